Source: an optimization exercise on an open RTL-to-GDS flow (aim: small area). Production flows keep margins and buffers that such runs may drop.
Where RTL was checked, it was by simulation tests only, not by an equivalence proof against the original.
Runs are listed by start time; runs that overlapped did not see each other's results, and the first one shown may already differ from the original design.
Not every run is shown, and edits may drop behaviour that the tests do not exercise.
The RTL of runs 2, 3 and 5 was laid out without a check of its function.
No activity file was given, so power comes from the tool's default toggle rates.

===== run.sh =====
#!/bin/bash
# synth_recipe.tcl (not shown) runs the flow's synth.tcl, then flattens the netlist and writes it again
# the make line also repeats each setting of config.mk as NAME=value (left out here)
make -C /OpenROAD-flow-scripts/flow DESIGN_CONFIG=/design/flow/config.mk WORK_HOME=/design/flow/orfs CLKGATE_MAP_FILE= SYNTH_SCRIPT=/design/flow/synth_recipe.tcl finish

===== config.mk =====
export PLATFORM = sky130hd
export DESIGN_NAME = uart_top
export DESIGN_NICKNAME = uart_top
export VERILOG_FILES = /design/flow/design.v
export SDC_FILE = /design/flow/constraint.sdc
export NUM_CORES = 4
export LEC_CHECK = 0
export CAP_MARGIN = 20
export CORE_MARGIN = 2
export CORE_UTILIZATION = 40
export SLEW_MARGIN = 20

===== constraint.sdc =====
create_clock -name core_clock -period 5.0 [get_ports {i_clk}]
set_input_delay 1.0000 -clock core_clock [delete_from_list [all_inputs] [get_ports {i_clk}]]
set_output_delay 1.0000 -clock core_clock [all_outputs]
set_load 0.01 [all_outputs]

===== design.v =====
module baud_gen #(
  parameter BAUD_WIDTH   = 24  
)(
  input  logic i_clk,
  input  logic i_rst_n,
  input  logic [BAUD_WIDTH - 1 : 0] i_brd_value,
  output logic o_baud
); 
  logic [BAUD_WIDTH - 1 : 0] p_brd_count, n_brd_count;
  logic tick;
  assign tick        = (p_brd_count == i_brd_value);
  assign n_brd_count = tick ? '0 : (p_brd_count + 1);
  always_ff @(posedge i_clk, negedge i_rst_n) begin: proc_devider_update
    if(~i_rst_n) p_brd_count  <= '0;
    else p_brd_count  <= n_brd_count;
  end
  assign o_baud = tick;
endmodule
module duo_port_RAM_single_clk #(
  parameter DATA_WIDTH = 8,
  parameter ADDR_WIDTH = 3
)(
  input  logic i_clk,
  input  logic [DATA_WIDTH - 1:0] i_data_a, i_data_b,
  input  logic [ADDR_WIDTH - 1:0] i_addr_a, i_addr_b,
  input  logic i_wr_a, i_wr_b,
  output logic [DATA_WIDTH - 1:0] o_data_a, o_data_b
);
  reg [DATA_WIDTH - 1:0] ram [2**ADDR_WIDTH - 1:0];
  always_ff @(posedge i_clk) begin
    if(i_wr_a) begin
      ram[i_addr_a] <= i_data_a;
      o_data_a      <= i_data_a;
    end else begin
      o_data_a      <= ram[i_addr_a];
    end
  end
  always_ff @(posedge i_clk) begin
    if(i_wr_b) begin
      ram[i_addr_b] <= i_data_b;
      o_data_b      <= i_data_b;
    end else begin
      o_data_b      <= ram[i_addr_b];
    end 
  end
endmodule
module syn_fifo #(
  parameter DEPTH = 16,
  parameter WIDTH = 8
)(
  input  logic i_clk,
  input  logic i_rst_n,
  input  logic i_wr_en,
  input  logic i_rd_en,
  input  logic [WIDTH - 1:0] i_data_in,
  output logic [WIDTH - 1:0] o_data_out,
  output logic o_full,
  output logic o_empty
);
  localparam ADDR_WIDTH = $clog2(DEPTH);
  logic [ADDR_WIDTH:0] p_rd_ptr, n_rd_ptr;
  logic [ADDR_WIDTH:0] p_wr_ptr, n_wr_ptr;
  logic update_wr_ptr, update_rd_ptr;
  assign update_wr_ptr = ~o_full  & i_wr_en;
  assign update_rd_ptr = ~o_empty & i_rd_en;
  always_ff @(posedge i_clk, negedge i_rst_n) begin: proc_update_ptr
    if(~i_rst_n) begin
      p_rd_ptr <= '0;
      p_wr_ptr <= '0;
    end
    else begin
      p_rd_ptr <= n_rd_ptr;
      p_wr_ptr <= n_wr_ptr;
    end
  end
  assign o_full  = (p_rd_ptr[ADDR_WIDTH] == ~p_wr_ptr[ADDR_WIDTH]) & (p_rd_ptr[ADDR_WIDTH - 1:0] == p_wr_ptr[ADDR_WIDTH - 1:0]);
  assign o_empty = (p_rd_ptr == p_wr_ptr);
  assign n_rd_ptr = update_rd_ptr ? (p_rd_ptr + 1'b1) : p_rd_ptr;
  assign n_wr_ptr = update_wr_ptr ? (p_wr_ptr + 1'b1) : p_wr_ptr;
  duo_port_RAM_single_clk #(.DATA_WIDTH(WIDTH), .ADDR_WIDTH(ADDR_WIDTH)) RAM (
    .i_clk(i_clk),
    .i_addr_a(p_wr_ptr[ADDR_WIDTH - 1:0]),
    .i_data_a(i_data_in),
    .i_addr_b(p_rd_ptr[ADDR_WIDTH - 1:0]),
    .i_data_b(i_data_in),
    .i_wr_a(update_wr_ptr),
    .i_wr_b(1'b0),
    .o_data_a(),
    .o_data_b(o_data_out)
  );
endmodule
module negedge_detect (
    input  logic i_clk,
    input  logic i_rst_n,
    input  logic i_rx_serial,
    input  logic i_rx_en,
    output logic o_rx_in,
    output logic o_start_signal
);
    logic rx_buffer_1, rx_buffer_2, rx_in;
    always_ff @(posedge i_clk, negedge i_rst_n) begin: proc_CDC_rx_buffer
        if(~i_rst_n) begin
            rx_buffer_1 <= 1'b1;
            rx_buffer_2 <= 1'b1;
            rx_in       <= 1'b1;
        end 
        else begin
            if(i_rx_en) begin
                rx_buffer_1 <= i_rx_serial;
                rx_buffer_2 <= rx_buffer_1;
                rx_in       <= rx_buffer_2;
            end 
            else begin
                rx_buffer_1 <= 1'b1;
                rx_buffer_2 <= 1'b1;
                rx_in       <= 1'b1;
            end
        end
    end
    assign o_start_signal = ~rx_buffer_2 & rx_in;
    assign o_rx_in        = rx_in;
endmodule
module parity_check (
    input  logic i_clk,
    input  logic i_baud,
    input  logic i_rst_n,
    input  logic i_rx_in,
    input  logic i_count_full,
    input  logic [2:0] i_parity_sel,
    input  logic [2:0] i_p_state,
    output logic o_parity_flag     
);
    localparam [2:0] IDLE        = 3'b000,
                     START       = 3'b001,
                     RECEIVER    = 3'b010,
                     PARITY      = 3'b011,
                     STOP_I      = 3'b100,
                     STOP_II     = 3'b101;
    logic p_xor_data, n_xor_data;
    always_comb begin: proc_parity_xor_data
        case(i_p_state)
            RECEIVER : n_xor_data = (i_count_full & i_baud)? (i_rx_in ^ p_xor_data) : p_xor_data;
            START    : n_xor_data = 1'b0;
            default  : n_xor_data = p_xor_data;
        endcase
    end    
    always_ff @(posedge i_clk, negedge i_rst_n) begin: proc_parity_check
        if(~i_rst_n) p_xor_data <= 1'b0;
        else p_xor_data <= n_xor_data;
    end
    logic parity_calc, parity_equal, parity_reg;
    always_comb begin: proc_sel_parity_calc_mode
        if(i_parity_sel[1]) parity_calc = i_parity_sel[0];  
        else parity_calc = p_xor_data ^ i_parity_sel[0];  
    end
    assign parity_equal  = i_parity_sel[2] & (parity_calc ^ i_rx_in);  
    always_comb begin: proc_setup_flag
        if(i_p_state == PARITY) parity_reg = parity_equal;
        else if(i_p_state == IDLE) parity_reg = 1'b0;
        else parity_reg = o_parity_flag;
    end
    always_ff @(posedge i_clk, negedge i_rst_n) begin: proc_parity_flag
        if(~i_rst_n) o_parity_flag <= 1'b0;
        else o_parity_flag <= parity_reg;
    end
endmodule
module data_collect (
    input  logic i_clk,
    input  logic i_rst_n,
    input  logic i_rx_serial,
    input  logic        i_count_full,
    input  logic [2:0]  i_p_state,
    input  logic [2:0]  i_index_data,
    output logic [7:0]  o_rx_data
);
    logic [7:0] temp_reg;
    localparam [2:0] IDLE        = 3'b000,
                     START       = 3'b001,
                     RECEIVER    = 3'b010,
                     PARITY      = 3'b011,
                     STOP_I      = 3'b100,
                     STOP_II     = 3'b101;
    logic [7:0] in_data, wr_en;
    always_ff @(posedge i_clk, negedge i_rst_n) begin: proc_rx_data
        if(~i_rst_n) temp_reg <= 8'b0;
        else temp_reg <= in_data;
    end
    always_comb begin: proc_decode_en
        case(i_index_data)
            3'b000 : wr_en = 8'b0000_0001;  
            3'b001 : wr_en = 8'b0000_0010;  
            3'b010 : wr_en = 8'b0000_0100;  
            3'b011 : wr_en = 8'b0000_1000;  
            3'b100 : wr_en = 8'b0001_0000;  
            3'b101 : wr_en = 8'b0010_0000;  
            3'b110 : wr_en = 8'b0100_0000;  
            3'b111 : wr_en = 8'b1000_0000;  
            default: wr_en = 8'b0000_0000;
        endcase
    end
    logic rec_state, start_state;
    assign rec_state   = (i_p_state == RECEIVER);  
    assign start_state = (i_p_state == START);
    always_comb begin: proc_mux_in_data
        integer i;
        for(i = 0; i < 8; i++) begin      
            if(start_state) in_data[i] = 1'b0;
            else if(rec_state) in_data[i] = (wr_en[i] & i_count_full) ? i_rx_serial : temp_reg[i];
            else in_data[i] = temp_reg[i];  
        end
    end
    assign o_rx_data = temp_reg;
endmodule
module overrun_check(
    input  logic i_clk,
    input  logic i_rst_n,
    input  logic i_rx_done,
    input  logic i_rx_fifo_full,
    output logic o_overrun_flag     
);
    localparam NORMAL  = 1'b0; 
    localparam OVERRUN = 1'b1;
    logic p_state, n_state;
    always_ff @(posedge i_clk, negedge i_rst_n) begin: proc_overrun_check
        if(~i_rst_n) p_state <= NORMAL;  
        else p_state <= n_state;  
    end
    always_comb begin
        case(p_state)
            NORMAL : n_state = (i_rx_fifo_full & i_rx_done) ? OVERRUN : NORMAL;  
            OVERRUN: n_state = i_rx_fifo_full ? OVERRUN : NORMAL;  
            default: n_state = NORMAL;  
        endcase
    end
    assign o_overrun_flag = p_state;
endmodule
module uart_rx #(parameter OV_SAMP = 16)(
    input  logic        i_clk,
    input  logic        i_baud,          
    input  logic        i_rst_n,
    input  logic        i_rx,            
    input  logic        i_fifo_full,     
    input  logic        i_rx_en,         
    input  logic [2:0]  i_parity_sel,    
    input  logic        i_stop_sel,      
    input  logic [1:0]  i_width_sel,     
    output logic        o_rx_fifo_wr_en, 
    output logic [7:0]  o_data,          
    output logic        o_error_frame,   
    output logic        o_error_parity,  
    output logic        o_error_overrun  
);
    localparam  MID_SAMP   = OV_SAMP/2;
    localparam [2:0] IDLE        = 3'b000,
                     START       = 3'b001,
                     RECEIVER    = 3'b010,
                     PARITY      = 3'b011,
                     STOP_I      = 3'b100,
                     STOP_II     = 3'b101;
    logic [2:0] bit_width;
    always_comb begin: proc_decode_bit_width
        case(i_width_sel)
            2'b00: bit_width    = 3'd4;  
            2'b01: bit_width    = 3'd5;  
            2'b10: bit_width    = 3'd6;  
            2'b11: bit_width    = 3'd7;  
            default: bit_width  = 3'd7;  
        endcase
    end
    logic rx_in, start_signal;
    negedge_detect rx_cdc_buffer(
        .i_clk(i_clk),
        .i_rst_n(i_rst_n),
        .i_rx_serial(i_rx),
        .i_rx_en(i_rx_en),
        .o_rx_in(rx_in),
        .o_start_signal(start_signal)
    );
    logic [2:0] p_state, n_state;
    logic [3:0] p_counter, n_counter; 
    logic [2:0] p_index, n_index;
    always_ff @(posedge i_clk, negedge i_rst_n) begin: proc_update_state
        if(~i_rst_n) begin
            p_state   <= IDLE;
            p_counter <= 4'b0;
            p_index   <= 4'b0;
        end
        else begin
            p_state   <= n_state;
            p_counter <= n_counter;
            p_index   <= n_index; 
        end 
    end
    logic  count_16, count_8;
    assign count_16 = (p_counter == OV_SAMP  - 1);   
    assign count_8  = (p_counter == MID_SAMP - 1);   
    logic receive_done;
    assign receive_done = (p_index == bit_width);  
    logic rx_done, parity_flag;
    assign o_rx_fifo_wr_en = rx_done;  
    assign o_error_parity  = parity_flag;
    assign o_error_frame   = ~rx_in;
    always_comb begin
        case(p_state)
            IDLE: begin 
                n_state   = (start_signal) ? START : IDLE;    
                n_counter = 4'b0;
                n_index   = 3'b0;
                rx_done   = 1'b0;
            end
            START: begin
                if(i_baud) begin  
                    if(count_8) n_state = rx_in ? IDLE : RECEIVER;  
                    else n_state = p_state;                         
                    n_counter = count_8 ? 4'b0 : p_counter + 4'b1;  
                end
                else begin
                    n_state   = p_state;
                    n_counter = p_counter;
                end
                n_index   = p_index;   
                rx_done   = 1'b0;
            end
            RECEIVER: begin
                if(i_baud) begin
                    if(count_16) begin
                        n_state   = receive_done ? (i_parity_sel[2] ? PARITY : STOP_I) : RECEIVER;
                        n_counter = 4'b0;
                        n_index   = receive_done ? 3'b0 : p_index + 3'b1;  
                    end
                    else begin
                        n_state   = p_state;
                        n_counter = p_counter + 4'b1;   
                        n_index   = p_index;
                    end
                end
                else begin
                    n_state   = p_state;
                    n_counter = p_counter;
                    n_index   = p_index;
                end
                rx_done = 1'b0;
            end
            PARITY: begin
                if(i_baud) begin 
                    if(count_16) begin
                        n_state   = STOP_I;  
                        n_counter = 4'b0;  
                    end
                    else begin
                        n_state   = p_state;
                        n_counter = p_counter + 4'b1;
                    end
                end
                else begin
                    n_state   = p_state;
                    n_counter = p_counter;
                end
                n_index   = p_index;
                rx_done = 1'b0;
            end
            STOP_I: begin
                if(i_baud) begin
                    if(count_16) begin
                        n_state   = i_stop_sel & rx_in ? STOP_II : IDLE;  
                        n_counter = 4'b0;
                        n_index   = 3'b0;
                        rx_done   = ~i_stop_sel | ~rx_in;  
                    end
                    else begin
                        n_state   = STOP_I;
                        n_counter = p_counter + 4'b1;
                        n_index   = p_index;
                        rx_done   = 1'b0;
                    end
                end
                else begin
                    n_state   = STOP_I;
                    n_counter = p_counter;
                    n_index   = p_index;
                    rx_done   = 1'b0;
                end
            end
            STOP_II: begin
                if(i_baud) begin
                    if(count_16) begin
                        n_state   = IDLE;
                        n_counter = 4'b0;
                        n_index   = 3'b0;
                        rx_done   = 1'b1;  
                    end
                    else begin
                        n_state   = STOP_II;
                        n_counter = p_counter + 4'b1;
                        n_index   = p_index;
                        rx_done   = 1'b0;
                    end
                end
                else begin
                    n_state   = STOP_II;
                    n_counter = p_counter;
                    n_index   = p_index;
                    rx_done   = 1'b0;
                end
            end
            default: begin
                n_state   = IDLE;
                n_counter = p_counter;
                n_index   = p_index;
                rx_done   = 1'b0;
            end
            endcase
    end
    parity_check parity_check(
        .i_clk(i_clk),
        .i_baud(i_baud),
        .i_rst_n(i_rst_n),
        .i_rx_in(rx_in),
        .i_count_full(count_16),
        .i_parity_sel(i_parity_sel),
        .i_p_state(p_state),
        .o_parity_flag(parity_flag)
    );
    data_collect data_collect(
        .i_clk(i_clk),
        .i_rst_n(i_rst_n),
        .i_rx_serial(rx_in),
        .i_count_full(count_16),
        .i_p_state(p_state),
        .i_index_data(p_index),
        .o_rx_data(o_data)
    );
    overrun_check overrun_check(
        .i_clk(i_clk),
        .i_rst_n(i_rst_n),
        .i_rx_done(rx_done),
        .i_rx_fifo_full(i_fifo_full),
        .o_overrun_flag(o_error_overrun)
    );
endmodule
module uart_tx #(parameter OV_SAMP = 16)(
    input  logic       i_clk,
    input  logic       i_baud,          
    input  logic       i_rst_n,
    input  logic       i_tx_en,         
    input  logic       i_fifo_tx_emty,  
    input  logic [7:0] i_data,          
    input  logic [2:0] i_parity_sel,    
    input  logic       i_stop_sel,      
    input  logic [1:0] i_width_sel,     
    output logic       o_tx_done,       
    output logic       o_tx             
);
    localparam MID_SAMPLE = OV_SAMP / 2;  
    localparam [2:0] IDLE        = 3'b000,
                     START       = 3'b001,
                     TRANSMITTER = 3'b010,
                     PARITY      = 3'b011,
                     STOP_I      = 3'b100,
                     STOP_II     = 3'b101;
    logic [2:0] bit_width;
    always_comb begin: proc_decode_bit_width
        case(i_width_sel)
            2'b00  : bit_width  = 3'd4;  
            2'b01  : bit_width  = 3'd5;  
            2'b10  : bit_width  = 3'd6;  
            2'b11  : bit_width  = 3'd7;  
            default: bit_width  = 3'd7;  
        endcase
    end
    logic [2:0] p_state, n_state;
    logic [3:0] p_counter, n_counter;
    logic [2:0] p_index, n_index;
    always_ff @(posedge i_clk or negedge i_rst_n) begin: proc_state_counter
        if(!i_rst_n) begin
            p_state   <= IDLE;
            p_counter <= 4'd0;
            p_index   <= 3'd0;
        end else begin
            p_state   <= n_state;
            p_counter <= n_counter;
            p_index   <= n_index;
        end
    end
    logic count_full, transmit_done;
    assign count_full    = (p_counter == OV_SAMP - 1);
    assign transmit_done = (p_index == bit_width);
    always_comb begin
        case(p_state)
            IDLE: begin
                n_state   = (i_tx_en & ~i_fifo_tx_emty) ? START : IDLE;
                n_counter = 4'b0;
                n_index   = 3'b0;
                o_tx_done = 1'b0;
            end
            START: begin
                if(i_baud) begin
                    n_state   = count_full ? TRANSMITTER : START;
                    n_counter = count_full ? 4'b0 : p_counter + 4'b1;
                end
                else begin
                    n_state   = p_state;
                    n_counter = p_counter;
                end
                n_index   = 3'b0;
                o_tx_done = 1'b0; 
            end
            TRANSMITTER: begin
                if(i_baud) begin
                    if(count_full) begin
                        n_state   = transmit_done ? (i_parity_sel[2] ? PARITY : STOP_I) : TRANSMITTER;
                        n_counter = 4'b0;
                        n_index   = transmit_done ? 3'b0 : p_index + 3'b1;
                    end
                    else begin
                        n_state   = p_state;
                        n_counter = p_counter + 4'b1;
                        n_index   = p_index;
                    end
                end 
                else begin
                    n_state   = p_state;
                    n_counter = p_counter;
                    n_index   = p_index;
                end
                o_tx_done = 1'b0;
            end
            PARITY: begin
                if(i_baud) begin
                    if(count_full) begin
                        n_state = STOP_I;
                        n_counter = 4'd0;
                    end
                    else begin
                        n_state   = p_state;
                        n_counter = p_counter + 1'b1;
                    end
                end
                else begin
                    n_state   = p_state;
                    n_counter = p_counter;
                end
                n_index   = p_index;
                o_tx_done = 1'b0;
            end
            STOP_I: begin
                if(i_baud) begin
                    if(count_full) begin
                        n_state = i_stop_sel ? STOP_II : IDLE;  
                        n_counter = 4'd0;
                        o_tx_done = ~i_stop_sel;  
                    end
                    else begin
                        n_state   = p_state;
                        n_counter = p_counter + 1'b1;
                        o_tx_done = 1'b0;
                    end
                end
                else begin
                    n_state   = p_state;
                    n_counter = p_counter;
                    o_tx_done = 1'b0;
                end
                n_index   = 3'd0;
            end
            STOP_II: begin
                if(i_baud) begin
                    if(count_full) begin
                        n_state   = IDLE;  
                        n_counter = 4'd0;
                        o_tx_done = 1'b1;
                    end
                    else begin
                        n_state   = p_state;
                        n_counter = p_counter + 1'b1;
                        o_tx_done = 1'b0;
                    end
                end
                else begin
                    n_state   = p_state;
                    n_counter = p_counter;
                    o_tx_done = 1'b0;
                end
                n_index   = 3'd0;
            end
            default: begin
                n_state   = IDLE;
                n_counter = p_counter;
                n_index   = p_index;
                o_tx_done = 1'b0;
            end
        endcase
    end
    logic [7:0] data_reg, data_in;
    assign data_in = ((p_state == START)) ? i_data : data_reg;
    always_ff @(posedge i_clk, negedge i_rst_n) begin: proc_latch_data
        if(~i_rst_n) data_reg <= 8'b0;
        else         data_reg <= data_in;
    end
    logic p_xor_data, n_xor_data;
    always_comb begin: proc_parity_xor_data
        case(p_state)
            TRANSMITTER: n_xor_data = (count_full & i_baud) ? (data_reg[p_index] ^ p_xor_data) : p_xor_data;
            START      : n_xor_data = 1'b0;
            default    : n_xor_data = p_xor_data;
        endcase
    end    
    always_ff @(posedge i_clk, negedge i_rst_n) begin: proc_parity_check
        if(~i_rst_n) p_xor_data <= 1'b0;
        else p_xor_data <= n_xor_data;
    end
    always_comb begin: proc_tx_out
        case(p_state)
            IDLE       : o_tx = 1'b1;  
            START      : o_tx = 1'b0;  
            TRANSMITTER: o_tx = data_reg[p_index];  
            PARITY     :  
            begin
                if(i_parity_sel[1]) o_tx = i_parity_sel[0];               
                else                o_tx = p_xor_data ^ i_parity_sel[0];  
            end
            STOP_I     : o_tx = 1'b1;  
            STOP_II    : o_tx = 1'b1;  
            default    : o_tx = 1'b1;  
        endcase
    end
endmodule
module uart_top(
    input  logic i_clk,  
    input  logic i_rst_n,  
    input  logic        i_rx_en,
    input  logic        i_tx_en,
    input  logic [ 1:0] i_width_sel,
    input  logic [ 2:0] i_parity_sel, 
    input  logic        i_stop_sel,   
    input  logic [23:0] i_baud_rate_value, 
    output logic o_tx_fifo_full,  
    output logic o_rx_data_avail,  
    output logic o_e_overrun_flag, 
    output logic o_e_parity_flag,  
    output logic o_e_frame_flag,   
    input  logic i_load_uart,   
    input  logic i_store_uart,  
    input  logic i_rx_serial,  
    output logic o_tx_serial,  
    input  logic [7:0] i_trans_data,
    output logic [7:0] o_receive_data
);
    logic baud_tick;
    baud_gen #(.BAUD_WIDTH(24)) baud_gen (
        .i_clk(i_clk),
        .i_rst_n(i_rst_n),
        .i_brd_value(i_baud_rate_value),
        .o_baud(baud_tick)
    );
    logic rx_fifo_full;
    logic rx_SIPO_done;
    logic rx_fifo_emty;
    logic fifo_e_frame, fifo_e_parity;
    assign o_rx_data_avail = ~rx_fifo_emty;
    logic [7:0] rx_data_in;
    logic [9:0] rx_fifo_data_in, rx_fifo_data_out;
    assign rx_fifo_data_in = {fifo_e_frame, fifo_e_parity, rx_data_in};
    assign o_e_frame_flag  = rx_fifo_data_out[9];
    assign o_e_parity_flag = rx_fifo_data_out[8];
    assign o_receive_data  = rx_fifo_data_out[7:0];
    syn_fifo #(.DEPTH(16), .WIDTH(10)) rx_fifo (
        .i_clk(i_clk),
        .i_rst_n(i_rst_n),
        .i_wr_en(rx_SIPO_done),
        .i_rd_en(i_load_uart),
        .i_data_in(rx_fifo_data_in),
        .o_data_out(rx_fifo_data_out),
        .o_full(rx_fifo_full),
        .o_empty(rx_fifo_emty)
    );
    uart_rx #(.OV_SAMP(16)) uart_rx (
        .i_clk(i_clk),
        .i_baud(baud_tick),
        .i_rst_n(i_rst_n),
        .i_rx(i_rx_serial),
        .i_fifo_full(rx_fifo_full),
        .i_rx_en(i_rx_en),
        .i_parity_sel(i_parity_sel),
        .i_stop_sel(i_stop_sel),
        .i_width_sel(i_width_sel),
        .o_rx_fifo_wr_en(rx_SIPO_done),
        .o_data(rx_data_in),
        .o_error_frame(fifo_e_frame),
        .o_error_parity(fifo_e_parity),
        .o_error_overrun(o_e_overrun_flag)
    );
    logic tx_fifo_empty;
    logic tx_done;
    logic [7:0] fifo_2_tx_data;
    syn_fifo #(.DEPTH(16), .WIDTH(8)) tx_fifo (
        .i_clk(i_clk),
        .i_rst_n(i_rst_n),
        .i_wr_en(i_store_uart),
        .i_rd_en(tx_done),
        .i_data_in(i_trans_data),
        .o_data_out(fifo_2_tx_data),
        .o_full(o_tx_fifo_full),
        .o_empty(tx_fifo_empty)
    );
    uart_tx #(.OV_SAMP(16)) uart_tx (
        .i_clk(i_clk),
        .i_baud(baud_tick),         
        .i_rst_n(i_rst_n),
        .i_tx_en(i_tx_en),        
        .i_fifo_tx_emty(tx_fifo_empty), 
        .i_data(fifo_2_tx_data),         
        .i_parity_sel(i_parity_sel),   
        .i_stop_sel(i_stop_sel),    
        .i_width_sel(i_width_sel),    
        .o_tx_done(tx_done),      
        .o_tx(o_tx_serial)           
    );  
endmodule

==> results_dict.tcl, run 1 <==
set metrics [dict create \
    status "no timing/DRC/antenna violations" \
    h-tree-depth 2 \
    max_freq_mhz 254.5 \
    synth_flop_cell "edfxtp_1" \
    timing.hold.ws_ns 0.4618 \
    via_per_inst 5.335 \
    power.density_mw_per_mm2 420.6 \
    rsz0062_at_grt "no" \
    dp_hpwl_um 22270 \
    path_clk_slew_ns 0.06 \
    die_x_um 206.2 \
    dr.pass1.iters 5 \
    track_usage_pct 16.68 \
    mappedNetlistArea_mm2 0.01636 \
    syn2layout_area_growth_pct 15.43 \
    arrival_ns 2.93 \
    ys_ff_latch 393 \
    start_kind "flip-flop" \
    fin_crit_sh_pct 78.60 \
    overflow 0 \
    utilization_pct 46.46 \
    initial_core_util_pct 40.25 \
    register_area_mm2 0.01119 \
    postCtsHoldBufs 0 \
    critPathCaptureType "output pin" \
    clock_sinks 393 \
    dpl-instance-area_mm2 0.01749 \
    clock_path_buffers 3 \
    wl_um 34340 \
    reg.largest.list "rx_fifo.RAM.ram (160), tx_fifo.RAM.ram (128), baud_gen.p_brd_count (24)" \
    num_antenna_cells 0 \
    hold_path.class "flip-flop to flip-flop" \
    final_antenna_net_count 0 \
    grt_pass1_wl_um 52950 \
    fin_cells 1609 \
    holdPathStages 1 \
    antenna_found_initial 0 \
    drive_above_1_share_pct 18.76 \
    finalCriticalPeriod_ns 3.930 \
    grt_max_degree 56 \
    syn_nets 1043 \
    post-cts-setup-buffers 0 \
    cp_max_fo 6 \
    grt_pass1_vias 8730 \
    syn_area_per_cell_um2 16.73 \
    post_drt_wl_per_cell_um 21.34 \
    dieArea_mm2 0.04253 \
    dr.first_iter.drc_count 648 \
    r2r_slack_ns 1.92 \
    clk_latency_ns 0.54 \
    die_h_um 206.2 \
    place.gp.congestion 0.8135 \
    fin_tns_setup_ns 0 \
    yosysUniqueCellTypes 66 \
    path_class "flip-flop to output pin" \
    setup_slack_ns 1.070 \
    hold_path_startpoint "tx_fifo.RAM.o_data_b[1]" \
    dp_slack_ns 0.8912 \
    largest_reg_flops 160 \
    nFillCells 3464 \
    drc 0 \
    placementRows 74 \
    reg2reg_from "baud_gen.p_brd_count[23]" \
    finalHoldViolations 0 \
    io_buffers 58 \
    setup_viol 0 \
    ios 59 \
    final_common_cell "edfxtp_1" \
    reg2reg_to "rx_fifo.RAM.ram[0][9]" \
    cts-root-buf "clkbuf_16" \
    cts_resized 0 \
    mostFrequentLayoutCells "288 x edfxtp_1, 92 x mux4_2, 81 x dfrtp_1, 73 x nor2_1, 60 x xnor2_1" \
    fin_area_mm2 0.01888 \
    tightest_slew_ns 0.9405 \
    p_leak_nw 6.865 \
    synth_enable_flop_cells 288 \
    dp_cells 1531 \
    vias 8584 \
    skew_ns 0.01234 \
    power_mw 7.942 \
    ir_drop_v 0.0002877 \
    core-area_mm2 0.04065 \
    maxCapViolations 0 \
    cts_buffers 42 \
    synthCells 978 \
    rr_worst_depth 5 \
    yosys_warnings 11 \
    slew_viol_final 0 \
    maxSlewHeadroom_pct 37.07 \
    largest_register "rx_fifo.RAM.ram" \
    worstPathRequired_ns 4.00 \
    final_nets 1108 \
    multiInputGateArea_mm2 0.004870 \
    seq_area_frac_synth_pct 68.39 \
    synth-async-reset-ratio_pct 22.14 \
    min_delay_worst_endpoint "uart_tx.data_reg[1]" \
    cts_tree "built" \
]
==> cells in the mapped netlist (14+ instances only) <==
cell type    n  area, µm²
xor2_1      19      166.4
a21oi_1     14      70.07
nand4_1     20      125.1
and3_1      20      125.1
xnor2_1     60      525.5
nand3_1     23      115.1
nor2_1      73      274.0
dfxtp_1     18      360.4
mux4_2      92       2072
ha_1        20      250.2
nand2_1     42      157.7
dfrtp_1     84       2102
inv_1       22      82.58
clkbuf_1    26      97.59
buf_2       19      95.09
o21ai_0     14      70.07
edfxtp_1   288       8648
==> power by group <==
part	internal, mW	switching, mW	leakage, nW
sequential	3.69	0.185	4.21
clock	1.84	1.24	0.679
combinational	0.467	0.521	1.98
==> layer usage <==
metal | track usage [%] | up-vias | wire, µm
met2 | 27.27 | 234 | 16890
met4 | 4.260 | 0 | 632
met3 | 2.617 | 53 | 1681
met5 | 0 | - | 0
li1 | - | 3907 | -
met1 | 23.45 | 4390 | 15140
==> how the worst max path moves through the flow <==
stage | from | depth (start not counted) | endpoint
2_1_floorplan | i_baud_rate_value[23] | 7 | rx_fifo.RAM.ram[3][0]
5_1_grt | uart_tx.p_index[0] | 5 | o_tx_serial
3_3_place_gp | i_baud_rate_value[23] | 6 | rx_fifo.RAM.ram[0][6]
3_5_place_dp | i_baud_rate_value[23] | 6 | rx_fifo.RAM.ram[0][9]
4_1_cts | uart_tx.p_index[0] | 5 | o_tx_serial
6_report | uart_tx.p_index[0] | 5 | o_tx_serial
==> area by class of cell <==
| cell class | instances | area share, % |
|---|---|---|
| inverter | 22 | 0.4373 |
| clock inverter | 21 | 1.000 |
| multi-input combinational | 512 | 25.79 |
| clock buffer | 57 | 6.361 |
| tap | 532 | 3.525 |
| timing repair buffer | 72 | 3.618 |
| sequential | 393 | 59.27 |
==> cell families after synthesis <==
kind of cell / count (synthesis) / synth area share (%)
compound gates: 70 / 2.914
xor+xnor: 79 / 4.229
fa+ha+maj: 20 / 1.530
buf+inv: 73 / 1.843
flops: 393 / 68.39
mux: 112 / 13.98
simple gates: 231 / 7.112
==> worst max-delay path: stages (launching register included) <==
cell	delay (ns)
dfrtp_1	0.49
mux4_2	0.55
mux2i_1	0.19
nor3_1	0.09
or4_1	0.56
clkdlybuf4s50_1	0.51
==> inputs of run 2 (changes only) <==
==> design.v (replaced) <==
module baud_gen #(
  parameter BAUD_WIDTH = 24
)(
  input  logic i_clk,
  input  logic i_rst_n,
  input  logic [BAUD_WIDTH - 1 : 0] i_brd_value,
  output logic o_baud
);
  logic [BAUD_WIDTH - 1 : 0] p_count;
  assign o_baud = (p_count == '0);
  always_ff @(posedge i_clk) begin: proc_divider_update
    if (~i_rst_n | o_baud) p_count <= i_brd_value;
    else                   p_count <= p_count - 1'b1;
  end
endmodule
module fifo_rows #(
  parameter DEPTH = 16,
  parameter WIDTH = 8
)(
  input  logic i_clk,
  input  logic [DEPTH - 1:0] i_hold,
  input  logic [DEPTH - 1:0] i_shift,
  input  logic [DEPTH - 1:0] i_load,
  input  logic [WIDTH - 1:0] i_data,
  output logic [WIDTH - 1:0] o_head
);
  logic [WIDTH - 1:0] mem [DEPTH];
  always_ff @(posedge i_clk) begin: proc_rows
    for (int i = 0; i < DEPTH; i++) begin
      if (i == DEPTH - 1)
        mem[i] <= ~(({WIDTH{i_hold[i]}} & mem[i]) |
                    ({WIDTH{i_load[i]}} & i_data));
      else
        mem[i] <= ~(({WIDTH{i_hold[i]}}  & mem[i]) |
                    ({WIDTH{i_shift[i]}} & mem[i + 1]) |
                    ({WIDTH{i_load[i]}}  & i_data));
    end
  end
  assign o_head = mem[0];
endmodule
module syn_fifo #(
  parameter DEPTH = 16,
  parameter WIDTH = 8
)(
  input  logic i_clk,
  input  logic i_rst_n,
  input  logic i_phase,           
  input  logic i_wr_en,
  input  logic i_rd_en,
  input  logic [WIDTH - 1:0] i_data_in,
  output logic [WIDTH - 1:0] o_data_out,
  output logic o_full,
  output logic o_empty
);
  localparam CW = $clog2(DEPTH) + 1;
  logic [CW - 1:0] p_count;
  assign o_full  = p_count[CW - 1];
  assign o_empty = (p_count == '0);
  logic do_wr, do_rd;
  assign do_wr = i_wr_en & ~o_full;
  assign do_rd = i_rd_en & ~o_empty;
  always_ff @(posedge i_clk, negedge i_rst_n) begin: proc_count
    if (~i_rst_n)            p_count <= '0;
    else if (do_wr & ~do_rd) p_count <= p_count + 1'b1;
    else if (do_rd & ~do_wr) p_count <= p_count - 1'b1;
  end
  logic [DEPTH:0] used;
  always_comb begin
    for (int i = 0; i <= DEPTH; i++) used[i] = (p_count > i);
  end
  logic [WIDTH - 1:0] din_x;
  assign din_x = i_data_in ^ {WIDTH{i_phase}};
  logic [DEPTH - 1:0] sel_hold, sel_shift, sel_in;
  always_comb begin
    for (int i = 0; i < DEPTH; i++) begin
      sel_hold[i]  = ~i_rd_en & used[i];
      sel_shift[i] =  i_rd_en & used[i + 1];
      sel_in[i]    = ~(sel_hold[i] | sel_shift[i]);
    end
  end
  logic [WIDTH - 1:0] head_x;
  fifo_rows #(.DEPTH(DEPTH), .WIDTH(WIDTH)) rows (
    .i_clk(i_clk),
    .i_hold(sel_hold),
    .i_shift(sel_shift),
    .i_load(sel_in),
    .i_data(din_x),
    .o_head(head_x)
  );
  assign o_data_out = head_x ^ {WIDTH{i_phase}};
endmodule
module uart_rx #(parameter OV_SAMP = 16)(
    input  logic        i_clk,
    input  logic        i_baud,          
    input  logic        i_rst_n,
    input  logic        i_rx,            
    input  logic        i_fifo_full,     
    input  logic        i_rx_en,
    input  logic [2:0]  i_parity_sel,
    input  logic        i_stop_sel,
    input  logic [1:0]  i_width_sel,
    output logic        o_rx_fifo_wr_en,  
    output logic [7:0]  o_data,
    output logic        o_error_frame,
    output logic        o_error_parity,
    output logic        o_error_overrun
);
    localparam [2:0] IDLE        = 3'b000,
                     START       = 3'b001,
                     RECEIVER    = 3'b010,
                     PARITY      = 3'b011,
                     STOP_I      = 3'b100,
                     STOP_II     = 3'b101;
    logic rx_buffer_1, rx_buffer_2, rx_in;
    logic sync_en;
    assign sync_en = i_rx_en & i_rst_n;
    always_ff @(posedge i_clk) begin: proc_sync
        rx_buffer_1 <= ~sync_en | i_rx;
        rx_buffer_2 <= ~sync_en | rx_buffer_1;
        rx_in       <= ~sync_en | rx_buffer_2;
    end
    logic start_signal;
    assign start_signal = ~rx_buffer_2 & rx_in;
    logic [2:0] p_state, n_state;
    logic [3:0] p_counter;
    logic [2:0] p_index;
    logic       p_parity;
    logic [7:0] p_data;
    logic       p_overrun;
    always_ff @(posedge i_clk, negedge i_rst_n) begin: proc_state
        if (~i_rst_n) p_state <= IDLE;
        else          p_state <= n_state;
    end
    logic bit_end, last_bit;
    assign bit_end  = i_baud & (p_counter == OV_SAMP - 1);
    assign last_bit = (p_index == {1'b1, i_width_sel});
    logic rx_done;
    always_comb begin
        n_state = p_state;
        rx_done = 1'b0;
        case (p_state)
            IDLE:     if (start_signal) n_state = START;
            START:    if (bit_end) n_state = rx_in ? IDLE : RECEIVER;
            RECEIVER: if (bit_end & last_bit) n_state = i_parity_sel[2] ? PARITY : STOP_I;
            PARITY:   if (bit_end) n_state = STOP_I;
            STOP_I:   if (bit_end) begin
                          n_state = (i_stop_sel & rx_in) ? STOP_II : IDLE;
                          rx_done = ~i_stop_sel | ~rx_in;
                      end
            STOP_II:  if (bit_end) begin
                          n_state = IDLE;
                          rx_done = 1'b1;
                      end
            default:  n_state = IDLE;
        endcase
    end
    always_ff @(posedge i_clk) begin: proc_datapath
        if (p_state == IDLE) p_counter <= 4'd8;
        else if (i_baud)     p_counter <= p_counter + 1'b1;
        if (p_state != RECEIVER) p_index <= '0;
        else if (bit_end)        p_index <= p_index + 1'b1;
        if (p_state == RECEIVER & bit_end) p_data[p_index] <= rx_in;
        if (p_state == START) p_parity <= 1'b0;
        else if (bit_end & ((p_state == RECEIVER & ~i_parity_sel[1]) | p_state == PARITY))
            p_parity <= p_parity ^ rx_in;
    end
    always_ff @(posedge i_clk, negedge i_rst_n) begin: proc_overrun
        if (~i_rst_n) p_overrun <= 1'b0;
        else          p_overrun <= i_fifo_full & (p_overrun | rx_done);
    end
    assign o_data = {p_data[7] & (&i_width_sel),
                     p_data[6] & i_width_sel[1],
                     p_data[5] & (|i_width_sel),
                     p_data[4:0]};
    assign o_error_parity  = i_parity_sel[2] & (p_parity ^ i_parity_sel[0]);
    assign o_error_frame   = ~rx_in;
    assign o_rx_fifo_wr_en = rx_done;
    assign o_error_overrun = p_overrun;
endmodule
module uart_tx #(parameter OV_SAMP = 16)(
    input  logic       i_clk,
    input  logic       i_baud,          
    input  logic       i_rst_n,
    input  logic       i_tx_en,         
    input  logic       i_fifo_tx_emty,  
    input  logic [7:0] i_data,          
    input  logic [2:0] i_parity_sel,
    input  logic       i_stop_sel,
    input  logic [1:0] i_width_sel,
    output logic       o_tx_done,       
    output logic       o_tx             
);
    localparam [2:0] IDLE        = 3'b000,
                     START       = 3'b001,
                     TRANSMITTER = 3'b010,
                     PARITY      = 3'b011,
                     STOP_I      = 3'b100,
                     STOP_II     = 3'b101;
    logic [2:0] p_state, n_state;
    logic [3:0] p_counter;
    logic [2:0] p_index;
    logic       p_xor_data;
    always_ff @(posedge i_clk or negedge i_rst_n) begin: proc_state
        if (!i_rst_n) p_state <= IDLE;
        else          p_state <= n_state;
    end
    logic bit_end, last_bit, data_bit;
    assign bit_end  = i_baud & (p_counter == OV_SAMP - 1);
    assign last_bit = (p_index == {1'b1, i_width_sel});
    assign data_bit = i_data[p_index];
    always_comb begin
        n_state   = p_state;
        o_tx_done = 1'b0;
        case (p_state)
            IDLE:        if (i_tx_en & ~i_fifo_tx_emty) n_state = START;
            START:       if (bit_end) n_state = TRANSMITTER;
            TRANSMITTER: if (bit_end & last_bit) n_state = i_parity_sel[2] ? PARITY : STOP_I;
            PARITY:      if (bit_end) n_state = STOP_I;
            STOP_I:      if (bit_end) begin
                             n_state   = i_stop_sel ? STOP_II : IDLE;
                             o_tx_done = ~i_stop_sel;
                         end
            STOP_II:     if (bit_end) begin
                             n_state   = IDLE;
                             o_tx_done = 1'b1;
                         end
            default:     n_state = IDLE;
        endcase
    end
    always_ff @(posedge i_clk) begin: proc_counters
        if (p_state == IDLE)  p_counter <= '0;
        else if (i_baud)      p_counter <= p_counter + 1'b1;
        if (p_state != TRANSMITTER) p_index <= '0;
        else if (bit_end)           p_index <= p_index + 1'b1;
        if (p_state == START)                      p_xor_data <= 1'b0;
        else if (p_state == TRANSMITTER & bit_end) p_xor_data <= p_xor_data ^ data_bit;
    end
    always_comb begin: proc_tx_out
        case (p_state)
            START      : o_tx = 1'b0;
            TRANSMITTER: o_tx = data_bit;
            PARITY     : o_tx = i_parity_sel[1] ? i_parity_sel[0] : (p_xor_data ^ i_parity_sel[0]);
            default    : o_tx = 1'b1;
        endcase
    end
endmodule
module uart_top(
    input  logic i_clk,
    input  logic i_rst_n,  
    input  logic        i_rx_en,
    input  logic        i_tx_en,
    input  logic [ 1:0] i_width_sel,
    input  logic [ 2:0] i_parity_sel,
    input  logic        i_stop_sel,
    input  logic [23:0] i_baud_rate_value,
    output logic o_tx_fifo_full,
    output logic o_rx_data_avail,
    output logic o_e_overrun_flag,
    output logic o_e_parity_flag,
    output logic o_e_frame_flag,
    input  logic i_load_uart,
    input  logic i_store_uart,
    input  logic i_rx_serial,
    output logic o_tx_serial,
    input  logic [7:0] i_trans_data,
    output logic [7:0] o_receive_data
);
    logic baud_tick;
    baud_gen #(.BAUD_WIDTH(24)) baud_gen (
        .i_clk(i_clk),
        .i_rst_n(i_rst_n),
        .i_brd_value(i_baud_rate_value),
        .o_baud(baud_tick)
    );
    logic phase;
    always_ff @(posedge i_clk, negedge i_rst_n) begin: proc_phase
        if (~i_rst_n) phase <= 1'b0;
        else          phase <= ~phase;
    end
    logic rx_fifo_full, rx_fifo_empty, rx_done;
    logic fifo_e_frame, fifo_e_parity;
    logic [7:0] rx_data_in;
    logic [9:0] rx_fifo_data_out;
    assign o_rx_data_avail = ~rx_fifo_empty;
    assign o_e_frame_flag  = rx_fifo_data_out[9];
    assign o_e_parity_flag = rx_fifo_data_out[8];
    assign o_receive_data  = rx_fifo_data_out[7:0];
    syn_fifo #(.DEPTH(16), .WIDTH(10)) rx_fifo (
        .i_clk(i_clk),
        .i_rst_n(i_rst_n),
        .i_phase(phase),
        .i_wr_en(rx_done),
        .i_rd_en(i_load_uart),
        .i_data_in({fifo_e_frame, fifo_e_parity, rx_data_in}),
        .o_data_out(rx_fifo_data_out),
        .o_full(rx_fifo_full),
        .o_empty(rx_fifo_empty)
    );
    uart_rx #(.OV_SAMP(16)) uart_rx (
        .i_clk(i_clk),
        .i_baud(baud_tick),
        .i_rst_n(i_rst_n),
        .i_rx(i_rx_serial),
        .i_fifo_full(rx_fifo_full),
        .i_rx_en(i_rx_en),
        .i_parity_sel(i_parity_sel),
        .i_stop_sel(i_stop_sel),
        .i_width_sel(i_width_sel),
        .o_rx_fifo_wr_en(rx_done),
        .o_data(rx_data_in),
        .o_error_frame(fifo_e_frame),
        .o_error_parity(fifo_e_parity),
        .o_error_overrun(o_e_overrun_flag)
    );
    logic tx_fifo_empty, tx_done;
    logic [7:0] fifo_2_tx_data;
    syn_fifo #(.DEPTH(16), .WIDTH(8)) tx_fifo (
        .i_clk(i_clk),
        .i_rst_n(i_rst_n),
        .i_phase(phase),
        .i_wr_en(i_store_uart),
        .i_rd_en(tx_done),
        .i_data_in(i_trans_data),
        .o_data_out(fifo_2_tx_data),
        .o_full(o_tx_fifo_full),
        .o_empty(tx_fifo_empty)
    );
    uart_tx #(.OV_SAMP(16)) uart_tx (
        .i_clk(i_clk),
        .i_baud(baud_tick),
        .i_rst_n(i_rst_n),
        .i_tx_en(i_tx_en),
        .i_fifo_tx_emty(tx_fifo_empty),
        .i_data(fifo_2_tx_data),
        .i_parity_sel(i_parity_sel),
        .i_stop_sel(i_stop_sel),
        .i_width_sel(i_width_sel),
        .o_tx_done(tx_done),
        .o_tx(o_tx_serial)
    );
endmodule
--- a/config.mk
+++ b/config.mk
@@ -9,3 +9,4 @@
 export CORE_MARGIN = 2
 export CORE_UTILIZATION = 40
 export SLEW_MARGIN = 20
+export SYNTH_HIERARCHICAL = 1
==> results_dict.tcl, run 2 <==
set metrics [dict create \
    status "no timing/DRC/antenna violations" \
    setup_viol 0 \
    crit_start "phase" \
    final_antenna_net_count 0 \
    cts_resized 0 \
    postCtsHoldBufs 0 \
    finalHoldViolations 0 \
    io_buffers 58 \
    max_freq_mhz 255.8 \
    fin_area_mm2 0.01635 \
    reg.largest.list "rx_fifo.rows.mem (160), tx_fifo.rows.mem (128), baud_gen.p_count (24)" \
    synthCells 1360 \
    drc 0 \
    cts_tree "built" \
    fin_tns_setup_ns 0 \
    utilization_pct 44.44 \
    path_cells "xor2_1 > nor2b_1 > a2111oi_4 > nor3_1 > or4_1 > clkdlybuf4s50_1" \
    final_common_cell "dfxtp_1" \
    ios 59 \
    mappedNetlistArea_mm2 0.01501 \
    place.gp.congestion 0.7766 \
    slew_viol_final 0 \
    setup_slack_ns 1.091 \
    yosysTopAreaCell "dfxtp_1" \
    dp_cells 1747 \
    post-cts-setup-buffers 0 \
    antenna_found_initial 0 \
    hold_path_startpoint "uart_rx.rx_buffer_1" \
    post_drt_wl_per_cell_um 19.41 \
    cp_max_fo 17 \
    ys_ff_latch 357 \
    start_kind "flip-flop" \
    final_nets 1386 \
    rsz0062_at_grt "no" \
    synth_area_leaders "dfxtp_1 44%, a222oi_1 18%, buf_6 5.4%, xor2_1 3.4%, dfrtp_1 3.0%" \
    worstPathRequired_ns 4.00 \
    grt_pass1_vias 10862 \
    drive_above_1_share_pct 8.996 \
    wl_um 35190 \
    die_x_um 197.7 \
    tightest_slew_ns 1.080 \
    dpl-instance-area_mm2 0.01512 \
    vias 11406 \
    fin_cells 1813 \
    cts_buffers 36 \
    synth_top_area_share_pct 44.13 \
    clock_sinks 357 \
    cts-root-buf "clkbuf_16" \
    reg2reg_from "baud_gen.p_count[11]" \
    clk_latency_ns 0.53 \
    skew_ns 0.02132 \
    maxSlewHeadroom_pct 27.38 \
    p_leak_nw 5.891 \
    via_per_inst 6.291 \
    critPathCaptureType "output pin" \
    synth_flop_cell "dfxtp_1" \
    synth.most_common_cell "dfxtp_1" \
    dp_hpwl_um 23410 \
    synth_common_cells "331 x dfxtp_1, 270 x a222oi_1, 72 x buf_6, 68 x nor2_1" \
    mostFrequentLayoutCells "331 x dfxtp_1, 270 x a222oi_1, 68 x nor2_1, 61 x nand2_1, 61 x a21oi_1" \
    finalCriticalPeriod_ns 3.909 \
    path_class "flip-flop to output pin" \
    die_h_um 197.7 \
    largest_register "rx_fifo.rows.mem" \
    overflow 0 \
    clock_path_buffers 3 \
    track_usage_pct 17.53 \
    initial_core_util_pct 40.82 \
    largest_reg_flops 160 \
    grt_max_degree 32 \
    placementRows 70 \
    power_mw 9.962 \
    power.density_mw_per_mm2 609.5 \
    syn2layout_area_growth_pct 8.867 \
    syn_area_per_cell_um2 11.04 \
    grt_pass1_wl_um 56460 \
    core-area_mm2 0.03679 \
    ir_drop_v 0.0003603 \
    synth_enable_flop_cells 8 \
    h-tree-depth 2 \
    seq_area_frac_synth_pct 48.73 \
    path_clk_slew_ns 0.06 \
    num_antenna_cells 0 \
    yosys_warnings 16 \
    dr.first_iter.drc_count 1706 \
    yosysUniqueCellTypes 76 \
    arrival_ns 2.91 \
    dr.pass1.iters 13 \
    hold_path.class "flip-flop to flip-flop" \
    max_stage_delay_ns 0.59 \
    critPathSlowestCell "dfrtp_2" \
    r2r_slack_ns 1.36 \
    dieArea_mm2 0.03910 \
    timing.hold.ws_ns 0.4155 \
    maxCapViolations 0 \
    nFillCells 3497 \
    fin_crit_sh_pct 78.18 \
    syn_nets 1429 \
    dp_slack_ns 1.158 \
    synth-async-reset-ratio_pct 5.042 \
]
==> run 2: cell count changes in the layout (fill, tap and decap cells not counted), sizes merged, moves of 35 or more <==
cell / delta
dfxtp: +313
a222oi: +270
dfrtp: -66
xnor2: -38
edfxtp: -280
o21ai: +35
mux4: -92
xor2: +39
a21oi: +47
==> run 2: path summary, 6_finish.rpt <==
check,to,depth (start not counted)
setup / recovery,o_tx_serial,6
max in group asynchronous,phase,2
min in group asynchronous,rx_fifo.p_count[1],2
hold reg to reg,uart_rx.rx_buffer_2,1
setup reg to reg,tx_fifo.rows.mem[9][5],10
hold / removal,uart_rx.rx_buffer_2,1
==> run 2: critical path, delay by kind of cell (launching register included) <==
kind,cells,cell delay (ns)
buf+inv,1,0.49
flops,1,0.59
xor+xnor,1,0.23
compound gates,1,0.37
simple gates,3,0.70
==> run 2: cell type report <==
class,instances,area (µm²),share of cell area (%)
well taps,468,585.6,3.582
inverters,19,71.32,0.4363
repair buffers,82,760.7,4.654
clock buffers,56,1079,6.598
clock inverters,10,135.1,0.8267
flip-flops and latches,357,7318,44.77
multi-input cells,821,6396,39.13
==> run 2: cell families after synthesis <==
logic type	synth area share [%]
buffers and inverters	8.850
muxes	1.108
adders and majority gates	2.000
AOI/OAI and AO/OA	25.84
DFF	48.73
and+or+nand+nor	8.800
xor gates and xnor gates	4.667
==> run 2: where the power goes <==
| part | total, mW | switching, mW | internal, mW |
|---|---|---|---|
| clock network | 2.75 | 1.10 | 1.65 |
| logic | 2.08 | 0.897 | 1.18 |
| registers | 5.14 | 0.979 | 4.16 |
==> run 2: per-layer routing <==
metal	up-vias	GRT usage, %	share of wire (%)
met3	42	2.368	4.8
met2	315	30.29	49
li1	5388	-	-
met5	-	0	0
met4	0	4.483	1.5
met1	5661	23.07	45
==> inputs of run 3 (changes only) <==
--- a/config.mk
+++ b/config.mk
@@ -7,6 +7,7 @@
 export LEC_CHECK = 0
 export CAP_MARGIN = 20
 export CORE_MARGIN = 2
-export CORE_UTILIZATION = 40
+export CORE_UTILIZATION = 60
+export CTS_BUF_LIST = sky130_fd_sc_hd__clkbuf_4 sky130_fd_sc_hd__clkbuf_8
 export SLEW_MARGIN = 20
 export SYNTH_HIERARCHICAL = 1
==> results_dict.tcl, run 3 <==
set metrics [dict create \
    rsz0062_at_grt "no" \
    fin_crit_sh_pct 79.21 \
    yosysUniqueCellTypes 76 \
    antenna_found_initial 0 \
    yosys_warnings 16 \
    worstPathRequired_ns 4.00 \
    seq_area_frac_synth_pct 48.73 \
    h-tree-depth 2 \
    cts-root-buf "clkbuf_8" \
    wl_um 33870 \
    ys_ff_latch 357 \
    drc 0 \
    overflow 0 \
    path_cells "xor2_1 > nor2b_1 > a2111oi_4 > nor3_1 > or4_1 > clkdlybuf4s50_1" \
    arrival_ns 2.96 \
    path_clk_slew_ns 0.06 \
    dr.first_iter.drc_count 1985 \
    synthCells 1360 \
    mappedNetlistArea_mm2 0.01501 \
    postCtsHoldBufs 0 \
    critPathCaptureType "output pin" \
    synth_enable_flop_cells 8 \
    crit_buf_inv 1 \
    place.gp.congestion 0.8172 \
    largest_reg_flops 160 \
    clk_latency_ns 0.58 \
    timing.hold.ws_ns 0.4171 \
    core-area_mm2 0.02446 \
    final_nets 1412 \
    maxSlewHeadroom_pct 33.67 \
    cpLargestDelayFamily "simple AND/OR/NAND/NOR gates" \
    tightest_slew_ns 0.9865 \
    synth_common_cells "331 x dfxtp_1, 270 x a222oi_1, 72 x buf_6, 68 x nor2_1" \
    reg.largest.list "rx_fifo.rows.mem (160), tx_fifo.rows.mem (128), baud_gen.p_count (24)" \
    die_h_um 162.2 \
    mostFrequentLayoutCells "331 x dfxtp_1, 270 x a222oi_1, 72 x clkbuf_8, 68 x nor2_1" \
    dp_cells 1609 \
    largest_register "rx_fifo.rows.mem" \
    placementRows 57 \
    nFillCells 2009 \
    vias 11535 \
    path_class "flip-flop to output pin" \
    dp_hpwl_um 22370 \
    max_freq_mhz 252.5 \
    maxCapViolations 0 \
    fin_tns_setup_ns 0 \
    cp_max_fo 16 \
    grt_max_degree 47 \
    syn_nets 1429 \
    die_x_um 162.2 \
    dieArea_mm2 0.02631 \
    dr.pass1.iters 10 \
    grt_pass1_vias 11053 \
    max_stage_delay_ns 0.57 \
    slew_viol_final 0 \
    critPathSlowestCell "dfrtp_2" \
    synth.most_common_cell "dfxtp_1" \
    power.density_mw_per_mm2 605.2 \
    via_per_inst 6.754 \
    utilization_pct 66.21 \
    cts_tree "built" \
    clock_sinks 357 \
    finalHoldViolations 0 \
    p_leak_nw 5.975 \
    initial_core_util_pct 61.38 \
    track_usage_pct 25.30 \
    grt_pass1_wl_um 55620 \
    ir_drop_v 0.0003293 \
    syn_area_per_cell_um2 11.04 \
    synth_area_leaders "dfxtp_1 44%, a222oi_1 18%, buf_6 5.4%, xor2_1 3.4%, dfrtp_1 3.0%" \
    hold_path.class "flip-flop to flip-flop" \
    power_mw 9.802 \
    reg2reg_from "baud_gen.p_count[11]" \
    io_buffers 58 \
    final_common_cell "dfxtp_1" \
    cts_resized 0 \
    cts_buffers 56 \
    synth_top_area_share_pct 44.13 \
    setup_viol 0 \
    synth-async-reset-ratio_pct 5.042 \
    post-cts-setup-buffers 0 \
    yosysTopAreaCell "dfxtp_1" \
    hold_path_startpoint "uart_rx.rx_buffer_1" \
    synth_flop_cell "dfxtp_1" \
    post_drt_wl_per_cell_um 19.83 \
    num_antenna_cells 0 \
    ios 59 \
    drive_above_1_share_pct 12.14 \
    status "no timing/DRC/antenna violations" \
    finalCriticalPeriod_ns 3.961 \
    crit_start "phase" \
    syn2layout_area_growth_pct 7.875 \
    skew_ns 0.01786 \
    fin_cells 1708 \
    start_kind "flip-flop" \
    final_antenna_net_count 0 \
    clock_path_buffers 3 \
]
-- run 3: cell count changes in the layout (fill, tap and decap cells not counted), moves of 3 or more --
| cell | previous run | this run |
|---|---|---|
| clkbuf_1 | 12 | 0 |
| clkbuf_4 | 0 | 16 |
| clkbuf_16 | 38 | 0 |
| clkinv_2 | 4 | 7 |
| buf_4 | 24 | 30 |
| clkbuf_8 | 6 | 72 |
-- run 3: layout make-up --
| class | instances | area (µm²) | area share (%) |
|---|---|---|---|
| Inverter | 19 | 71.32 | 0.4403 |
| Multi-Input combinational cell | 821 | 6374 | 39.35 |
| Tap cell | 324 | 405.4 | 2.503 |
| Sequential cell | 357 | 7318 | 45.18 |
| Timing Repair Buffer | 88 | 805.8 | 4.975 |
| Clock inverter | 11 | 111.4 | 0.6875 |
| Clock buffer | 88 | 1111 | 6.860 |
-- run 3: worst paths after layout --
check / to / cells after the start / slack [ns]
worst max-delay path: o_tx_serial / 6 / 1.04
worst min-delay path: uart_rx.rx_buffer_2 / 1 / 0.42
worst max register to register: tx_fifo.rows.mem[14][5] / 10 / 1.15
worst min register to register: uart_rx.rx_buffer_2 / 1 / 0.42
max in group asynchronous: phase / 2 / 3.91
min in group asynchronous: uart_rx.p_overrun / 2 / 0.82
-- run 3: cells by family after synthesis --
family	count (synthesis)	share of synthesized area, %
buf+inv	182	8.850
flops	357	48.73
mux	15	1.108
xor+xnor	80	4.667
compound gates	454	25.84
fa+ha+maj	24	2.000
simple gates	248	8.800
-- run 3: metrics by stage --
step	instance area (µm²)	setup WS [ns]
finish	16200	1.039
global route	16200	0.7383
CTS	16200	0.9837
detailed placement	14970	1.117
global placement	14970	1.156
floorplan	15010	1.312
-- run 3: metal layers --
layer	share of wire, %	global-route usage [%]	wire [µm]
met5	0	0	0
met4	1.8	6.999	603
met3	5.9	4.162	1997
met2	49	44.31	16650
met1	43	32.38	14620
-- run 3: power breakdown --
part | switching, mW | internal (mW)
sequential | 0.950 | 4.16
clock | 1.10 | 1.51
combinational | 0.894 | 1.19
==> inputs of run 4 (changes only) <==
--- a/design.v
+++ b/design.v
@@ -44,11 +44,10 @@
 )(
   input  logic i_clk,
   input  logic i_rst_n,
-  input  logic i_phase,           
   input  logic i_wr_en,
   input  logic i_rd_en,
-  input  logic [WIDTH - 1:0] i_data_in,
-  output logic [WIDTH - 1:0] o_data_out,
+  input  logic [WIDTH - 1:0] i_data_x,    
+  output logic [WIDTH - 1:0] o_head_x,    
   output logic o_full,
   output logic o_empty
 );
@@ -68,8 +67,6 @@
   always_comb begin
     for (int i = 0; i <= DEPTH; i++) used[i] = (p_count > i);
   end
-  logic [WIDTH - 1:0] din_x;
-  assign din_x = i_data_in ^ {WIDTH{i_phase}};
   logic [DEPTH - 1:0] sel_hold, sel_shift, sel_in;
   always_comb begin
     for (int i = 0; i < DEPTH; i++) begin
@@ -78,21 +75,20 @@
       sel_in[i]    = ~(sel_hold[i] | sel_shift[i]);
     end
   end
-  logic [WIDTH - 1:0] head_x;
   fifo_rows #(.DEPTH(DEPTH), .WIDTH(WIDTH)) rows (
     .i_clk(i_clk),
     .i_hold(sel_hold),
     .i_shift(sel_shift),
     .i_load(sel_in),
-    .i_data(din_x),
-    .o_head(head_x)
+    .i_data(i_data_x),
+    .o_head(o_head_x)
   );
-  assign o_data_out = head_x ^ {WIDTH{i_phase}};
 endmodule
 module uart_rx #(parameter OV_SAMP = 16)(
     input  logic        i_clk,
     input  logic        i_baud,          
     input  logic        i_rst_n,
+    input  logic        i_phase,         
     input  logic        i_rx,            
     input  logic        i_fifo_full,     
     input  logic        i_rx_en,
@@ -100,9 +96,7 @@
     input  logic        i_stop_sel,
     input  logic [1:0]  i_width_sel,
     output logic        o_rx_fifo_wr_en,  
-    output logic [7:0]  o_data,
-    output logic        o_error_frame,
-    output logic        o_error_parity,
+    output logic [9:0]  o_entry_x,       
     output logic        o_error_overrun
 );
     localparam [2:0] IDLE        = 3'b000,
@@ -125,7 +119,7 @@
     logic [3:0] p_counter;
     logic [2:0] p_index;
     logic       p_parity;
-    logic [7:0] p_data;
+    logic [7:0] p_data_x;    
     logic       p_overrun;
     always_ff @(posedge i_clk, negedge i_rst_n) begin: proc_state
         if (~i_rst_n) p_state <= IDLE;
@@ -159,7 +153,8 @@
         else if (i_baud)     p_counter <= p_counter + 1'b1;
         if (p_state != RECEIVER) p_index <= '0;
         else if (bit_end)        p_index <= p_index + 1'b1;
-        if (p_state == RECEIVER & bit_end) p_data[p_index] <= rx_in;
+        for (int i = 0; i < 8; i++)
+            p_data_x[i] <= ~((p_state == RECEIVER & bit_end & p_index == i) ? (rx_in ^ i_phase) : p_data_x[i]);
         if (p_state == START) p_parity <= 1'b0;
         else if (bit_end & ((p_state == RECEIVER & ~i_parity_sel[1]) | p_state == PARITY))
             p_parity <= p_parity ^ rx_in;
@@ -168,12 +163,12 @@
         if (~i_rst_n) p_overrun <= 1'b0;
         else          p_overrun <= i_fifo_full & (p_overrun | rx_done);
     end
-    assign o_data = {p_data[7] & (&i_width_sel),
-                     p_data[6] & i_width_sel[1],
-                     p_data[5] & (|i_width_sel),
-                     p_data[4:0]};
-    assign o_error_parity  = i_parity_sel[2] & (p_parity ^ i_parity_sel[0]);
-    assign o_error_frame   = ~rx_in;
+    assign o_entry_x = {~rx_in ^ i_phase,
+                        (i_parity_sel[2] & (p_parity ^ i_parity_sel[0])) ^ i_phase,
+                        (&i_width_sel) ? p_data_x[7] : i_phase,
+                        i_width_sel[1] ? p_data_x[6] : i_phase,
+                        (|i_width_sel) ? p_data_x[5] : i_phase,
+                        p_data_x[4:0]};
     assign o_rx_fifo_wr_en = rx_done;
     assign o_error_overrun = p_overrun;
 endmodule
@@ -183,7 +178,8 @@
     input  logic       i_rst_n,
     input  logic       i_tx_en,         
     input  logic       i_fifo_tx_emty,  
-    input  logic [7:0] i_data,          
+    input  logic [7:0] i_data_x,        
+    input  logic       i_phase,
     input  logic [2:0] i_parity_sel,
     input  logic       i_stop_sel,
     input  logic [1:0] i_width_sel,
@@ -207,7 +203,7 @@
     logic bit_end, last_bit, data_bit;
     assign bit_end  = i_baud & (p_counter == OV_SAMP - 1);
     assign last_bit = (p_index == {1'b1, i_width_sel});
-    assign data_bit = i_data[p_index];
+    assign data_bit = i_data_x[p_index] ^ i_phase;
     always_comb begin
         n_state   = p_state;
         o_tx_done = 1'b0;
@@ -278,21 +274,16 @@
         else          phase <= ~phase;
     end
     logic rx_fifo_full, rx_fifo_empty, rx_done;
-    logic fifo_e_frame, fifo_e_parity;
-    logic [7:0] rx_data_in;
-    logic [9:0] rx_fifo_data_out;
+    logic [9:0] rx_entry_x, rx_head_x;
     assign o_rx_data_avail = ~rx_fifo_empty;
-    assign o_e_frame_flag  = rx_fifo_data_out[9];
-    assign o_e_parity_flag = rx_fifo_data_out[8];
-    assign o_receive_data  = rx_fifo_data_out[7:0];
+    assign {o_e_frame_flag, o_e_parity_flag, o_receive_data} = rx_head_x ^ {10{phase}};
     syn_fifo #(.DEPTH(16), .WIDTH(10)) rx_fifo (
         .i_clk(i_clk),
         .i_rst_n(i_rst_n),
-        .i_phase(phase),
         .i_wr_en(rx_done),
         .i_rd_en(i_load_uart),
-        .i_data_in({fifo_e_frame, fifo_e_parity, rx_data_in}),
-        .o_data_out(rx_fifo_data_out),
+        .i_data_x(rx_entry_x),
+        .o_head_x(rx_head_x),
         .o_full(rx_fifo_full),
         .o_empty(rx_fifo_empty)
     );
@@ -300,6 +291,7 @@
         .i_clk(i_clk),
         .i_baud(baud_tick),
         .i_rst_n(i_rst_n),
+        .i_phase(phase),
         .i_rx(i_rx_serial),
         .i_fifo_full(rx_fifo_full),
         .i_rx_en(i_rx_en),
@@ -307,21 +299,18 @@
         .i_stop_sel(i_stop_sel),
         .i_width_sel(i_width_sel),
         .o_rx_fifo_wr_en(rx_done),
-        .o_data(rx_data_in),
-        .o_error_frame(fifo_e_frame),
-        .o_error_parity(fifo_e_parity),
+        .o_entry_x(rx_entry_x),
         .o_error_overrun(o_e_overrun_flag)
     );
     logic tx_fifo_empty, tx_done;
-    logic [7:0] fifo_2_tx_data;
+    logic [7:0] tx_head_x;
     syn_fifo #(.DEPTH(16), .WIDTH(8)) tx_fifo (
         .i_clk(i_clk),
         .i_rst_n(i_rst_n),
-        .i_phase(phase),
         .i_wr_en(i_store_uart),
         .i_rd_en(tx_done),
-        .i_data_in(i_trans_data),
-        .o_data_out(fifo_2_tx_data),
+        .i_data_x(i_trans_data ^ {8{phase}}),
+        .o_head_x(tx_head_x),
         .o_full(o_tx_fifo_full),
         .o_empty(tx_fifo_empty)
     );
@@ -331,7 +320,8 @@
         .i_rst_n(i_rst_n),
         .i_tx_en(i_tx_en),
         .i_fifo_tx_emty(tx_fifo_empty),
-        .i_data(fifo_2_tx_data),
+        .i_data_x(tx_head_x),
+        .i_phase(phase),
         .i_parity_sel(i_parity_sel),
         .i_stop_sel(i_stop_sel),
         .i_width_sel(i_width_sel),
==> flow/run.sh (new file) <==
#!/bin/bash
# The standard layout, with plain buf_1 cells as the port buffers.
set -euo pipefail
bash standard.sh "BUFFER_PORTS_ARGS=-buffer_cell sky130_fd_sc_hd__buf_1" finish > orfs_make.log 2>&1
==> standard.sh (new file) <==
#!/bin/bash
# synth_recipe.tcl (not shown) runs the flow's synth.tcl, then flattens the netlist and writes it again
# the make line also repeats each setting of config.mk as NAME=value (left out here)
make -C /OpenROAD-flow-scripts/flow DESIGN_CONFIG=/design/flow/config.mk WORK_HOME=/design/flow/orfs CLKGATE_MAP_FILE= SYNTH_SCRIPT=/design/flow/synth_recipe.tcl "${@:-finish}"
--- a/config.mk
+++ b/config.mk
@@ -7,7 +7,8 @@
 export LEC_CHECK = 0
 export CAP_MARGIN = 20
 export CORE_MARGIN = 2
-export CORE_UTILIZATION = 60
-export CTS_BUF_LIST = sky130_fd_sc_hd__clkbuf_4 sky130_fd_sc_hd__clkbuf_8
+export CORE_UTILIZATION = 70
+export CTS_CLUSTER_DIAMETER = 100
+export CTS_CLUSTER_SIZE = 30
 export SLEW_MARGIN = 20
 export SYNTH_HIERARCHICAL = 1
removed: run.sh
==> results_dict.tcl, run 4 <==
set metrics [dict create \
    die_h_um 149.7 \
    p_leak_nw 5.417 \
    dp_slack_ns 1.280 \
    finalHoldViolations 0 \
    dp_cells 1515 \
    via_per_inst 7.136 \
    core-area_mm2 0.02096 \
    setup_slack_ns 1.189 \
    slew_viol_final 0 \
    num_antenna_cells 0 \
    post_drt_wl_per_cell_um 20.98 \
    finalCriticalPeriod_ns 3.811 \
    maxCapViolations 0 \
    track_usage_pct 28.20 \
    synth-async-reset-ratio_pct 5.042 \
    netSwitchingFraction_pct 31.21 \
    maxSlewHeadroom_pct 29.35 \
    dr.first_iter.drc_count 1947 \
    syn_area_per_cell_um2 11.16 \
    ios 59 \
    switchingPower_mw 2.620 \
    die_x_um 149.7 \
    path_class "flip-flop to flip-flop" \
    grt_pass1_wl_um 52490 \
    io_buffers 58 \
    clk_latency_ns 0.51 \
    mostFrequentLayoutCells "339 x dfxtp_1, 270 x a222oi_1, 57 x buf_1, 55 x nand2_1, 52 x nor2_1" \
    tightest_slew_ns 1.049 \
    dpl-instance-area_mm2 0.01426 \
    vias 10968 \
    clock_sinks 357 \
    skew_ns 0.01737 \
    synth_common_cells "339 x dfxtp_1, 270 x a222oi_1, 74 x buf_6, 55 x nand2_1, 52 x nor2_1" \
    drc 0 \
    dr.pass1.iters 12 \
    syn_nets 1401 \
    cts_buffers 15 \
    cts_tree "built" \
    seq_power_share_pct 60.4 \
    critPathCaptureType "flip-flop" \
    yosysUniqueCellTypes 74 \
    max_stage_delay_ns 0.55 \
    arrival_ns 4.18 \
    placementRows 53 \
    mappedNetlistArea_mm2 0.01486 \
    grt_max_degree 49 \
    yosys_warnings 16 \
    max_freq_mhz 262.4 \
    status "no timing/DRC/antenna violations" \
    postCtsHoldBufs 0 \
    final_nets 1328 \
    fin_crit_sh_pct 76.22 \
    path_clk_slew_ns 0.11 \
    drive_above_1_share_pct 5.626 \
    setup_viol 0 \
    nFillCells 1571 \
    wl_um 32250 \
    synth_top_area_share_pct 45.67 \
    antenna_found_initial 0 \
    p_clk_share_pct 16.8 \
    post-cts-setup-buffers 0 \
    synth.most_common_cell "dfxtp_1" \
    pwr-share-comb_pct 22.8 \
    final_common_cell "dfxtp_1" \
    ir_drop_v 0.0004493 \
    rsz0062_at_grt "no" \
    grt_pass1_vias 9965 \
    reg.largest.list "rx_fifo.rows.mem (160), tx_fifo.rows.mem (128), baud_gen.p_count (24)" \
    worstPathRequired_ns 5.37 \
    critPathSlowestCell "nor2b_1" \
    initial_core_util_pct 70.92 \
    final_antenna_net_count 0 \
    ys_ff_latch 357 \
    cts_resized 0 \
    fin_tns_setup_ns 0 \
    dieArea_mm2 0.02241 \
    synthCells 1331 \
    largest_reg_flops 160 \
    h-tree-depth 1 \
    overflow 0 \
    seq_area_frac_synth_pct 48.70 \
    path_cells "nor4_2 > nand3_2 > nor2_1 > buf_4 > and4_1 > nand2_1 > nor3_2 > buf_4 > nor2b_1 > nor2b_1 > a222oi_1" \
    power.density_mw_per_mm2 572.6 \
    cts-root-buf "clkbuf_16" \
    largest_register "rx_fifo.rows.mem" \
    place.gp.congestion 0.8124 \
    clock_path_buffers 3 \
    synth_area_leaders "dfxtp_1 46%, a222oi_1 18%, buf_6 5.6%, dfrtp_1 3.0%, xor2_1 2.3%" \
    start_kind "flip-flop" \
    fin_cells 1537 \
    dp_hpwl_um 21950 \
    syn2layout_area_growth_pct -1.330 \
    synth_flop_cell "dfxtp_1" \
    hold_path.class "flip-flop to flip-flop" \
    intPower_mw 5.776 \
    cp_max_fo 48 \
    synth_enable_flop_cells 0 \
    yosysTopAreaCell "dfxtp_1" \
    fin_area_mm2 0.01466 \
]
==> run 4: cell types whose count changed in the layout (fill, tap and decap cells not counted), sizes merged, moves of 8 or more <==
cell,previous run,this run
a21boi,0,8
clkdlybuf4s50,58,0
nor2b,5,24
nand3,11,19
xor2,58,39
nor2,68,53
buf,30,74
a21oi,62,41
nand2b,11,3
dfxtp,331,339
mux2i,8,16
edfxtp,8,0
clkbuf,88,22
==> run 4: logic make-up (layout without fill, tap and decap cells) <==
logic type / count (synthesis) / in the layout / share of synthesized area (%)
xor+xnor: 63 / 63 / 3.713
mux: 24 / 24 / 1.886
fa+ha+maj: 25 / 25 / 2.105
buf+inv: 188 / 119 / 9.287
compound gates: 433 / 433 / 25.16
simple gates: 241 / 241 / 9.152
flops: 357 / 357 / 48.70
==> run 4: cell type report <==
cell class,instances,area [µm²],share of cell area [%]
sequential,357,7237,49.36
timing repair buffer,76,351.6,2.398
clock buffer,20,394.1,2.688
tap,275,344.1,2.347
multi-input combinational,786,6248,42.61
clock inverter,1,5.005,0.03413
inverter,22,82.58,0.5632
==> run 4: critical path: cells and delay by family, from the launching register on <==
family | cells | cell delay [ns]
AND/OR/NAND/NOR | 8 | 2.48
buffers and inverters | 2 | 0.60
flip-flops | 1 | 0.35
AO/OA/AOI/OAI | 1 | 0.22
==> run 4: power groups by stage <==
stage	clock network, mW	registers (mW)	logic [mW]
after floorplan	0	4.64	1.92
after CTS	1.43	5.04	1.92
after global routing	1.53	5.21	2.16
final	1.41	5.07	1.91
after global placement	0	5.06	1.84
after detailed placement	0	5.10	1.91
==> run 4: metal layers <==
layer,global-route usage [%],wire (µm)
met5,0,0
met2,44.61,14770
met1,42.10,14720
met4,5.896,501
met3,2.957,2266
==> run 4: path summary, 6_finish.rpt <==
| kind | to | cells after the start | slack, ns | from |
|---|---|---|---|---|
| worst max-delay path | tx_fifo.rows.mem[14][3] | 11 | 1.19 | baud_gen.p_count[11] |
| worst min-delay path | uart_rx.rx_buffer_2 | 1 | 0.44 | uart_rx.rx_buffer_1 |
| worst max register to register | tx_fifo.rows.mem[14][3] | 11 | 1.19 | baud_gen.p_count[11] |
| worst min register to register | uart_rx.rx_buffer_2 | 1 | 0.44 | uart_rx.rx_buffer_1 |
| max in group asynchronous | uart_rx.p_state[0] | 2 | 4.28 | i_rst_n |
| min in group asynchronous | tx_fifo.p_count[4] | 2 | 0.45 | i_rst_n |
==> run 4: through the flow <==
step	utilization, %	hold slack [ns]	power [mW]
finish	69.97	0.4395	8.396
global route	69.97	0.4578	8.899
CTS	69.95	0.4434	8.384
detailed placement	68.04	0.4210	7.008
global placement	68.04	0.4015	6.896
floorplan	-	0.3925	6.564
==> inputs of run 5 (changes only) <==
==> design.v (replaced) <==
module fifo_rows #(
  parameter DEPTH = 16,
  parameter WIDTH = 8
)(
  input  logic i_clk,
  input  logic [DEPTH - 1:0] i_hold,
  input  logic [DEPTH - 1:0] i_shift,
  input  logic [DEPTH - 1:0] i_load,
  input  logic [WIDTH - 1:0] i_data,
  output logic [WIDTH - 1:0] o_head
);
  logic [WIDTH - 1:0] mem [DEPTH];
  always_ff @(posedge i_clk) begin: proc_rows
    for (int i = 0; i < DEPTH; i++) begin
      if (i == DEPTH - 1)
        mem[i] <= ~(({WIDTH{i_hold[i]}} & mem[i]) |
                    ({WIDTH{i_load[i]}} & i_data));
      else
        mem[i] <= ~(({WIDTH{i_hold[i]}}  & mem[i]) |
                    ({WIDTH{i_shift[i]}} & mem[i + 1]) |
                    ({WIDTH{i_load[i]}}  & i_data));
    end
  end
  assign o_head = mem[0];
endmodule
module uart_top(
    input  logic i_clk,
    input  logic i_rst_n,  
    input  logic        i_rx_en,
    input  logic        i_tx_en,
    input  logic [ 1:0] i_width_sel,
    input  logic [ 2:0] i_parity_sel,
    input  logic        i_stop_sel,
    input  logic [23:0] i_baud_rate_value,
    output logic o_tx_fifo_full,
    output logic o_rx_data_avail,
    output logic o_e_overrun_flag,
    output logic o_e_parity_flag,
    output logic o_e_frame_flag,
    input  logic i_load_uart,
    input  logic i_store_uart,
    input  logic i_rx_serial,
    output logic o_tx_serial,
    input  logic [7:0] i_trans_data,
    output logic [7:0] o_receive_data
);
    localparam [2:0] IDLE   = 3'b000,
                     START  = 3'b001,
                     DATA   = 3'b010,
                     PARITY = 3'b011,
                     STOP_I = 3'b100,
                     STOP_II= 3'b101;
    logic [23:0] baud_count;
    logic        baud_tick;
    assign baud_tick = (baud_count == '0);
    always_ff @(posedge i_clk) begin: proc_baud
        if (~i_rst_n | baud_tick) baud_count <= i_baud_rate_value;
        else                      baud_count <= baud_count - 1'b1;
    end
    logic phase;
    always_ff @(posedge i_clk, negedge i_rst_n) begin: proc_phase
        if (~i_rst_n) phase <= 1'b0;
        else          phase <= ~phase;
    end
    logic [4:0]  rx_count, tx_count;
    logic [16:0] rx_used, tx_used;       
    logic        rx_push, rx_pop, tx_push, tx_pop;
    logic        rx_empty, tx_empty;
    assign rx_empty        = (rx_count == '0);
    assign tx_empty        = (tx_count == '0);
    assign o_rx_data_avail = ~rx_empty;
    assign o_tx_fifo_full  = tx_count[4];
    always_ff @(posedge i_clk, negedge i_rst_n) begin: proc_counts
        if (~i_rst_n) begin
            rx_count <= '0;
            tx_count <= '0;
        end else begin
            rx_count <= rx_count + (rx_push & ~rx_count[4]) - (rx_pop & ~rx_empty);
            tx_count <= tx_count + (tx_push & ~tx_count[4]) - (tx_pop & ~tx_empty);
        end
    end
    always_comb begin
        for (int i = 0; i <= 16; i++) begin
            rx_used[i] = (rx_count > i);
            tx_used[i] = (tx_count > i);
        end
    end
    logic [15:0] rx_hold, rx_shift, rx_load, tx_hold, tx_shift, tx_load;
    always_comb begin
        for (int i = 0; i < 16; i++) begin
            rx_hold[i]  = ~rx_pop & rx_used[i];
            rx_shift[i] =  rx_pop & rx_used[i + 1];
            rx_load[i]  = ~(rx_hold[i] | rx_shift[i]);
            tx_hold[i]  = ~tx_pop & tx_used[i];
            tx_shift[i] =  tx_pop & tx_used[i + 1];
            tx_load[i]  = ~(tx_hold[i] | tx_shift[i]);
        end
    end
    logic [9:0] rx_entry_x, rx_head_x;
    logic [7:0] tx_head_x;
    fifo_rows #(.DEPTH(16), .WIDTH(10)) rx_rows (
        .i_clk(i_clk),
        .i_hold(rx_hold),
        .i_shift(rx_shift),
        .i_load(rx_load),
        .i_data(rx_entry_x),
        .o_head(rx_head_x)
    );
    fifo_rows #(.DEPTH(16), .WIDTH(8)) tx_rows (
        .i_clk(i_clk),
        .i_hold(tx_hold),
        .i_shift(tx_shift),
        .i_load(tx_load),
        .i_data(i_trans_data ^ {8{phase}}),
        .o_head(tx_head_x)
    );
    assign {o_e_frame_flag, o_e_parity_flag, o_receive_data} = rx_head_x ^ {10{phase}};
    assign tx_push = i_store_uart;
    assign rx_pop  = i_load_uart;
    logic [2:0] tx_state, tx_state_n;
    logic [3:0] tx_counter;
    logic [2:0] tx_index;
    logic       tx_xor;
    logic       tx_bit_end, tx_last_bit, tx_data_bit;
    assign tx_bit_end  = baud_tick & (tx_counter == 4'd15);
    assign tx_last_bit = (tx_index == {1'b1, i_width_sel});
    assign tx_data_bit = tx_head_x[tx_index] ^ phase;
    always_comb begin
        tx_state_n = tx_state;
        tx_pop     = 1'b0;
        case (tx_state)
            IDLE:    if (i_tx_en & ~tx_empty) tx_state_n = START;
            START:   if (tx_bit_end) tx_state_n = DATA;
            DATA:    if (tx_bit_end & tx_last_bit) tx_state_n = i_parity_sel[2] ? PARITY : STOP_I;
            PARITY:  if (tx_bit_end) tx_state_n = STOP_I;
            STOP_I:  if (tx_bit_end) begin
                         tx_state_n = i_stop_sel ? STOP_II : IDLE;
                         tx_pop     = ~i_stop_sel;
                     end
            STOP_II: if (tx_bit_end) begin
                         tx_state_n = IDLE;
                         tx_pop     = 1'b1;
                     end
            default: tx_state_n = IDLE;
        endcase
    end
    always_ff @(posedge i_clk, negedge i_rst_n) begin: proc_tx_state
        if (~i_rst_n) tx_state <= IDLE;
        else          tx_state <= tx_state_n;
    end
    always_ff @(posedge i_clk) begin: proc_tx_datapath
        if (tx_state == IDLE) tx_counter <= '0;
        else if (baud_tick)   tx_counter <= tx_counter + 1'b1;
        if (tx_state != DATA) tx_index <= '0;
        else if (tx_bit_end)  tx_index <= tx_index + 1'b1;
        if (tx_state == START)                  tx_xor <= 1'b0;
        else if (tx_state == DATA & tx_bit_end) tx_xor <= tx_xor ^ tx_data_bit;
    end
    always_comb begin: proc_tx_out
        case (tx_state)
            START  : o_tx_serial = 1'b0;
            DATA   : o_tx_serial = tx_data_bit;
            PARITY : o_tx_serial = i_parity_sel[1] ? i_parity_sel[0] : (tx_xor ^ i_parity_sel[0]);
            default: o_tx_serial = 1'b1;
        endcase
    end
    logic rx_buffer_1, rx_buffer_2, rx_in, rx_sync_en;
    assign rx_sync_en = i_rx_en & i_rst_n;
    always_ff @(posedge i_clk) begin: proc_rx_sync
        rx_buffer_1 <= ~rx_sync_en | i_rx_serial;
        rx_buffer_2 <= ~rx_sync_en | rx_buffer_1;
        rx_in       <= ~rx_sync_en | rx_buffer_2;
    end
    logic [2:0] rx_state, rx_state_n;
    logic [3:0] rx_counter;
    logic [2:0] rx_index;
    logic       rx_parity;
    logic [7:0] rx_data_x;    
    logic       rx_bit_end, rx_last_bit;
    assign rx_bit_end  = baud_tick & (rx_counter == 4'd15);
    assign rx_last_bit = (rx_index == {1'b1, i_width_sel});
    always_comb begin
        rx_state_n = rx_state;
        rx_push    = 1'b0;
        case (rx_state)
            IDLE:    if (~rx_buffer_2 & rx_in) rx_state_n = START;
            START:   if (rx_bit_end) rx_state_n = rx_in ? IDLE : DATA;
            DATA:    if (rx_bit_end & rx_last_bit) rx_state_n = i_parity_sel[2] ? PARITY : STOP_I;
            PARITY:  if (rx_bit_end) rx_state_n = STOP_I;
            STOP_I:  if (rx_bit_end) begin
                         rx_state_n = (i_stop_sel & rx_in) ? STOP_II : IDLE;
                         rx_push    = ~i_stop_sel | ~rx_in;
                     end
            STOP_II: if (rx_bit_end) begin
                         rx_state_n = IDLE;
                         rx_push    = 1'b1;
                     end
            default: rx_state_n = IDLE;
        endcase
    end
    always_ff @(posedge i_clk, negedge i_rst_n) begin: proc_rx_state
        if (~i_rst_n) begin
            rx_state         <= IDLE;
            o_e_overrun_flag <= 1'b0;
        end else begin
            rx_state         <= rx_state_n;
            o_e_overrun_flag <= rx_count[4] & (o_e_overrun_flag | rx_push);
        end
    end
    always_ff @(posedge i_clk) begin: proc_rx_datapath
        if (rx_state == IDLE) rx_counter <= 4'd8;
        else if (baud_tick)   rx_counter <= rx_counter + 1'b1;
        if (rx_state != DATA) rx_index <= '0;
        else if (rx_bit_end)  rx_index <= rx_index + 1'b1;
        for (int i = 0; i < 8; i++)
            rx_data_x[i] <= ~((rx_state == DATA & rx_bit_end & rx_index == i) ? (rx_in ^ phase) : rx_data_x[i]);
        if (rx_state == START) rx_parity <= 1'b0;
        else if (rx_bit_end & ((rx_state == DATA & ~i_parity_sel[1]) | rx_state == PARITY))
            rx_parity <= rx_parity ^ rx_in;
    end
    assign rx_entry_x = {~rx_in ^ phase,
                         (i_parity_sel[2] & (rx_parity ^ i_parity_sel[0])) ^ phase,
                         (&i_width_sel) ? rx_data_x[7] : phase,
                         i_width_sel[1] ? rx_data_x[6] : phase,
                         (|i_width_sel) ? rx_data_x[5] : phase,
                         rx_data_x[4:0]};
endmodule
==> results_dict.tcl, run 5 <==
set metrics [dict create \
    num_antenna_cells 0 \
    grt_pass1_wl_um 51470 \
    ios 59 \
    place.gp.congestion 0.8658 \
    largest_reg_flops 160 \
    status "no timing/DRC/antenna violations" \
    dr.pass1.iters 11 \
    cp_max_fo 13 \
    core-area_mm2 0.02089 \
    initial_core_util_pct 70.84 \
    drive_above_1_share_pct 5.152 \
    post-cts-setup-buffers 0 \
    critPathCaptureType "flip-flop" \
    finalHoldViolations 0 \
    yosys_warnings 11 \
    max_freq_mhz 287.5 \
    cts_tree "built" \
    h-tree-depth 1 \
    hold_path.class "input pin to async pin" \
    arrival_ns 3.94 \
    clock_path_buffers 3 \
    syn_nets 1444 \
    maxCapViolations 0 \
    rr_worst_depth 16 \
    start_kind "flip-flop" \
    drc 0 \
    die_x_um 149.4 \
    wl_um 31710 \
    overflow 0 \
    dp_slack_ns 1.344 \
    postCtsHoldBufs 0 \
    tightest_slew_ns 0.9565 \
    power.density_mw_per_mm2 474.3 \
    worstPathRequired_ns 5.46 \
    post_drt_wl_per_cell_um 19.88 \
    reg.largest.list "rx_rows.mem (160), tx_rows.mem (128), baud_count (24)" \
    path_clk_slew_ns 0.12 \
    fin_crit_sh_pct 69.56 \
    cts_buffers 15 \
    grt_max_degree 49 \
    syn2layout_area_growth_pct 0.6593 \
    skew_ns 0.02457 \
    mappedNetlistArea_mm2 0.01480 \
    dp_hpwl_um 21520 \
    placementRows 53 \
    mostFrequentLayoutCells "339 x dfxtp_1, 270 x a222oi_1, 110 x nor2_1, 73 x nand2_1, 58 x buf_1" \
    die_h_um 149.4 \
    clock_sinks 357 \
    syn_area_per_cell_um2 10.91 \
    cts-root-buf "clkbuf_16" \
    cts_resized 0 \
    final_antenna_net_count 0 \
    fin_tns_setup_ns 0 \
    synthCells 1356 \
    vias 11210 \
    rsz0062_at_grt "no" \
    antenna_found_initial 0 \
    io_buffers 58 \
    final_common_cell "dfxtp_1" \
    clk_latency_ns 0.53 \
    path_class "flip-flop to flip-flop" \
    setup_viol 0 \
    ir_drop_v 0.0002235 \
    track_usage_pct 27.58 \
    largest_register "rx_rows.mem" \
    grt_pass1_vias 10535 \
    nFillCells 1621 \
    dr.first_iter.drc_count 1927 \
    final_nets 1406 \
    slew_viol_final 0 \
    setup_slack_ns 1.522 \
    finalCriticalPeriod_ns 3.478 \
    maxSlewHeadroom_pct 35.56 \
    p_leak_nw 5.611 \
    dieArea_mm2 0.02232 \
    via_per_inst 7.028 \
]
## run 5: cell types whose count changed in the layout (fill, tap and decap cells not counted), sizes merged, moves of 9 or more
cell   change
a21oi      -9
buf       +13
ha        +16
inv       +10
nand2     +18
nor2      +57
nor2b     -14
xnor2      +9
xor2       -9
## run 5: area by class of cell
type / count / area [µm²] / share of cell area, %
clock inverters: 2 / 13.76 / 0.09240
inverters: 31 / 116.4 / 0.7812
flip-flops and latches: 357 / 7237 / 48.58
multi-input cells: 826 / 6366 / 42.74
repair buffers: 87 / 435.4 / 2.923
clock buffers: 17 / 382.9 / 2.570
well taps: 275 / 344.1 / 2.310
## run 5: where the power goes
group / leakage (nW) / switching [mW] / internal [mW] / total (mW)
combinational: 2.28 / 0.951 / 0.755 / 1.71
clock: 0.196 / 0.849 / 0.559 / 1.41
sequential: 3.13 / 0.438 / 3.51 / 3.95
## run 5: worst paths after layout
kind / start / end / slack [ns]
max in group asynchronous: i_rst_n / rx_state[2] / 4.31
min in group core_clock: rx_buffer_1 / rx_buffer_2 / 0.44
setup / recovery: baud_count[0] / rx_count[4] / 1.52
setup reg to reg: baud_count[0] / rx_count[4] / 1.52
hold / removal: i_rst_n / tx_state[2] / 0.44
hold reg to reg: rx_buffer_1 / rx_buffer_2 / 0.44
## run 5: critical path, cell delays in order, from the launching register on
cell     delay (ns)
dfxtp_1        0.35
inv_1          0.09
ha_1           0.16
nor4b_1        0.22
nand4_1        0.12
buf_4          0.21
or3_1          0.40
nor3_1         0.34
nand2_1        0.11
ha_1           0.28
inv_1          0.04
ha_1           0.20
fa_1           0.43
a21oi_1        0.14
nor2_1         0.07
nor2_1         0.11
xor2_1         0.15
## run 5: per-stage QoR
| step | hold WS (ns) | instances | cell area [µm²] | utilization (%) | total power [mW] |
|---|---|---|---|---|---|
| 5_1_grt | 0.4681 | 1595 | 14900 | 71.31 | 7.426 |
| 2_1_floorplan | 0.3925 | 1356 | 14800 | - | 5.359 |
| 6_report | 0.4388 | 1595 | 14900 | 71.31 | 7.065 |
| 3_3_place_gp | 0.3960 | 1576 | 14500 | 69.41 | 5.615 |
| 3_5_place_dp | 0.4223 | 1576 | 14500 | 69.41 | 5.687 |
| 4_1_cts | 0.4416 | 1595 | 14900 | 71.31 | 7.069 |
## run 5: per-layer routing
| layer | wire, µm | GRT usage (%) | share of wire (%) |
|---|---|---|---|
| met4 | 553 | 6.143 | 1.7 |
| met2 | 16060 | 49.50 | 51 |
| met5 | 0 | 0 | 0 |
| met1 | 13700 | 36.19 | 43 |
| met3 | 1399 | 2.508 | 4.4 |
==> inputs of run 6 (changes only) <==
--- a/design.v
+++ b/design.v
@@ -22,6 +22,28 @@
     end
   end
   assign o_head = mem[0];
+endmodule
+module fifo_select (
+    input  logic        i_pop,
+    input  logic [16:0] i_free,     
+    output logic [15:0] o_hold,
+    output logic [15:0] o_shift,
+    output logic [15:0] o_load
+);
+    always_comb begin
+        for (int i = 0; i < 16; i++) begin
+            o_hold[i]  = ~(i_pop | i_free[i]);
+            o_shift[i] = ~(~i_pop | i_free[i + 1]);
+        end
+    end
+    fifo_nor nor_load (.i_a(o_hold), .i_b(o_shift), .o_y(o_load));
+endmodule
+module fifo_nor (
+    input  logic [15:0] i_a,
+    input  logic [15:0] i_b,
+    output logic [15:0] o_y
+);
+    assign o_y = ~(i_a | i_b);
 endmodule
 module uart_top(
     input  logic i_clk,
@@ -46,16 +68,21 @@
 );
     localparam [2:0] IDLE   = 3'b000,
                      START  = 3'b001,
-                     DATA   = 3'b010,
-                     PARITY = 3'b011,
-                     STOP_I = 3'b100,
-                     STOP_II= 3'b101;
-    logic [23:0] baud_count;
+                     DATA   = 3'b011,
+                     PARITY = 3'b111,
+                     STOP_I = 3'b110,
+                     STOP_II= 3'b100;
+    logic [23:0] baud_count_n;
+    logic [24:0] baud_ones;    
     logic        baud_tick;
-    assign baud_tick = (baud_count == '0);
+    assign baud_ones[0] = 1'b1;
+    for (genvar i = 0; i < 24; i++) begin: g_baud
+        assign baud_ones[i + 1] = baud_ones[i] & baud_count_n[i];
+    end
+    assign baud_tick = &baud_count_n;    
     always_ff @(posedge i_clk) begin: proc_baud
-        if (~i_rst_n | baud_tick) baud_count <= i_baud_rate_value;
-        else                      baud_count <= baud_count - 1'b1;
+        if (~i_rst_n | baud_tick) baud_count_n <= ~i_baud_rate_value;
+        else                      baud_count_n <= baud_count_n ^ baud_ones[23:0];
     end
     logic phase;
     always_ff @(posedge i_clk, negedge i_rst_n) begin: proc_phase
@@ -63,39 +90,47 @@
         else          phase <= ~phase;
     end
     logic [4:0]  rx_count, tx_count;
-    logic [16:0] rx_used, tx_used;       
+    logic [16:0] rx_free, tx_free;       
     logic        rx_push, rx_pop, tx_push, tx_pop;
-    logic        rx_empty, tx_empty;
+    logic        rx_empty, tx_empty, rx_up, rx_dn, tx_up, tx_dn;
     assign rx_empty        = (rx_count == '0);
     assign tx_empty        = (tx_count == '0);
     assign o_rx_data_avail = ~rx_empty;
     assign o_tx_fifo_full  = tx_count[4];
+    assign rx_up = rx_push & ~rx_count[4] & ~(rx_pop & ~rx_empty);
+    assign rx_dn = rx_pop & ~rx_empty & ~(rx_push & ~rx_count[4]);
+    assign tx_up = tx_push & ~tx_count[4] & ~(tx_pop & ~tx_empty);
+    assign tx_dn = tx_pop & ~tx_empty & ~(tx_push & ~tx_count[4]);
     always_ff @(posedge i_clk, negedge i_rst_n) begin: proc_counts
         if (~i_rst_n) begin
             rx_count <= '0;
             tx_count <= '0;
         end else begin
-            rx_count <= rx_count + (rx_push & ~rx_count[4]) - (rx_pop & ~rx_empty);
-            tx_count <= tx_count + (tx_push & ~tx_count[4]) - (tx_pop & ~tx_empty);
+            rx_count <= rx_count + {{4{rx_dn}}, rx_up | rx_dn};
+            tx_count <= tx_count + {{4{tx_dn}}, tx_up | tx_dn};
         end
     end
     always_comb begin
         for (int i = 0; i <= 16; i++) begin
-            rx_used[i] = (rx_count > i);
-            tx_used[i] = (tx_count > i);
+            rx_free[i] = (rx_count <= i);
+            tx_free[i] = (tx_count <= i);
         end
     end
     logic [15:0] rx_hold, rx_shift, rx_load, tx_hold, tx_shift, tx_load;
-    always_comb begin
-        for (int i = 0; i < 16; i++) begin
-            rx_hold[i]  = ~rx_pop & rx_used[i];
-            rx_shift[i] =  rx_pop & rx_used[i + 1];
-            rx_load[i]  = ~(rx_hold[i] | rx_shift[i]);
-            tx_hold[i]  = ~tx_pop & tx_used[i];
-            tx_shift[i] =  tx_pop & tx_used[i + 1];
-            tx_load[i]  = ~(tx_hold[i] | tx_shift[i]);
-        end
-    end
+    fifo_select rx_select (
+        .i_pop(rx_pop),
+        .i_free(rx_free),
+        .o_hold(rx_hold),
+        .o_shift(rx_shift),
+        .o_load(rx_load)
+    );
+    fifo_select tx_select (
+        .i_pop(tx_pop),
+        .i_free(tx_free),
+        .o_hold(tx_hold),
+        .o_shift(tx_shift),
+        .o_load(tx_load)
+    );
     logic [9:0] rx_entry_x, rx_head_x;
     logic [7:0] tx_head_x;
     fifo_rows #(.DEPTH(16), .WIDTH(10)) rx_rows (
@@ -149,10 +184,8 @@
         else          tx_state <= tx_state_n;
     end
     always_ff @(posedge i_clk) begin: proc_tx_datapath
-        if (tx_state == IDLE) tx_counter <= '0;
-        else if (baud_tick)   tx_counter <= tx_counter + 1'b1;
-        if (tx_state != DATA) tx_index <= '0;
-        else if (tx_bit_end)  tx_index <= tx_index + 1'b1;
+        tx_counter <= (tx_state == IDLE) ? 4'd0 : tx_counter + baud_tick;
+        tx_index <= (tx_state != DATA) ? 3'd0 : tx_index + tx_bit_end;
         if (tx_state == START)                  tx_xor <= 1'b0;
         else if (tx_state == DATA & tx_bit_end) tx_xor <= tx_xor ^ tx_data_bit;
     end
@@ -208,10 +241,8 @@
         end
     end
     always_ff @(posedge i_clk) begin: proc_rx_datapath
-        if (rx_state == IDLE) rx_counter <= 4'd8;
-        else if (baud_tick)   rx_counter <= rx_counter + 1'b1;
-        if (rx_state != DATA) rx_index <= '0;
-        else if (rx_bit_end)  rx_index <= rx_index + 1'b1;
+        rx_counter <= (rx_state == IDLE) ? 4'd8 : rx_counter + baud_tick;
+        rx_index <= (rx_state != DATA) ? 3'd0 : rx_index + rx_bit_end;
         for (int i = 0; i < 8; i++)
             rx_data_x[i] <= ~((rx_state == DATA & rx_bit_end & rx_index == i) ? (rx_in ^ phase) : rx_data_x[i]);
         if (rx_state == START) rx_parity <= 1'b0;
==> flow/run.sh (replaced) <==
#!/bin/bash
# The standard layout, with plain buf_1 cells as the port buffers and
# power recovery (gate downsizing on paths with slack) after global routing.
set -euo pipefail
bash standard.sh "BUFFER_PORTS_ARGS=-buffer_cell sky130_fd_sc_hd__buf_1" RECOVER_POWER=100 finish > orfs_make.log 2>&1
==> results_dict.tcl, run 6 <==
set metrics [dict create \
    maxCapViolations 1 \
    clk_latency_ns 0.50 \
    reg2reg_to "baud_count_n[23]" \
    vias 10148 \
    min_delay_worst_endpoint "rx_buffer_2" \
    arrival_ns 5.07 \
    core-area_mm2 0.01953 \
    rsz0062_at_grt "no" \
    place.gp.congestion 0.8222 \
    utilization_pct 71.31 \
    grt_max_degree 46 \
    yosysTopAreaCell "dfxtp_1" \
    failed_checks "capacitance limit, slew limit" \
    setup_viol 0 \
    antenna_found_initial 0 \
    dp_cells 1410 \
    fin_cells 1430 \
    yosys_warnings 12 \
    finalCriticalPeriod_ns 4.685 \
    post_drt_wl_per_cell_um 19.59 \
    drive_above_1_share_pct 3.605 \
    syn_area_per_cell_um2 11.53 \
    via_per_inst 7.097 \
    reg.largest.list "rx_rows.mem (160), tx_rows.mem (128), baud_count_n (24)" \
    yosysUniqueCellTypes 55 \
    dp_slack_ns 0.2908 \
    synth_fa_ha_area_share_pct 3.877 \
    worstPathRequired_ns 5.38 \
    num_antenna_cells 0 \
    initial_core_util_pct 71.40 \
    maxSlewHeadroom_pct -8.811 \
    postCtsHoldBufs 0 \
    cts_buffers 15 \
    path_clk_slew_ns 0.12 \
    h-tree-depth 1 \
    dr.pass1.iters 10 \
    path_class "flip-flop to flip-flop" \
    dr.first_iter.drc_count 1972 \
    grt_pass1_vias 9269 \
    timing.hold.ws_ns 0.4266 \
    largest_register "rx_rows.mem" \
    dieArea_mm2 0.02106 \
    synth_compound_area_share_pct 23.72 \
    r2r_slack_ns 0.31 \
    clock_path_buffers 3 \
    ys_ff_latch 357 \
    seq_area_frac_synth_pct 51.91 \
    mappedNetlistArea_mm2 0.01394 \
    power.density_mw_per_mm2 630.1 \
    setup_slack_ns 0.3149 \
    synthXorXnorAreaFrac_pct 2.639 \
    wl_um 28020 \
    final_antenna_net_count 0 \
    fin_tns_setup_ns 0 \
    cp_max_fo 2 \
    holdPathStages 1 \
    muxShareOfSynthArea_pct 1.400 \
    largest_reg_flops 160 \
    start_kind "flip-flop" \
    post-cts-setup-buffers 0 \
    skew_ns 0.01488 \
    ir_drop_v 0.0004421 \
    track_usage_pct 25.61 \
    placementRows 51 \
    die_h_um 145.1 \
    finalHoldViolations 0 \
    syn2layout_area_growth_pct -0.1167 \
    synthCells 1209 \
    mostFrequentLayoutCells "339 x dfxtp_1, 270 x a222oi_1, 80 x nor2_1, 57 x buf_1" \
    grt_pass1_wl_um 46220 \
    hold_path.class "flip-flop to flip-flop" \
    critPathCaptureType "flip-flop" \
    synth_flop_cell "dfxtp_1" \
    reg2reg_from "baud_count_n[0]" \
    synth_enable_flop_cells 0 \
    io_buffers 58 \
    overflow 0 \
    synth-async-reset-ratio_pct 5.042 \
    synth_top_family_by_area "compound AO/OA/AOI/OAI gates" \
    cts_tree "built" \
    yosys.area_share.simple_pct 7.853 \
    rr_worst_depth 24 \
    slew_viol_final 23 \
    ios 59 \
    synth_common_cells "339 x dfxtp_1, 270 x a222oi_1, 80 x nor2_1, 67 x buf_6" \
    synth_top_area_share_pct 48.68 \
    synth.most_common_cell "dfxtp_1" \
    final_common_cell "dfxtp_1" \
    drc 0 \
    dp_hpwl_um 19130 \
    syn_nets 1296 \
    hold_path_startpoint "rx_buffer_1" \
    synth_area_leaders "dfxtp_1 49%, a222oi_1 19%, buf_6 5.4%, ha_1 3.6%, dfrtp_1 3.2%" \
    clock_sinks 357 \
    fin_crit_sh_pct 93.70 \
    die_x_um 145.1 \
    cts_resized 0 \
    cts-root-buf "clkbuf_16" \
    max_freq_mhz 213.4 \
    status "finished with violations" \
    tightest_slew_ns 1.632 \
    p_leak_nw 5.451 \
    final_nets 1249 \
]
-- run 6: worst max-delay path by stage --
stage,cells past startpoint,start,to
after global placement,24,baud_count_n[0],baud_count_n[23]
after CTS,24,baud_count_n[0],baud_count_n[23]
final,24,baud_count_n[0],baud_count_n[23]
after detailed placement,24,baud_count_n[0],baud_count_n[23]
after floorplan,24,baud_count_n[0],baud_count_n[23]
after global routing,24,baud_count_n[0],baud_count_n[22]
-- run 6: cell type report --
cell class	instances	area, µm²
tap	265	331.6
clock inverter	1	5.005
timing repair buffer	79	352.8
clock buffer	19	390.4
multi-input combinational	683	5510
sequential	357	7237
fill	1464	5602
inverter	26	97.59
-- run 6: kinds of logic after synthesis --
| logic type | Yosys count |
|---|---|
| multiplexers | 16 |
| XOR/XNOR | 42 |
| flip-flops | 357 |
| buffers and inverters | 169 |
| AO/OA/AOI/OAI | 365 |
| AND/OR/NAND/NOR | 218 |
| adder cells (fa/ha/maj) | 42 |
-- run 6: worst max-delay path: stages, from the launching register on --
cell and delay [ns]:
dfxtp_1 0.33, ha_1 0.21, ha_1 0.19, ha_1 0.18
ha_1 0.18, ha_1 0.18, ha_1 0.18, ha_1 0.18
ha_1 0.18, ha_1 0.18, ha_1 0.17, ha_1 0.18
ha_1 0.18, ha_1 0.18, ha_1 0.18, ha_1 0.17
ha_1 0.18, ha_1 0.18, ha_1 0.18, ha_1 0.20
ha_1 0.20, ha_1 0.18, ha_1 0.18, xnor2_1 0.13
mux2i_1 0.08
-- run 6: per-module statistics from Yosys (local to each module, per instance), excerpt --
module       area (µm²)  copies in the design  cells
uart_top           3890                     1    419
fifo_nor          60.06                     2     16
fifo_select       177.7                     2     35
-- run 6: metal layers --
layer	up-vias	GRT usage (%)	routed length (µm)
met4	0	4.265	339
li1	4785	-	-
met5	-	0	0
met2	377	44.76	13760
met1	4957	35.24	12180
met3	29	2.610	1732
-- run 6: through the flow --
step                      instance area (µm²)  total power, mW
after global routing                    13920            9.325
after detailed placement                13570            7.415
after global placement                  13570            7.314
after floorplan                         13940            7.061
final                                   13920            8.774
after CTS                               13960            8.774
-- run 6: report_power, final --
group	switching (mW)	total (mW)	internal, mW
Clock	0.830	1.39	0.560
Combinational	1.30	2.47	1.17
Sequential	0.808	4.92	4.11
==> inputs of run 7 (changes only) <==
==> flow/run.sh (replaced) <==
#!/bin/bash
# The standard layout, with plain buf_1 cells as the port buffers.
set -euo pipefail
bash standard.sh "BUFFER_PORTS_ARGS=-buffer_cell sky130_fd_sc_hd__buf_1" finish > orfs_make.log 2>&1
==> results_dict.tcl, run 7 <==
set metrics [dict create \
    die_h_um 145.1 \
    worstPathRequired_ns 5.38 \
    drive_above_1_share_pct 4.635 \
    synthCells 1209 \
    topRoutingLayerUsed "met4" \
    m1WireLength_um 12150 \
    grt_pass1_wl_um 46220 \
    hold_path.class "flip-flop to flip-flop" \
    path_cells "ha_1 > ha_1 > ha_1 > ha_1 > ha_1 > ha_1 > ha_1 > ha_1 > ha_1 > ha_1 > ha_1 > ha_1 > ha_1 > ha_1 > ha_1 > ha_1 > ha_1 > ha_1 > ha_1 > ha_1 > ha_1 > ha_1 > xnor2_1 > mux2i_1" \
    final_common_cell "dfxtp_1" \
    seq_area_frac_synth_pct 51.91 \
    cts-root-buf "clkbuf_16" \
    dr.first_iter.drc_count 1950 \
    overflow 0 \
    postCtsHoldBufs 0 \
    tightest_slew_ns 0.8084 \
    yosysUniqueCellTypes 55 \
    finalCriticalPeriod_ns 4.687 \
    status "no timing/DRC/antenna violations" \
    mostFrequentLayoutCells "339 x dfxtp_1, 270 x a222oi_1, 80 x nor2_1, 57 x buf_1" \
    dpl-instance-area_mm2 0.01357 \
    io_buffers 58 \
    finalHoldViolations 0 \
    cts_tree "built" \
    power.density_mw_per_mm2 628.5 \
    synth_common_cells "339 x dfxtp_1, 270 x a222oi_1, 80 x nor2_1, 67 x buf_6" \
    syn_area_per_cell_um2 11.53 \
    post_drt_wl_per_cell_um 19.57 \
    largest_reg_flops 160 \
    core-area_mm2 0.01953 \
    critPathSlowestCell "dfxtp_1" \
    timing.hold.ws_ns 0.4267 \
    synth-async-reset-ratio_pct 5.042 \
    path_class "flip-flop to flip-flop" \
    max_freq_mhz 213.4 \
    final_antenna_net_count 0 \
    crit_top_cell "ha_1" \
    wl_met3_um 1615 \
    path_clk_slew_ns 0.12 \
    final_nets 1249 \
    mappedNetlistArea_mm2 0.01394 \
    dr.pass1.iters 12 \
    clk_latency_ns 0.50 \
    ios 59 \
    cpLargestDelayFamily "adder cells" \
    fin_crit_sh_pct 93.74 \
    arrival_ns 5.07 \
    utilization_pct 71.52 \
    die_x_um 145.1 \
    yosys_warnings 12 \
    wl_um 27990 \
    synth_flop_cell "dfxtp_1" \
    synth_enable_flop_cells 0 \
    dieArea_mm2 0.02106 \
    max_stage_delay_ns 0.33 \
    start_kind "flip-flop" \
    yosysTopAreaCell "dfxtp_1" \
    drc 0 \
    h-tree-depth 1 \
    setup_viol 0 \
    cp_max_fo 2 \
    place.gp.congestion 0.8222 \
    synth_top_area_share_pct 48.68 \
    largest_register "rx_rows.mem" \
    skew_ns 0.01523 \
    grt_max_degree 46 \
    cts_resized 0 \
    reg.largest.list "rx_rows.mem (160), tx_rows.mem (128), baud_count_n (24)" \
    syn2layout_area_growth_pct 0.1702 \
    vias 10087 \
    clock_path_buffers 3 \
    p_leak_nw 5.478 \
    num_antenna_cells 0 \
    rsz0062_at_grt "no" \
    clock_sinks 357 \
    synth_area_leaders "dfxtp_1 49%, a222oi_1 19%, buf_6 5.4%, ha_1 3.6%, dfrtp_1 3.2%" \
    setup_slack_ns 0.3131 \
    critPathCaptureType "flip-flop" \
    dp_slack_ns 0.2908 \
    grt_pass1_vias 9269 \
    via_per_inst 7.054 \
    track_usage_pct 25.61 \
    fin_area_mm2 0.01396 \
    fin_tns_setup_ns 0 \
    dp_hpwl_um 19130 \
    slew_viol_final 0 \
    ir_drop_v 0.0004389 \
    syn_nets 1296 \
    post-cts-setup-buffers 0 \
    cts_buffers 15 \
    antenna_found_initial 0 \
    ys_ff_latch 357 \
    maxCapViolations 0 \
    synth.most_common_cell "dfxtp_1" \
    crit_buf_inv 0 \
    wl_met2_um 13910 \
    placementRows 51 \
    maxSlewHeadroom_pct 46.03 \
    initial_core_util_pct 71.40 \
]
## run 7: cell counts after synthesis
Identical to the previous run, type by type.
## run 7: cell families (layout without fill, tap and decap cells)
family	count (synthesis)	count (layout)	share of synthesized area [%]
xor+xnor	42	42	2.639
mux	16	16	1.400
compound gates	365	365	23.72
buf+inv	169	125	8.598
simple gates	218	218	7.853
fa+ha+maj	42	42	3.877
flops	357	357	51.91
## run 7: per-stage QoR
stage	instances	power, mW
2_1_floorplan	1209	7.061
3_3_place_gp	1410	7.314
3_5_place_dp	1410	7.415
4_1_cts	1430	8.774
5_1_grt	1430	9.331
6_report	1430	8.777
## run 7: where the power goes
part           switching (mW)  internal [mW]  leakage, nW
sequential              0.808           4.11         3.05
combinational            1.30           1.17         2.23
clock                   0.830          0.560        0.193
## run 7: cell type report
cell class | instances | area (µm²)
well taps | 265 | 331.6
repair buffers | 79 | 376.6
clock inverters | 1 | 5.005
multi-input cells | 683 | 5527
fillers | 1457 | 5562
flip-flops and latches | 357 | 7237
clock buffers | 19 | 390.4
inverters | 26 | 97.59
## run 7: worst reg2reg max path: cells and delay by family, from the launching register on
kind | cells | cell delay [ns]
adder cells (fa/ha/maj) | 22 | 4.04
flip-flops | 1 | 0.33
XOR/XNOR | 1 | 0.13
multiplexers | 1 | 0.08
## run 7: per-layer routing
layer | vias to the layer above | track usage [%]
li1 | 4768 | -
met3 | 23 | 2.610
met4 | 0 | 4.265
met2 | 349 | 44.76
met5 | - | 0
met1 | 4947 | 35.24
## run 7: final timing paths
path,cells past startpoint,from,to,slack (ns)
max in group asynchronous,2,i_rst_n,rx_count[3],4.30
min,1,rx_buffer_1,rx_buffer_2,0.43
min in group asynchronous,2,i_rst_n,rx_state[1],0.47
min reg2reg,1,rx_buffer_1,rx_buffer_2,0.43
max reg2reg,24,baud_count_n[0],baud_count_n[23],0.31
max,24,baud_count_n[0],baud_count_n[23],0.31
## run 7: modules after synthesis, one instance, submodules excluded, excerpt
module	cells inside	flip-flops and latches	area, µm²
uart_top	419	69	3890
fifo_select	35	0	177.7
fifo_nor	16	0	60.06
==> inputs of run 8 (changes only) <==
==> flow/run.sh (replaced) <==
#!/bin/bash
# The standard layout, with:
#  - plain buf_1 cells as the port buffers,
#  - a clock tree of clkbuf_8 cells over clusters of up to 18 flip-flops,
#    a clkbuf_4 root and no dummy loads,
#  - power recovery (downsizing gates on paths with slack) after global
#    routing, followed by another slew/capacitance repair (flow/post_grt.tcl).
set -euo pipefail
HERE=$(cd "$(dirname "$0")" && pwd)
CTS="-sink_clustering_enable -repair_clock_nets -dont_use_dummy_load"
CTS="$CTS -sink_clustering_size 18 -sink_clustering_max_diameter 70"
CTS="$CTS -root_buf sky130_fd_sc_hd__clkbuf_4 -sink_clustering_buffer sky130_fd_sc_hd__clkbuf_8"
bash standard.sh "BUFFER_PORTS_ARGS=-buffer_cell sky130_fd_sc_hd__buf_1" "CTS_ARGS=$CTS" \
  RECOVER_POWER=100 "POST_GLOBAL_ROUTE_TCL=$HERE/post_grt.tcl" finish > orfs_make.log 2>&1
==> flow/post_grt.tcl (new file) <==
# Runs at the end of ORFS's global route step (POST_GLOBAL_ROUTE_TCL), after
# power recovery has downsized gates on paths with slack: repair the
# max-slew / max-capacitance limits again, then legalise and reroute the
# nets that changed.
global_route -start_incremental
repair_design_helper
detailed_placement
global_route -end_incremental -congestion_report_file $::env(REPORTS_DIR)/congestion_post_grt_hook.rpt
estimate_parasitics -global_routing
repair_timing_helper
global_route -start_incremental
detailed_placement
global_route -end_incremental -congestion_report_file $::env(REPORTS_DIR)/congestion_post_grt_hook2.rpt
estimate_parasitics -global_routing
write_guides $::env(RESULTS_DIR)/route.guide
==> results_dict.tcl, run 8 <==
set metrics [dict create \
    io_buffers 58 \
    largest_reg_flops 160 \
    yosys_warnings 12 \
    synth_top_area_share_pct 48.68 \
    grt_pass1_vias 9390 \
    postCtsHoldBufs 0 \
    post-cts-setup-buffers 0 \
    nFillCells 1476 \
    final_nets 1257 \
    largest_register "rx_rows.mem" \
    p_leak_nw 5.419 \
    timing.hold.ws_ns 0.3719 \
    placementRows 51 \
    drive_above_1_share_pct 4.366 \
    cp_max_fo 2 \
    track_usage_pct 25.77 \
    drc 0 \
    cts-root-buf "clkbuf_4" \
    start_kind "flip-flop" \
    critPathCaptureType "flip-flop" \
    syn_area_per_cell_um2 11.53 \
    synth_common_cells "339 x dfxtp_1, 270 x a222oi_1, 80 x nor2_1, 67 x buf_6" \
    p_clk_share_pct 14.0 \
    place.gp.congestion 0.8222 \
    synth-async-reset-ratio_pct 5.042 \
    via_per_inst 7.006 \
    maxSlewHeadroom_pct 39.55 \
    die_x_um 145.1 \
    max_freq_mhz 213.3 \
    mappedNetlistArea_mm2 0.01394 \
    synth.most_common_cell "dfxtp_1" \
    finalHoldViolations 0 \
    synth_area_leaders "dfxtp_1 49%, a222oi_1 19%, buf_6 5.4%, ha_1 3.6%, dfrtp_1 3.2%" \
    overflow 0 \
    mostFrequentLayoutCells "339 x dfxtp_1, 270 x a222oi_1, 80 x nor2_1, 57 x buf_1" \
    dr.first_iter.drc_count 1909 \
    syn_nets 1296 \
    clock_sinks 357 \
    hold_path.class "input pin to async pin" \
    cts_resized 0 \
    wl_um 28080 \
    path_clk_slew_ns 0.11 \
    fin_cells 1435 \
    syn2layout_area_growth_pct -0.7809 \
    final_common_cell "dfxtp_1" \
    netSwitchingFraction_pct 34.04 \
    initial_core_util_pct 71.40 \
    dr.pass1.iters 12 \
    post_drt_wl_per_cell_um 19.57 \
    h-tree-depth 1 \
    setup_viol 0 \
    die_h_um 145.1 \
    antenna_found_initial 1 \
    dp_hpwl_um 19130 \
    synth_enable_flop_cells 0 \
    intPower_mw 5.655 \
    seq_power_share_pct 57.3 \
    power.density_mw_per_mm2 619.8 \
    yosysTopAreaCell "dfxtp_1" \
    vias 10054 \
    dp_cells 1410 \
    path_class "flip-flop to flip-flop" \
    skew_ns 0.01923 \
    synthCells 1209 \
    fin_crit_sh_pct 93.76 \
    core-area_mm2 0.01953 \
    switchingPower_mw 2.919 \
    ir_drop_v 0.0004009 \
    synth_flop_cell "dfxtp_1" \
    fin_area_mm2 0.01383 \
    grt_max_degree 46 \
    status "no timing/DRC/antenna violations" \
    clk_latency_ns 0.70 \
    cts_tree "built" \
    worstPathRequired_ns 5.59 \
    finalCriticalPeriod_ns 4.688 \
    ios 59 \
    pwr-share-comb_pct 28.7 \
    fin_tns_setup_ns 0 \
    yosysUniqueCellTypes 55 \
    dpl-instance-area_mm2 0.01357 \
    grt_pass1_wl_um 46480 \
    tightest_slew_ns 0.9068 \
    slew_viol_final 0 \
    ys_ff_latch 357 \
    clock_path_buffers 3 \
    maxCapViolations 0 \
    final_antenna_net_count 0 \
    arrival_ns 5.27 \
    reg.largest.list "rx_rows.mem (160), tx_rows.mem (128), baud_count_n (24)" \
    seq_area_frac_synth_pct 51.91 \
    cts_buffers 23 \
    dieArea_mm2 0.02106 \
]
## run 8: changes by cell type in the layout (fill, tap and decap cells not counted), sizes merged
cell,before,now
clkbuf,20,31
buf,78,71
diode,0,2
clkinv,1,0
## run 8: cell type report
type / count / area, µm² / area share, %
sequential: 357 / 7237 / 52.32
inverter: 26 / 97.59 / 0.7056
multi-input combinational: 683 / 5510 / 39.84
tap: 265 / 331.6 / 2.397
antenna: 2 / 5.005 / 0.03618
clock buffer: 23 / 297.8 / 2.153
timing repair buffer: 79 / 352.8 / 2.551
## run 8: worst paths after layout
check | from | endpoint | slack, ns | depth (start not counted)
max in group asynchronous | i_rst_n | tx_state[2] | 4.25 | 2
min reg2reg | rx_buffer_1 | rx_buffer_2 | 0.42 | 1
max reg2reg | baud_count_n[0] | baud_count_n[23] | 0.31 | 24
min in group core_clock | rx_buffer_1 | rx_buffer_2 | 0.42 | 1
min | i_rst_n | rx_state[2] | 0.37 | 2
max | baud_count_n[0] | baud_count_n[23] | 0.31 | 24
## run 8: kinds of logic (layout without fill, tap and decap cells)
kind of cell	after synthesis	count (layout)	synth area share, %
XOR/XNOR	42	42	2.639
AND/OR/NAND/NOR	218	218	7.853
AO/OA/AOI/OAI	365	365	23.72
multiplexers	16	16	1.400
adder cells (fa/ha/maj)	42	42	3.877
other	0	2	0
flip-flops	357	357	51.91
buffers and inverters	169	128	8.598
## run 8: power groups by stage
| stage | combinational, mW | clock (mW) | sequential [mW] |
|---|---|---|---|
| 3_5_place_dp | 2.46 | 0 | 4.95 |
| 6_report | 2.46 | 1.20 | 4.92 |
| 4_1_cts | 2.46 | 1.24 | 4.89 |
| 3_3_place_gp | 2.38 | 0 | 4.93 |
| 2_1_floorplan | 2.45 | 0 | 4.61 |
## run 8: worst max-delay path: stages (launching register included)
cell and delay, ns:
dfxtp_1 0.32, ha_1 0.21, ha_1 0.19, ha_1 0.19, ha_1 0.19, ha_1 0.18, ha_1 0.18, ha_1 0.18
ha_1 0.18, ha_1 0.18, ha_1 0.18, ha_1 0.18, ha_1 0.18, ha_1 0.18, ha_1 0.18, ha_1 0.17
ha_1 0.18, ha_1 0.19, ha_1 0.18, ha_1 0.21, ha_1 0.20, ha_1 0.18, ha_1 0.18, xnor2_1 0.13
mux2i_1 0.08
## run 8: through the flow
| stage | setup WS (ns) | total power, mW | util, % |
|---|---|---|---|
| 6_report | 0.3118 | 8.574 | 70.84 |
| 4_1_cts | 0.2776 | 8.589 | 71.01 |
| 3_5_place_dp | 0.2908 | 7.415 | 69.49 |
| 3_3_place_gp | 0.4136 | 7.314 | 69.49 |
| 2_1_floorplan | 0.5608 | 7.061 | - |
## run 8: metal layers
metal | wire length, µm | GRT usage [%] | part of all wire (%) | up-vias
met5 | 0 | 0 | 0 | -
met4 | 493 | 5.637 | 1.8 | 0
met3 | 1425 | 2.421 | 5.1 | 32
met2 | 13900 | 45.17 | 50 | 326
met1 | 12250 | 34.89 | 44 | 4916
li1 | - | - | - | 4780
## run 8: Yosys stat by module, one instance, submodules excluded, a selection
module / flip-flops and latches / cell area (µm²)
fifo_select: 0 / 177.7
fifo_nor: 0 / 60.06
uart_top: 69 / 3890
==> inputs of run 9 (changes only) <==
==> flow/run.sh (replaced) <==
#!/bin/bash
# The standard layout, with plain buf_1 cells as the port buffers and power
# recovery (downsizing gates on paths with slack) after global routing,
# followed by another slew/capacitance repair (flow/post_grt.tcl).
set -euo pipefail
HERE=$(cd "$(dirname "$0")" && pwd)
bash standard.sh "BUFFER_PORTS_ARGS=-buffer_cell sky130_fd_sc_hd__buf_1" RECOVER_POWER=100 \
  "POST_GLOBAL_ROUTE_TCL=$HERE/post_grt.tcl" finish > orfs_make.log 2>&1
==> results_dict.tcl, run 9 <==
set metrics [dict create \
    drive_above_1_share_pct 3.863 \
    finalCriticalPeriod_ns 4.686 \
    via_per_inst 7.058 \
    grt_max_degree 46 \
    power_mw 8.769 \
    post-cts-setup-buffers 0 \
    reg2reg_from "baud_count_n[0]" \
    fin_crit_sh_pct 93.72 \
    synth-async-reset-ratio_pct 5.042 \
    slew_viol_final 0 \
    placementRows 51 \
    hold_path_startpoint "rx_buffer_1" \
    ios 59 \
    p_leak_nw 5.459 \
    largest_reg_flops 160 \
    multiInputGateArea_mm2 0.005510 \
    intPower_mw 5.834 \
    finalHoldViolations 0 \
    cp_max_fo 2 \
    reg.largest.list "rx_rows.mem (160), tx_rows.mem (128), baud_count_n (24)" \
    register_area_mm2 0.007237 \
    yosysTopAreaCell "dfxtp_1" \
    synth_common_cells "339 x dfxtp_1, 270 x a222oi_1, 80 x nor2_1, 67 x buf_6" \
    clock_path_buffers 3 \
    dr.pass1.iters 10 \
    switchingPower_mw 2.935 \
    ys_ff_latch 357 \
    reg2reg_to "baud_count_n[23]" \
    post_drt_wl_per_cell_um 19.57 \
    postCtsHoldBufs 0 \
    nFillCells 1462 \
    largest_register "rx_rows.mem" \
    ir_drop_v 0.0004394 \
    h-tree-depth 1 \
    hold_path.class "flip-flop to flip-flop" \
    syn_area_per_cell_um2 11.53 \
    synthCells 1209 \
    setup_slack_ns 0.3140 \
    vias 10093 \
    dr.first_iter.drc_count 2056 \
    rr_worst_depth 24 \
    io_buffers 58 \
    overflow 0 \
    arrival_ns 5.07 \
    worstPathRequired_ns 5.38 \
    initial_core_util_pct 71.40 \
    yosysUniqueCellTypes 55 \
    status "no timing/DRC/antenna violations" \
    clock_sinks 357 \
    drc 0 \
    critPathCaptureType "flip-flop" \
    synth_flop_cell "dfxtp_1" \
    max_freq_mhz 213.4 \
    cts_resized 0 \
    synth_area_leaders "dfxtp_1 49%, a222oi_1 19%, buf_6 5.4%, ha_1 3.6%, dfrtp_1 3.2%" \
    yosys_warnings 12 \
    maxSlewHeadroom_pct 41.98 \
    wl_um 27990 \
    pwr-share-comb_pct 28.1 \
    grt_pass1_vias 9269 \
    syn_nets 1296 \
    antenna_found_initial 0 \
    num_antenna_cells 0 \
    die_x_um 145.1 \
    maxCapViolations 0 \
    track_usage_pct 25.61 \
    synth_enable_flop_cells 0 \
    core-area_mm2 0.01953 \
    setup_viol 0 \
    netSwitchingFraction_pct 33.47 \
    synth_top_area_share_pct 48.68 \
    skew_ns 0.01546 \
    die_h_um 145.1 \
    final_nets 1249 \
    start_kind "flip-flop" \
    min_delay_worst_endpoint "rx_buffer_2" \
    final_common_cell "dfxtp_1" \
    mostFrequentLayoutCells "339 x dfxtp_1, 270 x a222oi_1, 80 x nor2_1, 57 x buf_1" \
    grt_pass1_wl_um 46220 \
    cts-root-buf "clkbuf_16" \
    dieArea_mm2 0.02106 \
    r2r_slack_ns 0.31 \
    syn2layout_area_growth_pct -0.08945 \
    holdPathStages 1 \
    final_antenna_net_count 0 \
    seq_power_share_pct 56.0 \
    place.gp.congestion 0.8222 \
    synth.most_common_cell "dfxtp_1" \
    clk_latency_ns 0.50 \
    tightest_slew_ns 0.8704 \
    dp_hpwl_um 19130 \
    cts_tree "built" \
    path_clk_slew_ns 0.12 \
    p_clk_share_pct 15.8 \
    path_class "flip-flop to flip-flop" \
    power.density_mw_per_mm2 629.6 \
    seq_area_frac_synth_pct 51.91 \
    timing.hold.ws_ns 0.4265 \
    dp_slack_ns 0.2908 \
    cts_buffers 15 \
    mappedNetlistArea_mm2 0.01394 \
    fin_tns_setup_ns 0 \
]
[run 9: cells by family after synthesis]
kind of cell	count (synthesis)	share of synthesized area, %
compound gates	365	23.72
mux	16	1.400
simple gates	218	7.853
flops	357	51.91
xor+xnor	42	2.639
fa+ha+maj	42	3.877
buf+inv	169	8.598
[run 9: layout make-up]
cell class / count / area share, %
clock buffer: 19 / 2.803
clock inverter: 1 / 0.03593
inverter: 26 / 0.7007
multi-input combinational: 683 / 39.56
sequential: 357 / 51.96
tap: 265 / 2.381
timing repair buffer: 79 / 2.560
[run 9: how the worst max path moves through the flow]
stage | startpoint | endpoint | slack [ns]
after floorplan | baud_count_n[0] | baud_count_n[23] | 0.56
final | baud_count_n[0] | baud_count_n[23] | 0.31
after CTS | baud_count_n[0] | baud_count_n[23] | 0.27
after global placement | baud_count_n[0] | baud_count_n[23] | 0.41
after detailed placement | baud_count_n[0] | baud_count_n[23] | 0.29
[run 9: worst max-delay path: stages (launching register included)]
cell	delay, ns
dfxtp_1	0.33
ha_1	0.21
ha_1	0.19
ha_1	0.18
ha_1	0.18
ha_1	0.18
ha_1	0.18
ha_1	0.18
ha_1	0.18
ha_1	0.18
ha_1	0.17
ha_1	0.18
ha_1	0.18
ha_1	0.18
ha_1	0.18
ha_1	0.17
ha_1	0.18
ha_1	0.18
ha_1	0.18
ha_1	0.20
ha_1	0.20
ha_1	0.18
ha_1	0.18
xnor2_1	0.13
mux2i_1	0.08
[run 9: power by group through the flow]
stage	clock (mW)	combinational (mW)	sequential (mW)
3_5_place_dp	0	2.46	4.95
4_1_cts	1.42	2.46	4.90
3_3_place_gp	0	2.38	4.93
6_report	1.39	2.47	4.91
2_1_floorplan	0	2.45	4.61
[run 9: stage by stage]
stage	instance area [µm²]	instances	utilization [%]
floorplan	13940	1209	-
global placement	13570	1410	69.49
detailed placement	13570	1410	69.49
CTS	13960	1430	71.51
finish	13930	1430	71.33
[run 9: Yosys stat by module, one instance, submodules excluded, excerpt]
module | cells | copies in the design
fifo_select | 35 | 2
uart_top | 419 | 1
fifo_nor | 16 | 2
[run 9: layer usage]
| metal | part of all wire (%) | track usage (%) | routed length [µm] | vias up |
|---|---|---|---|---|
| met2 | 50 | 44.76 | 13860 | 350 |
| li1 | - | - | - | 4784 |
| met3 | 5.7 | 2.610 | 1605 | 23 |
| met1 | 44 | 35.24 | 12230 | 4936 |
| met5 | 0 | 0 | 0 | - |
| met4 | 1.0 | 4.265 | 293 | 0 |
==> inputs of run 10 (changes only) <==
==> flow/run.sh (replaced) <==
#!/bin/bash
# The standard layout, with:
#  - plain buf_1 cells as the port buffers,
#  - a clock tree of clkbuf_8 cells over clusters of up to 18 flip-flops,
#    a clkbuf_4 root and no dummy loads,
#  - power recovery (downsizing gates on paths with slack) after global
#    routing, followed by another slew/capacitance repair (flow/post_grt.tcl).
set -euo pipefail
HERE=$(cd "$(dirname "$0")" && pwd)
CTS="-sink_clustering_enable -repair_clock_nets -dont_use_dummy_load"
CTS="$CTS -sink_clustering_size 18 -sink_clustering_max_diameter 70"
CTS="$CTS -root_buf sky130_fd_sc_hd__clkbuf_4 -sink_clustering_buffer sky130_fd_sc_hd__clkbuf_8"
bash standard.sh "BUFFER_PORTS_ARGS=-buffer_cell sky130_fd_sc_hd__buf_1" "CTS_ARGS=$CTS" \
  RECOVER_POWER=100 "POST_GLOBAL_ROUTE_TCL=$HERE/post_grt.tcl" finish > orfs_make.log 2>&1
--- a/config.mk
+++ b/config.mk
@@ -7,8 +7,7 @@
 export LEC_CHECK = 0
 export CAP_MARGIN = 20
 export CORE_MARGIN = 2
-export CORE_UTILIZATION = 70
-export CTS_CLUSTER_DIAMETER = 100
-export CTS_CLUSTER_SIZE = 30
+export CORE_UTILIZATION = 80
+export PLACE_DENSITY = 0.9
 export SLEW_MARGIN = 20
 export SYNTH_HIERARCHICAL = 1
==> results_dict.tcl, run 10 <==
set metrics [dict create \
    m1WireLength_um 11870 \
    slew_viol_final 0 \
    synth-async-reset-ratio_pct 5.042 \
    synth_common_cells "339 x dfxtp_1, 270 x a222oi_1, 80 x nor2_1, 67 x buf_6" \
    synth.most_common_cell "dfxtp_1" \
    h-tree-depth 1 \
    die_h_um 136.0 \
    maxCapViolations 0 \
    dp_slack_ns 0.2779 \
    cts_buffers 23 \
    largest_reg_flops 160 \
    setup_viol 0 \
    fin_area_mm2 0.01376 \
    post_drt_wl_per_cell_um 21.61 \
    start_kind "flip-flop" \
    mostFrequentLayoutCells "338 x dfxtp_1, 270 x a222oi_1, 80 x nor2_1, 57 x buf_1, 40 x nor2b_1" \
    synthCells 1209 \
    final_nets 1255 \
    place.gp.congestion 0.8170 \
    syn_nets 1296 \
    path_clk_slew_ns 0.11 \
    ir_drop_v 0.0004508 \
    via_per_inst 7.511 \
    placementRows 48 \
    power_mw 8.661 \
    wl_met2_um 15120 \
    yosysTopAreaCell "dfxtp_1" \
    clk_latency_ns 0.71 \
    cts_tree "built" \
    path_class "flip-flop to flip-flop" \
    die_x_um 136.0 \
    grt_max_degree 46 \
    arrival_ns 5.27 \
    drive_above_1_share_pct 4.374 \
    dr.first_iter.drc_count 2265 \
    status "no timing/DRC/antenna violations" \
    grt_pass1_vias 10209 \
    yosysUniqueCellTypes 55 \
    seq_area_frac_synth_pct 51.91 \
    topRoutingLayerUsed "met4" \
    drc 0 \
    cts_resized 0 \
    fin_tns_setup_ns 0 \
    syn2layout_area_growth_pct -1.310 \
    fin_crit_sh_pct 94.14 \
    core-area_mm2 0.01718 \
    mappedNetlistArea_mm2 0.01394 \
    ios 59 \
    finalCriticalPeriod_ns 4.707 \
    wl_met3_um 2269 \
    p_leak_nw 5.413 \
    synth_top_area_share_pct 48.68 \
    maxSlewHeadroom_pct 41.93 \
    vias 10455 \
    hold_path.class "input pin to async pin" \
    track_usage_pct 32.36 \
    dieArea_mm2 0.01850 \
    wl_um 30080 \
    tightest_slew_ns 0.8693 \
    cp_max_fo 2 \
    largest_register "rx_rows.mem" \
    max_freq_mhz 212.5 \
    yosys_warnings 12 \
    postCtsHoldBufs 0 \
    clock_path_buffers 3 \
    synth_enable_flop_cells 0 \
    clock_sinks 357 \
    final_common_cell "dfxtp_1" \
    setup_slack_ns 0.2932 \
    ys_ff_latch 357 \
    synth_area_leaders "dfxtp_1 49%, a222oi_1 19%, buf_6 5.4%, ha_1 3.6%, dfrtp_1 3.2%" \
    worstPathRequired_ns 5.56 \
    skew_ns 0.05966 \
    io_buffers 58 \
    power.density_mw_per_mm2 629.5 \
    critPathCaptureType "flip-flop" \
    post-cts-setup-buffers 0 \
    cts-root-buf "clkbuf_4" \
    antenna_found_initial 1 \
    initial_core_util_pct 81.16 \
    reg.largest.list "rx_rows.mem (160), tx_rows.mem (128), baud_count_n (24)" \
    grt_pass1_wl_um 49250 \
    final_antenna_net_count 0 \
    finalHoldViolations 0 \
    dp_hpwl_um 20200 \
    synth_flop_cell "dfxtp_1" \
    dpl-instance-area_mm2 0.01350 \
    overflow 0 \
    syn_area_per_cell_um2 11.53 \
    dr.pass1.iters 14 \
]
-- run 10: kinds of logic after synthesis --
logic type,after synthesis,share of synthesized area (%)
compound gates,365,23.72
xor+xnor,42,2.639
fa+ha+maj,42,3.877
buf+inv,169,8.598
flops,357,51.91
mux,16,1.400
simple gates,218,7.853
-- run 10: per-stage QoR --
step	hold slack (ns)	instances	util, %
3_3_place_gp	0.3951	1368	78.61
2_1_floorplan	0.3925	1209	-
3_5_place_dp	0.4112	1368	78.61
4_1_cts	0.2735	1391	80.35
6_report	0.3964	1392	80.10
-- run 10: area by class of cell --
cell class	count	area [µm²]
sequential	357	7238
multi-input combinational	683	5495
fill	1088	3418
timing repair buffer	77	345.3
clock buffer	23	297.8
tap	225	281.5
inverter	26	97.59
antenna	1	2.502
-- run 10: worst paths after layout --
path,startpoint,end,slack (ns),cells past startpoint
setup / recovery,baud_count_n[0],baud_count_n[23],0.29,24
hold / removal,i_rst_n,tx_count[1],0.40,2
setup reg to reg,baud_count_n[0],baud_count_n[23],0.29,24
hold reg to reg,tx_rows.mem[14][5],tx_rows.mem[13][5],0.43,1
max in group asynchronous,i_rst_n,tx_count[3],4.22,2
min in group core_clock,tx_rows.mem[14][5],tx_rows.mem[13][5],0.43,1
-- run 10: metal layers --
layer / up-vias / GRT usage [%]
met5: - / 0
met4: 0 / 12.91
met3: 64 / 4.362
met2: 522 / 57.15
met1: 5081 / 40.04
li1: 4788 / -
-- run 10: per-module statistics from Yosys (local to each module, per instance), excerpt --
| module | flip-flops and latches | cells inside | copies in the design |
|---|---|---|---|
| uart_top | 69 | 419 | 1 |
| fifo_select | 0 | 35 | 2 |
| fifo_nor | 0 | 16 | 2 |
-- run 10: worst max-delay path, cell delays in order, from the launching register on --
cell	delay (ns)
dfxtp_2	0.34
ha_1	0.21
ha_1	0.19
ha_1	0.19
ha_1	0.19
ha_1	0.18
ha_1	0.18
ha_1	0.18
ha_1	0.19
ha_1	0.18
ha_1	0.18
ha_1	0.18
ha_1	0.18
ha_1	0.18
ha_1	0.18
ha_1	0.18
ha_1	0.19
ha_2	0.17
ha_1	0.18
ha_1	0.18
ha_1	0.18
ha_1	0.18
ha_1	0.19
xnor2_1	0.15
mux2i_1	0.08
-- run 10: report_power, final --
group	internal (mW)	switching [mW]	total [mW]
clock	0.383	0.817	1.20
sequential	4.11	0.830	4.94
combinational	1.17	1.35	2.52
==> inputs of run 11 (changes only) <==
--- a/design.v
+++ b/design.v
@@ -25,6 +25,7 @@
 endmodule
 module fifo_select (
     input  logic        i_pop,
+    input  logic        i_pop_n,    
     input  logic [16:0] i_free,     
     output logic [15:0] o_hold,
     output logic [15:0] o_shift,
@@ -33,7 +34,7 @@
     always_comb begin
         for (int i = 0; i < 16; i++) begin
             o_hold[i]  = ~(i_pop | i_free[i]);
-            o_shift[i] = ~(~i_pop | i_free[i + 1]);
+            o_shift[i] = ~(i_pop_n | i_free[i + 1]);
         end
     end
     fifo_nor nor_load (.i_a(o_hold), .i_b(o_shift), .o_y(o_load));
@@ -119,6 +120,7 @@
     logic [15:0] rx_hold, rx_shift, rx_load, tx_hold, tx_shift, tx_load;
     fifo_select rx_select (
         .i_pop(rx_pop),
+        .i_pop_n(~rx_pop),
         .i_free(rx_free),
         .o_hold(rx_hold),
         .o_shift(rx_shift),
@@ -126,6 +128,7 @@
     );
     fifo_select tx_select (
         .i_pop(tx_pop),
+        .i_pop_n(~tx_pop),
         .i_free(tx_free),
         .o_hold(tx_hold),
         .o_shift(tx_shift),
--- a/config.mk
+++ b/config.mk
@@ -7,7 +7,8 @@
 export LEC_CHECK = 0
 export CAP_MARGIN = 20
 export CORE_MARGIN = 2
-export CORE_UTILIZATION = 80
-export PLACE_DENSITY = 0.9
+export CORE_UTILIZATION = 70
+export CTS_CLUSTER_DIAMETER = 100
+export CTS_CLUSTER_SIZE = 30
 export SLEW_MARGIN = 20
 export SYNTH_HIERARCHICAL = 1
==> results_dict.tcl, run 11 <==
set metrics [dict create \
    status "no timing/DRC/antenna violations" \
    io_buffers 58 \
    maxSlewHeadroom_pct 28.61 \
    switchingPower_mw 2.943 \
    cts_buffers 23 \
    fin_tns_setup_ns 0 \
    synth_area_leaders "dfxtp_1 48%, a222oi_1 19%, buf_6 5.9%, ha_1 3.6%, dfrtp_1 3.2%" \
    synth.most_common_cell "dfxtp_1" \
    cp_max_fo 2 \
    die_h_um 145.6 \
    power.density_mw_per_mm2 623.8 \
    p_clk_share_pct 13.9 \
    syn_area_per_cell_um2 11.46 \
    dp_hpwl_um 19550 \
    yosysUniqueCellTypes 56 \
    initial_core_util_pct 71.60 \
    grt_max_degree 46 \
    path_class "flip-flop to flip-flop" \
    ys_ff_latch 357 \
    drc 0 \
    critPathSlowestCell "dfxtp_1" \
    dieArea_mm2 0.02118 \
    track_usage_pct 25.27 \
    synth_enable_flop_cells 0 \
    antenna_found_initial 1 \
    core-area_mm2 0.01959 \
    max_freq_mhz 211.7 \
    arrival_ns 5.28 \
    vias 10165 \
    place.gp.congestion 0.8065 \
    finalCriticalPeriod_ns 4.724 \
    h-tree-depth 1 \
    dp_cells 1420 \
    clock_sinks 357 \
    grt_pass1_wl_um 46150 \
    synth-async-reset-ratio_pct 5.042 \
    final_common_cell "dfxtp_1" \
    cts-root-buf "clkbuf_4" \
    worstPathRequired_ns 5.56 \
    maxCapViolations 0 \
    placementRows 51 \
    finalHoldViolations 0 \
    netSwitchingFraction_pct 34.25 \
    nFillCells 1523 \
    crit_top_cell "ha_1" \
    cts_tree "built" \
    ir_drop_v 0.0003340 \
    synth_common_cells "339 x dfxtp_1, 270 x a222oi_1, 90 x nor2_1, 73 x buf_6" \
    largest_reg_flops 160 \
    path_clk_slew_ns 0.12 \
    ios 59 \
    p_leak_nw 5.459 \
    final_antenna_net_count 0 \
    yosysTopAreaCell "dfxtp_1" \
    path_cells "ha_1 > ha_1 > ha_1 > ha_1 > ha_1 > ha_1 > ha_1 > ha_1 > ha_1 > ha_1 > ha_1 > ha_1 > ha_1 > ha_1 > ha_1 > ha_1 > ha_1 > ha_1 > ha_1 > ha_1 > ha_1 > ha_1 > xnor2_1 > mux2i_1" \
    clk_latency_ns 0.69 \
    max_stage_delay_ns 0.32 \
    post_drt_wl_per_cell_um 19.28 \
    syn_nets 1311 \
    dr.first_iter.drc_count 1900 \
    via_per_inst 7.039 \
    mappedNetlistArea_mm2 0.01403 \
    mostFrequentLayoutCells "339 x dfxtp_1, 270 x a222oi_1, 101 x nor2_1, 58 x buf_1, 40 x ha_1" \
    fin_cells 1444 \
    critPathCaptureType "flip-flop" \
    rr_worst_depth 24 \
    largest_register "rx_rows.mem" \
    wl_um 27840 \
    seq_area_frac_synth_pct 51.60 \
    reg.largest.list "rx_rows.mem (160), tx_rows.mem (128), baud_count_n (24)" \
    multiInputGateArea_mm2 0.005458 \
    skew_ns 0.02769 \
    synth_top_area_share_pct 48.39 \
    die_x_um 145.6 \
    syn2layout_area_growth_pct -1.784 \
    hold_path.class "input pin to async pin" \
    yosys_warnings 12 \
    overflow 0 \
    dr.pass1.iters 12 \
    synthCells 1224 \
    clock_path_buffers 3 \
    final_nets 1267 \
    postCtsHoldBufs 0 \
    post-cts-setup-buffers 0 \
    setup_viol 0 \
    grt_pass1_vias 9146 \
    fin_crit_sh_pct 94.49 \
    register_area_mm2 0.007237 \
    start_kind "flip-flop" \
    seq_power_share_pct 57.3 \
    tightest_slew_ns 1.071 \
    intPower_mw 5.650 \
    synth_flop_cell "dfxtp_1" \
    pwr-share-comb_pct 28.8 \
    slew_viol_final 0 \
    cts_resized 0 \
    drive_above_1_share_pct 5.008 \
]
run 11: routing by layer:
metal	wire (µm)	vias up	track usage, %
li1	-	4832	-
met1	13010	4917	38.16
met2	12500	388	39.91
met3	1930	28	3.009
met4	397	0	4.363
met5	0	-	0
run 11: worst max-delay path, delay by kind of cell (launching register included):
family | cells | cell delay [ns]
flip-flops | 1 | 0.32
multiplexers | 1 | 0.09
XOR/XNOR | 1 | 0.13
adder cells (fa/ha/maj) | 22 | 4.06
run 11: kinds of logic (layout without fill, tap and decap cells):
kind of cell / after synthesis / in the layout / synth area share, %
XOR/XNOR: 41 / 41 / 2.560
adder cells (fa/ha/maj): 42 / 42 / 3.854
other: 0 / 1 / 0
AND/OR/NAND/NOR: 217 / 217 / 7.654
flip-flops: 357 / 357 / 51.60
AO/OA/AOI/OAI: 374 / 374 / 23.96
multiplexers: 16 / 16 / 1.151
buffers and inverters: 177 / 131 / 9.224
run 11: layout make-up:
cell class | count | share of cell area, %
inverter | 30 | 0.8174
antenna | 1 | 0.01817
timing repair buffer | 78 | 2.443
tap | 265 | 2.407
clock buffer | 23 | 2.162
multi-input combinational | 690 | 39.62
sequential | 357 | 52.53
run 11: power by group through the flow:
stage                     logic (mW)  registers [mW]  clock network [mW]
after floorplan                 2.49            4.61                   0
after global placement          2.39            4.91                   0
after detailed placement        2.48            4.95                   0
after CTS                       2.49            4.89                1.23
final                           2.47            4.92                1.20
run 11: metrics by stage:
stage | hold slack (ns) | total power, mW | utilization, % | setup slack, ns | instance area [µm²]
6_report | 0.3385 | 8.594 | 70.32 | 0.2755 | 13780
4_1_cts | 0.2190 | 8.610 | 70.70 | 0.2213 | 13850
3_5_place_dp | 0.4109 | 7.429 | 69.18 | 0.2448 | 13550
3_3_place_gp | 0.4013 | 7.301 | 69.18 | 0.4368 | 13550
2_1_floorplan | 0.3925 | 7.102 | - | 0.5602 | 14030
run 11: modules after synthesis, one instance, submodules excluded, excerpt:
| module | flip-flops and latches | cells |
|---|---|---|
| uart_top | 69 | 432 |
| fifo_select | 0 | 36 |
| fifo_nor | 0 | 16 |
run 11: worst paths after layout:
| kind | slack (ns) | start | end |
|---|---|---|---|
| setup reg to reg | 0.28 | baud_count_n[0] | baud_count_n[23] |
| min in group core_clock | 0.43 | rx_buffer_1 | rx_buffer_2 |
| hold reg to reg | 0.43 | rx_buffer_1 | rx_buffer_2 |
| setup / recovery | 0.28 | baud_count_n[0] | baud_count_n[23] |
| max in group asynchronous | 4.29 | i_rst_n | rx_count[2] |
| hold / removal | 0.34 | i_rst_n | rx_state[1] |
==> inputs of run 12 (changes only) <==
--- a/config.mk
+++ b/config.mk
@@ -8,7 +8,5 @@
 export CAP_MARGIN = 20
 export CORE_MARGIN = 2
 export CORE_UTILIZATION = 70
-export CTS_CLUSTER_DIAMETER = 100
-export CTS_CLUSTER_SIZE = 30
 export SLEW_MARGIN = 20
 export SYNTH_HIERARCHICAL = 1
==> results_dict.tcl, run 12 <==
set metrics [dict create \
    status "no timing/DRC/antenna violations" \
    p_leak_nw 5.459 \
    drc 0 \
    die_h_um 145.6 \
    synth_top_area_share_pct 48.39 \
    worstPathRequired_ns 5.56 \
    seq_area_frac_synth_pct 51.60 \
    antenna_found_initial 1 \
    initial_core_util_pct 71.60 \
    power.density_mw_per_mm2 623.8 \
    final_common_cell "dfxtp_1" \
    yosys_warnings 12 \
    core-area_mm2 0.01959 \
    slew_viol_final 0 \
    skew_ns 0.02769 \
    register_area_mm2 0.007237 \
    post-cts-setup-buffers 0 \
    drive_above_1_share_pct 5.008 \
    dp_cells 1420 \
    overflow 0 \
    ir_drop_v 0.0003340 \
    io_buffers 58 \
    multiInputGateArea_mm2 0.005458 \
    syn_area_per_cell_um2 11.46 \
    ys_ff_latch 357 \
    start_kind "flip-flop" \
    grt_pass1_wl_um 46150 \
    synth_common_cells "339 x dfxtp_1, 270 x a222oi_1, 90 x nor2_1, 73 x buf_6" \
    dr.pass1.iters 12 \
    ios 59 \
    syn_nets 1311 \
    reg.largest.list "rx_rows.mem (160), tx_rows.mem (128), baud_count_n (24)" \
    die_x_um 145.6 \
    final_nets 1267 \
    path_clk_slew_ns 0.12 \
    cts-root-buf "clkbuf_4" \
    post_drt_wl_per_cell_um 19.28 \
    yosysUniqueCellTypes 56 \
    fin_crit_sh_pct 94.49 \
    largest_register "rx_rows.mem" \
    fin_tns_setup_ns 0 \
    grt_pass1_vias 9146 \
    hold_path.class "input pin to async pin" \
    largest_reg_flops 160 \
    maxCapViolations 0 \
    cp_max_fo 2 \
    place.gp.congestion 0.8065 \
    path_class "flip-flop to flip-flop" \
    final_antenna_net_count 0 \
    cts_tree "built" \
    tightest_slew_ns 1.071 \
    dr.first_iter.drc_count 1900 \
    finalCriticalPeriod_ns 4.724 \
    fin_area_mm2 0.01378 \
    timing.hold.ws_ns 0.3385 \
    nFillCells 1523 \
    dp_hpwl_um 19550 \
    clk_latency_ns 0.69 \
    dieArea_mm2 0.02118 \
    dpl-instance-area_mm2 0.01355 \
    syn2layout_area_growth_pct -1.784 \
    track_usage_pct 25.27 \
    synth_enable_flop_cells 0 \
    cts_resized 0 \
    placementRows 51 \
    synth-async-reset-ratio_pct 5.042 \
    clock_path_buffers 3 \
    arrival_ns 5.28 \
    fin_cells 1444 \
    grt_max_degree 46 \
    mappedNetlistArea_mm2 0.01403 \
    power_mw 8.594 \
    vias 10165 \
    synth_area_leaders "dfxtp_1 48%, a222oi_1 19%, buf_6 5.9%, ha_1 3.6%, dfrtp_1 3.2%" \
    critPathCaptureType "flip-flop" \
    synth.most_common_cell "dfxtp_1" \
    clock_sinks 357 \
    cts_buffers 23 \
    postCtsHoldBufs 0 \
    max_freq_mhz 211.7 \
    via_per_inst 7.039 \
    mostFrequentLayoutCells "339 x dfxtp_1, 270 x a222oi_1, 101 x nor2_1, 58 x buf_1, 40 x ha_1" \
    finalHoldViolations 0 \
    wl_um 27840 \
    synth_flop_cell "dfxtp_1" \
    synthCells 1224 \
    h-tree-depth 1 \
    setup_viol 0 \
    maxSlewHeadroom_pct 28.61 \
    yosysTopAreaCell "dfxtp_1" \
]
==> run 12: final cells by class <==
class,count,area share (%)
Clock buffer,23,2.162
Antenna cell,1,0.01817
Multi-Input combinational cell,690,39.62
Inverter,30,0.8174
Tap cell,265,2.407
Sequential cell,357,52.53
Timing Repair Buffer,78,2.443
==> run 12: per-stage QoR <==
step,utilization [%],setup slack (ns)
after floorplan,-,0.5602
after detailed placement,69.18,0.2448
final,70.32,0.2755
after CTS,70.70,0.2213
after global placement,69.18,0.4368
==> run 12: report_power, final <==
part	leakage (nW)	switching, mW	internal (mW)
Combinational	2.25	1.32	1.16
Clock	0.158	0.812	0.383
Sequential	3.05	0.814	4.11
==> run 12: per-layer routing <==
| layer | GRT usage (%) | part of all wire [%] |
|---|---|---|
| met4 | 4.363 | 1.4 |
| met1 | 38.16 | 47 |
| met5 | 0 | 0 |
| met3 | 3.009 | 6.9 |
| met2 | 39.91 | 45 |
==> run 12: per-module statistics from Yosys, one instance, submodules excluded, excerpt <==
| module | cells | flops+latches |
|---|---|---|
| uart_top | 432 | 69 |
| fifo_nor | 16 | 0 |
| fifo_select | 36 | 0 |
==> run 12: worst max-delay path: stages, from the launching register on <==
cell	delay [ns]
dfxtp_1	0.32
ha_1	0.21
ha_1	0.19
ha_1	0.18
ha_1	0.18
ha_1	0.18
ha_1	0.18
ha_1	0.18
ha_1	0.18
ha_1	0.18
ha_1	0.18
ha_1	0.18
ha_1	0.18
ha_1	0.18
ha_1	0.19
ha_1	0.18
ha_1	0.18
ha_1	0.19
ha_1	0.18
ha_1	0.19
ha_1	0.19
ha_1	0.19
ha_1	0.19
xnor2_1	0.13
mux2i_1	0.09
==> run 12: final timing paths <==
check | from | endpoint | slack (ns) | cells after the start
min reg2reg | rx_buffer_1 | rx_buffer_2 | 0.43 | 1
max | baud_count_n[0] | baud_count_n[23] | 0.28 | 24
max in group asynchronous | i_rst_n | rx_count[2] | 4.29 | 2
min | i_rst_n | rx_state[1] | 0.34 | 2
min in group core_clock | rx_buffer_1 | rx_buffer_2 | 0.43 | 1
max reg2reg | baud_count_n[0] | baud_count_n[23] | 0.28 | 24
==> run 12: cell families (layout without fill, tap and decap cells) <==
kind of cell | count (synthesis) | count (layout) | share of synthesized area (%)
compound gates | 374 | 374 | 23.96
fa+ha+maj | 42 | 42 | 3.854
mux | 16 | 16 | 1.151
simple gates | 217 | 217 | 7.654
flops | 357 | 357 | 51.60
xor+xnor | 41 | 41 | 2.560
buf+inv | 177 | 131 | 9.224
other cells | 0 | 1 | 0
==> inputs of run 13 (changes only) <==
--- a/config.mk
+++ b/config.mk
@@ -7,6 +7,7 @@
 export LEC_CHECK = 0
 export CAP_MARGIN = 20
 export CORE_MARGIN = 2
-export CORE_UTILIZATION = 70
+export CORE_UTILIZATION = 80
+export PLACE_DENSITY = 0.9
 export SLEW_MARGIN = 20
 export SYNTH_HIERARCHICAL = 1
==> results_dict.tcl, run 13 <==
set metrics [dict create \
    yosysTopAreaCell "dfxtp_1" \
    fin_crit_sh_pct 94.20 \
    placementRows 48 \
    synth_flop_cell "dfxtp_1" \
    post_drt_wl_per_cell_um 21.11 \
    drc 0 \
    initial_core_util_pct 81.37 \
    setup_viol 0 \
    tightest_slew_ns 1.040 \
    seq_area_frac_synth_pct 51.60 \
    overflow 0 \
    mappedNetlistArea_mm2 0.01403 \
    fin_area_mm2 0.01371 \
    synth_top_area_share_pct 48.39 \
    cts_buffers 23 \
    dpl-instance-area_mm2 0.01347 \
    p_leak_nw 5.446 \
    h-tree-depth 1 \
    crit_top_cell "ha_1" \
    hold_path.class "input pin to async pin" \
    path_cells "ha_2 > ha_1 > ha_1 > ha_1 > ha_1 > ha_1 > ha_1 > ha_1 > ha_1 > ha_1 > ha_1 > ha_1 > ha_1 > ha_1 > ha_1 > ha_1 > ha_2 > ha_1 > ha_1 > ha_1 > ha_1 > ha_1 > nand2_1 > o21ai_0" \
    cts_tree "built" \
    reg.largest.list "rx_rows.mem (160), tx_rows.mem (128), baud_count_n (24)" \
    power_mw 8.674 \
    dp_cells 1375 \
    mostFrequentLayoutCells "339 x dfxtp_1, 270 x a222oi_1, 101 x nor2_1, 58 x buf_1, 38 x ha_1" \
    synthCells 1224 \
    dr.first_iter.drc_count 2326 \
    maxCapViolations 0 \
    clock_sinks 357 \
    track_usage_pct 31.20 \
    dr.pass1.iters 17 \
    finalHoldViolations 0 \
    cpLargestDelayFamily "adder cells" \
    register_area_mm2 0.007237 \
    critPathCaptureType "flip-flop" \
    final_antenna_net_count 0 \
    largest_reg_flops 160 \
    cts_resized 0 \
    critPathSlowestCell "dfxtp_1" \
    syn_nets 1311 \
    synth.most_common_cell "dfxtp_1" \
    drive_above_1_share_pct 5.115 \
    largest_register "rx_rows.mem" \
    via_per_inst 7.554 \
    post-cts-setup-buffers 0 \
    dieArea_mm2 0.01861 \
    max_freq_mhz 212.3 \
    start_kind "flip-flop" \
    cp_max_fo 2 \
    place.gp.congestion 0.8696 \
    grt_max_degree 28 \
    fin_tns_setup_ns 0 \
    ios 59 \
    yosysUniqueCellTypes 56 \
    ys_ff_latch 357 \
    path_clk_slew_ns 0.11 \
    core-area_mm2 0.01724 \
    clock_path_buffers 3 \
    wl_um 29540 \
    synth_area_leaders "dfxtp_1 48%, a222oi_1 19%, buf_6 5.9%, ha_1 3.6%, dfrtp_1 3.2%" \
    arrival_ns 5.29 \
    worstPathRequired_ns 5.58 \
    cts-root-buf "clkbuf_4" \
    synth_enable_flop_cells 0 \
    clk_latency_ns 0.71 \
    fin_cells 1399 \
    synth-async-reset-ratio_pct 5.042 \
    max_stage_delay_ns 0.33 \
    slew_viol_final 0 \
    final_nets 1262 \
    dp_hpwl_um 20400 \
    ir_drop_v 0.0004044 \
    vias 10568 \
    power.density_mw_per_mm2 632.8 \
    status "no timing/DRC/antenna violations" \
    die_x_um 136.4 \
    path_class "flip-flop to flip-flop" \
    nFillCells 1146 \
    final_common_cell "dfxtp_1" \
    synth_common_cells "339 x dfxtp_1, 270 x a222oi_1, 90 x nor2_1, 73 x buf_6" \
    grt_pass1_vias 9758 \
    postCtsHoldBufs 0 \
    syn_area_per_cell_um2 11.46 \
    maxSlewHeadroom_pct 30.66 \
    grt_pass1_wl_um 47840 \
    yosys_warnings 12 \
    syn2layout_area_growth_pct -2.266 \
    skew_ns 0.02650 \
    multiInputGateArea_mm2 0.005463 \
    finalCriticalPeriod_ns 4.710 \
    crit_buf_inv 0 \
    antenna_found_initial 1 \
    io_buffers 58 \
    die_h_um 136.4 \
]
==> run 13: path summary, 6_finish.rpt <==
kind | start | slack [ns] | end | depth (start not counted)
max in group asynchronous | i_rst_n | 4.28 | tx_count[3] | 2
worst min-delay path | i_rst_n | 0.34 | rx_state[1] | 2
worst max-delay path | baud_count_n[0] | 0.29 | baud_count_n[22] | 24
worst min register to register | rx_buffer_1 | 0.44 | rx_buffer_2 | 1
worst max register to register | baud_count_n[0] | 0.29 | baud_count_n[22] | 24
min in group core_clock | rx_buffer_1 | 0.44 | rx_buffer_2 | 1
==> run 13: final cells by class <==
cell class	instances	share of cell area [%]
multi-input cells	690	39.85
flip-flops and latches	357	52.79
inverters	30	0.8215
diodes	1	0.01825
well taps	225	2.054
clock buffers	23	2.172
repair buffers	73	2.291
==> run 13: power breakdown <==
part | leakage, nW | total [mW] | switching [mW] | internal [mW]
clock network | 0.158 | 1.19 | 0.810 | 0.383
registers | 3.05 | 4.97 | 0.858 | 4.11
logic | 2.23 | 2.51 | 1.36 | 1.15
total | 5.45 | 8.67 | 3.02 | 5.65
==> run 13: through the flow <==
stage                     worst slack (ns)  utilization, %  hold WS [ns]
after global placement              0.4664           78.12        0.3995
after detailed placement            0.2313           78.12        0.4188
final                               0.2902           79.53        0.3358
after CTS                           0.2068           79.85        0.2148
after floorplan                     0.5602               -        0.3925
==> run 13: cell families (layout without fill, tap and decap cells) <==
kind of cell               Yosys count  in the layout  synth area share [%]
xor gates and xnor gates            41             41                 2.560
muxes                               16             16                 1.151
adders and majority gates           42             42                 3.854
and+or+nand+nor                    217            217                 7.654
other                                0              1                     0
buffers and inverters              177            126                 9.224
AOI/OAI and AO/OA                  374            374                 23.96
DFF                                357            357                 51.60
==> run 13: per-layer routing <==
| layer | global-route usage, % | up-vias | wire (µm) |
|---|---|---|---|
| met1 | 42.82 | 5130 | 12400 |
| met4 | 8.449 | 0 | 608 |
| met5 | 0 | - | 0 |
| met3 | 4.773 | 57 | 2552 |
| li1 | - | 4838 | - |
| met2 | 51.73 | 543 | 13980 |
==> run 13: per-module statistics from Yosys (local to each module, per instance), a selection <==
| module | times used | cells |
|---|---|---|
| fifo_nor | 2 | 16 |
| fifo_select | 2 | 36 |
| uart_top | 1 | 432 |
==> inputs of run 14 (changes only) <==
--- a/design.v
+++ b/design.v
@@ -246,8 +246,14 @@
     always_ff @(posedge i_clk) begin: proc_rx_datapath
         rx_counter <= (rx_state == IDLE) ? 4'd8 : rx_counter + baud_tick;
         rx_index <= (rx_state != DATA) ? 3'd0 : rx_index + rx_bit_end;
-        for (int i = 0; i < 8; i++)
-            rx_data_x[i] <= ~((rx_state == DATA & rx_bit_end & rx_index == i) ? (rx_in ^ phase) : rx_data_x[i]);
+        if (rx_state == DATA & rx_bit_end)
+            rx_data_x <= ~{rx_in ^ phase,
+                           (i_width_sel == 2'd2) ? rx_in ^ phase : rx_data_x[7],
+                           (i_width_sel == 2'd1) ? rx_in ^ phase : rx_data_x[6],
+                           (i_width_sel == 2'd0) ? rx_in ^ phase : rx_data_x[5],
+                           rx_data_x[4:1]};
+        else
+            rx_data_x <= ~rx_data_x;
         if (rx_state == START) rx_parity <= 1'b0;
         else if (rx_bit_end & ((rx_state == DATA & ~i_parity_sel[1]) | rx_state == PARITY))
             rx_parity <= rx_parity ^ rx_in;
==> results_dict.tcl, run 14 <==
set metrics [dict create \
    status "no timing/DRC/antenna violations" \
    die_h_um 136.0 \
    intPower_mw 5.680 \
    p_clk_share_pct 13.7 \
    seq_power_share_pct 56.9 \
    maxCapViolations 0 \
    cts-root-buf "clkbuf_4" \
    synth_top_area_share_pct 48.69 \
    final_nets 1256 \
    placementRows 48 \
    fin_crit_sh_pct 95.83 \
    grt_max_degree 47 \
    place.gp.congestion 0.8846 \
    io_buffers 58 \
    mappedNetlistArea_mm2 0.01394 \
    yosysUniqueCellTypes 52 \
    synth_enable_flop_cells 0 \
    pwr-share-comb_pct 29.4 \
    wl_um 30300 \
    synthXorXnorAreaFrac_pct 2.639 \
    h-tree-depth 1 \
    grt_pass1_vias 10004 \
    synth.most_common_cell "dfxtp_1" \
    cp_max_fo 2 \
    switchingPower_mw 3.094 \
    tightest_slew_ns 0.9861 \
    reg.largest.list "rx_rows.mem (160), tx_rows.mem (128), baud_count_n (24)" \
    largest_reg_flops 160 \
    final_antenna_net_count 0 \
    seq_area_frac_synth_pct 51.93 \
    clock_path_buffers 3 \
    drc 0 \
    clk_latency_ns 0.71 \
    arrival_ns 5.39 \
    grt_pass1_wl_um 48090 \
    synth_compound_area_share_pct 24.03 \
    ys_ff_latch 357 \
    syn_area_per_cell_um2 11.47 \
    start_kind "flip-flop" \
    p_leak_nw 5.383 \
    synth-async-reset-ratio_pct 5.042 \
    maxSlewHeadroom_pct 34.20 \
    netSwitchingFraction_pct 35.26 \
    utilization_pct 79.44 \
    overflow 0 \
    clock_sinks 357 \
    finalHoldViolations 0 \
    synth_area_leaders "dfxtp_1 49%, a222oi_1 19%, buf_6 5.9%, ha_1 3.6%, dfrtp_1 3.2%" \
    synth_top_family_by_area "compound AO/OA/AOI/OAI gates" \
    path_class "flip-flop to flip-flop" \
    dr.pass1.iters 11 \
    fin_tns_setup_ns 0 \
    cts_resized 0 \
    synthCells 1215 \
    yosysTopAreaCell "dfxtp_1" \
    postCtsHoldBufs 0 \
    syn_nets 1302 \
    hold_path.class "input pin to async pin" \
    drive_above_1_share_pct 5.227 \
    dieArea_mm2 0.01849 \
    ir_drop_v 0.0004998 \
    via_per_inst 7.550 \
    track_usage_pct 31.56 \
    vias 10517 \
    syn2layout_area_growth_pct -2.092 \
    largest_register "rx_rows.mem" \
    setup_viol 0 \
    core-area_mm2 0.01718 \
    synth_flop_cell "dfxtp_1" \
    skew_ns 0.02037 \
    post_drt_wl_per_cell_um 21.75 \
    dp_hpwl_um 20600 \
    path_clk_slew_ns 0.11 \
    critPathCaptureType "flip-flop" \
    power.density_mw_per_mm2 643.0 \
    max_freq_mhz 208.7 \
    antenna_found_initial 1 \
    finalCriticalPeriod_ns 4.791 \
    synth_fa_ha_area_share_pct 3.878 \
    yosys_warnings 12 \
    ios 59 \
    slew_viol_final 0 \
    final_common_cell "dfxtp_1" \
    post-cts-setup-buffers 0 \
    die_x_um 136.0 \
    synth_common_cells "339 x dfxtp_1, 270 x a222oi_1, 94 x nor2_1, 73 x buf_6, 42 x nand2_1" \
    cts_tree "built" \
    cts_buffers 23 \
    dr.first_iter.drc_count 2162 \
    worstPathRequired_ns 5.60 \
    mostFrequentLayoutCells "339 x dfxtp_1, 270 x a222oi_1, 106 x nor2_1, 58 x buf_1, 42 x nand2_1" \
    yosys.area_share.simple_pct 7.326 \
    initial_core_util_pct 81.14 \
    muxShareOfSynthArea_pct 1.050 \
]
-- run 14: area by class of cell --
class	instances	area [µm²]
fill	1101	3531
timing repair buffer	74	321.6
inverter	27	101.3
clock buffer	23	297.8
tap	225	281.5
sequential	357	7237
antenna	1	2.502
multi-input combinational	686	5404
-- run 14: per-layer routing --
layer  wire [µm]  GRT usage [%]  up-vias
li1            -              -     4771
met1       11960          40.47     5135
met2       15310          54.57      535
met3        2168          4.400       76
met4         863          11.75        0
met5           0              0        -
-- run 14: power groups by stage --
stage / clock [mW] / sequential, mW / combinational (mW)
after floorplan: 0 / 4.64 / 2.51
after global placement: 0 / 4.95 / 2.39
after detailed placement: 0 / 5.01 / 2.57
after CTS: 1.22 / 4.95 / 2.57
final: 1.20 / 4.99 / 2.58
-- run 14: kinds of logic after synthesis --
family,Yosys count
fa+ha+maj,42
flops,357
buf+inv,172
xor+xnor,42
compound gates,374
mux,12
simple gates,216
-- run 14: stage by stage --
step | hold WS (ns) | cell area [µm²] | setup WS, ns | power [mW] | cells
2_1_floorplan | 0.3925 | 13940 | 0.5602 | 7.146 | 1215
6_report | 0.3431 | 13650 | 0.2086 | 8.774 | 1393
3_3_place_gp | 0.3971 | 13400 | 0.4167 | 7.343 | 1368
3_5_place_dp | 0.4153 | 13400 | 0.2880 | 7.574 | 1368
4_1_cts | 0.2374 | 13700 | 0.1656 | 8.739 | 1391
-- run 14: critical path: stages, from the launching register on --
cell and delay (ns):
dfxtp_1 0.33, ha_1 0.22, ha_1 0.20, ha_1 0.19, ha_1 0.21, ha_1 0.19, ha_1 0.18, ha_1 0.18
ha_1 0.18, ha_1 0.20, ha_1 0.19, ha_1 0.18, ha_1 0.18, ha_1 0.18, ha_1 0.18, ha_1 0.20
ha_1 0.21, ha_1 0.19, ha_1 0.18, ha_1 0.18, ha_1 0.18, ha_1 0.18, ha_1 0.18, xnor2_1 0.13
mux2i_1 0.09
-- run 14: per-module statistics from Yosys, one instance, submodules excluded, excerpt --
module | flops+latches | copies in the design | cell area (µm²) | cells inside
fifo_nor | 0 | 2 | 60.06 | 16
fifo_select | 0 | 2 | 201.4 | 36
uart_top | 69 | 1 | 3839 | 423
-- run 14: worst paths after layout --
kind	slack [ns]	start	to	depth (start not counted)
max	0.21	baud_count_n[0]	baud_count_n[23]	24
min	0.34	i_rst_n	rx_count[0]	2
max reg2reg	0.21	baud_count_n[0]	baud_count_n[23]	24
min reg2reg	0.44	rx_buffer_1	rx_buffer_2	1
max in group asynchronous	4.29	i_rst_n	rx_count[2]	2
min in group core_clock	0.44	rx_buffer_1	rx_buffer_2	1

[re-timing with driven ports]
In the flow no input, the clock included, has a driving cell. The finished layouts below were timed again as built, in two steps. Step 1 assumes that a clkbuf_16 drives the clock port and a buf_2 every other input. Step 2 times the ports against the registers' clock, not the clock port: input delays grow and output delays shrink by t, the midpoint of the rising clock arrivals with the driver on. Slacks: ideal / step 1 / step 2; pairs: ideal / step 1.
| run | t, ns | setup WS [ns] | slew at the worst register clock pin (ns) |
|---|---|---|---|
| run 1 | 0.595 | 1.070 / 1.014 / 0.865 | 0.06 / 0.06 |
| run 2 | 0.575 | 1.091 / 1.040 / 1.129 | 0.07 / 0.07 |
| run 3 | 0.621 | 1.039 / 0.991 / 1.105 | 0.06 / 0.06 |
| run 4 | 0.549 | 1.189 / 1.189 / 1.189 | 0.12 / 0.12 |
| run 5 | 0.562 | 1.522 / 1.522 / 1.278 | 0.12 / 0.12 |
| run 6 | 0.540 | 0.315 / 0.315 / 0.315 | 0.12 / 0.12 |
| run 7 | 0.542 | 0.313 / 0.313 / 0.313 | 0.12 / 0.12 |
| run 8 | 0.732 | 0.312 / 0.312 / 0.312 | 0.11 / 0.11 |
| run 9 | 0.542 | 0.314 / 0.314 / 0.314 | 0.12 / 0.12 |
| run 10 | 0.726 | 0.293 / 0.293 / 0.293 | 0.11 / 0.11 |
| run 11 | 0.722 | 0.276 / 0.276 / 0.276 | 0.12 / 0.12 |
| run 12 | 0.722 | 0.276 / 0.276 / 0.276 | 0.12 / 0.12 |
| run 13 | 0.739 | 0.290 / 0.290 / 0.290 | 0.11 / 0.11 |
| run 14 | 0.738 | 0.209 / 0.209 / 0.209 | 0.11 / 0.11 |
The setup slack of run 5, which loses most, moves by 0.000 ns with the drivers and by -0.244 ns with both steps.
